Background: an optimization exercise with open tools, aiming at small area. Do not read the settings as production practice. At most, simulation tests tie the RTL to the original design; equivalence was not proved. Runs are listed by start time; runs that overlapped did not see each other's results, and the first one shown may already differ from the original design. Some runs may be left out. An edit can pass the tests and still lose a function that they never use. The RTL of run 4 was laid out without a check of its function.

## design/flow/run.sh

```bash
#!/bin/bash
# synth_recipe.tcl (not shown) runs the flow's synth.tcl, then flattens the netlist and writes it again
# the make line also repeats each setting of config.mk as NAME=value (left out here)
make -C /OpenROAD-flow-scripts/flow DESIGN_CONFIG=/design/flow/config.mk WORK_HOME=/design/flow/orfs CLKGATE_MAP_FILE= SYNTH_SCRIPT=/design/flow/synth_recipe.tcl finish
```

## design/flow/config.mk

```make
export PLATFORM = sky130hd
export DESIGN_NAME = copter_soc
export DESIGN_NICKNAME = copter_soc
export VERILOG_FILES = /design/flow/design.v
export SDC_FILE = /design/flow/constraint.sdc
export NUM_CORES = 4
export LEC_CHECK = 0
export CAP_MARGIN = 20
export CORE_MARGIN = 2
export CORE_UTILIZATION = 40
export SLEW_MARGIN = 20
```

## design/flow/constraint.sdc

```tcl
create_clock -name core_clock -period 8.0 [get_ports {clk}]
set_input_delay 1.6000 -clock core_clock [delete_from_list [all_inputs] [get_ports {clk}]]
set_output_delay 1.6000 -clock core_clock [all_outputs]
set_load 0.01 [all_outputs]
```

## design/flow/design.v

```verilog
module spi_slave(
    input clk,
    input rst,
    input ss,
    input mosi,
    output miso,
    input sck,
    output done,
    input [7:0] din,
    output [7:0] dout
    );
reg mosi_d, mosi_q;
reg ss_d, ss_q;
reg sck_d, sck_q;
reg sck_old_d, sck_old_q;
reg [7:0] data_d, data_q;
reg done_d, done_q;
reg [2:0] bit_ct_d, bit_ct_q;
reg [7:0] dout_d, dout_q;
reg miso_d, miso_q;
assign miso = miso_q;
assign done = done_q;
assign dout = dout_q;
always @(*) begin
    ss_d = ss;
    mosi_d = mosi;
    miso_d = miso_q;
    sck_d = sck;
    sck_old_d = sck_q;
    data_d = data_q;
    done_d = 1'b0;
    bit_ct_d = bit_ct_q;
    dout_d = dout_q;
    if (ss_q) begin
        bit_ct_d = 3'b0;
        data_d = din;
        miso_d = data_q[7];
    end else begin
        if (!sck_old_q && sck_q) begin  
            data_d = {data_q[6:0], mosi_q};
            bit_ct_d = bit_ct_q + 1'b1;
            if (bit_ct_q == 3'b111) begin
                dout_d = {data_q[6:0], mosi_q};
                done_d = 1'b1;
                data_d = din;
            end
        end else if (sck_old_q && !sck_q) begin  
            miso_d = data_q[7];
        end
    end
end
always @(posedge clk) begin
    if (rst) begin
        done_q <= 1'b0;
        bit_ct_q <= 3'b0;
        dout_q <= 8'b0;
        miso_q <= 1'b1;
    end else begin
        done_q <= done_d;
        bit_ct_q <= bit_ct_d;
        dout_q <= dout_d;
        miso_q <= miso_d;
    end
    sck_q <= sck_d;
    mosi_q <= mosi_d;
    ss_q <= ss_d;
    data_q <= data_d;
    sck_old_q <= sck_old_d;
end
endmodule
module FIFO_v #(parameter ADDR_W = 4, DATA_W = 24, BUFF_L = 16, ALMST_F = 3, ALMST_E = 3) 	 
			(
			output reg 		[DATA_W- 1	:	0]				data_out,
			output reg 		[ADDR_W		:	0]				data_count,
			output	reg															empty,
			output	reg															full,
			output	reg															almst_empty,
			output	reg															almst_full,
			output	reg															err,
			input		wire	[DATA_W -1	:	0]				data_in,
			input		wire														wr_en,
			input		wire														rd_en,
			input		wire 														n_reset,
			input		wire														clk
			);
			reg 				[DATA_W-1 : 0] 	mem_array [0 : (2**ADDR_W)-1];
			reg					[ADDR_W-1 : 0]	rd_ptr, wr_ptr;
			reg					[ADDR_W-1 : 0]	rd_ptr_nxt, wr_ptr_nxt;
			reg														full_ff, empty_ff;
			reg														full_ff_nxt, empty_ff_nxt;
			reg														almst_f_ff, almst_e_ff;
			reg														almst_f_ff_nxt, almst_e_ff_nxt;
			reg					[ADDR_W : 0]		q_reg, q_nxt;
			reg														q_add, q_sub;
	always @ (posedge clk)
		begin	:	reg_update
			if(n_reset == 1'b 0)
				begin
					rd_ptr <= {(ADDR_W-1){1'b 0}};
					wr_ptr <= {(ADDR_W-1){1'b 0}};
					full_ff <= 1'b 0;
					empty_ff <= 1'b 1;
					almst_f_ff <= 1'b 0;
					almst_e_ff <= 1'b 1;
					q_reg <= {(ADDR_W){1'b 0}};
				end
			else
				begin
					rd_ptr <= rd_ptr_nxt;
					wr_ptr <= wr_ptr_nxt;
					full_ff <= full_ff_nxt;
					empty_ff <= empty_ff_nxt;
					almst_f_ff <= almst_f_ff_nxt;
					almst_e_ff <= almst_e_ff_nxt;
					q_reg <= q_nxt;
				 end
		end	 
	always @ ( almst_e_ff, almst_f_ff, q_reg)
		begin	:	Wtr_Mrk_Cont
			almst_e_ff_nxt = almst_e_ff;
			almst_f_ff_nxt = almst_f_ff;				
			if(q_reg < ALMST_E)
				almst_e_ff_nxt = 1'b 1;
			else
				almst_e_ff_nxt = 1'b 0;
			if(q_reg > BUFF_L-ALMST_F)
				almst_f_ff_nxt = 1'b 1;
			else
				almst_f_ff_nxt = 1'b 0;
		end	 
	always @ (wr_en, rd_en, wr_ptr, rd_ptr, empty_ff, full_ff, q_reg)
		begin
			wr_ptr_nxt = wr_ptr ;											 
			rd_ptr_nxt = rd_ptr;
			full_ff_nxt = full_ff;
			empty_ff_nxt = empty_ff;
			q_add = 1'b 0;
			q_sub = 1'b 0;
			if(wr_en == 1'b 1 & rd_en == 1'b 0)
				begin
					if(full_ff == 1'b 0)
						begin
							if(wr_ptr < BUFF_L-1)									
								begin
									q_add = 1'b 1;
									wr_ptr_nxt = wr_ptr + 1;
									empty_ff_nxt = 1'b 0;
								end
							else
								begin
									wr_ptr_nxt = {(ADDR_W-1){1'b 0}};
									empty_ff_nxt = 1'b 0;
								end
							if( (wr_ptr+1 == rd_ptr) || ((wr_ptr == BUFF_L-1) && (rd_ptr == 1'b 0)))   
								full_ff_nxt = 1'b 1;
						end
				end
			if( (wr_en == 1'b 0) && (rd_en == 1'b 1))
				begin					
					if(empty_ff == 1'b 0) 
						begin
							if(rd_ptr < BUFF_L-1 )													
								begin
									if(q_reg > 0)
										q_sub = 1'b 1;
									else
										q_sub = 1'b 0;
									rd_ptr_nxt = rd_ptr + 1;
									full_ff_nxt = 1'b 0;
								end
							else	
								begin
									rd_ptr_nxt = {(ADDR_W-1){1'b 0}}; 
									full_ff_nxt = 1'b 0;		
								end
							if( (rd_ptr  + 1 == wr_ptr) || ((rd_ptr == BUFF_L -1) && (wr_ptr == 1'b 0 )))  
								empty_ff_nxt = 1'b 1;
						end
				end
			if( (wr_en == 1'b 1) && (rd_en == 1'b 1) && (full_ff == 1'b 1))
				begin
					if(rd_ptr < BUFF_L -1)
						rd_ptr_nxt = rd_ptr + 1;
					else
						rd_ptr_nxt = {(ADDR_W-1){1'b 0}};
					full_ff_nxt = 1'b 0;
					q_sub = 1'b 1;
				end
			else if( (wr_en == 1'b 1) && (rd_en == 1'b 1)) 
				begin
					if(wr_ptr < BUFF_L -1) 
						wr_ptr_nxt = wr_ptr  + 1;	
					else											
						wr_ptr_nxt =  {(ADDR_W-1){1'b 0}}; 
					if(rd_ptr < BUFF_L -1) 
						rd_ptr_nxt = rd_ptr + 1;		
					else
						rd_ptr_nxt = {(ADDR_W-1){1'b 0}}; 
				end
		end   
	always @ (posedge clk)
		begin		:		mem_cont
			if( n_reset == 1'b 0)
				begin
					mem_array[rd_ptr] <=  {(DATA_W-1){1'b 0}}; 
					data_out <= {(DATA_W-1){1'b 0}}; 
					err <= 1'b 0;
				end
			else
				begin
					if( (wr_en == 1'b 1) && (full_ff == 1'b 0) )
						begin
							mem_array[wr_ptr] <=  data_in;
							err <= 1'b 0;						
						end
					else if( (wr_en == 1'b 1) && (full_ff == 1'b 1))       
						err <= 1'b 1;
					if( (rd_en == 1'b 1) && (empty_ff == 1'b 0))
						begin
							data_out <= mem_array[rd_ptr];
							err <= 1'b 0;
						end
					else if( (rd_en == 1'b 1) && (empty_ff == 1'b 1))
						err <= 1'b 1;
				end	 
		end	 
	always @ ( q_sub, q_add, q_reg)
		begin	:	Counter
			case( {q_sub , q_add} )
				2'b 01 :
						q_nxt = q_reg + 1;
				2'b 10 :
						q_nxt = q_reg - 1;
				default :
						q_nxt = q_reg;
			endcase 	
		end	 
	always @ (full_ff, empty_ff, almst_e_ff, almst_f_ff, q_reg)
		begin
			full = full_ff;
			empty = empty_ff;
			almst_empty = almst_e_ff; 
			almst_full = almst_f_ff;
			data_count = q_reg;
		end
endmodule
module axis_wb_master #
(
    parameter IMPLICIT_FRAMING = 0,                   
    parameter COUNT_SIZE = 16,                        
    parameter AXIS_DATA_WIDTH = 8,                    
    parameter AXIS_KEEP_WIDTH = (AXIS_DATA_WIDTH/8),  
    parameter WB_DATA_WIDTH = 32,                     
    parameter WB_ADDR_WIDTH = 32,                     
    parameter WB_SELECT_WIDTH = (WB_DATA_WIDTH/8),    
    parameter READ_REQ = 8'hA1,                       
    parameter WRITE_REQ = 8'hA2,                      
    parameter READ_RESP = 8'hA3,                      
    parameter WRITE_RESP = 8'hA4                      
)
(
    input  wire                       clk,
    input  wire                       rst,
    input  wire [AXIS_DATA_WIDTH-1:0] input_axis_tdata,
    input  wire [AXIS_KEEP_WIDTH-1:0] input_axis_tkeep,
    input  wire                       input_axis_tvalid,
    output wire                       input_axis_tready,
    input  wire                       input_axis_tlast,
    input  wire                       input_axis_tuser,
    output wire [AXIS_DATA_WIDTH-1:0] output_axis_tdata,
    output wire [AXIS_KEEP_WIDTH-1:0] output_axis_tkeep,
    output wire                       output_axis_tvalid,
    input  wire                       output_axis_tready,
    output wire                       output_axis_tlast,
    output wire                       output_axis_tuser,
    output wire [WB_ADDR_WIDTH-1:0]   wb_adr_o,    
    input  wire [WB_DATA_WIDTH-1:0]   wb_dat_i,    
    output wire [WB_DATA_WIDTH-1:0]   wb_dat_o,    
    output wire                       wb_we_o,     
    output wire [WB_SELECT_WIDTH-1:0] wb_sel_o,    
    output wire                       wb_stb_o,    
    input  wire                       wb_ack_i,    
    input  wire                       wb_err_i,    
    output wire                       wb_cyc_o,    
    output wire                       busy
);
localparam AXIS_DATA_WORD_SIZE = AXIS_DATA_WIDTH / AXIS_KEEP_WIDTH;
parameter WB_VALID_ADDR_WIDTH = WB_ADDR_WIDTH - $clog2(WB_SELECT_WIDTH);
parameter WB_WORD_WIDTH = WB_SELECT_WIDTH;
parameter WB_WORD_SIZE = WB_DATA_WIDTH/WB_WORD_WIDTH;
parameter WORD_PART_ADDR_WIDTH = $clog2(WB_WORD_SIZE/AXIS_DATA_WORD_SIZE);
parameter ADDR_WIDTH_ADJ = WB_ADDR_WIDTH+WORD_PART_ADDR_WIDTH;
parameter COUNT_WORD_WIDTH = (COUNT_SIZE+AXIS_DATA_WORD_SIZE-1)/AXIS_DATA_WORD_SIZE;
parameter ADDR_WORD_WIDTH = (ADDR_WIDTH_ADJ+AXIS_DATA_WORD_SIZE-1)/AXIS_DATA_WORD_SIZE;
localparam [2:0]
    STATE_IDLE = 3'd0,
    STATE_HEADER = 3'd1,
    STATE_READ_1 = 3'd2,
    STATE_READ_2 = 3'd3,
    STATE_WRITE_1 = 3'd4,
    STATE_WRITE_2 = 3'd5,
    STATE_WAIT_LAST = 3'd6;
reg [2:0] state_reg, state_next;
reg [COUNT_SIZE-1:0] ptr_reg, ptr_next;
reg [7:0] count_reg, count_next;
reg last_cycle_reg;
reg [ADDR_WIDTH_ADJ-1:0] addr_reg, addr_next;
reg [WB_DATA_WIDTH-1:0] data_reg, data_next;
reg input_axis_tready_reg, input_axis_tready_next;
reg wb_we_o_reg, wb_we_o_next;
reg [WB_SELECT_WIDTH-1:0] wb_sel_o_reg, wb_sel_o_next;
reg wb_stb_o_reg, wb_stb_o_next;
reg wb_cyc_o_reg, wb_cyc_o_next;
reg busy_reg;
reg [AXIS_DATA_WIDTH-1:0] output_axis_tdata_int;
reg [AXIS_KEEP_WIDTH-1:0] output_axis_tkeep_int;
reg                       output_axis_tvalid_int;
reg                       output_axis_tready_int_reg;
reg                       output_axis_tlast_int;
reg                       output_axis_tuser_int;
wire                      output_axis_tready_int_early;
assign input_axis_tready = input_axis_tready_reg;
assign wb_adr_o = {addr_reg[ADDR_WIDTH_ADJ-1:ADDR_WIDTH_ADJ-WB_VALID_ADDR_WIDTH], {WB_ADDR_WIDTH-WB_VALID_ADDR_WIDTH{1'b0}}};
assign wb_dat_o = data_reg;
assign wb_we_o = wb_we_o_reg;
assign wb_sel_o = wb_sel_o_reg;
assign wb_stb_o = wb_stb_o_reg;
assign wb_cyc_o = wb_cyc_o_reg;
assign busy = busy_reg;
always @* begin
    state_next = STATE_IDLE;
    ptr_next = ptr_reg;
    count_next = count_reg;
    input_axis_tready_next = 1'b0;
    output_axis_tdata_int = {AXIS_DATA_WIDTH{1'b0}};
    output_axis_tkeep_int = {{AXIS_KEEP_WIDTH-1{1'b0}}, 1'b1};
    output_axis_tvalid_int = 1'b0;
    output_axis_tlast_int = 1'b0;
    output_axis_tuser_int = 1'b0;
    addr_next = addr_reg;
    data_next = data_reg;
    wb_we_o_next = wb_we_o_reg;
    wb_sel_o_next = wb_sel_o_reg;
    wb_stb_o_next = 1'b0;
    wb_cyc_o_next = 1'b0;
    case (state_reg)
        STATE_IDLE: begin
            input_axis_tready_next = output_axis_tready_int_early;
            wb_we_o_next = 1'b0;
            if (input_axis_tready & input_axis_tvalid) begin
                if (!IMPLICIT_FRAMING & input_axis_tlast) begin
                    state_next = STATE_IDLE;
                end else if (input_axis_tdata == READ_REQ) begin
                    output_axis_tdata_int = READ_RESP;
                    output_axis_tvalid_int = 1'b1;
                    output_axis_tlast_int = 1'b0;
                    output_axis_tuser_int = 1'b0;
                    wb_we_o_next = 1'b0;
                    count_next = COUNT_WORD_WIDTH+ADDR_WORD_WIDTH-1;
                    state_next = STATE_HEADER;
                end else if (input_axis_tdata == WRITE_REQ) begin
                    output_axis_tdata_int = WRITE_RESP;
                    output_axis_tvalid_int = 1'b1;
                    output_axis_tlast_int = 1'b0;
                    output_axis_tuser_int = 1'b0;
                    wb_we_o_next = 1'b1;
                    count_next = COUNT_WORD_WIDTH+ADDR_WORD_WIDTH-1;
                    state_next = STATE_HEADER;
                end else begin
                    if (IMPLICIT_FRAMING) begin
                        state_next = STATE_IDLE;
                    end else begin
                        state_next = STATE_WAIT_LAST;
                    end
                end
            end else begin
                state_next = STATE_IDLE;
            end
        end
        STATE_HEADER: begin
            input_axis_tready_next = output_axis_tready_int_early;
            if (input_axis_tready & input_axis_tvalid) begin
                output_axis_tdata_int = input_axis_tdata;
                output_axis_tvalid_int = 1'b1;
                output_axis_tlast_int = 1'b0;
                output_axis_tuser_int = 1'b0;
                if (count_reg < COUNT_WORD_WIDTH) begin
                    ptr_next[AXIS_DATA_WORD_SIZE*count_reg +: AXIS_DATA_WORD_SIZE] = input_axis_tdata;
                end else begin
                    addr_next[AXIS_DATA_WORD_SIZE*(count_reg-COUNT_WORD_WIDTH) +: AXIS_DATA_WORD_SIZE] = input_axis_tdata;
                end
                count_next = count_reg - 1;
                if (count_reg == 0) begin
                    if (WB_ADDR_WIDTH == WB_VALID_ADDR_WIDTH && WORD_PART_ADDR_WIDTH == 0) begin
                        count_next = 0;
                    end else begin
                        count_next = addr_reg[ADDR_WIDTH_ADJ-WB_VALID_ADDR_WIDTH-1:0];
                    end
                    wb_sel_o_next = {WB_SELECT_WIDTH{1'b0}};
                    data_next = {WB_DATA_WIDTH{1'b0}};
                    if (wb_we_o_reg) begin
                        if (input_axis_tlast) begin
                            output_axis_tlast_int = 1'b1;
                            output_axis_tuser_int = 1'b1;
                            state_next = STATE_IDLE;
                        end else begin
                            output_axis_tlast_int = 1'b1;
                            state_next = STATE_WRITE_1;
                        end
                    end else begin
                        if (IMPLICIT_FRAMING) begin
                            input_axis_tready_next = 1'b0;
                        end else begin
                            input_axis_tready_next = !(last_cycle_reg || (input_axis_tvalid & input_axis_tlast));
                        end
                        wb_cyc_o_next = 1'b1;
                        wb_stb_o_next = 1'b1;
                        wb_sel_o_next = {WB_SELECT_WIDTH{1'b1}};
                        state_next = STATE_READ_1;
                    end
                end else begin
                    if (IMPLICIT_FRAMING) begin
                        state_next = STATE_HEADER;
                    end else begin
                        if (input_axis_tlast) begin
                            output_axis_tlast_int = 1'b1;
                            output_axis_tuser_int = 1'b1;
                            state_next = STATE_IDLE;
                        end else begin
                            state_next = STATE_HEADER;
                        end
                    end
                end
            end else begin
                state_next = STATE_HEADER;
            end
        end
        STATE_READ_1: begin
            wb_cyc_o_next = 1'b1;
            wb_stb_o_next = 1'b1;
            if (!IMPLICIT_FRAMING) begin
                input_axis_tready_next = !(last_cycle_reg || (input_axis_tvalid & input_axis_tlast));
            end
            if (wb_ack_i || wb_err_i) begin
                data_next = wb_dat_i;
                addr_next = addr_reg + (1 << (WB_ADDR_WIDTH-WB_VALID_ADDR_WIDTH+WORD_PART_ADDR_WIDTH));
                wb_cyc_o_next = 1'b0;
                wb_stb_o_next = 1'b0;
                wb_sel_o_next = {WB_SELECT_WIDTH{1'b0}};
                state_next = STATE_READ_2;
            end else begin
                state_next = STATE_READ_1;
            end
        end
        STATE_READ_2: begin
            if (!IMPLICIT_FRAMING) begin
                input_axis_tready_next = !(last_cycle_reg || (input_axis_tvalid & input_axis_tlast));
            end
            if (output_axis_tready_int_reg) begin
                output_axis_tdata_int = data_reg[AXIS_DATA_WORD_SIZE*count_reg +: AXIS_DATA_WORD_SIZE];
                output_axis_tvalid_int = 1'b1;
                output_axis_tlast_int = 1'b0;
                output_axis_tuser_int = 1'b0;
                count_next = count_reg + 1;
                ptr_next = ptr_reg - 1;
                if (ptr_reg == 1) begin
                    output_axis_tlast_int = 1'b1;
                    if (!IMPLICIT_FRAMING && !(last_cycle_reg || (input_axis_tvalid & input_axis_tlast))) begin
                        state_next = STATE_WAIT_LAST;
                    end else begin
                        input_axis_tready_next = output_axis_tready_int_early;
                        state_next = STATE_IDLE;
                    end
                end else if (count_reg == (WB_SELECT_WIDTH*WB_WORD_SIZE/AXIS_DATA_WORD_SIZE)-1) begin
                    count_next = 0;
                    wb_cyc_o_next = 1'b1;
                    wb_stb_o_next = 1'b1;
                    wb_sel_o_next = {WB_SELECT_WIDTH{1'b1}};
                    state_next = STATE_READ_1;
                end else begin
                    state_next = STATE_READ_2;
                end
            end else begin
                state_next = STATE_READ_2;
            end
        end
        STATE_WRITE_1: begin
            input_axis_tready_next = 1'b1;
            if (input_axis_tready & input_axis_tvalid) begin
                data_next[AXIS_DATA_WORD_SIZE*count_reg +: AXIS_DATA_WORD_SIZE] = input_axis_tdata;
                count_next = count_reg + 1;
                ptr_next = ptr_reg - 1;
                wb_sel_o_next[count_reg >> ((WB_WORD_SIZE/AXIS_DATA_WORD_SIZE)-1)] = 1'b1;
                if (count_reg == (WB_SELECT_WIDTH*WB_WORD_SIZE/AXIS_DATA_WORD_SIZE)-1 || ptr_reg == 1) begin
                    count_next = 0;
                    input_axis_tready_next = 1'b0;
                    wb_cyc_o_next = 1'b1;
                    wb_stb_o_next = 1'b1;
                    state_next = STATE_WRITE_2;
                end else begin
                    state_next = STATE_WRITE_1;
                end
            end else begin
                state_next = STATE_WRITE_1;
            end
        end
        STATE_WRITE_2: begin
            wb_cyc_o_next = 1'b1;
            wb_stb_o_next = 1'b1;
            if (wb_ack_i || wb_err_i) begin
                data_next = {WB_DATA_WIDTH{1'b0}};
                addr_next = addr_reg + (1 << (WB_ADDR_WIDTH-WB_VALID_ADDR_WIDTH+WORD_PART_ADDR_WIDTH));
                wb_cyc_o_next = 1'b0;
                wb_stb_o_next = 1'b0;
                wb_sel_o_next = {WB_SELECT_WIDTH{1'b0}};
                if (ptr_reg == 0) begin
                    if (!IMPLICIT_FRAMING && !last_cycle_reg) begin
                        input_axis_tready_next = 1'b1;
                        state_next = STATE_WAIT_LAST;
                    end else begin
                        input_axis_tready_next = output_axis_tready_int_early;
                        state_next = STATE_IDLE;
                    end
                end else begin
                    state_next = STATE_WRITE_1;
                end
            end else begin
                state_next = STATE_WRITE_2;
            end
        end
        STATE_WAIT_LAST: begin
            input_axis_tready_next = 1'b1;
            if (input_axis_tready & input_axis_tvalid) begin
                if (input_axis_tlast) begin
                    input_axis_tready_next = output_axis_tready_int_early;
                    state_next = STATE_IDLE;
                end else begin
                    state_next = STATE_WAIT_LAST;
                end
            end else begin
                state_next = STATE_WAIT_LAST;
            end
        end
    endcase
end
always @(posedge clk) begin
    if (rst) begin
        state_reg <= STATE_IDLE;
        input_axis_tready_reg <= 1'b0;
        wb_stb_o_reg <= 1'b0;
        wb_cyc_o_reg <= 1'b0;
        busy_reg <= 1'b0;
    end else begin
        state_reg <= state_next;
        input_axis_tready_reg <= input_axis_tready_next;
        wb_stb_o_reg <= wb_stb_o_next;
        wb_cyc_o_reg <= wb_cyc_o_next;
        busy_reg <= state_next != STATE_IDLE;
    end
    ptr_reg <= ptr_next;
    count_reg <= count_next;
    if (input_axis_tready & input_axis_tvalid) begin
        last_cycle_reg <= input_axis_tlast;
    end
    addr_reg <= addr_next;
    data_reg <= data_next;
    wb_we_o_reg <= wb_we_o_next;
    wb_sel_o_reg <= wb_sel_o_next;
end
reg [AXIS_DATA_WIDTH-1:0] output_axis_tdata_reg;
reg [AXIS_KEEP_WIDTH-1:0] output_axis_tkeep_reg;
reg                       output_axis_tvalid_reg, output_axis_tvalid_next;
reg                       output_axis_tlast_reg;
reg                       output_axis_tuser_reg;
reg [AXIS_DATA_WIDTH-1:0] temp_axis_tdata_reg;
reg [AXIS_KEEP_WIDTH-1:0] temp_axis_tkeep_reg;
reg                       temp_axis_tvalid_reg, temp_axis_tvalid_next;
reg                       temp_axis_tlast_reg;
reg                       temp_axis_tuser_reg;
reg store_axis_int_to_output;
reg store_axis_int_to_temp;
reg store_axis_temp_to_output;
assign output_axis_tdata = output_axis_tdata_reg;
assign output_axis_tkeep = output_axis_tkeep_reg;
assign output_axis_tvalid = output_axis_tvalid_reg;
assign output_axis_tlast = output_axis_tlast_reg;
assign output_axis_tuser = output_axis_tuser_reg;
assign output_axis_tready_int_early = output_axis_tready | (~temp_axis_tvalid_reg & (~output_axis_tvalid_reg | ~output_axis_tvalid_int));
always @* begin
    output_axis_tvalid_next = output_axis_tvalid_reg;
    temp_axis_tvalid_next = temp_axis_tvalid_reg;
    store_axis_int_to_output = 1'b0;
    store_axis_int_to_temp = 1'b0;
    store_axis_temp_to_output = 1'b0;
    if (output_axis_tready_int_reg) begin
        if (output_axis_tready | ~output_axis_tvalid_reg) begin
            output_axis_tvalid_next = output_axis_tvalid_int;
            store_axis_int_to_output = 1'b1;
        end else begin
            temp_axis_tvalid_next = output_axis_tvalid_int;
            store_axis_int_to_temp = 1'b1;
        end
    end else if (output_axis_tready) begin
        output_axis_tvalid_next = temp_axis_tvalid_reg;
        temp_axis_tvalid_next = 1'b0;
        store_axis_temp_to_output = 1'b1;
    end
end
always @(posedge clk) begin
    if (rst) begin
        output_axis_tvalid_reg <= 1'b0;
        output_axis_tready_int_reg <= 1'b0;
        temp_axis_tvalid_reg <= 1'b0;
    end else begin
        output_axis_tvalid_reg <= output_axis_tvalid_next;
        output_axis_tready_int_reg <= output_axis_tready_int_early;
        temp_axis_tvalid_reg <= temp_axis_tvalid_next;
    end
    if (store_axis_int_to_output) begin
        output_axis_tdata_reg <= output_axis_tdata_int;
        output_axis_tkeep_reg <= output_axis_tkeep_int;
        output_axis_tlast_reg <= output_axis_tlast_int;
        output_axis_tuser_reg <= output_axis_tuser_int;
    end else if (store_axis_temp_to_output) begin
        output_axis_tdata_reg <= temp_axis_tdata_reg;
        output_axis_tkeep_reg <= temp_axis_tkeep_reg;
        output_axis_tlast_reg <= temp_axis_tlast_reg;
        output_axis_tuser_reg <= temp_axis_tuser_reg;
    end
    if (store_axis_int_to_temp) begin
        temp_axis_tdata_reg <= output_axis_tdata_int;
        temp_axis_tkeep_reg <= output_axis_tkeep_int;
        temp_axis_tlast_reg <= output_axis_tlast_int;
        temp_axis_tuser_reg <= output_axis_tuser_int;
    end
end
endmodule
module spiwishbone
(
input wire          i_clk,
input wire          i_resetn,   
input wire          i_spi_clk,
output wire         o_spi_miso,
input wire          i_spi_mosi,
input wire          i_spi_cs,
output wire [31:0]  m_wb_adr_o,    
input wire [31:0]   m_wb_dat_i,    
output wire [31:0]  m_wb_dat_o,    
output wire         m_wb_we_o,     
output wire [3:0]   m_wb_sel_o,    
output wire         m_wb_stb_o,    
input wire          m_wb_ack_i,    
input wire          m_wb_err_i,    
output wire         m_wb_cyc_o,    
output wire         o_busy);
wire rx_ready_spi;
wire axis_tready;
reg readFifo;
reg readyToReadFifo;
wire [7:0] fifo_rd_byte;
wire fifo_empty;
wire s_axis_tkeep = 1'b1;
wire [7:0]  c_axis_tdata;
wire        c_axis_tvalid;
wire c_axis_tready;
wire [7:0]  s_axis_tdata;
wire        s_axis_tvalid;
wire        s_axis_tready;
assign s_axis_tvalid = rx_ready_spi & s_axis_tready;
always @(posedge i_clk or negedge i_resetn) begin
    if (!i_resetn) begin
         readFifo <= 1'b0;
         readyToReadFifo <= 1'b0;
    end
    else begin
        if ( ~readyToReadFifo  & rx_ready_spi )
            readyToReadFifo <= 1'b1;
        if (~fifo_empty & ~readFifo & readyToReadFifo) begin
            readFifo <= 1'b1;
            readyToReadFifo <= 1'b0;
        end
        else if (readFifo ) begin
                readFifo <= 1'b0;
        end
    end  
end
spi_slave spi(  .clk(i_clk),
                .rst(~i_resetn),
                .ss(i_spi_cs),
                .mosi(i_spi_mosi),
                .miso(o_spi_miso),
                .sck(i_spi_clk),
                .done(rx_ready_spi),
                .din(fifo_rd_byte),
                .dout(s_axis_tdata));
FIFO_v  #(.DATA_W(8))
          axis_fifo  ( .data_out(fifo_rd_byte),
                        .data_count(),
                        .empty(fifo_empty),
                        .full(c_axis_tready),
                        .almst_empty(),
                        .almst_full(),
                        .err(),
                        .data_in(c_axis_tdata),
                        .wr_en(c_axis_tvalid),
                        .rd_en(readFifo),
                        .n_reset(i_resetn),
                        .clk(i_clk));
axis_wb_master #( .IMPLICIT_FRAMING(1) )
                 wb_master (.clk(i_clk),
                            .rst(~i_resetn),
                            .input_axis_tdata(s_axis_tdata),
                            .input_axis_tkeep(s_axis_tkeep),
                            .input_axis_tvalid(s_axis_tvalid),
                            .input_axis_tready(s_axis_tready),
                            .input_axis_tlast(1'b0),
                            .input_axis_tuser(1'b0),
                            .output_axis_tdata(c_axis_tdata),
                            .output_axis_tkeep(),
                            .output_axis_tvalid(c_axis_tvalid),
                            .output_axis_tready(~c_axis_tready),
                            .output_axis_tlast(),
                            .output_axis_tuser(),
                            .wb_adr_o(m_wb_adr_o),
                            .wb_dat_i(m_wb_dat_i),
                            .wb_dat_o(m_wb_dat_o),
                            .wb_we_o(m_wb_we_o), 
                            .wb_sel_o(m_wb_sel_o),
                            .wb_stb_o(m_wb_stb_o),
                            .wb_ack_i(m_wb_ack_i),
                            .wb_err_i(m_wb_err_i),
                            .wb_cyc_o(m_wb_cyc_o),
                          .busy(o_busy));
endmodule
module threeport_mux #
(
    parameter DATA_WIDTH = 32,                     
    parameter ADDR_WIDTH = 32,                     
    parameter SELECT_WIDTH = (DATA_WIDTH/8)        
)
(
    input  wire                    clk,
    input  wire                    rst,
    input  wire [ADDR_WIDTH-1:0]   wbm_adr_i,      
    input  wire [DATA_WIDTH-1:0]   wbm_dat_i,      
    output wire [DATA_WIDTH-1:0]   wbm_dat_o,      
    input  wire                    wbm_we_i,       
    input  wire [SELECT_WIDTH-1:0] wbm_sel_i,      
    input  wire                    wbm_stb_i,      
    output wire                    wbm_ack_o,      
    output wire                    wbm_err_o,      
    output wire                    wbm_rty_o,      
    input  wire                    wbm_cyc_i,      
    output wire [ADDR_WIDTH-1:0]   wbs0_adr_o,     
    input  wire [DATA_WIDTH-1:0]   wbs0_dat_i,     
    output wire [DATA_WIDTH-1:0]   wbs0_dat_o,     
    output wire                    wbs0_we_o,      
    output wire [SELECT_WIDTH-1:0] wbs0_sel_o,     
    output wire                    wbs0_stb_o,     
    input  wire                    wbs0_ack_i,     
    input  wire                    wbs0_err_i,     
    input  wire                    wbs0_rty_i,     
    output wire                    wbs0_cyc_o,     
    input  wire [ADDR_WIDTH-1:0]   wbs0_addr,      
    input  wire [ADDR_WIDTH-1:0]   wbs0_addr_msk,  
    output wire [ADDR_WIDTH-1:0]   wbs1_adr_o,     
    input  wire [DATA_WIDTH-1:0]   wbs1_dat_i,     
    output wire [DATA_WIDTH-1:0]   wbs1_dat_o,     
    output wire                    wbs1_we_o,      
    output wire [SELECT_WIDTH-1:0] wbs1_sel_o,     
    output wire                    wbs1_stb_o,     
    input  wire                    wbs1_ack_i,     
    input  wire                    wbs1_err_i,     
    input  wire                    wbs1_rty_i,     
    output wire                    wbs1_cyc_o,     
    input  wire [ADDR_WIDTH-1:0]   wbs1_addr,      
    input  wire [ADDR_WIDTH-1:0]   wbs1_addr_msk,  
    output wire [ADDR_WIDTH-1:0]   wbs2_adr_o,     
    input  wire [DATA_WIDTH-1:0]   wbs2_dat_i,     
    output wire [DATA_WIDTH-1:0]   wbs2_dat_o,     
    output wire                    wbs2_we_o,      
    output wire [SELECT_WIDTH-1:0] wbs2_sel_o,     
    output wire                    wbs2_stb_o,     
    input  wire                    wbs2_ack_i,     
    input  wire                    wbs2_err_i,     
    input  wire                    wbs2_rty_i,     
    output wire                    wbs2_cyc_o,     
    input  wire [ADDR_WIDTH-1:0]   wbs2_addr,      
    input  wire [ADDR_WIDTH-1:0]   wbs2_addr_msk   
);
wire wbs0_match = ~|((wbm_adr_i ^ wbs0_addr) & wbs0_addr_msk);
wire wbs1_match = ~|((wbm_adr_i ^ wbs1_addr) & wbs1_addr_msk);
wire wbs2_match = ~|((wbm_adr_i ^ wbs2_addr) & wbs2_addr_msk);
wire wbs0_sel = wbs0_match;
wire wbs1_sel = wbs1_match & ~(wbs0_match);
wire wbs2_sel = wbs2_match & ~(wbs0_match | wbs1_match);
wire master_cycle = wbm_cyc_i & wbm_stb_i;
wire select_error = ~(wbs0_sel | wbs1_sel | wbs2_sel) & master_cycle;
assign wbm_dat_o = wbs0_sel ? wbs0_dat_i :
                   wbs1_sel ? wbs1_dat_i :
                   wbs2_sel ? wbs2_dat_i :
                   {DATA_WIDTH{1'b0}};
assign wbm_ack_o = wbs0_ack_i |
                   wbs1_ack_i |
                   wbs2_ack_i;
assign wbm_err_o = wbs0_err_i |
                   wbs1_err_i |
                   wbs2_err_i |
                   select_error;
assign wbm_rty_o = wbs0_rty_i |
                   wbs1_rty_i |
                   wbs2_rty_i;
assign wbs0_adr_o = wbm_adr_i;
assign wbs0_dat_o = wbm_dat_i;
assign wbs0_we_o = wbm_we_i & wbs0_sel;
assign wbs0_sel_o = wbm_sel_i;
assign wbs0_stb_o = wbm_stb_i & wbs0_sel;
assign wbs0_cyc_o = wbm_cyc_i & wbs0_sel;
assign wbs1_adr_o = wbm_adr_i;
assign wbs1_dat_o = wbm_dat_i;
assign wbs1_we_o = wbm_we_i & wbs1_sel;
assign wbs1_sel_o = wbm_sel_i;
assign wbs1_stb_o = wbm_stb_i & wbs1_sel;
assign wbs1_cyc_o = wbm_cyc_i & wbs1_sel;
assign wbs2_adr_o = wbm_adr_i;
assign wbs2_dat_o = wbm_dat_i;
assign wbs2_we_o = wbm_we_i & wbs2_sel;
assign wbs2_sel_o = wbm_sel_i;
assign wbs2_stb_o = wbm_stb_i & wbs2_sel;
assign wbs2_cyc_o = wbm_cyc_i & wbs2_sel;
endmodule
module mux_oneshotpwmled #
(
    parameter DATA_WIDTH = 32,                     
    parameter ADDR_WIDTH = 32,                     
    parameter SELECT_WIDTH = (DATA_WIDTH/8)        
)
(
    input  wire                    clk,
    input  wire                    rstn,
    input  wire [ADDR_WIDTH-1:0]   wbm_adr_i,      
    input  wire [DATA_WIDTH-1:0]   wbm_dat_i,      
    output wire [DATA_WIDTH-1:0]   wbm_dat_o,      
    input  wire                    wbm_we_i,       
    input  wire [SELECT_WIDTH-1:0] wbm_sel_i,      
    input  wire                    wbm_stb_i,      
    output wire                    wbm_ack_o,      
    output wire                    wbm_err_o,      
    output wire                    wbm_rty_o,      
    input  wire                    wbm_cyc_i,      
    output wire [ADDR_WIDTH-1:0]   led_adr_o,     
    input  wire [DATA_WIDTH-1:0]   led_dat_i,     
    output wire [DATA_WIDTH-1:0]   led_dat_o,     
    output wire                    led_we_o,      
    output wire [SELECT_WIDTH-1:0] led_sel_o,     
    output wire                    led_stb_o,     
    input  wire                    led_ack_i,     
    input  wire                    led_err_i,     
    input  wire                    led_rty_i,     
    output wire                    led_cyc_o,     
    output wire [ADDR_WIDTH-1:0]   pwmdecoder_adr_o,     
    input  wire [DATA_WIDTH-1:0]   pwmdecoder_dat_i,     
    output wire [DATA_WIDTH-1:0]   pwmdecoder_dat_o,     
    output wire                    pwmdecoder_we_o,      
    output wire [SELECT_WIDTH-1:0] pwmdecoder_sel_o,     
    output wire                    pwmdecoder_stb_o,     
    input  wire                    pwmdecoder_ack_i,     
    input  wire                    pwmdecoder_err_i,     
    input  wire                    pwmdecoder_rty_i,     
    output wire                    pwmdecoder_cyc_o,     
    output wire [ADDR_WIDTH-1:0]   oneshot_adr_o,     
    input  wire [DATA_WIDTH-1:0]   oneshot_dat_i,     
    output wire [DATA_WIDTH-1:0]   oneshot_dat_o,     
    output wire                    oneshot_we_o,      
    output wire [SELECT_WIDTH-1:0] oneshot_sel_o,     
    output wire                    oneshot_stb_o,     
    input  wire                    oneshot_ack_i,     
    input  wire                    oneshot_err_i,     
    input  wire                    oneshot_rty_i,     
    output wire                    oneshot_cyc_o  
);
threeport_mux mux( .clk(clk),
            .rst(rstn),
            .wbm_adr_i(wbm_adr_i),
            .wbm_dat_i(wbm_dat_i),
            .wbm_dat_o(wbm_dat_o),
            .wbm_we_i(wbm_we_i),
            .wbm_sel_i(wbm_sel_i),
            .wbm_stb_i(wbm_stb_i),
            .wbm_ack_o(wbm_ack_o),
            .wbm_err_o(wbm_err_o),
            .wbm_rty_o(wbm_rty_o),
            .wbm_cyc_i(wbm_cyc_i),
            .wbs0_adr_o(led_adr_o),
            .wbs0_dat_i(led_dat_i),
            .wbs0_dat_o(led_dat_o),
            .wbs0_we_o(led_we_o),
            .wbs0_sel_o(led_sel_o),
            .wbs0_stb_o(led_stb_o),
            .wbs0_ack_i(led_ack_i),
            .wbs0_err_i(led_err_i),
            .wbs0_rty_i(led_rty_i),
            .wbs0_cyc_o(led_cyc_o),
            .wbs0_addr(32'h0000_00FF),
            .wbs0_addr_msk(32'hFFFF_FF00),
            .wbs1_adr_o(pwmdecoder_adr_o),
            .wbs1_dat_i(pwmdecoder_dat_i),
            .wbs1_dat_o(pwmdecoder_dat_o),
            .wbs1_we_o(pwmdecoder_we_o),
            .wbs1_sel_o(pwmdecoder_sel_o),
            .wbs1_stb_o(pwmdecoder_stb_o),
            .wbs1_ack_i(pwmdecoder_ack_i),
            .wbs1_err_i(pwmdecoder_err_i),
            .wbs1_rty_i(pwmdecoder_rty_i),
            .wbs1_cyc_o(pwmdecoder_cyc_o),
            .wbs1_addr(32'h0000_01FF),
            .wbs1_addr_msk(32'hFFFF_FE00),
            .wbs2_adr_o(oneshot_adr_o),
            .wbs2_dat_i(oneshot_dat_i),
            .wbs2_dat_o(oneshot_dat_o),
            .wbs2_we_o(oneshot_we_o),
            .wbs2_sel_o(oneshot_sel_o),
            .wbs2_stb_o(oneshot_stb_o),
            .wbs2_ack_i(oneshot_ack_i),
            .wbs2_err_i(oneshot_err_i),
            .wbs2_rty_i(oneshot_rty_i),
            .wbs2_cyc_o(oneshot_cyc_o),
            .wbs2_addr(32'h0000_03FF),
        .wbs2_addr_msk(32'hFFFF_FC00));
endmodule
module led_wb #
(
    parameter DATA_WIDTH = 32,                   
    parameter ADDR_WIDTH = 32,                   
    parameter SELECT_WIDTH = (DATA_WIDTH/8)      
)
(
    input  wire                    clk,
    input  wire                    rst,
    input  wire [ADDR_WIDTH-1:0]   wb_adr_i,    
    input  wire [DATA_WIDTH-1:0]   wb_dat_i,    
    output wire [DATA_WIDTH-1:0]   wb_dat_o,    
    input  wire                    wb_we_i,     
    input  wire [SELECT_WIDTH-1:0] wb_sel_i,    
    input  wire                    wb_stb_i,    
    output wire                    wb_ack_o,    
    output wire                    wb_err_o,    
    output wire                    wb_rty_o,    
    input  wire                    wb_cyc_i,    
    output wire o_led_0,
    output wire o_led_1,
    output wire o_led_2,
    output wire o_led_3,
    output wire o_led_green,
    output wire o_led_blue,
    output wire o_led_red );
reg [31:0] led;
reg ack;
assign wb_rty_o = 0;
assign wb_err_o = 0;
assign wb_dat_o = led; 
assign o_led_0 = led[0];
assign o_led_1 = led[1];
assign o_led_2 = led[2];
assign o_led_3 = led[3];
assign o_led_green = led[4];
assign o_led_blue = led[5]; 
assign o_led_red = led[6];
always @(posedge clk) begin
    if (~rst) begin
        led <= 0;
        ack <= 1'b0;
    end else begin
        if ((~ack & wb_cyc_i & wb_stb_i)) begin
            if (wb_we_i) begin
                case(wb_adr_i[3:0])
                8'h4 :  led <= led ^ wb_dat_i;
                8'h8 :  led <= led & ~wb_dat_i;
                default:
                    led <= wb_dat_i;
                endcase
            end
            ack <= 1'b1;
        end
        if (ack) begin
            ack <= 1'b0;
        end
    end     
end
assign  wb_ack_o = ack;
endmodule
module oneshot_wb #
(
    parameter DATA_WIDTH = 32,                     
    parameter ADDR_WIDTH = 32,                     
    parameter SELECT_WIDTH = (DATA_WIDTH/8)        
)
(
    input wire i_clk,
    input wire i_rst,
    input  wire [ADDR_WIDTH-1:0]   wbm_adr_i,      
    input  wire [DATA_WIDTH-1:0]   wbm_dat_i,      
    output wire [DATA_WIDTH-1:0]   wbm_dat_o,      
    input  wire                    wbm_we_i,       
    input  wire [SELECT_WIDTH-1:0] wbm_sel_i,      
    input  wire                    wbm_stb_i,      
    output wire                    wbm_ack_o,      
    output wire                    wbm_err_o,      
    output wire                    wbm_rty_o,      
    input  wire                    wbm_cyc_i      
);
reg [DATA_WIDTH-1:0]   lcl_wbm_dat_o;      
reg                    lcl_wbm_ack_o;      
reg                    lcl_wbm_err_o;      
reg                    lcl_wbm_rty_o;      
reg                    lcl_ack;
wire [31:0]  pwm_0 = 32'h0;
wire [31:0]  pwm_1 = 32'h1;
wire [31:0]  pwm_2 = 32'h2;
wire [31:0]  pwm_3 = 32'h13;
wire [31:0]  pwm_4 = 32'h5;
wire [31:0]  pwm_5 = 32'h6;
    always @(posedge i_clk) begin
        if (~i_rst) begin
            lcl_ack <= 1'b0;
            lcl_wbm_dat_o <= {DATA_WIDTH{1'b0}};
        end
        else if ( wbm_stb_i & wbm_cyc_i & ~wbm_we_i & ~lcl_ack)
        begin
            lcl_ack <= 1'b1;
            case (wbm_adr_i & 32'h0FF)
            32'h0: begin
                lcl_wbm_dat_o <= pwm_0;
            end
            32'h4: begin
                lcl_wbm_dat_o <= pwm_1;
            end
            32'h8: begin
                lcl_wbm_dat_o <= pwm_2;
            end
            32'h0C: begin
                lcl_wbm_dat_o <= pwm_3;
            end
            32'h10: begin
                lcl_wbm_dat_o <= pwm_4;
            end   
            32'h14: begin
                lcl_wbm_dat_o <= pwm_5;
            end 
            endcase
        end
        else if (lcl_ack) begin
            lcl_ack <= 1'b0;
        end
end    
assign wbm_dat_o = lcl_wbm_dat_o;
assign wbm_ack_o = lcl_ack;
assign wbm_err_o = 1'b0;
assign wbm_rty_o = 1'b0;
endmodule
`default_nettype none
module pwmdecoder #(
        parameter clockFreq = 50000000)
        (input wire i_clk,
        input wire i_pwm,
        input wire i_resetn,
        output wire  o_pwm_ready,
        output reg [15:0] o_pwm_value);
reg [15:0] pwm_on_count;
reg [15:0] pwm_off_count;
reg pwm_ready;
reg [1:0] state;
reg [15:0] clk_counter;
reg [1:0] pwm_sig;
localparam CLK_DIVIDER = (clockFreq / 1_000_000) -1;
localparam GUARD_ERROR_LOW 	= 16'hC000;
localparam GUARD_ERROR_HIGH = 16'h8000;
localparam MEASURING_ON = 2'b1;
localparam MEASURING_OFF = 2'b0;
localparam MEASURE_COMPLETE = 2'b10;
localparam NO_ERROR = 16'h0;
localparam GUARD_TIME_ON_MAX = 16'd2600; 
localparam GUARD_TIME_ON_MIN = 16'd800;
localparam GUARD_TIME_OFF_MAX = 16'd20000;
assign o_pwm_ready = pwm_ready;
always @(posedge i_clk or negedge i_resetn) begin
    if (!i_resetn) begin
        pwm_ready <= 0;
        state <= MEASURING_OFF;
        clk_counter <= 0; 
        pwm_on_count <= 0;
        pwm_off_count <= 0;
        pwm_sig <= 0;
	    o_pwm_value <= GUARD_ERROR_LOW;
    end
    else begin
        if (clk_counter < CLK_DIVIDER )
            clk_counter <= clk_counter + 1'b1;
        else 
             clk_counter <= 0;
        pwm_sig = {pwm_sig[0], i_pwm};
        case (state)
            MEASURING_OFF: begin 
                if (pwm_sig[1] == 0) 
                begin
                    if (clk_counter == CLK_DIVIDER ) 
                    begin
                        if (pwm_off_count < GUARD_TIME_OFF_MAX)
                            pwm_off_count <= pwm_off_count + 1'b1;
                        else 
                        begin
                            o_pwm_value <= pwm_off_count | GUARD_ERROR_LOW; 
		                    pwm_ready <= 1;
                    	   state <= MEASURE_COMPLETE;
                        end
                    end
                end
                else begin
                    pwm_on_count <= 0;
                    pwm_ready <= 0;
                    state <= MEASURING_ON;
                    clk_counter <= 0;
                end
            end
            MEASURING_ON: begin  
                if (pwm_sig[1]) begin
                    if (clk_counter == CLK_DIVIDER )
                    begin
                        if (pwm_on_count < GUARD_TIME_ON_MAX)                           
                            pwm_on_count <= pwm_on_count + 1'b1;
                        else begin
						    state <= MEASURE_COMPLETE;
							o_pwm_value <= pwm_on_count  | GUARD_ERROR_HIGH;
							pwm_ready <= 1;
						end
                    end
                end
                else 
                begin
                    pwm_ready <= 1;
                    state <= MEASURE_COMPLETE;
		            o_pwm_value <= pwm_on_count;
                end
            end
            MEASURE_COMPLETE: begin  
                clk_counter <= 0;
                pwm_ready <= 0;
                state <= MEASURING_OFF;
                pwm_on_count <=0;
                pwm_off_count <= 0;
            end
        endcase 
    end
end
endmodule
`default_nettype none
module pwmdecoder_wb #
    (
    parameter clockFreq = 100_000_000,
    parameter DATA_WIDTH = 32,                     
    parameter ADDR_WIDTH = 32,                     
    parameter SELECT_WIDTH = (DATA_WIDTH/8)        
)
(
    input wire i_clk,
    input wire i_rstn,
    input  wire [ADDR_WIDTH-1:0]              wb_adr_i,      
    input  wire [DATA_WIDTH-1:0]   wb_dat_i,      
    output wire [DATA_WIDTH-1:0]   wb_dat_o,      
    input  wire                    wb_we_i,       
    input  wire [SELECT_WIDTH-1:0] wb_sel_i,      
    input  wire                    wb_stb_i,      
    output wire                    wb_ack_o,      
    output wire                    wb_err_o,      
    output wire                    wb_rty_o,      
    input  wire                    wb_cyc_i,      
    input wire i_pwm_0,
    input wire i_pwm_1,
    input wire i_pwm_2,
    input wire i_pwm_3,
    input wire i_pwm_4,
    input wire i_pwm_5
);
reg [DATA_WIDTH-1:0]   lcl_wb_dat_o;      
reg                    lcl_wb_ack_o;
wire pwm_ready_0;
wire [15:0] pwm_value_0;
wire [15:0] pwm_value_1;
wire [15:0] pwm_value_2;
wire [15:0] pwm_value_3;
wire [15:0] pwm_value_4;
wire [15:0] pwm_value_5;
always @(posedge i_clk) begin
    if ( wb_stb_i & wb_cyc_i)
        begin
            casez (wb_adr_i)
            5'h0: begin
               lcl_wb_dat_o <= { 16'h0, pwm_value_0};
            end
            5'h4: begin
                lcl_wb_dat_o <= { 16'h0, pwm_value_1};
            end
            5'h8: begin
                lcl_wb_dat_o <= { 16'h0,  pwm_value_2};
            end
            5'h0C: begin
                lcl_wb_dat_o <= { 16'h0, pwm_value_3};
            end
            5'h10: begin
                lcl_wb_dat_o <= { 16'h0, pwm_value_4};
            end   
            5'h14: begin
                lcl_wb_dat_o <= { 16'h0, pwm_value_5};
            end 
            default:
                lcl_wb_dat_o <= 32'hFFFFFFFF;
            endcase
        end
end
pwmdecoder #(.clockFreq(clockFreq)) pwmDecoder_0  (.i_clk(i_clk),
                        .i_pwm(i_pwm_0),
                        .i_resetn(i_rstn),
                        .o_pwm_ready(),
                        .o_pwm_value(pwm_value_0));   
pwmdecoder #(.clockFreq(clockFreq)) pwmDecoder_1 (.i_clk(i_clk),
                        .i_pwm(i_pwm_1),
                        .i_resetn(i_rstn),
                        .o_pwm_ready(),
                        .o_pwm_value(pwm_value_1));   
pwmdecoder #(.clockFreq(clockFreq)) pwmDecoder_2 
                        (.i_clk(i_clk),
                        .i_pwm(i_pwm_2),
                        .i_resetn(i_rstn),
                        .o_pwm_ready(),
                        .o_pwm_value(pwm_value_2));   
pwmdecoder #(.clockFreq(clockFreq)) pwmDecoder_3 
                        (.i_clk(i_clk),
                        .i_pwm(i_pwm_3),
                        .i_resetn(i_rstn),
                        .o_pwm_ready(),
                        .o_pwm_value(pwm_value_3));   
pwmdecoder #(.clockFreq(clockFreq)) pwmDecoder_4 
                        (.i_clk(i_clk),
                        .i_pwm(i_pwm_4),
                        .i_resetn(i_rstn),
                        .o_pwm_ready(),
                        .o_pwm_value(pwm_value_4));   
pwmdecoder #(.clockFreq(clockFreq)) pwmDecoder_5
                        (.i_clk(i_clk),
                        .i_pwm(i_pwm_5),
                        .i_resetn(i_rstn),
                        .o_pwm_ready(),
                        .o_pwm_value(pwm_value_5));   
always @(posedge i_clk) begin
if ( wb_stb_i & wb_cyc_i & ~lcl_wb_ack_o)
    begin
        lcl_wb_ack_o <= 1'b1;
    end
    else begin
        lcl_wb_ack_o <= 1'b0;
    end
end
assign wb_dat_o = lcl_wb_dat_o;
assign wb_ack_o = lcl_wb_ack_o;
assign wb_err_o = 1'b0;
assign wb_rty_o = 1'b0;
endmodule
module copter_soc (
    input  wire       clk,
    input  wire       rstn,          
    input  wire       spi_sck,
    input  wire       spi_mosi,
    input  wire       spi_cs,        
    output wire       spi_miso,
    input  wire [5:0] pwm_in,
    output wire [6:0] led,
    output wire       busy
);
wire [31:0] m_adr;
wire [31:0] m_dat_r;
wire [31:0] m_dat_w;
wire        m_we;
wire [3:0]  m_sel;
wire        m_stb;
wire        m_ack;
wire        m_err;
wire        m_rty;
wire        m_cyc;
wire [31:0] led_adr, led_dat_r, led_dat_w;
wire        led_we, led_stb, led_ack, led_err, led_rty, led_cyc;
wire [3:0]  led_sel;
wire [31:0] pwm_adr, pwm_dat_r, pwm_dat_w;
wire        pwm_we, pwm_stb, pwm_ack, pwm_err, pwm_rty, pwm_cyc;
wire [3:0]  pwm_sel;
wire [31:0] os_adr, os_dat_r, os_dat_w;
wire        os_we, os_stb, os_ack, os_err, os_rty, os_cyc;
wire [3:0]  os_sel;
spiwishbone bridge (
    .i_clk(clk),
    .i_resetn(rstn),
    .i_spi_clk(spi_sck),
    .o_spi_miso(spi_miso),
    .i_spi_mosi(spi_mosi),
    .i_spi_cs(spi_cs),
    .m_wb_adr_o(m_adr),
    .m_wb_dat_i(m_dat_r),
    .m_wb_dat_o(m_dat_w),
    .m_wb_we_o(m_we),
    .m_wb_sel_o(m_sel),
    .m_wb_stb_o(m_stb),
    .m_wb_ack_i(m_ack),
    .m_wb_err_i(m_err),
    .m_wb_cyc_o(m_cyc),
    .o_busy(busy));
mux_oneshotpwmled mux (
    .clk(clk),
    .rstn(rstn),
    .wbm_adr_i(m_adr),
    .wbm_dat_i(m_dat_w),
    .wbm_dat_o(m_dat_r),
    .wbm_we_i(m_we),
    .wbm_sel_i(m_sel),
    .wbm_stb_i(m_stb),
    .wbm_ack_o(m_ack),
    .wbm_err_o(m_err),
    .wbm_rty_o(m_rty),
    .wbm_cyc_i(m_cyc),
    .led_adr_o(led_adr),
    .led_dat_i(led_dat_r),
    .led_dat_o(led_dat_w),
    .led_we_o(led_we),
    .led_sel_o(led_sel),
    .led_stb_o(led_stb),
    .led_ack_i(led_ack),
    .led_err_i(led_err),
    .led_rty_i(led_rty),
    .led_cyc_o(led_cyc),
    .pwmdecoder_adr_o(pwm_adr),
    .pwmdecoder_dat_i(pwm_dat_r),
    .pwmdecoder_dat_o(pwm_dat_w),
    .pwmdecoder_we_o(pwm_we),
    .pwmdecoder_sel_o(pwm_sel),
    .pwmdecoder_stb_o(pwm_stb),
    .pwmdecoder_ack_i(pwm_ack),
    .pwmdecoder_err_i(pwm_err),
    .pwmdecoder_rty_i(pwm_rty),
    .pwmdecoder_cyc_o(pwm_cyc),
    .oneshot_adr_o(os_adr),
    .oneshot_dat_i(os_dat_r),
    .oneshot_dat_o(os_dat_w),
    .oneshot_we_o(os_we),
    .oneshot_sel_o(os_sel),
    .oneshot_stb_o(os_stb),
    .oneshot_ack_i(os_ack),
    .oneshot_err_i(os_err),
    .oneshot_rty_i(os_rty),
    .oneshot_cyc_o(os_cyc));
led_wb leds (
    .clk(clk),
    .rst(rstn),
    .wb_adr_i(led_adr),
    .wb_dat_i(led_dat_w),
    .wb_dat_o(led_dat_r),
    .wb_we_i(led_we),
    .wb_sel_i(led_sel),
    .wb_stb_i(led_stb),
    .wb_ack_o(led_ack),
    .wb_err_o(led_err),
    .wb_rty_o(led_rty),
    .wb_cyc_i(led_cyc),
    .o_led_0(led[0]),
    .o_led_1(led[1]),
    .o_led_2(led[2]),
    .o_led_3(led[3]),
    .o_led_green(led[4]),
    .o_led_blue(led[5]),
    .o_led_red(led[6]));
pwmdecoder_wb #(.clockFreq(16_000_000)) pwm (
    .i_clk(clk),
    .i_rstn(rstn),
    .wb_adr_i({24'h0, pwm_adr[7:0]}),
    .wb_dat_i(pwm_dat_w),
    .wb_dat_o(pwm_dat_r),
    .wb_we_i(pwm_we),
    .wb_sel_i(pwm_sel),
    .wb_stb_i(pwm_stb),
    .wb_ack_o(pwm_ack),
    .wb_err_o(pwm_err),
    .wb_rty_o(pwm_rty),
    .wb_cyc_i(pwm_cyc),
    .i_pwm_0(pwm_in[0]),
    .i_pwm_1(pwm_in[1]),
    .i_pwm_2(pwm_in[2]),
    .i_pwm_3(pwm_in[3]),
    .i_pwm_4(pwm_in[4]),
    .i_pwm_5(pwm_in[5]));
oneshot_wb oneshot (
    .i_clk(clk),
    .i_rst(rstn),
    .wbm_adr_i(os_adr),
    .wbm_dat_i(os_dat_w),
    .wbm_dat_o(os_dat_r),
    .wbm_we_i(os_we),
    .wbm_sel_i(os_sel),
    .wbm_stb_i(os_stb),
    .wbm_ack_o(os_ack),
    .wbm_err_o(os_err),
    .wbm_rty_o(os_rty),
    .wbm_cyc_i(os_cyc));
endmodule
```

==> impl_metrics.py, run 1 <==
metrics = {
    "timing": {
        "setup-tns-final_ps": 0,
        "maxSlewViolCount": 0,
        "finalCritPeriodShare_pct": 70.9,
        "max_slew_margin_pct": 26.5,
        "clock.fmax_ghz": 0.176,
        "worstMarginPinSlew_ps": 1100,
        "min_period_ps": 5670,
        "clock_skew_ps": 24.2,
        "hold_viol": 0,
        "setup_viol": 0,
        "rsz0062_at_grt": "no",
    },
    "synth": {
        "synthAdderAreaFrac_pct": 3.41,
        "syn_inst": 3496,
        "synthTopCellsByArea": "dfrtp_1 26%, edfxtp_1 21%, dfxtp_1 4.5%",
        "synth_mux_area_share_pct": 8.93,
        "yosysWarnings": 8,
        "synth_top_family_by_area": "simple AND/OR/NAND/NOR gates",
        "synthSimpleGateAreaFrac_pct": 17.2,
        "synthArstFlopShare_pct": 54.2,
        "synth-xor-area-share_pct": 2.62,
        "synth_compound_area_share_pct": 11.7,
        "synth_top_area_share_pct": 26.5,
        "synth_edf_count": 258,
        "ys_ff_latch": 745,
        "yosysTopAreaCell": "dfrtp_1",
        "dominantRegCellSynth": "dfrtp_1",
        "syn_avg_cell_area_sq_um": 10.6,
        "syn_area_sq_mm": 0.0370,
        "seq_area_frac_synth_pct": 52.7,
        "synth_cell_types": 91,
    },
    "critical_path": {
        "cp.required_ps": 8360,
        "cp.depth": 14,
        "crit_buf_inv": 1,
        "endpoint_kind": "flip-flop",
        "worstSetupEndpoint": "bridge.wb_master.addr_reg[24]",
        "critical_path.slowest_cell": "edfxtp_1",
        "rrSetupSlack_ps": 2330,
        "worstPathArrival_ps": 6030,
        "reg2reg_depth": 14,
        "r2r-end": "bridge.wb_master.addr_reg[24]",
        "r2r_start": "bridge.wb_master.count_reg[1]",
        "crit_chain": "clkinv_1 > ha_1 > nor3b_2 > nand3_1 > nand4_2 > or3_1 > ha_1 > nor4bb_1 > nand4_1 > nand2b_1 > nor4_1 > nand4_1 > o21ai_0 > a21oi_1",
        "worstSetupPathType": "flip-flop to flip-flop",
        "critPathMaxFanout": 16,
        "slowest_delay_ps": 710,
        "critPathTopFamily": "simple AND/OR/NAND/NOR gates",
        "startpoint": "bridge.wb_master.count_reg[1]",
        "start_kind": "flip-flop",
    },
    "floorplanning": {
        "die_w_um": 308,
        "die_y_um": 308,
        "num_rows": 111,
        "initial_utilization_pct": 40.4,
        "core_sq_mm": 0.0917,
        "die_area_sq_mm": 0.0950,
        "io_pins": 20,
    },
    "finish": {
        "layout-drive-gt1-share_pct": 11.8,
        "design_area_sq_mm": 0.0417,
        "largest_reg_flops": 128,
        "antenna_cells": 0,
        "regMostFlops": "bridge.axis_fifo.mem_array",
        "final_net_count": 3635,
        "area_growth_syn_to_layout_pct": 12.5,
    },
    "clock_tree": {
        "clkLatencyLatePin_ps": 650,
        "cts_tree": "done",
        "path_clk_slew_ps": 60,
        "hold_buffers": 0,
        "cts_root_buf": "clkbuf_16",
        "htreeDepth": 3,
        "cts_made_buffers": 85,
        "post-cts-setup-buffer-count": 0,
        "clockBufferDepth": 3,
        "clock_sinks": 745,
        "ctsResizeCount": 0,
    },
    "flow_run": {
        "drv_cap": 0,
    },
    "status": {
        "status": "no timing/DRC/antenna violations",
    },
    "grt": {
        "grt_pass1_wl_um": 144000,
        "overflow": 0,
        "grt_max_degree": 134,
        "antenna_found_initial": 1,
        "grt_util_all_layers_pct": 19.0,
        "grt_pass1_vias": 25600,
    },
    "min_path": {
        "hold_path_class": "flip-flop to flip-flop",
        "hold_start": "bridge.spi.sck_q",
    },
    "drt": {
        "drt_iter0_drc": 2322,
        "drc": 0,
        "routed_wl_um": 89800,
        "drtAntennaViolNets": 0,
        "firstDrtPassIters": 7,
        "wl_per_cell_um": 18.8,
        "vias": 26500,
        "avgViaCountPerCell": 5.55,
    },
    "placed_design": {
        "dp_hpwl_um": 59900,
        "placed_area_sq_mm": 0.0386,
        "io_buffers": 19,
        "place_congestion": 0.916,
    },
}
## Yosys cell counts (all sizes together) (11+ instances only)
master	n
nor3	95
o22ai	41
a222oi	32
or2	12
o31ai	11
or3	46
mux4	48
a31oi	41
nor4b	11
xor2	20
a21o	15
nor2	326
nor2b	48
dfrtp	392
o211ai	42
nand2	288
dfstp	12
nand4	42
nor4	64
and3	57
ha	101
a21oi	220
a21boi	13
nor3b	17
nand2b	68
inv	120
mux2i	74
edfxtp	258
o21ai	148
nand3	171
and2	13
mux2	132
dfxtp	83
buf	32
xnor2	91
clkbuf	157
## kinds of logic after synthesis
logic type,Yosys count
buffers and inverters,311
xor gates and xnor gates,111
and+or+nand+nor,1295
other,1
muxes,254
DFF,745
AOI/OAI and AO/OA,678
adders and majority gates,101
## metal layers
metal,share of wire (%),track usage [%],up-vias
li1,-,-,12800
met2,46,30.0,642
met3,4.8,2.56,143
met4,2.7,5.49,2
met5,0.014,0,-
met1,47,27.2,12900
## layout by cell type, fill, tap and decap left out, types with 42 or more instances in the layout
cell | synthesis | final
dfrtp_1 | 392 | 392
nor2_1 | 326 | 324
nand2_1 | 288 | 288
edfxtp_1 | 258 | 258
a21oi_1 | 220 | 218
nand3_1 | 171 | 171
o21ai_0 | 147 | 145
mux2_2 | 132 | 132
inv_1 | 120 | 119
ha_1 | 101 | 99
nor3_1 | 95 | 94
xnor2_1 | 91 | 91
clkbuf_16 | 0 | 88
dfxtp_1 | 83 | 82
mux2i_1 | 74 | 74
conb_1 | 1 | 72
nand2b_1 | 68 | 68
nor4_1 | 63 | 59
and3_1 | 57 | 57
mux4_2 | 48 | 48
nor2b_1 | 48 | 48
or3_1 | 46 | 46
o211ai_1 | 42 | 42
## worst reg2reg max path, cell delays in order, from the launching register on
cell      delay [ps]
edfxtp_1         710
clkinv_1         460
ha_1             450
nor3b_2          260
nand3_1          200
nand4_2          200
or3_1            530
ha_1             340
nor4bb_1         280
nand4_1          150
nand2b_1         180
nor4_1           500
nand4_1          650
o21ai_0          420
a21oi_1           60
## worst min-delay path by stage
stage | end | slack, ps | cells after the start
after floorplan | bridge.spi.sck_old_q | 330 | 0
after global placement | bridge.spi.sck_old_q | 350 | 0
after detailed placement | bridge.spi.sck_old_q | 340 | 0
after CTS | bridge.spi.sck_old_q | 360 | 0
after global routing | bridge.spi.sck_old_q | 370 | 0
final | bridge.spi.sck_old_q | 360 | 0
## area by class of cell
class                   count  area [sq um]
well taps                1186          1480
flip-flops and latches    745         19500
multi-input cells        2511         16600
clock buffers             110          2370
inverters                 122           458
clock inverters            48           684
repair buffers             58           500
fillers                  8492         50000
## metrics by stage
stage / hold slack (ps) / util (%) / setup slack, ps / std cells
6_report: 356 / 45.5 / 2330 / 4780
2_1_floorplan: 331 / - / 3570 / 3567
5_1_grt: 367 / 45.5 / 1610 / 4780
4_1_cts: 359 / 45.4 / 2310 / 4780
3_3_place_gp: 346 / 42.1 / 2420 / 4622
3_5_place_dp: 344 / 42.1 / 2310 / 4622
Power of run 1 is not shown: the default activity estimate is doubtful for this run.
==> run 2: changes to the inputs <==
==> design/flow/design.v (replaced) <==
`default_nettype none
module pwmdecoder (
    input  wire        clk,
    input  wire        rstn,
    input  wire        pwm,
    output wire [15:0] value
);
reg        sig;        
reg        on;         
reg        fin;        
reg [18:0] ctr;        
reg [11:0] val;
reg        f15, f14;
wire [14:0] cnt  = ctr[18:4];
wire        tick = &ctr[3:0];
wire        at_on_max  = cnt[11] & cnt[9] & cnt[5] & cnt[3];              
wire        at_off_max = cnt[14] & cnt[11] & cnt[10] & cnt[9] & cnt[5];   
wire        stop = on ? (~sig | (tick & at_on_max)) : (~sig & tick & at_off_max);
assign value = {f15, f14, 2'b00, val};
always @(posedge clk) begin
    if (!rstn) begin
        sig <= 1'b0;
        on  <= 1'b0;
        fin <= 1'b0;
        ctr <= 19'd0;
        val <= 12'd0;
        f15 <= 1'b1;
        f14 <= 1'b1;
    end else begin
        sig <= pwm;
        if (fin | (~on & sig))
            ctr <= 19'd0;
        else
            ctr <= ctr + 1'b1;
        if (fin) begin
            fin <= 1'b0;
        end else if (stop) begin
            fin <= 1'b1;
            on  <= 1'b0;
            val <= cnt[11:0];
            f15 <= ~on | sig;
            f14 <= ~on;
        end else if (sig) begin
            on  <= 1'b1;
        end
    end
end
endmodule
`default_nettype wire
`default_nettype none
module copter_soc (
    input  wire       clk,
    input  wire       rstn,          
    input  wire       spi_sck,
    input  wire       spi_mosi,
    input  wire       spi_cs,        
    output wire       spi_miso,
    input  wire [5:0] pwm_in,
    output wire [6:0] led,
    output wire       busy
);
reg        sck_q, sck_old_q, mosi_q, ss_q;
reg  [7:0] sh;           
reg        rx_valid;     
reg  [2:0] bit_ct;
reg  [7:0] rx_byte;
reg        miso_q;
wire [7:0] fifo_q;
wire sck_rise = ~ss_q & ~sck_old_q & sck_q;
wire sck_fall = ~ss_q & sck_old_q & ~sck_q;
wire rx_done  = sck_rise & (&bit_ct);
always @(posedge clk) begin
    sck_q     <= spi_sck;
    sck_old_q <= sck_q;
    mosi_q    <= spi_mosi;
    ss_q      <= spi_cs;
    if (ss_q | rx_done)
        sh <= fifo_q;
    else if (sck_rise)
        sh <= {sh[6:0], mosi_q};
    if (rx_done)
        rx_byte <= {sh[6:0], mosi_q};
    if (!rstn) begin
        rx_valid <= 1'b0;
        bit_ct   <= 3'd0;
        miso_q   <= 1'b1;
    end else begin
        rx_valid <= rx_done;
        if (ss_q)
            bit_ct <= 3'd0;
        else if (sck_rise)
            bit_ct <= bit_ct + 1'b1;
        if (ss_q | sck_fall)
            miso_q <= sh[7];
    end
end
assign spi_miso = miso_q;
reg rd_fifo, rd_pend;
reg fifo_empty;
always @(posedge clk) begin
    if (!rstn) begin
        rd_fifo <= 1'b0;
        rd_pend <= 1'b0;
    end else begin
        if (~rd_pend & rx_valid)
            rd_pend <= 1'b1;
        if (~fifo_empty & ~rd_fifo & rd_pend) begin
            rd_fifo <= 1'b1;
            rd_pend <= 1'b0;
        end else begin
            rd_fifo <= 1'b0;
        end
    end
end
reg  [7:0] mem [0:15];
reg  [3:0] rp, wp;
reg        fifo_full;
reg  [7:0] fifo_dout;
reg        ov;           
reg  [7:0] od;
wire       fifo_wr = ov & ~fifo_full;
assign fifo_q = fifo_dout;
always @(posedge clk) begin
    if (fifo_wr)
        mem[wp] <= od;
    if (!rstn) begin
        rp         <= 4'd0;
        wp         <= 4'd0;
        fifo_full  <= 1'b0;
        fifo_empty <= 1'b1;
        fifo_dout  <= 8'd0;
    end else begin
        if (fifo_wr)
            wp <= wp + 1'b1;
        if (rd_fifo) begin
            rp        <= rp + 1'b1;
            fifo_dout <= mem[rp];
        end
        if (rd_fifo)
            fifo_full <= 1'b0;
        else if (fifo_wr)
            fifo_full <= (wp + 1'b1) == rp;
        if (rd_fifo & ~ov)
            fifo_empty <= (rp + 1'b1) == wp;
        else if (fifo_wr)
            fifo_empty <= 1'b0;
    end
end
localparam [2:0] S_IDLE = 3'd0,
                 S_HR   = 3'd1,    
                 S_HW   = 3'd2,    
                 S_R1   = 3'd3,    
                 S_R2   = 3'd4,    
                 S_W1   = 3'd5,    
                 S_W2   = 3'd6;    
localparam [1:0] H_ZERO = 2'd0,    
                 H_ONES = 2'd1,    
                 H_FFFE = 2'd2,    
                 H_FAR  = 2'd3;    
reg  [2:0]  st;
reg  [15:0] ptr;         
reg  [2:0]  cnt;         
reg  [1:0]  hc;          
reg  [5:0]  u6;          
reg  [7:0]  alo;         
reg  [31:0] data;
reg         tready;      
reg         ack;         
reg         oready;         
reg         tv;          
reg  [7:0]  td;
reg  [31:0] led_r;
reg  [2:0]  os_r;        
wire [15:0] pv0, pv1, pv2, pv3, pv4, pv5;
wire       in_v    = rx_valid & tready;
wire [7:0] in_d    = rx_byte;
wire       out_rdy = ~fifo_full;
wire       is_hdr = (st == S_HR) | (st == S_HW);
wire       stb    = (st == S_R1) | (st == S_W2);
wire       we     = (st == S_W2);
wire       hi_zero = (hc == H_ZERO) & (u6 == 6'd0);
wire       sel_led = hi_zero & (alo[7:6] == 2'b00);
wire       sel_pwm = hi_zero & (alo[7:6] == 2'b01);
wire       sel_os  = hi_zero & alo[7];
wire       bus_err  = stb & ~hi_zero;
wire       bus_done = ack | bus_err;
wire       first    = stb & ~ack;
reg  [2:0] os_new;
always @* begin
    case (alo[5:0])
        6'd0: os_new = 3'd0;
        6'd1: os_new = 3'd1;
        6'd2: os_new = 3'd2;
        6'd3: os_new = 3'd3;
        6'd4: os_new = 3'd5;
        6'd5: os_new = 3'd6;
        default: os_new = os_r;
    endcase
end
reg [31:0] pwm_word;
always @* begin
    case (alo[5:0])
        6'd0: pwm_word = {16'h0, pv0};
        6'd1: pwm_word = {16'h0, pv1};
        6'd2: pwm_word = {16'h0, pv2};
        6'd3: pwm_word = {16'h0, pv3};
        6'd4: pwm_word = {16'h0, pv4};
        6'd5: pwm_word = {16'h0, pv5};
        default: pwm_word = 32'hFFFF_FFFF;
    endcase
end
wire [31:0] rd_val = sel_led ? led_r :
                     sel_pwm ? pwm_word :
                     sel_os  ? {27'd0, os_new == 3'd3, 1'b0, os_new} :
                               32'd0;
reg        tv_int;
reg  [7:0] td_int;
always @* begin
    tv_int = 1'b0;
    td_int = 8'h00;
    case (st)
        S_IDLE: if (in_v & (in_d == 8'hA1)) begin
                    tv_int = 1'b1;
                    td_int = 8'hA3;
                end else if (in_v & (in_d == 8'hA2)) begin
                    tv_int = 1'b1;
                    td_int = 8'hA4;
                end
        S_HR, S_HW: if (in_v) begin
                    tv_int = 1'b1;
                    td_int = in_d;
                end
        S_R2: if (oready) begin
                    tv_int = 1'b1;
                    td_int = data[8*cnt[1:0] +: 8];
                end
        default: ;
    endcase
end
wire early = out_rdy | (~tv & (~ov | ~tv_int));
wire [13:0] a_inc = {u6, alo} + 1'b1;
wire        a_cy  = &{u6, alo};
reg  [1:0]  hc_inc;
always @* begin
    case (hc)
        H_ZERO:  hc_inc = H_FAR;
        H_ONES:  hc_inc = H_ZERO;
        H_FFFE:  hc_inc = H_ONES;
        default: hc_inc = H_FAR;
    endcase
end
always @(posedge clk) begin
    if (!rstn) begin
        st     <= S_IDLE;
        tready <= 1'b0;
        ack    <= 1'b0;
    end else begin
        ack    <= first & hi_zero & ~(sel_os & we);
        tready <= 1'b0;
        case (st)
            S_IDLE: begin
                tready <= early;
                if (in_v & (in_d == 8'hA1))
                    st <= S_HR;
                else if (in_v & (in_d == 8'hA2))
                    st <= S_HW;
            end
            S_HR, S_HW: begin
                tready <= early;
                if (in_v & (cnt == 3'd0)) begin
                    if (st == S_HW) begin
                        st <= S_W1;
                    end else begin
                        tready <= 1'b0;
                        st <= S_R1;
                    end
                end
            end
            S_R1: if (bus_done) st <= S_R2;
            S_R2: if (oready) begin
                if (ptr == 16'd1) begin
                    tready <= early;
                    st <= S_IDLE;
                end else if (cnt[1:0] == 2'd3) begin
                    st <= S_R1;
                end
            end
            S_W1: begin
                tready <= 1'b1;
                if (in_v & ((cnt[1:0] == 2'd3) | (ptr == 16'd1))) begin
                    tready <= 1'b0;
                    st <= S_W2;
                end
            end
            S_W2: if (bus_done) begin
                if (ptr == 16'd0) begin
                    tready <= early;
                    st <= S_IDLE;
                end else begin
                    st <= S_W1;
                end
            end
            default: st <= S_IDLE;
        endcase
    end
end
always @(posedge clk) begin
    case (st)
        S_IDLE: if (in_v & ((in_d == 8'hA1) | (in_d == 8'hA2)))
            cnt <= 3'd5;
        S_HR, S_HW: if (in_v) begin
            cnt <= cnt - 1'b1;
            case (cnt)
                3'd5: hc <= (in_d == 8'h00) ? H_ZERO : (in_d == 8'hFF) ? H_ONES : H_FAR;
                3'd4: hc <= (hc == H_ZERO && in_d == 8'h00) ? H_ZERO :
                            (hc == H_ONES && in_d == 8'hFF) ? H_ONES :
                            (hc == H_ONES && in_d == 8'hFE) ? H_FFFE : H_FAR;
                3'd3: {u6, alo[7:6]} <= in_d;
                3'd2: {alo[5:0], ptr[1:0]} <= in_d;
                3'd1: ptr[15:8] <= in_d;
                default: begin
                    ptr[7:0] <= in_d;
                    cnt  <= {1'b0, ptr[1:0]};
                    data <= 32'd0;
                end
            endcase
        end
        S_R1: begin
            if (~ack)
                data <= rd_val;
            if (bus_done) begin
                {u6, alo} <= a_inc;
                if (a_cy) hc <= hc_inc;
            end
        end
        S_R2: if (oready) begin
            cnt <= cnt + 1'b1;
            ptr <= ptr - 1'b1;
            if (cnt[1:0] == 2'd3)
                cnt <= 3'd0;
        end
        S_W1: if (in_v) begin
            data[8*cnt[1:0] +: 8] <= in_d;
            cnt <= cnt + 1'b1;
            ptr <= ptr - 1'b1;
            if ((cnt[1:0] == 2'd3) | (ptr == 16'd1))
                cnt <= 3'd0;
        end
        S_W2: if (bus_done) begin
            data <= 32'd0;
            {u6, alo} <= a_inc;
            if (a_cy) hc <= hc_inc;
        end
        default: ;
    endcase
end
always @(posedge clk) begin
    if (!rstn) begin
        ov  <= 1'b0;
        oready <= 1'b0;
        tv  <= 1'b0;
    end else begin
        oready <= early;
        if (oready) begin
            if (out_rdy | ~ov)
                ov <= tv_int;
            else
                tv <= tv_int;
        end else if (out_rdy) begin
            ov <= tv;
            tv <= 1'b0;
        end
    end
    if (oready) begin
        if (out_rdy | ~ov)
            od <= td_int;
        else
            td <= td_int;
    end else if (out_rdy) begin
        od <= td;
    end
end
always @(posedge clk) begin
    if (!rstn) begin
        led_r <= 32'd0;
        os_r  <= 3'd0;
    end else begin
        if (first & sel_led & we) begin
            case (alo[1:0])
                2'b01:   led_r <= led_r ^ data;
                2'b10:   led_r <= led_r & ~data;
                default: led_r <= data;
            endcase
        end
        if (first & sel_os & ~we)
            os_r <= os_new;
    end
end
assign led  = led_r[6:0];
assign busy = (st != S_IDLE);
pwmdecoder ch0 (.clk(clk), .rstn(rstn), .pwm(pwm_in[0]), .value(pv0));
pwmdecoder ch1 (.clk(clk), .rstn(rstn), .pwm(pwm_in[1]), .value(pv1));
pwmdecoder ch2 (.clk(clk), .rstn(rstn), .pwm(pwm_in[2]), .value(pv2));
pwmdecoder ch3 (.clk(clk), .rstn(rstn), .pwm(pwm_in[3]), .value(pv3));
pwmdecoder ch4 (.clk(clk), .rstn(rstn), .pwm(pwm_in[4]), .value(pv4));
pwmdecoder ch5 (.clk(clk), .rstn(rstn), .pwm(pwm_in[5]), .value(pv5));
endmodule
`default_nettype wire
==> run 2 against run 1 <==
- worst setup slack improved by 1800 ps
- fmax rose by 46%
- sequential share of layout area fell by 0.26 points
- first-iteration DRC count fell by 37%
- sequential cell count fell by 230
- largest cell class unchanged
- still clean
- synthesized cell count fell by 35%
- area after synthesis fell by 34%
- clock skew rose by 0.86 ps
==> impl_metrics.py, run 2 <==
metrics = {
    "status": {
        "status": "no timing/DRC/antenna violations",
    },
    "finish": {
        "layout-drive-gt1-share_pct": 9.44,
        "regArea_sq_mm": 0.0126,
        "final_cell_mix": "287 x dfxtp_1, 258 x nor2_1, 227 x edfxtp_1, 132 x nand2_1, 115 x nor2b_1",
        "largest_reg_flops": 128,
        "final_net_count": 2313,
        "multi_input_area_sq_mm": 0.0107,
        "area_growth_syn_to_layout_pct": 11.2,
        "antenna_cells": 0,
        "layout.cells.most_common": "dfxtp_1",
        "post-route-util_pct": 44.9,
        "regMostFlops": "mem",
        "fillers": 5500,
        "top_regs": "mem x128, data x32, led_r x32",
    },
    "timing": {
        "maxSlewViolCount": 0,
        "clock_skew_ps": 25.1,
        "min_period_ps": 3870,
        "hold_viol": 0,
        "clock.fmax_ghz": 0.258,
        "setup-tns-final_ps": 0,
        "finalCritPeriodShare_pct": 48.4,
        "max_slew_margin_pct": 25.3,
        "worstMarginPinSlew_ps": 1120,
        "rsz0062_at_grt": "no",
        "setup_viol": 0,
    },
    "synth": {
        "yosysTopAreaCell": "edfxtp_1",
        "syn_avg_cell_area_sq_um": 10.7,
        "syn_area_sq_mm": 0.0243,
        "syn_inst": 2279,
        "synthTopCellsByCount": "288 x dfxtp_1, 258 x nor2_1, 227 x edfxtp_1, 132 x nand2_1, 115 x nor2b_1",
        "ys_ff_latch": 515,
        "seq_area_frac_synth_pct": 51.8,
        "synthArstFlopShare_pct": 0,
        "synth_cell_types": 82,
        "yosys.cell_count.top_type": "dfxtp_1",
        "synth_edf_count": 227,
        "synthTopCellsByArea": "edfxtp_1 28%, dfxtp_1 24%, mux4_2 4.5%",
        "yosysWarnings": 2,
        "synth_top_area_share_pct": 28.1,
        "dominantRegCellSynth": "dfxtp_1",
    },
    "min_path": {
        "hold_path_class": "flip-flop to flip-flop",
    },
    "critical_path": {
        "rrSetupSlack_ps": 4300,
        "reg2reg_depth": 8,
        "worstSetupEndpoint": "busy",
        "worstSetupPathType": "flip-flop to output pin",
        "critPathMaxFanout": 19,
        "cp.required_ps": 6400,
        "r2r_start": "cnt[0]",
        "slowest_delay_ps": 730,
        "r2r-end": "data[30]",
        "startpoint": "st[1]",
        "critical_path.slowest_cell": "dfxtp_1",
        "worstPathArrival_ps": 2270,
        "endpoint_kind": "output pin",
        "crit_chain": "or3_1 > clkdlybuf4s50_1",
        "start_kind": "flip-flop",
    },
    "floorplanning": {
        "die_y_um": 250,
        "die_w_um": 250,
        "die_area_sq_mm": 0.0627,
        "num_rows": 90,
        "core_sq_mm": 0.0601,
        "initial_utilization_pct": 40.4,
        "io_pins": 20,
    },
    "drt": {
        "drc": 0,
        "wl_per_cell_um": 18.3,
        "avgViaCountPerCell": 5.47,
        "drt_iter0_drc": 1460,
        "routed_wl_um": 56200,
        "drtAntennaViolNets": 0,
        "firstDrtPassIters": 6,
        "vias": 16800,
    },
    "grt": {
        "met2_usage_pct": 28.3,
        "overflow": 0,
        "antenna_found_initial": 2,
        "grt_max_degree": 77,
        "grt_pass1_wl_um": 89300,
        "use_met3_pct": 2.60,
        "grt_pass1_vias": 16100,
        "use_met1_pct": 24.8,
        "grt_util_all_layers_pct": 17.7,
        "grt_busiest_layer": "met2",
    },
    "clock_tree": {
        "cts_made_buffers": 57,
        "clock_sinks": 515,
        "path_clk_slew_ps": 60,
        "clockBufferDepth": 3,
        "post-cts-setup-buffer-count": 0,
        "cts_tree": "done",
        "ctsResizeCount": 0,
        "clkLatencyLatePin_ps": 620,
        "cts_root_buf": "clkbuf_16",
        "htreeDepth": 2,
        "hold_buffers": 0,
    },
    "flow_run": {
        "drv_cap": 0,
    },
    "placed_design": {
        "dp_hpwl_um": 38200,
        "place_congestion": 0.830,
        "io_buffers": 19,
    },
}
-- run 2: cell types whose count changed in the layout (fill, tap and decap cells not counted), moves of 90 or more --
cell and change:
dfxtp_1 +205, dfrtp_1 -392, a21oi_1 -124, nand2_1 -156
o21ai_0 -90, mux2_2 -114
-- run 2: critical path: cells and delay by family, from the launching register on --
family,cells,cell delay (ps)
buf+inv,1,620
simple gates,1,310
flops,1,730
-- run 2: final cells by class --
type / instances / area share (%)
clock inverter: 33 / 1.33
multi-input combinational: 1521 / 39.8
tap: 782 / 3.62
sequential: 515 / 46.6
timing repair buffer: 39 / 1.25
inverter: 106 / 1.47
clock buffer: 74 / 5.94
-- run 2: cell families after synthesis --
| group | Yosys count | synth area share, % |
|---|---|---|
| compound gates | 376 | 10.7 |
| flops | 515 | 51.8 |
| simple gates | 801 | 16.6 |
| buf+inv | 243 | 4.13 |
| fa+ha+maj | 62 | 3.19 |
| mux | 153 | 8.87 |
| xor+xnor | 129 | 4.65 |
-- run 2: worst min path at each step --
stage / start / end / cells past startpoint
2_1_floorplan: sck_q / sck_old_q / 0
3_3_place_gp: sck_q / sck_old_q / 0
3_5_place_dp: sck_q / sck_old_q / 0
4_1_cts: sck_q / sck_old_q / 0
5_1_grt: sck_q / sck_old_q / 0
6_report: sck_q / sck_old_q / 0
-- run 2: metal layers --
| layer | wire length (um) | vias to the layer above | part of all wire [%] |
|---|---|---|---|
| met2 | 25800 | 412 | 46 |
| li1 | - | 8103 | - |
| met4 | 1320 | 0 | 2.4 |
| met1 | 26400 | 8188 | 47 |
| met5 | 0 | - | 0 |
| met3 | 2650 | 89 | 4.7 |
-- run 2: metrics by stage --
step | worst slack, ps | area [sq um] | hold WS, ps | cells
finish | 4130 | 27000 | 375 | 3070
global route | 3910 | 27000 | 380 | 3070
CTS | 4110 | 27000 | 372 | 3070
detailed placement | 4310 | 25000 | 363 | 2963
global placement | 4400 | 25000 | 356 | 2963
floorplan | 3910 | 24300 | 331 | 2279
Power of run 2 is not shown: the default activity estimate is doubtful for this run.
==> run 3: changes to the inputs <==
--- a/design/flow/config.mk
+++ b/design/flow/config.mk
@@ -5,7 +5,8 @@
 export SDC_FILE = /design/flow/constraint.sdc
 export NUM_CORES = 4
 export LEC_CHECK = 0
+export ABC_AREA = 1
 export CAP_MARGIN = 20
 export CORE_MARGIN = 2
-export CORE_UTILIZATION = 40
+export CORE_UTILIZATION = 70
 export SLEW_MARGIN = 20
==> run 3 against run 2 <==
- largest cell class unchanged
- utilization rose by 31 points
- critical endpoint unchanged
- critical path type unchanged
- non-clock buffer count down 12
- area after synthesis shrank 0.27%
- via count up 22%
==> impl_metrics.py, run 3 <==
metrics = {
    "clock_tree": {
        "cts_made_buffers": 50,
        "post-cts-setup-buffer-count": 0,
        "cts_tree": "done",
        "clockBufferDepth": 3,
        "htreeDepth": 2,
        "clkLatencyLatePin_ps": 610,
        "ctsResizeCount": 0,
        "path_clk_slew_ps": 60,
        "clock_sinks": 515,
        "hold_buffers": 0,
        "cts_root_buf": "clkbuf_16",
    },
    "drt": {
        "wl_per_cell_um": 18.0,
        "drt_iter0_drc": 2028,
        "drtAntennaViolNets": 0,
        "avgViaCountPerCell": 6.06,
        "drc": 0,
        "vias": 20500,
        "routed_wl_um": 60700,
        "firstDrtPassIters": 8,
    },
    "finish": {
        "antenna_cells": 0,
        "area_growth_syn_to_layout_pct": 8.07,
        "largest_reg_flops": 128,
        "top_regs": "mem x128, data x32, led_r x32",
        "layout.cells.most_common": "nand2_1",
        "regMostFlops": "mem",
        "final_cell_mix": "483 x nand2_1, 388 x o21ai_0, 338 x inv_1, 327 x nor2_1, 287 x dfxtp_1",
        "final_net_count": 2958,
        "layout-drive-gt1-share_pct": 4.72,
    },
    "synth": {
        "syn_area_sq_mm": 0.0242,
        "synth_edf_count": 227,
        "syn_inst": 2930,
        "synthArstFlopShare_pct": 0,
        "synthTopCellsByArea": "edfxtp_1 28%, dfxtp_1 24%, o21ai_0 8.0%",
        "yosys.cell_count.top_type": "nand2_1",
        "synth_top_area_share_pct": 28.1,
        "synth_cell_types": 50,
        "dominantRegCellSynth": "dfxtp_1",
        "synthTopCellsByCount": "485 x nand2_1, 388 x o21ai_0, 338 x inv_1, 327 x nor2_1, 288 x dfxtp_1",
        "seq_area_frac_synth_pct": 52.0,
        "ys_ff_latch": 515,
        "yosysWarnings": 2,
        "syn_avg_cell_area_sq_um": 8.27,
        "yosysTopAreaCell": "edfxtp_1",
    },
    "critical_path": {
        "cp.required_ps": 6400,
        "critPathMaxFanout": 6,
        "start_kind": "flip-flop",
        "worstPathArrival_ps": 2080,
        "crit_chain": "nor2_1 > inv_1 > nor2_1 > inv_1 > clkdlybuf4s50_1",
        "rrSetupSlack_ps": 4490,
        "slowest_delay_ps": 500,
        "worstSetupPathType": "flip-flop to output pin",
        "critical_path.slowest_cell": "clkdlybuf4s50_1",
        "endpoint_kind": "output pin",
    },
    "floorplanning": {
        "die_area_sq_mm": 0.0361,
        "initial_utilization_pct": 70.6,
        "io_pins": 20,
        "die_y_um": 190,
        "num_rows": 68,
        "core_sq_mm": 0.0343,
        "die_w_um": 190,
    },
    "grt": {
        "grt_max_degree": 108,
        "grt_pass1_vias": 19300,
        "grt_pass1_wl_um": 96900,
        "antenna_found_initial": 0,
        "use_met1_pct": 44.2,
        "grt_busiest_layer": "met2",
        "overflow": 0,
        "grt_util_all_layers_pct": 33.4,
        "met2_usage_pct": 54.8,
        "use_met3_pct": 5.42,
    },
    "timing": {
        "clock_skew_ps": 20.4,
        "min_period_ps": 3680,
        "rsz0062_at_grt": "no",
        "finalCritPeriodShare_pct": 46.0,
        "max_slew_margin_pct": 26.1,
        "setup_viol": 0,
        "clock.fmax_ghz": 0.272,
        "setup_slack_ps": 4320,
        "maxSlewViolCount": 0,
        "setup-tns-final_ps": 0,
        "worstMarginPinSlew_ps": 1110,
        "hold_viol": 0,
    },
    "min_path": {
        "hold_path_class": "flip-flop to flip-flop",
    },
    "placed_design": {
        "place_congestion": 0.952,
        "dp_hpwl_um": 41300,
        "io_buffers": 19,
        "place_ws_ps": 4570,
    },
    "flow_run": {
        "drv_cap": 0,
    },
    "status": {
        "status": "no timing/DRC/antenna violations",
    },
}
## run 3: cell count changes in the layout (fill, tap and decap cells not counted), moves of 52 or more
| cell | delta |
|---|---|
| nor2b_1 | -115 |
| mux2i_1 | -87 |
| a21oi_1 | +151 |
| o21ai_0 | +333 |
| nor2_1 | +69 |
| nand2_1 | +351 |
| inv_1 | +232 |
| o21ai_1 | +53 |
| xor2_1 | -52 |
## run 3: cell type report
type,instances,area (sq um)
clock inverter,21,256
multi-input combinational,1936,9770
fill,2468,8110
inverter,355,1330
timing repair buffer,27,248
tap,455,569
sequential,515,12600
clock buffer,69,1410
## run 3: cell families after synthesis
kind of cell	count (synthesis)	share of synthesized area (%)
adder cells (fa/ha/maj)	62	3.20
flip-flops	515	52.0
buffers and inverters	479	7.76
XOR/XNOR	27	0.976
AO/OA/AOI/OAI	837	18.7
AND/OR/NAND/NOR	1010	17.5
## run 3: stage by stage
stage               instance area, sq um  cells  hold WS, ps  util [%]
global route                       26200   3378          369      76.3
floorplan                          24200   2930          331         -
global placement                   24500   3288          334      71.5
CTS                                26200   3378          356      76.3
detailed placement                 24500   3288          343      71.5
finish                             26200   3378          354      76.3
## run 3: final timing paths
check / startpoint / depth (start not counted) / endpoint
worst max-delay path: st[1] / 5 / busy
worst min-delay path: sck_q / 0 / sck_old_q
worst max register to register: cnt[0] / 10 / data[9]
worst min register to register: sck_q / 0 / sck_old_q
## run 3: critical path: cells and delay by family (launching register included)
family	cells	cell delay, ps
buf+inv	3	720
flops	1	370
simple gates	2	390
## run 3: metal layers
layer  routed length, um  share of wire, %
met2               28600                47
met4                2500               4.1
met1               25100                41
met3                4550               7.5
met5                   0                 0
Power of run 3 is not shown: the default activity estimate is doubtful for this run.
==> run 4: changes to the inputs <==
--- a/design/flow/design.v
+++ b/design/flow/design.v
@@ -16,6 +16,16 @@
 wire        at_on_max  = cnt[11] & cnt[9] & cnt[5] & cnt[3];              
 wire        at_off_max = cnt[14] & cnt[11] & cnt[10] & cnt[9] & cnt[5];   
 wire        stop = on ? (~sig | (tick & at_on_max)) : (~sig & tick & at_off_max);
+reg [18:0] ctr_inc;
+reg        c;
+integer    i;
+always @* begin
+    c = 1'b1;
+    for (i = 0; i < 19; i = i + 1) begin
+        ctr_inc[i] = ctr[i] ^ c;
+        c = c & ctr[i];
+    end
+end
 assign value = {f15, f14, 2'b00, val};
 always @(posedge clk) begin
     if (!rstn) begin
@@ -31,7 +41,7 @@
         if (fin | (~on & sig))
             ctr <= 19'd0;
         else
-            ctr <= ctr + 1'b1;
+            ctr <= ctr_inc;
         if (fin) begin
             fin <= 1'b0;
         end else if (stop) begin
@@ -59,6 +69,28 @@
     output wire [6:0] led,
     output wire       busy
 );
+function [15:0] inc16(input [15:0] x);
+    integer i;
+    reg c;
+    begin
+        c = 1'b1;
+        for (i = 0; i < 16; i = i + 1) begin
+            inc16[i] = x[i] ^ c;
+            c = c & x[i];
+        end
+    end
+endfunction
+function [15:0] dec16(input [15:0] x);
+    integer i;
+    reg b;
+    begin
+        b = 1'b1;
+        for (i = 0; i < 16; i = i + 1) begin
+            dec16[i] = x[i] ^ b;
+            b = b & ~x[i];
+        end
+    end
+endfunction
 reg        sck_q, sck_old_q, mosi_q, ss_q;
 reg  [7:0] sh;           
 reg        rx_valid;     
@@ -89,7 +121,7 @@
         if (ss_q)
             bit_ct <= 3'd0;
         else if (sck_rise)
-            bit_ct <= bit_ct + 1'b1;
+            bit_ct <= inc16({13'd0, bit_ct});
         if (ss_q | sck_fall)
             miso_q <= sh[7];
     end
@@ -119,6 +151,10 @@
 reg        ov;           
 reg  [7:0] od;
 wire       fifo_wr = ov & ~fifo_full;
+wire [15:0] wp_inc16 = inc16({12'd0, wp});
+wire [15:0] rp_inc16 = inc16({12'd0, rp});
+wire [3:0] wp_inc = wp_inc16[3:0];
+wire [3:0] rp_inc = rp_inc16[3:0];
 assign fifo_q = fifo_dout;
 always @(posedge clk) begin
     if (fifo_wr)
@@ -131,17 +167,17 @@
         fifo_dout  <= 8'd0;
     end else begin
         if (fifo_wr)
-            wp <= wp + 1'b1;
+            wp <= wp_inc;
         if (rd_fifo) begin
-            rp        <= rp + 1'b1;
+            rp        <= rp_inc;
             fifo_dout <= mem[rp];
         end
         if (rd_fifo)
             fifo_full <= 1'b0;
         else if (fifo_wr)
-            fifo_full <= (wp + 1'b1) == rp;
+            fifo_full <= wp_inc == rp;
         if (rd_fifo & ~ov)
-            fifo_empty <= (rp + 1'b1) == wp;
+            fifo_empty <= rp_inc == wp;
         else if (fifo_wr)
             fifo_empty <= 1'b0;
     end
@@ -155,8 +191,7 @@
                  S_W2   = 3'd6;    
 localparam [1:0] H_ZERO = 2'd0,    
                  H_ONES = 2'd1,    
-                 H_FFFE = 2'd2,    
-                 H_FAR  = 2'd3;    
+                 H_FAR  = 2'd2;    
 reg  [2:0]  st;
 reg  [15:0] ptr;         
 reg  [2:0]  cnt;         
@@ -237,15 +272,19 @@
         default: ;
     endcase
 end
+wire [15:0] cnt_inc16 = inc16({13'd0, cnt});
+wire [15:0] cnt_dec16 = dec16({13'd0, cnt});
+wire [2:0] cnt_inc = cnt_inc16[2:0];
+wire [2:0] cnt_dec = cnt_dec16[2:0];
 wire early = out_rdy | (~tv & (~ov | ~tv_int));
-wire [13:0] a_inc = {u6, alo} + 1'b1;
+wire [15:0] a_inc16 = inc16({2'd0, u6, alo});
+wire [13:0] a_inc = a_inc16[13:0];
 wire        a_cy  = &{u6, alo};
 reg  [1:0]  hc_inc;
 always @* begin
     case (hc)
         H_ZERO:  hc_inc = H_FAR;
         H_ONES:  hc_inc = H_ZERO;
-        H_FFFE:  hc_inc = H_ONES;
         default: hc_inc = H_FAR;
     endcase
 end
@@ -309,12 +348,11 @@
         S_IDLE: if (in_v & ((in_d == 8'hA1) | (in_d == 8'hA2)))
             cnt <= 3'd5;
         S_HR, S_HW: if (in_v) begin
-            cnt <= cnt - 1'b1;
+            cnt <= cnt_dec;
             case (cnt)
                 3'd5: hc <= (in_d == 8'h00) ? H_ZERO : (in_d == 8'hFF) ? H_ONES : H_FAR;
                 3'd4: hc <= (hc == H_ZERO && in_d == 8'h00) ? H_ZERO :
-                            (hc == H_ONES && in_d == 8'hFF) ? H_ONES :
-                            (hc == H_ONES && in_d == 8'hFE) ? H_FFFE : H_FAR;
+                            (hc == H_ONES && in_d == 8'hFF) ? H_ONES : H_FAR;
                 3'd3: {u6, alo[7:6]} <= in_d;
                 3'd2: {alo[5:0], ptr[1:0]} <= in_d;
                 3'd1: ptr[15:8] <= in_d;
@@ -334,15 +372,15 @@
             end
         end
         S_R2: if (oready) begin
-            cnt <= cnt + 1'b1;
-            ptr <= ptr - 1'b1;
+            cnt <= cnt_inc;
+            ptr <= dec16(ptr);
             if (cnt[1:0] == 2'd3)
                 cnt <= 3'd0;
         end
         S_W1: if (in_v) begin
             data[8*cnt[1:0] +: 8] <= in_d;
-            cnt <= cnt + 1'b1;
-            ptr <= ptr - 1'b1;
+            cnt <= cnt_inc;
+            ptr <= dec16(ptr);
             if ((cnt[1:0] == 2'd3) | (ptr == 16'd1))
                 cnt <= 3'd0;
         end
--- a/design/flow/config.mk
+++ b/design/flow/config.mk
@@ -5,8 +5,7 @@
 export SDC_FILE = /design/flow/constraint.sdc
 export NUM_CORES = 4
 export LEC_CHECK = 0
-export ABC_AREA = 1
 export CAP_MARGIN = 20
 export CORE_MARGIN = 2
-export CORE_UTILIZATION = 70
+export CORE_UTILIZATION = 75
 export SLEW_MARGIN = 20
==> run 4 against run 3 <==
- global-route usage rose by 1.5 points
- critical path depth rose by 14
- highest routed layer unchanged
- via count fell by 17%
- area after synthesis fell by 2.5%
- hold slack improved by 26 ps
- routed wire length fell by 5.8%
- die area fell by 8.8%
- clock-buffer cell count rose by 13
- utilization rose by 6.5 points
- final area fell by 2.4%
==> impl_metrics.py, run 4 <==
metrics = {
    "status": {
        "status": "no timing/DRC/antenna violations",
    },
    "timing": {
        "finalCritPeriodShare_pct": 53.3,
        "clock.fmax_ghz": 0.234,
        "maxSlewViolCount": 0,
        "setup_slack_ps": 3730,
        "setup_viol": 0,
        "rsz0062_at_grt": "no",
        "min_period_ps": 4270,
        "setup-tns-final_ps": 0,
        "max_slew_margin_pct": 28.4,
        "fin_hold_ws_ps": 381,
        "worstMarginPinSlew_ps": 1070,
        "hold_viol": 0,
        "clock_skew_ps": 16.3,
    },
    "finish": {
        "regArea_sq_mm": 0.0126,
        "top_regs": "mem x128, data x32, led_r x32",
        "final_cell_mix": "287 x dfxtp_1, 227 x edfxtp_1, 225 x nand2_1, 180 x ha_1, 117 x and2_1",
        "area_growth_syn_to_layout_pct": 8.15,
        "multi_input_area_sq_mm": 0.0102,
        "largest_reg_flops": 128,
        "layoutNonFillerInstCount": 2535,
        "final_net_count": 2290,
        "layout-drive-gt1-share_pct": 8.79,
        "layout.cells.most_common": "dfxtp_1",
        "fillers": 1748,
        "antenna_cells": 0,
        "regMostFlops": "mem",
    },
    "critical_path": {
        "reg2reg_depth": 19,
        "endpoint_kind": "flip-flop",
        "start_kind": "flip-flop",
        "r2r-end": "ch1.ctr[18]",
        "r2r_start": "ch1.ctr[0]",
        "slowest_delay_ps": 320,
        "crit_chain": "ha_1 > ha_1 > ha_1 > ha_1 > ha_1 > ha_1 > ha_1 > ha_1 > ha_1 > ha_1 > ha_1 > ha_1 > ha_1 > ha_1 > ha_1 > ha_1 > ha_1 > xnor2_1 > nor4_1",
        "cp_common_cell": "ha_1",
        "critPathMaxFanout": 2,
        "rrSetupSlack_ps": 3730,
        "worstPathArrival_ps": 4730,
        "critical_path.slowest_cell": "dfxtp_1",
        "cp.required_ps": 8460,
        "worstSetupPathType": "flip-flop to flip-flop",
    },
    "floorplanning": {
        "num_rows": 64,
        "core_sq_mm": 0.0308,
        "die_y_um": 181,
        "die_w_um": 181,
        "die_area_sq_mm": 0.0329,
        "io_pins": 20,
        "initial_utilization_pct": 76.6,
    },
    "placed_design": {
        "place_ws_ps": 3880,
        "dp_hpwl_um": 36900,
        "placedCellCount": 2440,
        "io_buffers": 19,
        "place_congestion": 0.897,
    },
    "clock_tree": {
        "path_clk_slew_ps": 70,
        "cts_tree": "done",
        "clockBufferDepth": 3,
        "clkLatencyLatePin_ps": 580,
        "hold_buffers": 0,
        "clock_sinks": 515,
        "post-cts-setup-buffer-count": 0,
        "htreeDepth": 2,
        "cts_made_buffers": 50,
        "cts_root_buf": "clkbuf_16",
        "ctsResizeCount": 0,
    },
    "drt": {
        "drc": 0,
        "avgViaCountPerCell": 6.71,
        "routed_wl_um": 57200,
        "drt_iter0_drc": 2093,
        "firstDrtPassIters": 8,
        "wl_per_cell_um": 22.6,
        "drtAntennaViolNets": 0,
        "vias": 17000,
    },
    "grt": {
        "grt_pass1_vias": 16700,
        "antenna_found_initial": 0,
        "overflow": 0,
        "grt_util_all_layers_pct": 34.9,
        "grt_pass1_wl_um": 90600,
        "grt_max_degree": 100,
    },
    "flow_run": {
        "drv_cap": 0,
    },
    "synth": {
        "synthAdderAreaFrac_pct": 9.64,
        "ys_ff_latch": 515,
        "yosysWarnings": 2,
        "synth_top_family_by_area": "simple AND/OR/NAND/NOR gates",
        "dominantRegCellSynth": "dfxtp_1",
        "synth_mux_area_share_pct": 6.15,
        "syn_avg_cell_area_sq_um": 11.0,
        "synthArstFlopShare_pct": 0,
        "synth_edf_count": 227,
        "seq_area_frac_synth_pct": 53.3,
        "yosys.cell_count.top_type": "dfxtp_1",
        "synthTopCellsByCount": "288 x dfxtp_1, 227 x edfxtp_1, 225 x nand2_1, 182 x ha_1",
        "synth_top_area_share_pct": 28.9,
        "synth_compound_area_share_pct": 11.7,
        "synth-xor-area-share_pct": 0.816,
        "synthSimpleGateAreaFrac_pct": 14.7,
        "syn_inst": 2143,
        "syn_area_sq_mm": 0.0236,
        "yosysTopAreaCell": "edfxtp_1",
        "synth_cell_types": 71,
        "synthTopCellsByArea": "edfxtp_1 29%, dfxtp_1 24%, ha_1 9.6%",
    },
    "min_path": {
        "hold-path-endpoint": "sck_old_q",
        "hold_path_class": "flip-flop to flip-flop",
        "hold_depth": 0,
        "hold_start": "sck_q",
    },
}
-- run 4: cell types whose count changed after synthesis, moves of 26 or more --
cell	delta
o22ai_1	-37
o21ai_0	-282
nand2_1	-260
a21oi_1	-158
mux4_2	+40
ha_1	+120
o21ai_1	-56
and2_1	+117
nor2_1	-210
o211ai_1	+44
mux2_2	+26
inv_1	-268
mux2i_1	+26
-- run 4: layer usage --
layer / up-vias / global-route usage [%] / share of wire, %
met5: - / 0 / 0
met4: 0 / 12.1 / 3.5
met3: 170 / 7.24 / 9.6
met2: 944 / 57.1 / 47
met1: 8156 / 46.8 / 39
li1: 7743 / - / -
-- run 4: area by class of cell --
class	instances	area share (%)
sequential	515	49.3
multi-input combinational	1413	40.0
clock buffer	82	5.84
tap	396	1.94
timing repair buffer	46	1.53
inverter	71	1.04
clock inverter	12	0.421
-- run 4: cell families (layout without fill, tap and decap cells) --
family	count (synthesis)	in the layout
XOR/XNOR	22	22
multiplexers	92	92
buffers and inverters	215	211
AO/OA/AOI/OAI	417	417
flip-flops	515	515
AND/OR/NAND/NOR	700	700
adder cells (fa/ha/maj)	182	182
-- run 4: critical path: cells and delay by family, from the launching register on --
family        cells  cell delay [ps]
fa+ha+maj        17             3440
simple gates      1              260
flops             1              320
xor+xnor          1              120
-- run 4: worst max-delay path by stage --
stage,cells past startpoint,end,startpoint,slack [ps]
3_5_place_dp,19,ch1.ctr[18],ch1.ctr[0],3880
6_report,19,ch1.ctr[18],ch1.ctr[0],3730
4_1_cts,19,ch1.ctr[18],ch1.ctr[0],3750
3_3_place_gp,5,ch4.ctr[17],rstn,3670
2_1_floorplan,9,data[0],cnt[0],4020
5_1_grt,19,ch1.ctr[18],ch1.ctr[0],3620
-- run 4: metrics by stage --
stage                     area [sq um]  util [%]
final                            25500      82.9
after detailed placement         23900      77.6
after global routing             25500      82.9
after CTS                        25500      82.8
after global placement           23900      77.5
after floorplan                  23600         -
Power of run 4 is not shown: the default activity estimate is doubtful for this run.
==> run 5: changes to the inputs <==
--- a/design/flow/design.v
+++ b/design/flow/design.v
@@ -198,7 +198,7 @@
 reg  [1:0]  hc;          
 reg  [5:0]  u6;          
 reg  [7:0]  alo;         
-reg  [31:0] data;
+reg  [13:0] sd;
 reg         tready;      
 reg         ack;         
 reg         oready;         
@@ -232,22 +232,36 @@
         default: os_new = os_r;
     endcase
 end
-reg [31:0] pwm_word;
+reg [15:0] pwm_sel;
 always @* begin
-    case (alo[5:0])
-        6'd0: pwm_word = {16'h0, pv0};
-        6'd1: pwm_word = {16'h0, pv1};
-        6'd2: pwm_word = {16'h0, pv2};
-        6'd3: pwm_word = {16'h0, pv3};
-        6'd4: pwm_word = {16'h0, pv4};
-        6'd5: pwm_word = {16'h0, pv5};
-        default: pwm_word = 32'hFFFF_FFFF;
+    case (alo[2:0])
+        3'd0:    pwm_sel = pv0;
+        3'd1:    pwm_sel = pv1;
+        3'd2:    pwm_sel = pv2;
+        3'd3:    pwm_sel = pv3;
+        3'd4:    pwm_sel = pv4;
+        default: pwm_sel = pv5;
     endcase
 end
-wire [31:0] rd_val = sel_led ? led_r :
-                     sel_pwm ? pwm_word :
-                     sel_os  ? {27'd0, os_new == 3'd3, 1'b0, os_new} :
-                               32'd0;
+wire pwm_none = (alo[5:0] > 6'd5);    
+wire [1:0] lane = cnt[1:0];
+reg  [7:0] rd_byte;
+always @* begin
+    rd_byte = 8'h00;
+    if (sel_led)
+        rd_byte = led_r[8*lane +: 8];
+    else if (sel_pwm) begin
+        if (pwm_none)
+            rd_byte = 8'hFF;
+        else if (lane == 2'd0)
+            rd_byte = sd[7:0];
+        else if (lane == 2'd1)
+            rd_byte = {sd[13:12], 2'b00, sd[11:8]};
+    end else if (sel_os) begin
+        if (lane == 2'd0)
+            rd_byte = {3'd0, os_r == 3'd3, 1'b0, os_r};
+    end
+end
 reg        tv_int;
 reg  [7:0] td_int;
 always @* begin
@@ -267,7 +281,7 @@
                 end
         S_R2: if (oready) begin
                     tv_int = 1'b1;
-                    td_int = data[8*cnt[1:0] +: 8];
+                    td_int = rd_byte;
                 end
         default: ;
     endcase
@@ -358,34 +372,36 @@
                 3'd1: ptr[15:8] <= in_d;
                 default: begin
                     ptr[7:0] <= in_d;
-                    cnt  <= {1'b0, ptr[1:0]};
-                    data <= 32'd0;
+                    cnt <= {1'b0, ptr[1:0]};
+                    sd  <= 14'd0;
                 end
             endcase
         end
-        S_R1: begin
-            if (~ack)
-                data <= rd_val;
-            if (bus_done) begin
-                {u6, alo} <= a_inc;
-                if (a_cy) hc <= hc_inc;
-            end
-        end
+        S_R1: if (~ack)
+            sd <= {pwm_sel[15:14], pwm_sel[11:0]};
         S_R2: if (oready) begin
             cnt <= cnt_inc;
             ptr <= dec16(ptr);
-            if (cnt[1:0] == 2'd3)
+            if (cnt[1:0] == 2'd3) begin
                 cnt <= 3'd0;
+                {u6, alo} <= a_inc;
+                if (a_cy) hc <= hc_inc;
+            end
         end
         S_W1: if (in_v) begin
-            data[8*cnt[1:0] +: 8] <= in_d;
+            case (lane)
+                2'd0: sd[7:0] <= in_d;
+                2'd1: sd[8]   <= 1'b1;
+                2'd2: sd[9]   <= 1'b1;
+                default: sd[10] <= 1'b1;
+            endcase
             cnt <= cnt_inc;
             ptr <= dec16(ptr);
             if ((cnt[1:0] == 2'd3) | (ptr == 16'd1))
                 cnt <= 3'd0;
         end
         S_W2: if (bus_done) begin
-            data <= 32'd0;
+            sd <= 14'd0;
             {u6, alo} <= a_inc;
             if (a_cy) hc <= hc_inc;
         end
@@ -423,11 +439,23 @@
         led_r <= 32'd0;
         os_r  <= 3'd0;
     end else begin
+        if ((st == S_W1) & in_v & sel_led & (lane != 2'd0)) begin
+            case (alo[1:0])
+                2'b01:   led_r[8*lane +: 8] <= led_r[8*lane +: 8] ^ in_d;
+                2'b10:   led_r[8*lane +: 8] <= led_r[8*lane +: 8] & ~in_d;
+                default: led_r[8*lane +: 8] <= in_d;
+            endcase
+        end
         if (first & sel_led & we) begin
             case (alo[1:0])
-                2'b01:   led_r <= led_r ^ data;
-                2'b10:   led_r <= led_r & ~data;
-                default: led_r <= data;
+                2'b01:   led_r[7:0] <= led_r[7:0] ^ sd[7:0];
+                2'b10:   led_r[7:0] <= led_r[7:0] & ~sd[7:0];
+                default: begin
+                    led_r[7:0] <= sd[7:0];
+                    if (~sd[8])  led_r[15:8]  <= 8'd0;
+                    if (~sd[9])  led_r[23:16] <= 8'd0;
+                    if (~sd[10]) led_r[31:24] <= 8'd0;
+                end
             endcase
         end
         if (first & sel_os & ~we)
--- a/design/flow/config.mk
+++ b/design/flow/config.mk
@@ -8,4 +8,7 @@
 export CAP_MARGIN = 20
 export CORE_MARGIN = 2
 export CORE_UTILIZATION = 75
+export CTS_BUF_LIST = sky130_fd_sc_hd__clkbuf_8
+export CTS_CLUSTER_DIAMETER = 50
+export CTS_CLUSTER_SIZE = 18
 export SLEW_MARGIN = 20
==> run 5 against run 4 <==
- hold slack got worse by 12 ps
- synthesized cell count is 13% lower
- first-iteration DRC count is 28% lower
- sequential cell count down 18
- critical path type unchanged
- sequential share of layout area grew 2.2 points
- area after synthesis is 6.2% lower
- routed wire length decreased by 14%
- register-to-register slack better by 60 ps
- via count fell by 14%
- critical endpoint is now ch2.ctr[18]
==> impl_metrics.py, run 5 <==
metrics = {
    "synth": {
        "synthTopCellsByArea": "edfxtp_1 28%, dfxtp_1 26%, ha_1 9.5%",
        "yosysTopAreaCell": "edfxtp_1",
        "synth_compound_area_share_pct": 8.42,
        "dominantRegCellSynth": "dfxtp_1",
        "synth_edf_count": 209,
        "synth_top_area_share_pct": 28.3,
        "yosys.cell_count.top_type": "dfxtp_1",
        "syn_inst": 1871,
        "synth_cell_types": 70,
        "synthTopCellsByCount": "288 x dfxtp_1, 209 x edfxtp_1, 177 x nor2_1, 168 x ha_1, 131 x and2_1",
        "synthSimpleGateAreaFrac_pct": 13.8,
        "yosysWarnings": 2,
        "syn_area_sq_mm": 0.0221,
        "synthAdderAreaFrac_pct": 9.49,
        "seq_area_frac_synth_pct": 54.4,
        "synth_mux_area_share_pct": 10.1,
        "synth-xor-area-share_pct": 0.870,
        "ys_ff_latch": 497,
        "syn_avg_cell_area_sq_um": 11.8,
        "synthArstFlopShare_pct": 0,
        "synth_top_family_by_area": "simple AND/OR/NAND/NOR gates",
    },
    "timing": {
        "min_period_ps": 4210,
        "worstMarginPinSlew_ps": 1120,
        "maxSlewViolCount": 0,
        "setup_slack_ps": 3790,
        "finalCritPeriodShare_pct": 52.6,
        "clock.fmax_ghz": 0.237,
        "setup_viol": 0,
        "hold_viol": 0,
        "clock_skew_ps": 23.4,
        "max_slew_margin_pct": 24.9,
        "setup-tns-final_ps": 0,
        "rsz0062_at_grt": "no",
    },
    "clock_tree": {
        "cts_root_buf": "clkbuf_8",
        "clockBufferDepth": 3,
        "cts_tree": "done",
        "clock_sinks": 497,
        "cts_made_buffers": 39,
        "ctsResizeCount": 0,
        "path_clk_slew_ps": 110,
        "hold_buffers": 0,
        "post-cts-setup-buffer-count": 0,
        "htreeDepth": 2,
        "clkLatencyLatePin_ps": 610,
    },
    "drt": {
        "wl_per_cell_um": 22.0,
        "firstDrtPassIters": 6,
        "drt_iter0_drc": 1509,
        "drc": 0,
        "routed_wl_um": 49400,
        "avgViaCountPerCell": 6.52,
        "drtAntennaViolNets": 0,
        "vias": 14700,
    },
    "placed_design": {
        "io_buffers": 19,
        "place_ws_ps": 3570,
        "place_congestion": 0.936,
        "placed_area_sq_mm": 0.0225,
        "dp_hpwl_um": 35000,
    },
    "finish": {
        "area_growth_syn_to_layout_pct": 5.64,
        "final_net_count": 2019,
        "layout.cells.most_common": "dfxtp_1",
        "layout-drive-gt1-share_pct": 9.15,
        "design_area_sq_mm": 0.0234,
        "antenna_cells": 0,
        "post-route-util_pct": 81.1,
        "largest_reg_flops": 128,
        "final_cell_mix": "287 x dfxtp_1, 209 x edfxtp_1, 176 x nor2_1, 168 x ha_1, 131 x and2_1",
        "top_regs": "mem x128, led_r x32",
        "fillers": 1715,
        "regMostFlops": "mem",
    },
    "grt": {
        "antenna_found_initial": 0,
        "grt_pass1_wl_um": 79000,
        "overflow": 0,
        "grt_max_degree": 87,
        "grt_util_all_layers_pct": 32.8,
        "grt_pass1_vias": 14400,
    },
    "floorplanning": {
        "core_sq_mm": 0.0289,
        "die_y_um": 176,
        "num_rows": 62,
        "die_w_um": 176,
        "die_area_sq_mm": 0.0309,
        "io_pins": 20,
        "initial_utilization_pct": 76.7,
    },
    "critical_path": {
        "cp.required_ps": 8510,
        "worstPathArrival_ps": 4720,
        "critPathMaxFanout": 2,
        "start_kind": "flip-flop",
        "rrSetupSlack_ps": 3790,
        "endpoint_kind": "flip-flop",
        "worstSetupPathType": "flip-flop to flip-flop",
    },
    "min_path": {
        "hold_path_class": "flip-flop to flip-flop",
    },
    "flow_run": {
        "drv_cap": 0,
    },
    "status": {
        "status": "no timing/DRC/antenna violations",
    },
}
==> run 5: path summary, 6_finish.rpt <==
check                 to  startpoint  cells past startpoint
max          ch2.ctr[18]  ch2.ctr[0]                     19
min            sck_old_q       sck_q                      0
max reg2reg  ch2.ctr[18]  ch2.ctr[0]                     19
min reg2reg    sck_old_q       sck_q                      0
==> run 5: layer usage <==
metal | track usage, % | part of all wire [%] | vias to the layer above
li1 | - | - | 6768
met1 | 45.6 | 42 | 7172
met2 | 53.9 | 48 | 627
met3 | 4.91 | 7.4 | 121
met4 | 10.5 | 3.1 | 0
met5 | 0 | 0 | -
==> run 5: cells by family (layout without fill, tap and decap cells) <==
kind of cell             count (synthesis)  in the layout
AO/OA/AOI/OAI                          270            270
multiplexers                           160            160
adder cells (fa/ha/maj)                168            168
AND/OR/NAND/NOR                        593            593
XOR/XNOR                                22             22
buffers and inverters                  161            158
flip-flops                             497            497
==> run 5: final cells by class <==
cell class / instances / area [sq um] / area share [%]
tap: 384 / 480 / 2.05
clock inverter: 29 / 310 / 1.33
clock buffer: 40 / 551 / 2.35
timing repair buffer: 37 / 320 / 1.37
inverter: 52 / 198 / 0.845
multi-input combinational: 1213 / 9490 / 40.6
sequential: 497 / 12000 / 51.5
==> run 5: per-stage QoR <==
stage,hold WS [ps],cells
after floorplan,331,1871
after CTS,370,2252
final,369,2252
after detailed placement,356,2183
after global placement,337,2182
after global routing,391,2252
==> run 5: critical path, stage by stage, from the launching register on <==
cell	delay, ps
dfxtp_1	340
ha_1	230
ha_1	200
ha_1	190
ha_1	200
ha_1	210
ha_1	200
ha_1	200
ha_1	200
ha_1	210
ha_1	220
ha_1	210
ha_1	210
ha_1	220
ha_1	200
ha_1	200
ha_1	200
ha_1	200
xnor2_1	120
nor4_1	150
Power of run 5 is not shown: the default activity estimate is doubtful for this run.
==> run 6: changes to the inputs <==
--- a/design/flow/config.mk
+++ b/design/flow/config.mk
@@ -8,7 +8,7 @@
 export CAP_MARGIN = 20
 export CORE_MARGIN = 2
 export CORE_UTILIZATION = 75
-export CTS_BUF_LIST = sky130_fd_sc_hd__clkbuf_8
-export CTS_CLUSTER_DIAMETER = 50
-export CTS_CLUSTER_SIZE = 18
+export CTS_BUF_LIST = sky130_fd_sc_hd__clkbuf_4 sky130_fd_sc_hd__clkbuf_8
+export CTS_CLUSTER_DIAMETER = 40
+export CTS_CLUSTER_SIZE = 16
 export SLEW_MARGIN = 20
==> run 6 against run 5 <==
- die area is the same
- synthesized cell count did not move
- fmax up 0.37%
- sequential cell count unchanged
- highest routed layer unchanged
- clock-buffer cell count increased by 20
- hold slack lost 7.0 ps
- sequential share of layout area down 0.54 points
- routed wire length rose by 1.6%
- via count rose by 1.1%
==> impl_metrics.py, run 6 <==
metrics = {
    "floorplanning": {
        "die_y_um": 176,
        "num_rows": 62,
        "die_w_um": 176,
        "core_sq_mm": 0.0289,
        "io_pins": 20,
        "die_area_sq_mm": 0.0309,
        "initial_utilization_pct": 76.7,
    },
    "timing": {
        "setup_viol": 0,
        "hold_viol": 0,
        "min_period_ps": 4200,
        "max_slew_margin_pct": 24.0,
        "clock.fmax_ghz": 0.238,
        "finalCritPeriodShare_pct": 52.5,
        "fin_hold_ws_ps": 362,
        "worstMarginPinSlew_ps": 1130,
        "rsz0062_at_grt": "no",
        "maxSlewViolCount": 0,
        "setup-tns-final_ps": 0,
        "clock_skew_ps": 42.1,
    },
    "grt": {
        "grt_util_all_layers_pct": 33.3,
        "grt_pass1_vias": 14600,
        "grt_pass1_wl_um": 80200,
        "antenna_found_initial": 0,
        "overflow": 0,
        "grt_max_degree": 87,
    },
    "placed_design": {
        "io_buffers": 19,
        "dp_hpwl_um": 35000,
        "place_congestion": 0.936,
    },
    "critical_path": {
        "endpoint_kind": "flip-flop",
        "start_kind": "flip-flop",
        "cp.required_ps": 8520,
        "rrSetupSlack_ps": 3800,
        "critPathMaxFanout": 2,
        "reg2reg_depth": 19,
        "startpoint": "ch0.ctr[0]",
        "cp_common_cell": "ha_1",
        "crit_chain": "ha_1 > ha_1 > ha_1 > ha_1 > ha_1 > ha_1 > ha_1 > ha_1 > ha_1 > ha_1 > ha_1 > ha_1 > ha_1 > ha_1 > ha_1 > ha_1 > ha_1 > xor2_1 > and2_1",
        "critical_path.slowest_cell": "dfxtp_1",
        "r2r-end": "ch0.ctr[18]",
        "worstSetupPathType": "flip-flop to flip-flop",
        "r2r_start": "ch0.ctr[0]",
        "slowest_delay_ps": 350,
        "worstPathArrival_ps": 4720,
    },
    "synth": {
        "synth_top_area_share_pct": 28.3,
        "yosys.cell_count.top_type": "dfxtp_1",
        "seq_area_frac_synth_pct": 54.4,
        "synthSimpleGateAreaFrac_pct": 13.8,
        "synthAdderAreaFrac_pct": 9.49,
        "yosysWarnings": 2,
        "syn_area_sq_mm": 0.0221,
        "synth_compound_area_share_pct": 8.42,
        "syn_inst": 1871,
        "synth_mux_area_share_pct": 10.1,
        "synthTopCellsByCount": "288 x dfxtp_1, 209 x edfxtp_1, 177 x nor2_1, 168 x ha_1, 131 x and2_1",
        "syn_avg_cell_area_sq_um": 11.8,
        "yosysTopAreaCell": "edfxtp_1",
        "synth-xor-area-share_pct": 0.870,
        "synth_edf_count": 209,
        "ys_ff_latch": 497,
        "synth_top_family_by_area": "simple AND/OR/NAND/NOR gates",
        "synth_cell_types": 70,
        "synthArstFlopShare_pct": 0,
        "dominantRegCellSynth": "dfxtp_1",
        "synthTopCellsByArea": "edfxtp_1 28%, dfxtp_1 26%, ha_1 9.5%",
    },
    "clock_tree": {
        "htreeDepth": 2,
        "cts_made_buffers": 49,
        "cts_root_buf": "clkbuf_8",
        "clockBufferDepth": 3,
        "ctsResizeCount": 0,
        "clock_sinks": 497,
        "clkLatencyLatePin_ps": 620,
        "hold_buffers": 0,
        "cts_tree": "done",
        "post-cts-setup-buffer-count": 0,
        "path_clk_slew_ps": 100,
    },
    "finish": {
        "fillers": 1668,
        "antenna_cells": 0,
        "top_regs": "mem x128, led_r x32",
        "layout.cells.most_common": "dfxtp_1",
        "multi_input_area_sq_mm": 0.00949,
        "post-route-util_pct": 81.9,
        "layout-drive-gt1-share_pct": 10.6,
        "final_net_count": 2029,
        "area_growth_syn_to_layout_pct": 6.75,
        "regMostFlops": "mem",
        "final_cell_mix": "287 x dfxtp_1, 209 x edfxtp_1, 176 x nor2_1, 168 x ha_1, 131 x and2_1",
        "regArea_sq_mm": 0.0120,
        "largest_reg_flops": 128,
    },
    "drt": {
        "drc": 0,
        "wl_met1_um": 20600,
        "vias": 14800,
        "highest_layer": "met4",
        "avgViaCountPerCell": 6.53,
        "wl_met3_um": 4120,
        "wl_per_cell_um": 22.1,
        "drt_iter0_drc": 1637,
        "drtAntennaViolNets": 0,
        "firstDrtPassIters": 6,
        "routed_wl_um": 50200,
        "met2_length_um": 23900,
    },
    "flow_run": {
        "drv_cap": 0,
    },
    "min_path": {
        "hold_start": "sck_q",
        "hold_depth": 0,
        "hold-path-endpoint": "sck_old_q",
        "hold_path_class": "flip-flop to flip-flop",
    },
    "status": {
        "status": "no timing/DRC/antenna violations",
    },
}
==> run 6: cell counts after synthesis <==
No cell type changed its count.
==> run 6: metrics by stage <==
stage / cell area, sq um / cells / setup slack, ps
2_1_floorplan: 22100 / 1871 / 4100
3_3_place_gp: 22500 / 2182 / 3740
3_5_place_dp: 22500 / 2183 / 3570
4_1_cts: 23600 / 2274 / 3790
5_1_grt: 23600 / 2274 / 3600
6_report: 23600 / 2274 / 3800
==> run 6: how the worst max path moves through the flow <==
| stage | slack [ps] | end | cells past startpoint |
|---|---|---|---|
| 2_1_floorplan | 4100 | ch0.ctr[18] | 19 |
| 4_1_cts | 3790 | ch0.ctr[18] | 19 |
| 3_5_place_dp | 3570 | ch2.ctr[5] | 6 |
| 5_1_grt | 3600 | ch2.ctr[18] | 19 |
| 6_report | 3800 | ch0.ctr[18] | 19 |
| 3_3_place_gp | 3740 | ch2.ctr[17] | 6 |
==> run 6: layer usage <==
| layer | up-vias | GRT usage, % |
|---|---|---|
| met4 | 0 | 11.1 |
| met5 | - | 0 |
| met3 | 140 | 5.04 |
| li1 | 6790 | - |
| met2 | 678 | 54.6 |
| met1 | 7238 | 46.0 |
==> run 6: kinds of logic after synthesis <==
family / after synthesis
xor gates and xnor gates: 22
muxes: 160
buffers and inverters: 161
and+or+nand+nor: 593
DFF: 497
AOI/OAI and AO/OA: 270
adders and majority gates: 168
==> run 6: cell type report <==
type / count / share of cell area, %
sequential: 497 / 50.9
multi-input combinational: 1213 / 40.1
clock buffer: 60 / 3.28
tap: 384 / 2.03
clock inverter: 31 / 1.42
timing repair buffer: 37 / 1.35
inverter: 52 / 0.836
==> run 6: critical path, delay by kind of cell (launching register included) <==
kind,cells,cell delay (ps)
xor gates and xnor gates,1,130
adders and majority gates,17,3450
DFF,1,350
and+or+nand+nor,1,140
Power of run 6 is not shown: the default activity estimate is doubtful for this run.
==> run 7: changes to the inputs <==
--- a/design/flow/design.v
+++ b/design/flow/design.v
@@ -3,19 +3,18 @@
     input  wire        clk,
     input  wire        rstn,
     input  wire        pwm,
-    output wire [15:0] value
+    output wire [11:0] code
 );
 reg        sig;        
 reg        on;         
-reg        fin;        
 reg [18:0] ctr;        
 reg [11:0] val;
-reg        f15, f14;
 wire [14:0] cnt  = ctr[18:4];
 wire        tick = &ctr[3:0];
+wire        fin  = cnt[14] & cnt[13];
 wire        at_on_max  = cnt[11] & cnt[9] & cnt[5] & cnt[3];              
 wire        at_off_max = cnt[14] & cnt[11] & cnt[10] & cnt[9] & cnt[5];   
-wire        stop = on ? (~sig | (tick & at_on_max)) : (~sig & tick & at_off_max);
+wire        stop = ~fin & (on ? (~sig | (tick & at_on_max)) : (~sig & tick & at_off_max));
 reg [18:0] ctr_inc;
 reg        c;
 integer    i;
@@ -26,33 +25,24 @@
         c = c & ctr[i];
     end
 end
-assign value = {f15, f14, 2'b00, val};
+assign code = val;
 always @(posedge clk) begin
     if (!rstn) begin
         sig <= 1'b0;
         on  <= 1'b0;
-        fin <= 1'b0;
         ctr <= 19'd0;
-        val <= 12'd0;
-        f15 <= 1'b1;
-        f14 <= 1'b1;
+        val <= 12'hFFF;
     end else begin
         sig <= pwm;
         if (fin | (~on & sig))
             ctr <= 19'd0;
+        else if (stop)
+            ctr <= {2'b11, ctr_inc[16:0]};
         else
             ctr <= ctr_inc;
-        if (fin) begin
-            fin <= 1'b0;
-        end else if (stop) begin
-            fin <= 1'b1;
-            on  <= 1'b0;
-            val <= cnt[11:0];
-            f15 <= ~on | sig;
-            f14 <= ~on;
-        end else if (sig) begin
-            on  <= 1'b1;
-        end
+        on <= ~fin & ~stop & (on | sig);
+        if (stop)
+            val <= {cnt[11], cnt[10] | (on & sig), cnt[9:0]};
     end
 end
 endmodule
@@ -198,7 +188,7 @@
 reg  [1:0]  hc;          
 reg  [5:0]  u6;          
 reg  [7:0]  alo;         
-reg  [13:0] sd;
+reg  [11:0] sd;
 reg         tready;      
 reg         ack;         
 reg         oready;         
@@ -206,7 +196,7 @@
 reg  [7:0]  td;
 reg  [31:0] led_r;
 reg  [2:0]  os_r;        
-wire [15:0] pv0, pv1, pv2, pv3, pv4, pv5;
+wire [11:0] pv0, pv1, pv2, pv3, pv4, pv5;
 wire       in_v    = rx_valid & tready;
 wire [7:0] in_d    = rx_byte;
 wire       out_rdy = ~fifo_full;
@@ -232,7 +222,7 @@
         default: os_new = os_r;
     endcase
 end
-reg [15:0] pwm_sel;
+reg [11:0] pwm_sel;
 always @* begin
     case (alo[2:0])
         3'd0:    pwm_sel = pv0;
@@ -244,6 +234,10 @@
     endcase
 end
 wire pwm_none = (alo[5:0] > 6'd5);    
+wire        sp     = sd[11] & sd[10];
+wire [15:0] pwm_val = ~sp    ? {4'h0, sd} :
+                      sd[8]  ? 16'hC000 :
+                      sd[3]  ? 16'h8A28 : 16'hCE20;
 wire [1:0] lane = cnt[1:0];
 reg  [7:0] rd_byte;
 always @* begin
@@ -254,9 +248,9 @@
         if (pwm_none)
             rd_byte = 8'hFF;
         else if (lane == 2'd0)
-            rd_byte = sd[7:0];
+            rd_byte = pwm_val[7:0];
         else if (lane == 2'd1)
-            rd_byte = {sd[13:12], 2'b00, sd[11:8]};
+            rd_byte = pwm_val[15:8];
     end else if (sel_os) begin
         if (lane == 2'd0)
             rd_byte = {3'd0, os_r == 3'd3, 1'b0, os_r};
@@ -373,12 +367,12 @@
                 default: begin
                     ptr[7:0] <= in_d;
                     cnt <= {1'b0, ptr[1:0]};
-                    sd  <= 14'd0;
+                    sd  <= 12'd0;
                 end
             endcase
         end
         S_R1: if (~ack)
-            sd <= {pwm_sel[15:14], pwm_sel[11:0]};
+            sd <= pwm_sel;
         S_R2: if (oready) begin
             cnt <= cnt_inc;
             ptr <= dec16(ptr);
@@ -401,7 +395,7 @@
                 cnt <= 3'd0;
         end
         S_W2: if (bus_done) begin
-            sd <= 14'd0;
+            sd <= 12'd0;
             {u6, alo} <= a_inc;
             if (a_cy) hc <= hc_inc;
         end
@@ -464,11 +458,11 @@
 end
 assign led  = led_r[6:0];
 assign busy = (st != S_IDLE);
-pwmdecoder ch0 (.clk(clk), .rstn(rstn), .pwm(pwm_in[0]), .value(pv0));
-pwmdecoder ch1 (.clk(clk), .rstn(rstn), .pwm(pwm_in[1]), .value(pv1));
-pwmdecoder ch2 (.clk(clk), .rstn(rstn), .pwm(pwm_in[2]), .value(pv2));
-pwmdecoder ch3 (.clk(clk), .rstn(rstn), .pwm(pwm_in[3]), .value(pv3));
-pwmdecoder ch4 (.clk(clk), .rstn(rstn), .pwm(pwm_in[4]), .value(pv4));
-pwmdecoder ch5 (.clk(clk), .rstn(rstn), .pwm(pwm_in[5]), .value(pv5));
+pwmdecoder ch0 (.clk(clk), .rstn(rstn), .pwm(pwm_in[0]), .code(pv0));
+pwmdecoder ch1 (.clk(clk), .rstn(rstn), .pwm(pwm_in[1]), .code(pv1));
+pwmdecoder ch2 (.clk(clk), .rstn(rstn), .pwm(pwm_in[2]), .code(pv2));
+pwmdecoder ch3 (.clk(clk), .rstn(rstn), .pwm(pwm_in[3]), .code(pv3));
+pwmdecoder ch4 (.clk(clk), .rstn(rstn), .pwm(pwm_in[4]), .code(pv4));
+pwmdecoder ch5 (.clk(clk), .rstn(rstn), .pwm(pwm_in[5]), .code(pv5));
 endmodule
 `default_nettype wire
--- a/design/flow/config.mk
+++ b/design/flow/config.mk
@@ -8,7 +8,7 @@
 export CAP_MARGIN = 20
 export CORE_MARGIN = 2
 export CORE_UTILIZATION = 75
-export CTS_BUF_LIST = sky130_fd_sc_hd__clkbuf_4 sky130_fd_sc_hd__clkbuf_8
-export CTS_CLUSTER_DIAMETER = 40
-export CTS_CLUSTER_SIZE = 16
+export CTS_BUF_LIST = sky130_fd_sc_hd__clkbuf_8
+export CTS_CLUSTER_DIAMETER = 50
+export CTS_CLUSTER_SIZE = 18
 export SLEW_MARGIN = 20
==> run 7 against run 6 <==
- global-route usage decreased by 1.4 points
- critical path depth is the same
- first-iteration DRC count increased by 4.9%
- clock skew decreased by 22 ps
- routed wire length down 4.7%
- critical endpoint is now ch1.ctr[18]
- non-clock buffer count shrank 8
- sequential share of layout area shrank 0.30 points
==> impl_metrics.py, run 7 <==
metrics = {
    "status": {
        "status": "no timing/DRC/antenna violations",
    },
    "synth": {
        "synth_cell_types": 74,
        "dominantRegCellSynth": "dfxtp_1",
        "syn_inst": 1927,
        "synthTopCellsByCount": "270 x dfxtp_1, 207 x edfxtp_1, 167 x ha_1, 148 x nand2_1, 128 x and2_1",
        "synth-xor-area-share_pct": 0.961,
        "yosysTopAreaCell": "edfxtp_1",
        "synth_edf_count": 207,
        "ys_ff_latch": 477,
        "synth_mux_area_share_pct": 7.19,
        "synthSimpleGateAreaFrac_pct": 13.7,
        "yosys.cell_count.top_type": "dfxtp_1",
        "synth_top_family_by_area": "simple AND/OR/NAND/NOR gates",
        "synthTopCellsByArea": "edfxtp_1 28%, dfxtp_1 25%, ha_1 9.6%",
        "syn_area_sq_mm": 0.0219,
        "synth_compound_area_share_pct": 10.9,
        "yosysWarnings": 2,
        "synthAdderAreaFrac_pct": 9.55,
        "synthArstFlopShare_pct": 0,
        "synth_top_area_share_pct": 28.4,
        "syn_avg_cell_area_sq_um": 11.4,
        "seq_area_frac_synth_pct": 53.1,
    },
    "placed_design": {
        "placed_area_sq_mm": 0.0221,
        "dp_hpwl_um": 33400,
        "place_congestion": 0.921,
        "io_buffers": 19,
    },
    "timing": {
        "clock_skew_ps": 20.1,
        "setup-tns-final_ps": 0,
        "finalCritPeriodShare_pct": 53.0,
        "worstMarginPinSlew_ps": 1090,
        "maxSlewViolCount": 0,
        "setup_viol": 0,
        "clock.fmax_ghz": 0.236,
        "min_period_ps": 4240,
        "hold_viol": 0,
        "rsz0062_at_grt": "no",
        "max_slew_margin_pct": 27.1,
    },
    "drt": {
        "avgViaCountPerCell": 6.51,
        "drtAntennaViolNets": 0,
        "routed_wl_um": 47800,
        "wl_per_cell_um": 20.8,
        "drc": 0,
        "drt_iter0_drc": 1717,
        "firstDrtPassIters": 9,
        "vias": 14900,
    },
    "grt": {
        "grt_max_degree": 52,
        "met2_usage_pct": 51.4,
        "antenna_found_initial": 0,
        "use_met3_pct": 5.11,
        "grt_busiest_layer": "met2",
        "grt_pass1_vias": 14600,
        "grt_pass1_wl_um": 77000,
        "use_met1_pct": 43.7,
        "grt_util_all_layers_pct": 31.9,
        "overflow": 0,
    },
    "clock_tree": {
        "cts_made_buffers": 39,
        "cts_tree": "done",
        "clock_sinks": 477,
        "path_clk_slew_ps": 110,
        "ctsResizeCount": 0,
        "clockBufferDepth": 3,
        "clkLatencyLatePin_ps": 580,
        "cts_root_buf": "clkbuf_8",
        "post-cts-setup-buffer-count": 0,
        "hold_buffers": 0,
        "htreeDepth": 2,
    },
    "critical_path": {
        "critPathTopFamily": "adder cells",
        "slowest_delay_ps": 340,
        "cp.required_ps": 8490,
        "worstPathArrival_ps": 4720,
        "worstSetupPathType": "flip-flop to flip-flop",
        "crit_chain": "ha_1 > ha_1 > ha_1 > ha_1 > ha_1 > ha_1 > ha_1 > ha_1 > ha_1 > ha_1 > ha_1 > ha_1 > ha_1 > ha_1 > ha_1 > ha_1 > ha_1 > xor2_1 > o21a_1",
        "critPathMaxFanout": 2,
        "critical_path.slowest_cell": "dfxtp_1",
        "cp_common_cell": "ha_1",
        "start_kind": "flip-flop",
        "endpoint_kind": "flip-flop",
        "crit_buf_inv": 0,
    },
    "finish": {
        "final_cell_mix": "269 x dfxtp_1, 207 x edfxtp_1, 167 x ha_1, 148 x nand2_1, 132 x inv_1",
        "post-route-util_pct": 80.0,
        "area_growth_syn_to_layout_pct": 4.91,
        "top_regs": "mem x128, led_r x32",
        "regMostFlops": "mem",
        "final_net_count": 2060,
        "layout-drive-gt1-share_pct": 8.42,
        "fillers": 1754,
        "design_area_sq_mm": 0.0230,
        "antenna_cells": 0,
        "layout.cells.most_common": "dfxtp_1",
        "largest_reg_flops": 128,
    },
    "min_path": {
        "hold_path_class": "flip-flop to flip-flop",
    },
    "floorplanning": {
        "num_rows": 62,
        "io_pins": 20,
        "initial_utilization_pct": 76.2,
        "core_sq_mm": 0.0287,
        "die_y_um": 175,
        "die_w_um": 175,
        "die_area_sq_mm": 0.0306,
    },
    "flow_run": {
        "drv_cap": 0,
    },
}
-- run 7: per-layer routing --
layer,routed length [um],vias up
met3,3720,148
li1,-,6909
met1,20000,7217
met2,22200,665
met5,0,-
met4,1890,0
-- run 7: area by class of cell --
cell class,instances,area [sq um],area share (%)
Multi-Input combinational cell,1212,9290,40.5
Sequential cell,477,11600,50.6
Timing Repair Buffer,29,263,1.14
Inverter,123,462,2.01
Tap cell,384,480,2.09
Clock buffer,42,578,2.52
Clock inverter,28,260,1.13
-- run 7: logic make-up after synthesis --
logic type | Yosys count
AND/OR/NAND/NOR | 579
AO/OA/AOI/OAI | 347
buffers and inverters | 238
XOR/XNOR | 24
flip-flops | 477
multiplexers | 95
adder cells (fa/ha/maj) | 167
-- run 7: worst paths after layout --
kind	start	cells after the start	endpoint	slack, ps
worst max register to register	ch1.ctr[0]	19	ch1.ctr[18]	3760
worst min register to register	sck_q	0	sck_old_q	360
worst max-delay path	ch1.ctr[0]	19	ch1.ctr[18]	3760
worst min-delay path	sck_q	0	sck_old_q	360
-- run 7: worst register-to-register path, stage by stage, from the launching register on --
cell and delay (ps):
dfxtp_1 340, ha_1 230, ha_1 210, ha_1 190, ha_1 200, ha_1 210, ha_1 210, ha_1 200
ha_1 200, ha_1 200, ha_1 200, ha_1 200, ha_1 200, ha_1 210, ha_1 200, ha_1 200
ha_1 220, ha_1 210, xor2_1 150, o21a_1 170
-- run 7: metrics by stage --
stage          hold WS (ps)  worst slack (ps)  cells
6_report                360              3760   2295
5_1_grt                 363              3600   2295
4_1_cts                 361              3780   2295
3_5_place_dp            345              3800   2225
3_3_place_gp            343              3990   2225
2_1_floorplan           331              4080   1927
Power of run 7 is not shown: the default activity estimate is doubtful for this run.
==> run 8: changes to the inputs <==
--- a/design/flow/config.mk
+++ b/design/flow/config.mk
@@ -7,8 +7,8 @@
 export LEC_CHECK = 0
 export CAP_MARGIN = 20
 export CORE_MARGIN = 2
-export CORE_UTILIZATION = 75
+export CORE_UTILIZATION = 85
 export CTS_BUF_LIST = sky130_fd_sc_hd__clkbuf_8
-export CTS_CLUSTER_DIAMETER = 50
-export CTS_CLUSTER_SIZE = 18
+export CTS_CLUSTER_DIAMETER = 45
+export CTS_CLUSTER_SIZE = 20
 export SLEW_MARGIN = 20
==> run 8 against run 7 <==
- critical path depth did not move
- first-iteration DRC count rose by 53%
- sequential cell count did not move
- final area fell by 0.38%
- fmax fell by 4.3%
- still clean
- via count rose by 6.7%
==> impl_metrics.py, run 8 <==
metrics = {
    "status": {
        "status": "no timing/DRC/antenna violations",
    },
    "timing": {
        "setup_viol": 0,
        "setup_slack_ps": 3570,
        "min_period_ps": 4430,
        "worstMarginPinSlew_ps": 1060,
        "finalCritPeriodShare_pct": 55.3,
        "setup-tns-final_ps": 0,
        "max_slew_margin_pct": 29.6,
        "clock_skew_ps": 43.2,
        "hold_viol": 0,
        "maxSlewViolCount": 0,
        "rsz0062_at_grt": "no",
        "clock.fmax_ghz": 0.226,
    },
    "finish": {
        "area_growth_syn_to_layout_pct": 4.51,
        "largest_reg_flops": 128,
        "post-route-util_pct": 90.5,
        "regMostFlops": "mem",
        "layout.cells.most_common": "dfxtp_1",
        "top_regs": "mem x128, led_r x32",
        "antenna_cells": 0,
        "layout-drive-gt1-share_pct": 8.62,
        "multi_input_area_sq_mm": 0.00929,
        "final_cell_mix": "269 x dfxtp_1, 207 x edfxtp_1, 167 x ha_1, 148 x nand2_1, 129 x inv_1",
        "regArea_sq_mm": 0.0116,
        "fillers": 989,
        "final_net_count": 2061,
    },
    "synth": {
        "syn_inst": 1927,
        "synth_top_family_by_area": "simple AND/OR/NAND/NOR gates",
        "syn_area_sq_mm": 0.0219,
        "syn_avg_cell_area_sq_um": 11.4,
        "synth_compound_area_share_pct": 10.9,
        "synthAdderAreaFrac_pct": 9.55,
        "yosysWarnings": 2,
        "seq_area_frac_synth_pct": 53.1,
        "synth_top_area_share_pct": 28.4,
        "yosys.cell_count.top_type": "dfxtp_1",
        "synth-xor-area-share_pct": 0.961,
        "dominantRegCellSynth": "dfxtp_1",
        "synth_cell_types": 74,
        "synthSimpleGateAreaFrac_pct": 13.7,
        "synthTopCellsByCount": "270 x dfxtp_1, 207 x edfxtp_1, 167 x ha_1, 148 x nand2_1, 128 x and2_1",
        "synthArstFlopShare_pct": 0,
        "synthTopCellsByArea": "edfxtp_1 28%, dfxtp_1 25%, ha_1 9.6%",
        "ys_ff_latch": 477,
        "synth_edf_count": 207,
        "synth_mux_area_share_pct": 7.19,
        "yosysTopAreaCell": "edfxtp_1",
    },
    "placed_design": {
        "place_ws_ps": 3690,
        "io_buffers": 19,
        "dp_hpwl_um": 35600,
        "place_congestion": 0.955,
    },
    "drt": {
        "firstDrtPassIters": 11,
        "routed_wl_um": 55100,
        "avgViaCountPerCell": 7.11,
        "drtAntennaViolNets": 0,
        "drc": 0,
        "drt_iter0_drc": 2620,
        "vias": 15900,
        "wl_per_cell_um": 24.5,
    },
    "floorplanning": {
        "io_pins": 20,
        "num_rows": 58,
        "die_area_sq_mm": 0.0270,
        "die_y_um": 164,
        "die_w_um": 164,
        "core_sq_mm": 0.0253,
        "initial_utilization_pct": 86.6,
    },
    "min_path": {
        "hold_start": "sck_q",
        "hold-path-endpoint": "sck_old_q",
        "hold_depth": 0,
        "hold_path_class": "flip-flop to flip-flop",
    },
    "grt": {
        "grt_util_all_layers_pct": 41.6,
        "overflow": 0,
        "grt_pass1_vias": 15600,
        "grt_max_degree": 79,
        "antenna_found_initial": 1,
        "grt_pass1_wl_um": 85400,
    },
    "critical_path": {
        "start_kind": "flip-flop",
        "rrSetupSlack_ps": 3570,
        "critPathMaxFanout": 2,
        "worstSetupPathType": "flip-flop to flip-flop",
        "cp.required_ps": 8520,
        "r2r-end": "ch1.ctr[18]",
        "worstPathArrival_ps": 4950,
        "reg2reg_depth": 19,
        "endpoint_kind": "flip-flop",
        "r2r_start": "ch1.ctr[0]",
    },
    "clock_tree": {
        "htreeDepth": 2,
        "cts_tree": "done",
        "clkLatencyLatePin_ps": 620,
        "ctsResizeCount": 0,
        "path_clk_slew_ps": 120,
        "clock_sinks": 477,
        "cts_made_buffers": 39,
        "clockBufferDepth": 3,
        "cts_root_buf": "clkbuf_8",
        "post-cts-setup-buffer-count": 0,
        "hold_buffers": 0,
    },
    "flow_run": {
        "drv_cap": 0,
    },
}
run 8: cell count changes in the layout (fill, tap and decap cells not counted), sizes merged:
cell	change
inv	+4
clkinvlp	-1
clkinv	+1
bufinv	-3
clkbuf	+1
buf	+1
run 8: cells by family (layout without fill, tap and decap cells):
family,after synthesis,count (layout)
AO/OA/AOI/OAI,347,347
XOR/XNOR,24,24
adder cells (fa/ha/maj),167,167
buffers and inverters,238,225
flip-flops,477,477
multiplexers,95,95
AND/OR/NAND/NOR,579,579
run 8: final cells by class:
type / count / share of cell area (%)
Clock buffer: 43 / 2.59
Clock inverter: 29 / 0.941
Inverter: 123 / 2.02
Multi-Input combinational cell: 1212 / 40.6
Sequential cell: 477 / 50.8
Tap cell: 330 / 1.81
Timing Repair Buffer: 30 / 1.18
run 8: worst max-delay path by stage:
stage,start,end,slack [ps],cells after the start
finish,ch1.ctr[0],ch1.ctr[18],3570,19
global route,ch1.ctr[0],ch1.ctr[18],3440,19
CTS,ch1.ctr[0],ch1.ctr[18],3600,19
detailed placement,ch1.ctr[0],ch1.ctr[18],3690,19
global placement,ch2.ctr[0],ch2.ctr[18],3990,19
floorplan,ch3.ctr[0],ch3.ctr[18],4080,19
run 8: layer usage:
| layer | up-vias | share of wire [%] | routed length, um | GRT usage [%] |
|---|---|---|---|---|
| li1 | 6897 | - | - | - |
| met1 | 7606 | 36 | 19700 | 52.6 |
| met2 | 1150 | 47 | 26100 | 68.4 |
| met3 | 292 | 11 | 5890 | 8.46 |
| met4 | 0 | 6.2 | 3410 | 22.1 |
| met5 | - | 0 | 0 | 0 |
run 8: worst max-delay path: stages, from the launching register on:
cell and delay (ps):
dfxtp_1 360, ha_1 250, ha_1 220, ha_1 210, ha_1 200, ha_1 210
ha_1 210, ha_1 200, ha_1 200, ha_1 200, ha_1 200, ha_1 240
ha_1 260, ha_1 210, ha_1 210, ha_1 200, ha_1 190, ha_1 220
xor2_1 160, o21a_1 180
run 8: per-stage QoR:
stage	hold WS, ps	std cells	instance area (sq um)
CTS	375	2244	22800
floorplan	331	1927	21900
global route	392	2244	22900
detailed placement	352	2172	22000
global placement	337	2172	22000
finish	387	2244	22900
Power of run 8 is not shown: the default activity estimate is doubtful for this run.
==> run 9: changes to the inputs <==
==> design/flow/flow/run.sh (new file) <==
#!/bin/bash
# Layout flow: the standard ORFS flow (standard.sh) with two changes:
#  - clock tree synthesis without dummy loads, clustered onto clkbuf_8 leaves;
#  - input and output ports buffered with the smallest buffer.
# Each tool's output goes to a log of its own in this folder.
set -euo pipefail
export CTS_ARGS="-sink_clustering_enable -repair_clock_nets -sink_clustering_size 18 -sink_clustering_max_diameter 50 -buf_list sky130_fd_sc_hd__clkbuf_8 -dont_use_dummy_load"
export BUFFER_PORTS_ARGS="-buffer_cell sky130_fd_sc_hd__buf_1"
bash standard.sh > orfs_make.log 2>&1
==> design/flow/standard.sh (new file) <==
#!/bin/bash
# synth_recipe.tcl (not shown) runs the flow's synth.tcl, then flattens the netlist and writes it again
# the make line also repeats each setting of config.mk as NAME=value (left out here)
make -C /OpenROAD-flow-scripts/flow DESIGN_CONFIG=/design/flow/config.mk WORK_HOME=/design/flow/orfs CLKGATE_MAP_FILE= SYNTH_SCRIPT=/design/flow/synth_recipe.tcl "${@:-finish}"
--- a/design/flow/config.mk
+++ b/design/flow/config.mk
@@ -7,8 +7,8 @@
 export LEC_CHECK = 0
 export CAP_MARGIN = 20
 export CORE_MARGIN = 2
-export CORE_UTILIZATION = 85
+export CORE_UTILIZATION = 75
 export CTS_BUF_LIST = sky130_fd_sc_hd__clkbuf_8
-export CTS_CLUSTER_DIAMETER = 45
-export CTS_CLUSTER_SIZE = 20
+export CTS_CLUSTER_DIAMETER = 50
+export CTS_CLUSTER_SIZE = 18
 export SLEW_MARGIN = 20
removed: design/flow/run.sh
==> run 9 against run 8 <==
- still clean on timing, DRC and antenna
- cell count is 0.89% higher
- clock skew rose by 26 ps
- sequential share of layout area rose by 0.75 points
- critical path depth did not move
- non-clock buffer count decreased by 1
- worst setup slack improved by 280 ps
- global-route usage shrank 11 points
- fmax is 6.9% higher
- register-to-register slack improved by 280 ps
- first-iteration DRC count decreased by 38%
- critical path type unchanged
==> impl_metrics.py, run 9 <==
metrics = {
    "status": {
        "status": "no timing/DRC/antenna violations",
    },
    "min_path": {
        "hold_path_class": "flip-flop to flip-flop",
    },
    "clock_tree": {
        "clock_sinks": 477,
        "cts_root_buf": "clkbuf_8",
        "cts_made_buffers": 39,
        "cts_tree": "done",
        "hold_buffers": 0,
        "clockBufferDepth": 3,
        "ctsResizeCount": 0,
        "clkLatencyLatePin_ps": 590,
        "post-cts-setup-buffer-count": 0,
        "path_clk_slew_ps": 110,
        "htreeDepth": 2,
    },
    "timing": {
        "hold_viol": 0,
        "min_period_ps": 4140,
        "rsz0062_at_grt": "no",
        "worstMarginPinSlew_ps": 1040,
        "setup-tns-final_ps": 0,
        "clock_skew_ps": 69.7,
        "max_slew_margin_pct": 29.6,
        "fin_hold_ws_ps": 361,
        "setup_slack_ps": 3860,
        "clock.fmax_ghz": 0.241,
        "finalCritPeriodShare_pct": 51.8,
        "maxSlewViolCount": 0,
        "setup_viol": 0,
    },
    "floorplanning": {
        "io_pins": 20,
        "die_area_sq_mm": 0.0306,
        "num_rows": 62,
        "die_y_um": 175,
        "initial_utilization_pct": 76.2,
        "core_sq_mm": 0.0287,
        "die_w_um": 175,
    },
    "synth": {
        "ys_ff_latch": 477,
        "synth_cell_types": 74,
        "yosysTopAreaCell": "edfxtp_1",
        "synthTopCellsByArea": "edfxtp_1 28%, dfxtp_1 25%, ha_1 9.6%",
        "synthTopCellsByCount": "270 x dfxtp_1, 207 x edfxtp_1, 167 x ha_1, 148 x nand2_1, 128 x and2_1",
        "synthArstFlopShare_pct": 0,
        "synth_edf_count": 207,
        "syn_area_sq_mm": 0.0219,
        "yosysWarnings": 2,
        "seq_area_frac_synth_pct": 53.1,
        "syn_inst": 1927,
        "synth_top_area_share_pct": 28.4,
        "dominantRegCellSynth": "dfxtp_1",
        "yosys.cell_count.top_type": "dfxtp_1",
        "syn_avg_cell_area_sq_um": 11.4,
    },
    "finish": {
        "regMostFlops": "mem",
        "fillers": 1823,
        "final_cell_mix": "269 x dfxtp_1, 207 x edfxtp_1, 167 x ha_1, 148 x nand2_1, 128 x and2_1",
        "top_regs": "mem x128, led_r x32",
        "layout-drive-gt1-share_pct": 7.34,
        "area_growth_syn_to_layout_pct": 3.00,
        "final_net_count": 2060,
        "largest_reg_flops": 128,
        "layout.cells.most_common": "dfxtp_1",
        "antenna_cells": 0,
    },
    "grt": {
        "grt_max_degree": 52,
        "grt_util_all_layers_pct": 31.1,
        "grt_pass1_vias": 14100,
        "antenna_found_initial": 0,
        "overflow": 0,
        "grt_pass1_wl_um": 75500,
    },
    "placed_design": {
        "dp_hpwl_um": 32500,
        "place_congestion": 0.916,
        "place_ws_ps": 3840,
        "io_buffers": 19,
    },
    "critical_path": {
        "cp.required_ps": 8460,
        "critPathMaxFanout": 2,
        "endpoint_kind": "flip-flop",
        "cp_common_cell": "ha_1",
        "critical_path.slowest_cell": "dfxtp_1",
        "worstPathArrival_ps": 4600,
        "crit_chain": "ha_1 > ha_1 > ha_1 > ha_1 > ha_1 > ha_1 > ha_1 > ha_1 > ha_1 > ha_1 > ha_1 > ha_1 > ha_1 > ha_1 > ha_1 > ha_1 > ha_1 > xor2_1 > o21a_1",
        "worstSetupPathType": "flip-flop to flip-flop",
        "start_kind": "flip-flop",
        "slowest_delay_ps": 330,
    },
    "flow_run": {
        "drv_cap": 0,
    },
    "drt": {
        "drt_iter0_drc": 1612,
        "firstDrtPassIters": 6,
        "avgViaCountPerCell": 6.49,
        "drc": 0,
        "wl_per_cell_um": 20.5,
        "routed_wl_um": 46400,
        "drtAntennaViolNets": 0,
        "vias": 14700,
    },
}
==> run 9: path summary, 6_finish.rpt <==
path                                  from           to  slack [ps]  depth (start not counted)
worst min-delay path                 sck_q    sck_old_q         360                          0
worst max-delay path            ch5.ctr[0]  ch5.ctr[18]        3860                         19
worst min register to register       sck_q    sck_old_q         360                          0
worst max register to register  ch5.ctr[0]  ch5.ctr[18]        3860                         19
==> run 9: per-stage QoR <==
stage / std cells / area (sq um) / utilization (%)
CTS: 2263 / 22500 / 78.4
floorplan: 1927 / 21900 / -
detailed placement: 2224 / 22000 / 76.5
global placement: 2224 / 22000 / 76.5
global route: 2264 / 22500 / 78.5
finish: 2264 / 22500 / 78.5
==> run 9: per-layer routing <==
| layer | part of all wire (%) | GRT usage (%) | up-vias |
|---|---|---|---|
| met3 | 7.2 | 3.96 | 113 |
| met5 | 0 | 0 | - |
| met4 | 3.5 | 10.4 | 0 |
| met2 | 46 | 49.5 | 601 |
| met1 | 43 | 44.7 | 7118 |
| li1 | - | - | 6867 |
==> run 9: worst max-delay path, delay by kind of cell (launching register included) <==
family,cells,cell delay (ps)
XOR/XNOR,1,140
adder cells (fa/ha/maj),17,3400
AO/OA/AOI/OAI,1,160
flip-flops,1,330
==> run 9: area by class of cell <==
class                   count  area, sq um  area share [%]
well taps                 384          480            2.13
flip-flops and latches    477        11600            51.6
repair buffers             29          150           0.666
inverters                 123          462            2.05
multi-input cells        1212         9280            41.2
clock buffers              39          537            2.38
==> run 9: cell families (layout without fill, tap and decap cells) <==
group	Yosys count	count (layout)	share of synthesized area [%]
AND/OR/NAND/NOR	579	579	13.7
flip-flops	477	477	53.1
AO/OA/AOI/OAI	347	347	10.9
buffers and inverters	238	191	4.59
adder cells (fa/ha/maj)	167	167	9.55
multiplexers	95	95	7.19
XOR/XNOR	24	24	0.961
Power of run 9 is not shown: the default activity estimate is doubtful for this run.
==> run 10: changes to the inputs <==
--- a/design/flow/design.v
+++ b/design/flow/design.v
@@ -383,12 +383,8 @@
             end
         end
         S_W1: if (in_v) begin
-            case (lane)
-                2'd0: sd[7:0] <= in_d;
-                2'd1: sd[8]   <= 1'b1;
-                2'd2: sd[9]   <= 1'b1;
-                default: sd[10] <= 1'b1;
-            endcase
+            if (lane == 2'd0)
+                sd[7:0] <= in_d;
             cnt <= cnt_inc;
             ptr <= dec16(ptr);
             if ((cnt[1:0] == 2'd3) | (ptr == 16'd1))
@@ -428,30 +424,39 @@
         od <= td;
     end
 end
+wire led_set  = (alo[1] == alo[0]);
+wire led_tog  = ~alo[1] & alo[0];
+wire led_clrm = alo[1] & ~alo[0];
+wire led_w0   = first & sel_led & we;
+wire led_w1   = (st == S_W1) & in_v & sel_led;
+wire led_zero = ~rstn | (sel_led & led_set &
+                ((st == S_HW) & in_v & (cnt == 3'd0) | (st == S_W1) & ~tready));
+genvar gk, gj;
+generate
+    for (gj = 0; gj < 8; gj = gj + 1) begin : g_lane0
+        wire q  = led_r[gj];
+        wire en = ~rstn | (led_w0 & (led_set | sd[gj]));
+        wire dv = rstn & (led_set ? sd[gj] : (led_tog & ~q));
+        always @(posedge clk)
+            if (en)
+                led_r[gj] <= dv;
+    end
+    for (gk = 1; gk < 4; gk = gk + 1) begin : g_lane
+        wire put = led_w1 & (lane == gk);
+        for (gj = 0; gj < 8; gj = gj + 1) begin : g_bit
+            wire q  = led_r[8*gk + gj];
+            wire en = led_zero | (put & in_d[gj]);
+            wire dv = ~led_zero & ~led_clrm & ~q;
+            always @(posedge clk)
+                if (en)
+                    led_r[8*gk + gj] <= dv;
+        end
+    end
+endgenerate
 always @(posedge clk) begin
     if (!rstn) begin
-        led_r <= 32'd0;
-        os_r  <= 3'd0;
+        os_r <= 3'd0;
     end else begin
-        if ((st == S_W1) & in_v & sel_led & (lane != 2'd0)) begin
-            case (alo[1:0])
-                2'b01:   led_r[8*lane +: 8] <= led_r[8*lane +: 8] ^ in_d;
-                2'b10:   led_r[8*lane +: 8] <= led_r[8*lane +: 8] & ~in_d;
-                default: led_r[8*lane +: 8] <= in_d;
-            endcase
-        end
-        if (first & sel_led & we) begin
-            case (alo[1:0])
-                2'b01:   led_r[7:0] <= led_r[7:0] ^ sd[7:0];
-                2'b10:   led_r[7:0] <= led_r[7:0] & ~sd[7:0];
-                default: begin
-                    led_r[7:0] <= sd[7:0];
-                    if (~sd[8])  led_r[15:8]  <= 8'd0;
-                    if (~sd[9])  led_r[23:16] <= 8'd0;
-                    if (~sd[10]) led_r[31:24] <= 8'd0;
-                end
-            endcase
-        end
         if (first & sel_os & ~we)
             os_r <= os_new;
     end
==> run 10 against run 9 <==
- sequential share of layout area is 2.3 points higher
- register-to-register slack worse by 70 ps
- first-iteration DRC count is 13% lower
- area after synthesis is 1.7% lower
- global-route usage is 0.14 points lower
- die area is 1.7% lower
- via count is 4.4% lower
- utilization is 0.62 points higher
- clock-buffer cell count stayed put
- final area is 1.6% lower
- highest routed layer unchanged
==> impl_metrics.py, run 10 <==
metrics = {
    "critical_path": {
        "worstPathArrival_ps": 4680,
        "endpoint_kind": "flip-flop",
        "slowest_delay_ps": 330,
        "worstSetupPathType": "flip-flop to flip-flop",
        "reg2reg_depth": 19,
        "cp_common_cell": "ha_1",
        "crit_buf_inv": 0,
        "start_kind": "flip-flop",
        "cp.required_ps": 8470,
        "critPathMaxFanout": 2,
        "crit_chain": "ha_1 > ha_1 > ha_1 > ha_1 > ha_1 > ha_1 > ha_1 > ha_1 > ha_1 > ha_1 > ha_1 > ha_1 > ha_1 > ha_1 > ha_1 > ha_1 > ha_1 > xor2_1 > o21a_1",
        "cp.depth": 19,
        "critPathTopFamily": "adder cells",
        "critical_path.slowest_cell": "dfxtp_1",
    },
    "grt": {
        "grt_max_degree": 60,
        "overflow": 0,
        "grt_pass1_wl_um": 73700,
        "grt_pass1_vias": 13900,
        "antenna_found_initial": 1,
        "grt_util_all_layers_pct": 30.9,
    },
    "synth": {
        "synthTopCellsByArea": "edfxtp_1 33%, dfxtp_1 22%, ha_1 8.8%",
        "yosysTopAreaCell": "edfxtp_1",
        "ys_ff_latch": 477,
        "synth_edf_count": 239,
        "synth_top_area_share_pct": 33.4,
        "synth_cell_types": 70,
        "synthArstFlopShare_pct": 0,
        "syn_avg_cell_area_sq_um": 11.6,
        "syn_area_sq_mm": 0.0215,
        "yosys.cell_count.top_type": "edfxtp_1",
        "yosysWarnings": 2,
        "synthTopCellsByCount": "239 x edfxtp_1, 238 x dfxtp_1, 151 x ha_1, 116 x nor2_1, 115 x and2_1",
        "syn_inst": 1847,
        "dominantRegCellSynth": "edfxtp_1",
        "seq_area_frac_synth_pct": 55.5,
    },
    "drt": {
        "drc": 0,
        "firstDrtPassIters": 5,
        "avgViaCountPerCell": 6.44,
        "routed_wl_um": 45500,
        "wl_per_cell_um": 20.8,
        "vias": 14100,
        "drtAntennaViolNets": 0,
        "drt_iter0_drc": 1406,
    },
    "timing": {
        "min_period_ps": 4210,
        "rsz0062_at_grt": "no",
        "finalCritPeriodShare_pct": 52.6,
        "fin_hold_ws_ps": 356,
        "hold_viol": 0,
        "maxSlewViolCount": 0,
        "worstMarginPinSlew_ps": 1040,
        "clock.fmax_ghz": 0.238,
        "setup-tns-final_ps": 0,
        "clock_skew_ps": 84.0,
        "max_slew_margin_pct": 30.1,
        "setup_viol": 0,
    },
    "floorplanning": {
        "die_y_um": 173,
        "io_pins": 20,
        "core_sq_mm": 0.0280,
        "initial_utilization_pct": 76.8,
        "num_rows": 61,
        "die_area_sq_mm": 0.0300,
        "die_w_um": 173,
    },
    "finish": {
        "area_growth_syn_to_layout_pct": 3.05,
        "largest_reg_flops": 128,
        "regMostFlops": "mem",
        "layout-drive-gt1-share_pct": 7.54,
        "layout.cells.most_common": "edfxtp_1",
        "final_cell_mix": "239 x edfxtp_1, 237 x dfxtp_1, 151 x ha_1, 116 x nor2_1, 115 x and2_1",
        "design_area_sq_mm": 0.0222,
        "final_net_count": 1968,
        "top_regs": "mem x128, led_r x32",
        "antenna_cells": 0,
    },
    "placed_design": {
        "place_congestion": 0.927,
        "placed_area_sq_mm": 0.0216,
        "io_buffers": 19,
        "dp_hpwl_um": 31800,
    },
    "flow_run": {
        "drv_cap": 0,
    },
    "clock_tree": {
        "post-cts-setup-buffer-count": 0,
        "cts_made_buffers": 39,
        "path_clk_slew_ps": 100,
        "hold_buffers": 0,
        "clkLatencyLatePin_ps": 580,
        "cts_root_buf": "clkbuf_8",
        "cts_tree": "done",
        "clockBufferDepth": 3,
        "ctsResizeCount": 0,
        "clock_sinks": 477,
        "htreeDepth": 2,
    },
    "status": {
        "status": "no timing/DRC/antenna violations",
    },
    "min_path": {
        "hold_path_class": "flip-flop to flip-flop",
        "hold_depth": 0,
    },
}
[run 10: routing by layer]
metal	routed length [um]	track usage (%)
met5	0	0
met2	21500	50.0
met4	1470	10.6
met1	19100	43.2
met3	3470	5.00
[run 10: final timing paths]
check | start | to | slack (ps)
max | ch1.ctr[0] | ch1.ctr[18] | 3790
min | sck_q | sck_old_q | 360
max reg2reg | ch1.ctr[0] | ch1.ctr[18] | 3790
min reg2reg | sck_q | sck_old_q | 360
[run 10: per-stage QoR]
stage | setup slack [ps] | cells | util [%]
2_1_floorplan | 4080 | 1847 | -
3_3_place_gp | 3980 | 2143 | 77.1
3_5_place_dp | 3850 | 2143 | 77.1
4_1_cts | 3770 | 2182 | 79.1
5_1_grt | 3640 | 2182 | 79.1
6_report | 3790 | 2182 | 79.1
[run 10: cell type report]
class | count | area (sq um)
flip-flops and latches | 477 | 11900
fillers | 1718 | 5850
well taps | 378 | 473
inverters | 113 | 424
multi-input cells | 1142 | 8610
repair buffers | 33 | 180
clock buffers | 39 | 537
[run 10: cells by family (layout without fill, tap and decap cells)]
logic type               after synthesis  in the layout  share of synthesized area, %
AO/OA/AOI/OAI                        332            332                          10.3
AND/OR/NAND/NOR                      560            560                          13.4
buffers and inverters                228            185                          4.61
adder cells (fa/ha/maj)              151            151                          8.78
XOR/XNOR                              23             23                         0.937
flip-flops                           477            477                          55.5
multiplexers                          76             76                          6.39
Power of run 10 is not shown: the default activity estimate is doubtful for this run.
==> run 11: changes to the inputs <==
==> design/flow/flow/run.sh (replaced) <==
#!/bin/bash
# Layout flow: the standard ORFS flow (standard.sh) with two changes:
#  - clock tree synthesis without dummy loads, clustered onto clkbuf_16 leaves;
#  - input and output ports buffered with the smallest buffer.
# Each tool's output goes to a log of its own in this folder.
set -euo pipefail
export CTS_ARGS="-sink_clustering_enable -repair_clock_nets -sink_clustering_size 36 -sink_clustering_max_diameter 70 -buf_list sky130_fd_sc_hd__clkbuf_16 -dont_use_dummy_load"
export BUFFER_PORTS_ARGS="-buffer_cell sky130_fd_sc_hd__buf_1"
bash standard.sh > orfs_make.log 2>&1
==> run 11 against run 10 <==
- first-iteration DRC count increased by 16%
- critical path type unchanged
- routed wire length increased by 5.4%
- die area unchanged
- register-to-register slack got worse by 210 ps
- sequential share of layout area decreased by 0.28 points
- clock-buffer cell count decreased by 13
- synthesized cell count unchanged
- still clean on timing, DRC and antenna
- global-route usage increased by 1.6 points
- via count increased by 1.4%
- cell count decreased by 0.60%
- worst setup slack got worse by 210 ps
==> impl_metrics.py, run 11 <==
metrics = {
    "finish": {
        "fillers": 1677,
        "layout.cells.most_common": "edfxtp_1",
        "antenna_cells": 0,
        "area_growth_syn_to_layout_pct": 3.58,
        "layout-drive-gt1-share_pct": 6.87,
        "top_regs": "mem x128, led_r x32",
        "final_cell_mix": "239 x edfxtp_1, 237 x dfxtp_1, 151 x ha_1, 116 x nor2_1, 115 x and2_1",
        "post-route-util_pct": 79.5,
        "final_net_count": 1955,
        "largest_reg_flops": 128,
        "regMostFlops": "mem",
    },
    "drt": {
        "drt_iter0_drc": 1635,
        "firstDrtPassIters": 6,
        "drc": 0,
        "avgViaCountPerCell": 6.57,
        "routed_wl_um": 47900,
        "drtAntennaViolNets": 0,
        "wl_per_cell_um": 22.1,
        "vias": 14300,
    },
    "grt": {
        "grt_pass1_wl_um": 77300,
        "grt_util_all_layers_pct": 32.6,
        "antenna_found_initial": 1,
        "overflow": 0,
        "grt_pass1_vias": 14200,
        "grt_max_degree": 60,
    },
    "placed_design": {
        "place_ws_ps": 3850,
        "io_buffers": 19,
        "place_congestion": 0.927,
        "dp_hpwl_um": 31800,
    },
    "flow_run": {
        "drv_cap": 0,
    },
    "clock_tree": {
        "post-cts-setup-buffer-count": 0,
        "clock_sinks": 477,
        "cts_tree": "done",
        "clkLatencyLatePin_ps": 590,
        "clockBufferDepth": 3,
        "ctsResizeCount": 0,
        "htreeDepth": 1,
        "path_clk_slew_ps": 90,
        "hold_buffers": 0,
        "cts_root_buf": "clkbuf_16",
        "cts_made_buffers": 26,
    },
    "critical_path": {
        "rrSetupSlack_ps": 3580,
        "worstSetupPathType": "flip-flop to flip-flop",
        "crit_chain": "ha_1 > ha_1 > ha_1 > ha_1 > ha_1 > ha_1 > ha_1 > ha_1 > ha_1 > ha_1 > ha_1 > ha_1 > ha_1 > ha_1 > ha_1 > ha_1 > ha_1 > o21a_1",
        "cp.required_ps": 8460,
        "start_kind": "flip-flop",
        "cp_common_cell": "ha_1",
        "crit_buf_inv": 0,
        "critPathMaxFanout": 2,
        "critical_path.slowest_cell": "dfxtp_1",
        "endpoint_kind": "flip-flop",
        "slowest_delay_ps": 340,
        "worstPathArrival_ps": 4880,
        "critPathTopFamily": "adder cells",
    },
    "synth": {
        "yosys.cell_count.top_type": "edfxtp_1",
        "synth_top_area_share_pct": 33.4,
        "dominantRegCellSynth": "edfxtp_1",
        "syn_area_sq_mm": 0.0215,
        "synthTopCellsByArea": "edfxtp_1 33%, dfxtp_1 22%, ha_1 8.8%",
        "seq_area_frac_synth_pct": 55.5,
        "yosysTopAreaCell": "edfxtp_1",
        "synth_cell_types": 70,
        "synthArstFlopShare_pct": 0,
        "syn_avg_cell_area_sq_um": 11.6,
        "syn_inst": 1847,
        "synthTopCellsByCount": "239 x edfxtp_1, 238 x dfxtp_1, 151 x ha_1, 116 x nor2_1, 115 x and2_1",
        "synth_edf_count": 239,
        "yosysWarnings": 2,
        "ys_ff_latch": 477,
    },
    "timing": {
        "clock_skew_ps": 79.9,
        "rsz0062_at_grt": "no",
        "setup_viol": 0,
        "min_period_ps": 4420,
        "hold_viol": 0,
        "max_slew_margin_pct": 31.0,
        "clock.fmax_ghz": 0.226,
        "worstMarginPinSlew_ps": 1030,
        "setup_slack_ps": 3580,
        "setup-tns-final_ps": 0,
        "finalCritPeriodShare_pct": 55.2,
        "maxSlewViolCount": 0,
    },
    "floorplanning": {
        "die_area_sq_mm": 0.0300,
        "io_pins": 20,
        "initial_utilization_pct": 76.8,
        "die_y_um": 173,
        "core_sq_mm": 0.0280,
        "num_rows": 61,
        "die_w_um": 173,
    },
    "min_path": {
        "hold_path_class": "flip-flop to flip-flop",
    },
    "status": {
        "status": "no timing/DRC/antenna violations",
    },
}
-- run 11: area by class of cell --
type	instances	area [sq um]	share of cell area (%)
multi-input combinational	1142	8610	38.6
tap	378	473	2.12
timing repair buffer	33	180	0.809
inverter	113	424	1.90
sequential	477	11900	53.6
clock buffer	26	651	2.92
-- run 11: path summary, 6_finish.rpt --
path,start,endpoint,cells after the start
hold / removal,sck_q,sck_old_q,0
setup / recovery,ch1.ctr[0],ch1.ctr[17],18
setup reg to reg,ch1.ctr[0],ch1.ctr[17],18
hold reg to reg,sck_q,sck_old_q,0
-- run 11: metrics by stage --
| stage | std cells | area, sq um | hold slack [ps] |
|---|---|---|---|
| 6_report | 2169 | 22300 | 352 |
| 4_1_cts | 2169 | 22300 | 352 |
| 3_3_place_gp | 2143 | 21600 | 336 |
| 2_1_floorplan | 1847 | 21500 | 331 |
| 3_5_place_dp | 2143 | 21600 | 337 |
| 5_1_grt | 2169 | 22300 | 351 |
-- run 11: metal layers --
layer / GRT usage (%) / vias to the layer above / wire length [um]
met5: 0 / - / 0
met1: 44.6 / 6916 / 19200
li1: - / 6564 / -
met4: 10.8 / 0 / 1700
met3: 4.89 / 116 / 4000
met2: 54.0 / 658 / 23000
-- run 11: cell families after synthesis --
kind of cell / after synthesis / synth area share, %
and+or+nand+nor: 560 / 13.4
DFF: 477 / 55.5
AOI/OAI and AO/OA: 332 / 10.3
buffers and inverters: 228 / 4.61
adders and majority gates: 151 / 8.78
muxes: 76 / 6.39
xor gates and xnor gates: 23 / 0.937
Power of run 11 is not shown: the default activity estimate is doubtful for this run.
==> run 12: changes to the inputs <==
==> design/flow/flow/run.sh (replaced) <==
#!/bin/bash
# Layout flow: the standard ORFS flow (standard.sh) with two changes:
#  - clock tree synthesis without dummy loads, clustered onto clkbuf_16 leaves;
#  - input and output ports buffered with the smallest buffer.
# Each tool's output goes to a log of its own in this folder.
set -euo pipefail
export CTS_ARGS="-sink_clustering_enable -repair_clock_nets -sink_clustering_size 24 -sink_clustering_max_diameter 50 -buf_list sky130_fd_sc_hd__clkbuf_16 -dont_use_dummy_load"
export BUFFER_PORTS_ARGS="-buffer_cell sky130_fd_sc_hd__buf_1"
bash standard.sh > orfs_make.log 2>&1
==> run 12 against run 11 <==
- critical endpoint is now ch1.ctr[18]
- largest cell class unchanged
- critical path depth is 1 higher
- sequential cell count stayed put
- routed wire length is 0.47% lower
==> impl_metrics.py, run 12 <==
metrics = {
    "synth": {
        "synthArstFlopShare_pct": 0,
        "ys_ff_latch": 477,
        "yosysTopAreaCell": "edfxtp_1",
        "synthTopCellsByCount": "239 x edfxtp_1, 238 x dfxtp_1, 151 x ha_1, 116 x nor2_1, 115 x and2_1",
        "yosysWarnings": 2,
        "syn_inst": 1847,
        "synth_edf_count": 239,
        "syn_area_sq_mm": 0.0215,
        "dominantRegCellSynth": "edfxtp_1",
        "yosys.cell_count.top_type": "edfxtp_1",
        "synth_top_area_share_pct": 33.4,
        "syn_avg_cell_area_sq_um": 11.6,
        "seq_area_frac_synth_pct": 55.5,
        "synthTopCellsByArea": "edfxtp_1 33%, dfxtp_1 22%, ha_1 8.8%",
        "synth_cell_types": 70,
    },
    "critical_path": {
        "startpoint": "ch1.ctr[0]",
        "worstPathArrival_ps": 4730,
        "rrSetupSlack_ps": 3720,
        "worstSetupPathType": "flip-flop to flip-flop",
        "start_kind": "flip-flop",
        "worstSetupEndpoint": "ch1.ctr[18]",
        "endpoint_kind": "flip-flop",
        "critPathMaxFanout": 2,
        "r2r_start": "ch1.ctr[0]",
        "r2r-end": "ch1.ctr[18]",
        "cp.required_ps": 8440,
        "reg2reg_depth": 19,
    },
    "grt": {
        "antenna_found_initial": 0,
        "grt_pass1_wl_um": 76700,
        "grt_pass1_vias": 14200,
        "grt_max_degree": 60,
        "overflow": 0,
        "grt_util_all_layers_pct": 32.4,
    },
    "drt": {
        "drc": 0,
        "wl_per_cell_um": 21.9,
        "drt_iter0_drc": 1749,
        "vias": 14300,
        "routed_wl_um": 47700,
        "drtAntennaViolNets": 0,
        "firstDrtPassIters": 5,
        "avgViaCountPerCell": 6.56,
    },
    "timing": {
        "min_period_ps": 4280,
        "rsz0062_at_grt": "no",
        "maxSlewViolCount": 0,
        "fin_hold_ws_ps": 353,
        "hold_viol": 0,
        "setup-tns-final_ps": 0,
        "clock_skew_ps": 44.3,
        "worstMarginPinSlew_ps": 993,
        "max_slew_margin_pct": 33.2,
        "setup_viol": 0,
        "clock.fmax_ghz": 0.233,
        "finalCritPeriodShare_pct": 53.5,
    },
    "placed_design": {
        "placed_area_sq_mm": 0.0216,
        "place_congestion": 0.927,
        "io_buffers": 19,
        "placedCellCount": 2143,
        "dp_hpwl_um": 31800,
    },
    "clock_tree": {
        "post-cts-setup-buffer-count": 0,
        "clockBufferDepth": 3,
        "hold_buffers": 0,
        "clock_sinks": 477,
        "cts_made_buffers": 37,
        "path_clk_slew_ps": 90,
        "ctsResizeCount": 0,
        "htreeDepth": 2,
        "cts_tree": "done",
        "cts_root_buf": "clkbuf_16",
        "clkLatencyLatePin_ps": 540,
    },
    "finish": {
        "design_area_sq_mm": 0.0226,
        "regMostFlops": "mem",
        "final_cell_mix": "239 x edfxtp_1, 237 x dfxtp_1, 151 x ha_1, 116 x nor2_1, 115 x and2_1",
        "area_growth_syn_to_layout_pct": 4.86,
        "largest_reg_flops": 128,
        "final_net_count": 1966,
        "layout.cells.most_common": "edfxtp_1",
        "top_regs": "mem x128, led_r x32",
        "antenna_cells": 0,
        "layout-drive-gt1-share_pct": 7.44,
        "layoutNonFillerInstCount": 2180,
    },
    "floorplanning": {
        "die_w_um": 173,
        "core_sq_mm": 0.0280,
        "io_pins": 20,
        "die_area_sq_mm": 0.0300,
        "num_rows": 61,
        "initial_utilization_pct": 76.8,
        "die_y_um": 173,
    },
    "status": {
        "status": "no timing/DRC/antenna violations",
    },
    "min_path": {
        "hold_path_class": "flip-flop to flip-flop",
    },
    "flow_run": {
        "drv_cap": 0,
    },
}
-- run 12: area by class of cell --
cell class / instances / area [sq um]
fillers: 1631 / 5460
repair buffers: 33 / 180
multi-input cells: 1142 / 8610
well taps: 378 / 473
inverters: 113 / 424
flip-flops and latches: 477 / 11900
clock buffers: 37 / 926
-- run 12: per-stage QoR --
stage / utilization, % / setup slack (ps)
3_5_place_dp: 77.1 / 3850
4_1_cts: 80.4 / 3730
6_report: 80.5 / 3720
5_1_grt: 80.5 / 3520
3_3_place_gp: 77.1 / 3980
2_1_floorplan: - / 4080
-- run 12: routing by layer --
| layer | vias to the layer above | GRT usage, % | share of wire (%) | wire (um) |
|---|---|---|---|---|
| met3 | 125 | 4.32 | 7.4 | 3540 |
| met1 | 6974 | 45.0 | 41 | 19600 |
| met4 | 0 | 11.6 | 3.3 | 1560 |
| met2 | 624 | 53.2 | 48 | 23000 |
| li1 | 6587 | - | - | - |
| met5 | - | 0 | 0 | 0 |
-- run 12: cells by family after synthesis --
kind of cell	synth area share, %
buf+inv	4.61
fa+ha+maj	8.78
mux	6.39
simple gates	13.4
xor+xnor	0.937
compound gates	10.3
flops	55.5
-- run 12: worst min-delay path by stage --
stage | start | endpoint | cells after the start
final | sck_q | sck_old_q | 0
after global routing | sck_q | sck_old_q | 0
after CTS | sck_q | sck_old_q | 0
after detailed placement | sck_q | sck_old_q | 0
after global placement | sck_q | sck_old_q | 0
after floorplan | sck_q | sck_old_q | 0
-- run 12: critical path: stages, from the launching register on --
cell and delay, ps:
dfxtp_1 330, ha_1 220, ha_1 210, ha_1 200, ha_1 220, ha_1 220
ha_1 210, ha_1 210, ha_1 210, ha_1 210, ha_1 210, ha_1 220
ha_1 200, ha_1 200, ha_1 200, ha_1 200, ha_1 200, ha_1 210
xor2_1 150, o21a_1 170
Power of run 12 is not shown: the default activity estimate is doubtful for this run.
==> run 13: changes to the inputs <==
--- a/design/flow/design.v
+++ b/design/flow/design.v
@@ -179,13 +179,10 @@
                  S_R2   = 3'd4,    
                  S_W1   = 3'd5,    
                  S_W2   = 3'd6;    
-localparam [1:0] H_ZERO = 2'd0,    
-                 H_ONES = 2'd1,    
-                 H_FAR  = 2'd2;    
 reg  [2:0]  st;
 reg  [15:0] ptr;         
 reg  [2:0]  cnt;         
-reg  [1:0]  hc;          
+reg         hz, ho;      
 reg  [5:0]  u6;          
 reg  [7:0]  alo;         
 reg  [11:0] sd;
@@ -203,7 +200,7 @@
 wire       is_hdr = (st == S_HR) | (st == S_HW);
 wire       stb    = (st == S_R1) | (st == S_W2);
 wire       we     = (st == S_W2);
-wire       hi_zero = (hc == H_ZERO) & (u6 == 6'd0);
+wire       hi_zero = hz & (u6 == 6'd0);
 wire       sel_led = hi_zero & (alo[7:6] == 2'b00);
 wire       sel_pwm = hi_zero & (alo[7:6] == 2'b01);
 wire       sel_os  = hi_zero & alo[7];
@@ -288,14 +285,6 @@
 wire [15:0] a_inc16 = inc16({2'd0, u6, alo});
 wire [13:0] a_inc = a_inc16[13:0];
 wire        a_cy  = &{u6, alo};
-reg  [1:0]  hc_inc;
-always @* begin
-    case (hc)
-        H_ZERO:  hc_inc = H_FAR;
-        H_ONES:  hc_inc = H_ZERO;
-        default: hc_inc = H_FAR;
-    endcase
-end
 always @(posedge clk) begin
     if (!rstn) begin
         st     <= S_IDLE;
@@ -358,9 +347,10 @@
         S_HR, S_HW: if (in_v) begin
             cnt <= cnt_dec;
             case (cnt)
-                3'd5: hc <= (in_d == 8'h00) ? H_ZERO : (in_d == 8'hFF) ? H_ONES : H_FAR;
-                3'd4: hc <= (hc == H_ZERO && in_d == 8'h00) ? H_ZERO :
-                            (hc == H_ONES && in_d == 8'hFF) ? H_ONES : H_FAR;
+                3'd5, 3'd4: begin
+                    hz <= (in_d == 8'h00) & (cnt[0] | hz);
+                    ho <= (in_d == 8'hFF) & (cnt[0] | ho);
+                end
                 3'd3: {u6, alo[7:6]} <= in_d;
                 3'd2: {alo[5:0], ptr[1:0]} <= in_d;
                 3'd1: ptr[15:8] <= in_d;
@@ -379,7 +369,10 @@
             if (cnt[1:0] == 2'd3) begin
                 cnt <= 3'd0;
                 {u6, alo} <= a_inc;
-                if (a_cy) hc <= hc_inc;
+                if (a_cy) begin
+                    hz <= ho;
+                    ho <= 1'b0;
+                end
             end
         end
         S_W1: if (in_v) begin
@@ -393,7 +386,10 @@
         S_W2: if (bus_done) begin
             sd <= 12'd0;
             {u6, alo} <= a_inc;
-            if (a_cy) hc <= hc_inc;
+            if (a_cy) begin
+                hz <= ho;
+                ho <= 1'b0;
+            end
         end
         default: ;
     endcase
==> design/flow/flow/run.sh (replaced) <==
#!/bin/bash
# Layout flow: the standard ORFS flow (standard.sh) with two changes:
#  - clock tree synthesis without dummy loads, clustered onto clkbuf_8 leaves;
#  - input and output ports buffered with the smallest buffer.
# Each tool's output goes to a log of its own in this folder.
set -euo pipefail
export CTS_ARGS="-sink_clustering_enable -repair_clock_nets -sink_clustering_size 18 -sink_clustering_max_diameter 50 -buf_list sky130_fd_sc_hd__clkbuf_8 -dont_use_dummy_load"
export BUFFER_PORTS_ARGS="-buffer_cell sky130_fd_sc_hd__buf_1"
bash standard.sh > orfs_make.log 2>&1
==> run 13 against run 12 <==
- still clean
- die area fell by 1.0%
- first-iteration DRC count decreased by 4.1%
- non-clock buffer count is 5 higher
- clock-buffer cell count is 3 higher
- critical path depth unchanged
- largest cell class unchanged
- highest routed layer unchanged
==> impl_metrics.py, run 13 <==
metrics = {
    "status": {
        "status": "no timing/DRC/antenna violations",
    },
    "synth": {
        "yosysTopAreaCell": "edfxtp_1",
        "dominantRegCellSynth": "edfxtp_1",
        "synthTopCellsByArea": "edfxtp_1 34%, dfxtp_1 22%, ha_1 8.9%",
        "syn_avg_cell_area_sq_um": 12.0,
        "yosysWarnings": 2,
        "synthArstFlopShare_pct": 0,
        "synth_cell_types": 78,
        "synthTopCellsByCount": "239 x edfxtp_1, 238 x dfxtp_1, 162 x nand2_1, 151 x ha_1, 120 x and2_1",
        "syn_area_sq_mm": 0.0213,
        "seq_area_frac_synth_pct": 56.1,
        "synth_edf_count": 239,
        "synth_top_area_share_pct": 33.7,
        "ys_ff_latch": 477,
        "yosys.cell_count.top_type": "edfxtp_1",
        "syn_inst": 1776,
    },
    "timing": {
        "maxSlewViolCount": 0,
        "max_slew_margin_pct": 28.4,
        "rsz0062_at_grt": "no",
        "finalCritPeriodShare_pct": 51.0,
        "min_period_ps": 4080,
        "clock_skew_ps": 48.9,
        "clock.fmax_ghz": 0.245,
        "hold_viol": 0,
        "setup-tns-final_ps": 0,
        "worstMarginPinSlew_ps": 1070,
        "setup_viol": 0,
    },
    "clock_tree": {
        "post-cts-setup-buffer-count": 0,
        "ctsResizeCount": 0,
        "clockBufferDepth": 3,
        "hold_buffers": 0,
        "cts_tree": "done",
        "path_clk_slew_ps": 110,
        "htreeDepth": 2,
        "clkLatencyLatePin_ps": 570,
        "cts_made_buffers": 40,
        "clock_sinks": 477,
        "cts_root_buf": "clkbuf_8",
    },
    "drt": {
        "routed_wl_um": 46200,
        "drtAntennaViolNets": 0,
        "wl_per_cell_um": 21.7,
        "vias": 13900,
        "firstDrtPassIters": 6,
        "drt_iter0_drc": 1677,
        "drc": 0,
        "avgViaCountPerCell": 6.52,
    },
    "placed_design": {
        "io_buffers": 19,
        "dp_hpwl_um": 32600,
        "place_congestion": 0.929,
    },
    "critical_path": {
        "r2r_start": "ch5.ctr[0]",
        "start_kind": "flip-flop",
        "crit_chain": "ha_1 > ha_1 > ha_1 > ha_1 > ha_1 > ha_1 > ha_1 > ha_1 > ha_1 > ha_1 > ha_1 > ha_1 > ha_1 > ha_1 > ha_1 > ha_1 > ha_1 > xnor2_1 > a21oi_1",
        "rrSetupSlack_ps": 3920,
        "worstSetupPathType": "flip-flop to flip-flop",
        "r2r-end": "ch5.ctr[18]",
        "reg2reg_depth": 19,
        "endpoint_kind": "flip-flop",
        "critPathMaxFanout": 2,
        "worstPathArrival_ps": 4540,
        "critical_path.slowest_cell": "dfxtp_1",
        "cp_common_cell": "ha_1",
        "critPathTopFamily": "adder cells",
        "crit_buf_inv": 0,
        "cp.required_ps": 8450,
        "slowest_delay_ps": 330,
    },
    "finish": {
        "regMostFlops": "mem",
        "top_regs": "mem x128, led_r x32",
        "fillers": 1663,
        "area_growth_syn_to_layout_pct": 3.87,
        "antenna_cells": 0,
        "multi_input_area_sq_mm": 0.00879,
        "final_cell_mix": "239 x edfxtp_1, 237 x dfxtp_1, 162 x nand2_1, 151 x ha_1, 120 x and2_1",
        "layout-drive-gt1-share_pct": 7.30,
        "largest_reg_flops": 128,
        "final_net_count": 1917,
        "regArea_sq_mm": 0.0119,
        "layout.cells.most_common": "edfxtp_1",
    },
    "grt": {
        "grt_max_degree": 70,
        "overflow": 0,
        "grt_pass1_vias": 13100,
        "grt_util_all_layers_pct": 31.7,
        "antenna_found_initial": 0,
        "grt_pass1_wl_um": 72000,
    },
    "floorplanning": {
        "die_area_sq_mm": 0.0297,
        "core_sq_mm": 0.0279,
        "io_pins": 20,
        "die_y_um": 172,
        "num_rows": 61,
        "initial_utilization_pct": 76.4,
        "die_w_um": 172,
    },
    "flow_run": {
        "drv_cap": 0,
    },
    "min_path": {
        "hold_path_class": "flip-flop to flip-flop",
        "hold_depth": 0,
        "hold_start": "sck_q",
        "hold-path-endpoint": "sck_old_q",
    },
}
-- run 13: cell types whose count changed in the layout (fill, tap and decap cells not counted), moves of 19 or more --
| cell | previous run | this run |
|---|---|---|
| nand3_1 | 83 | 31 |
| inv_1 | 112 | 36 |
| mux2i_1 | 17 | 78 |
| nor3_1 | 31 | 12 |
| clkbuf_16 | 37 | 0 |
| nand2_1 | 101 | 162 |
| o211ai_1 | 69 | 3 |
| clkbuf_8 | 0 | 40 |
-- run 13: layout make-up --
cell class,count,share of cell area (%)
Sequential cell,477,54.0
Tap cell,378,2.14
Clock buffer,40,2.49
Timing Repair Buffer,38,0.984
Inverter,38,0.645
Multi-Input combinational cell,1160,39.7
-- run 13: cells by family (layout without fill, tap and decap cells) --
kind of cell | count (synthesis) | count (layout) | synth area share, %
buffers and inverters | 139 | 116 | 2.67
DFF | 477 | 477 | 56.1
adders and majority gates | 151 | 151 | 8.87
AOI/OAI and AO/OA | 295 | 295 | 9.19
muxes | 128 | 128 | 8.43
and+or+nand+nor | 563 | 563 | 13.8
xor gates and xnor gates | 23 | 23 | 0.946
-- run 13: worst max path at each step --
stage / from / end / slack, ps / depth (start not counted)
after detailed placement: ch0.ctr[0] / ch0.ctr[18] / 3930 / 19
after global routing: cnt[0] / sd[0] / 3670 / 7
after CTS: ch5.ctr[0] / ch5.ctr[18] / 3910 / 19
after floorplan: ch5.ctr[0] / ch5.ctr[18] / 4170 / 19
final: ch5.ctr[0] / ch5.ctr[18] / 3920 / 19
after global placement: ch4.ctr[0] / ch4.ctr[18] / 4060 / 19
-- run 13: through the flow --
| step | worst slack, ps | area, sq um | hold slack, ps | util [%] | cells |
|---|---|---|---|---|---|
| 2_1_floorplan | 4170 | 21300 | 331 | - | 1776 |
| 3_3_place_gp | 4060 | 21600 | 343 | 77.4 | 2091 |
| 3_5_place_dp | 3930 | 21600 | 354 | 77.4 | 2091 |
| 4_1_cts | 3910 | 22100 | 365 | 79.4 | 2131 |
| 5_1_grt | 3670 | 22100 | 381 | 79.4 | 2131 |
| 6_report | 3920 | 22100 | 368 | 79.4 | 2131 |
-- run 13: routing by layer --
layer  global-route usage (%)  routed length (um)  vias to the layer above
li1                         -                   -                     6444
met1                     43.0               18700                     6721
met2                     52.9               22500                      629
met3                     5.10                3620                      104
met4                     10.1                1360                        0
met5                        0                   0                        -
Power of run 13 is not shown: the default activity estimate is doubtful for this run.
==> run 14: changes to the inputs <==
==> design/flow/flow/run.sh (replaced) <==
#!/bin/bash
# Layout flow: the standard ORFS flow (standard.sh) with two changes:
#  - clock tree synthesis without dummy loads, clustered onto clkbuf_8 leaves;
#  - input and output ports buffered with the smallest buffer.
# Each tool's output goes to a log of its own in this folder.
set -euo pipefail
export CTS_ARGS="-sink_clustering_enable -repair_clock_nets -sink_clustering_size 20 -sink_clustering_max_diameter 50 -buf_list sky130_fd_sc_hd__clkbuf_8 -dont_use_dummy_load"
export BUFFER_PORTS_ARGS="-buffer_cell sky130_fd_sc_hd__buf_1"
export RECOVER_POWER=100
bash standard.sh > orfs_make.log 2>&1
==> run 14 against run 13 <==
- now fails the layout checks on max-capacitance violations, max-slew violations
- critical path depth down 13
- synthesized cell count unchanged
- clock skew up 18 ps
- clock-buffer cell count down 2
- via count down 0.37%
- register-to-register slack worse by 870 ps
- final area down 0.58%
- sequential cell count unchanged
- utilization down 0.46 points
- die area unchanged
- fmax down 20%
==> impl_metrics.py, run 14 <==
metrics = {
    "clock_tree": {
        "hold_buffers": 0,
        "clock_sinks": 477,
        "path_clk_slew_ps": 110,
        "clkLatencyLatePin_ps": 590,
        "cts_tree": "done",
        "cts_made_buffers": 38,
        "clockBufferDepth": 3,
        "cts_root_buf": "clkbuf_8",
        "post-cts-setup-buffer-count": 0,
        "htreeDepth": 2,
        "ctsResizeCount": 0,
    },
    "grt": {
        "grt_max_degree": 70,
        "overflow": 0,
        "use_met3_pct": 5.77,
        "grt_busiest_layer": "met2",
        "grt_pass1_wl_um": 71900,
        "use_met1_pct": 42.8,
        "met2_usage_pct": 53.0,
        "grt_pass1_vias": 13200,
        "grt_util_all_layers_pct": 31.8,
        "antenna_found_initial": 0,
    },
    "critical_path": {
        "cp_common_cell": "clkbuf_1",
        "reg2reg_depth": 9,
        "crit_chain": "clkbuf_1 > clkbuf_1 > o31ai_1 > clkbuf_1 > or2_0 > nor2_1",
        "endpoint_kind": "flip-flop",
        "slowest_delay_ps": 1210,
        "r2r-end": "led_r[25]",
        "rrSetupSlack_ps": 3050,
        "worstPathArrival_ps": 5480,
        "critPathMaxFanout": 34,
        "start_kind": "input pin",
        "cp.required_ps": 8360,
        "r2r_start": "cnt[0]",
        "worstSetupPathType": "input pin to flip-flop",
        "critPathTopFamily": "buffers and inverters",
        "startpoint": "rstn",
        "critical_path.slowest_cell": "clkbuf_1",
        "crit_buf_inv": 3,
    },
    "synth": {
        "seq_area_frac_synth_pct": 56.1,
        "dominantRegCellSynth": "edfxtp_1",
        "syn_inst": 1776,
        "synthArstFlopShare_pct": 0,
        "synth_edf_count": 239,
        "synth_cell_types": 78,
        "yosys.cell_count.top_type": "edfxtp_1",
        "syn_area_sq_mm": 0.0213,
        "yosysTopAreaCell": "edfxtp_1",
        "synthTopCellsByCount": "239 x edfxtp_1, 238 x dfxtp_1, 162 x nand2_1, 151 x ha_1, 120 x and2_1",
        "ys_ff_latch": 477,
        "syn_avg_cell_area_sq_um": 12.0,
        "synthTopCellsByArea": "edfxtp_1 34%, dfxtp_1 22%, ha_1 8.9%",
        "yosysWarnings": 2,
        "synth_top_area_share_pct": 33.7,
    },
    "floorplanning": {
        "die_y_um": 172,
        "num_rows": 61,
        "die_area_sq_mm": 0.0297,
        "core_sq_mm": 0.0279,
        "die_w_um": 172,
        "initial_utilization_pct": 76.4,
        "io_pins": 20,
    },
    "finish": {
        "layout.cells.most_common": "edfxtp_1",
        "layoutNonFillerInstCount": 2129,
        "final_net_count": 1915,
        "regMostFlops": "mem",
        "area_growth_syn_to_layout_pct": 3.27,
        "top_regs": "mem x128, led_r x32",
        "antenna_cells": 0,
        "layout-drive-gt1-share_pct": 6.05,
        "largest_reg_flops": 128,
        "final_cell_mix": "239 x edfxtp_1, 237 x dfxtp_1, 162 x nand2_1, 151 x ha_1, 100 x nor2_1",
    },
    "status": {
        "status": "complete, but fails checks",
        "so.violations": "max-capacitance violations, max-slew violations",
    },
    "timing": {
        "fin_hold_ws_ps": 369,
        "clock_skew_ps": 66.9,
        "finalCritPeriodShare_pct": 63.9,
        "setup-tns-final_ps": 0,
        "max_slew_margin_pct": -88.7,
        "hold_viol": 0,
        "clock.fmax_ghz": 0.196,
        "min_period_ps": 5110,
        "worstMarginPinSlew_ps": 2830,
        "rsz0062_at_grt": "no",
        "maxSlewViolCount": 136,
        "setup_viol": 0,
    },
    "placed_design": {
        "placedCellCount": 2091,
        "dp_hpwl_um": 32600,
        "io_buffers": 19,
        "place_congestion": 0.929,
    },
    "drt": {
        "drtAntennaViolNets": 0,
        "firstDrtPassIters": 8,
        "drt_iter0_drc": 1700,
        "drc": 0,
        "routed_wl_um": 46300,
        "vias": 13800,
        "avgViaCountPerCell": 6.50,
        "wl_per_cell_um": 21.8,
    },
    "flow_run": {
        "drv_cap": 3,
    },
    "min_path": {
        "hold-path-endpoint": "sck_old_q",
        "hold_start": "sck_q",
        "hold_path_class": "flip-flop to flip-flop",
        "hold_depth": 0,
    },
}
run 14: cell counts after synthesis:
Identical to the previous run, type by type.
run 14: metrics by stage:
| step | worst slack, ps | utilization, % | area [sq um] |
|---|---|---|---|
| floorplan | 4170 | - | 21300 |
| CTS | 3900 | 79.3 | 22100 |
| finish | 2890 | 78.9 | 22000 |
| global placement | 4060 | 77.4 | 21600 |
| global route | 2650 | 78.9 | 22000 |
| detailed placement | 3930 | 77.4 | 21600 |
run 14: how the worst max path moves through the flow:
stage,slack (ps),end,cells past startpoint
final,2890,led_r[25],6
after global routing,2650,led_r[25],6
after CTS,3900,ch5.ctr[17],19
after detailed placement,3930,ch0.ctr[18],19
after global placement,4060,ch4.ctr[18],19
after floorplan,4170,ch5.ctr[18],19
run 14: cell families (layout without fill, tap and decap cells):
kind of cell / after synthesis / in the layout / synth area share, %
multiplexers: 128 / 128 / 8.43
flip-flops: 477 / 477 / 56.1
buffers and inverters: 139 / 114 / 2.67
XOR/XNOR: 23 / 23 / 0.946
AND/OR/NAND/NOR: 563 / 563 / 13.8
adder cells (fa/ha/maj): 151 / 151 / 8.87
AO/OA/AOI/OAI: 295 / 295 / 9.19
run 14: worst register-to-register path: stages, from the launching register on:
cell and delay [ps]:
edfxtp_1 730, inv_1 240, ha_1 580, ha_1 320, nand3_1 110, o32a_1 330
o31ai_1 220, clkbuf_1 900, or2_0 1080, nor2_1 120
run 14: final cells by class:
class / instances / area [sq um]
clock buffer: 38 / 523
fill: 1685 / 5870
inverter: 38 / 143
multi-input combinational: 1160 / 8730
sequential: 477 / 11900
tap: 378 / 473
timing repair buffer: 38 / 173
run 14: routing by layer:
layer  wire [um]  vias up
li1            -     6433
met1       18600     6709
met2       22700      610
met3        3780       94
met4        1300        0
met5           0        -
Power of run 14 is not shown: the default activity estimate is doubtful for this run.
==> run 15: changes to the inputs <==
--- a/design/flow/design.v
+++ b/design/flow/design.v
@@ -26,12 +26,15 @@
     end
 end
 assign code = val;
+always @(posedge clk)
+    if (~rstn | stop)
+        val <= {cnt[11] | ~rstn, cnt[10] | (on & sig) | ~rstn, cnt[9:0]};
+always @(posedge clk)
+    on <= ~fin & ~stop & (on | sig);
 always @(posedge clk) begin
     if (!rstn) begin
         sig <= 1'b0;
-        on  <= 1'b0;
         ctr <= 19'd0;
-        val <= 12'hFFF;
     end else begin
         sig <= pwm;
         if (fin | (~on & sig))
@@ -40,9 +43,6 @@
             ctr <= {2'b11, ctr_inc[16:0]};
         else
             ctr <= ctr_inc;
-        on <= ~fin & ~stop & (on | sig);
-        if (stop)
-            val <= {cnt[11], cnt[10] | (on & sig), cnt[9:0]};
     end
 end
 endmodule
@@ -102,16 +102,14 @@
         sh <= {sh[6:0], mosi_q};
     if (rx_done)
         rx_byte <= {sh[6:0], mosi_q};
+    rx_valid <= rx_done;
+    if (ss_q)
+        bit_ct <= 3'd0;
+    else if (sck_rise)
+        bit_ct <= inc16({13'd0, bit_ct});
     if (!rstn) begin
-        rx_valid <= 1'b0;
-        bit_ct   <= 3'd0;
         miso_q   <= 1'b1;
     end else begin
-        rx_valid <= rx_done;
-        if (ss_q)
-            bit_ct <= 3'd0;
-        else if (sck_rise)
-            bit_ct <= inc16({13'd0, bit_ct});
         if (ss_q | sck_fall)
             miso_q <= sh[7];
     end
@@ -233,7 +231,7 @@
 wire pwm_none = (alo[5:0] > 6'd5);    
 wire        sp     = sd[11] & sd[10];
 wire [15:0] pwm_val = ~sp    ? {4'h0, sd} :
-                      sd[8]  ? 16'hC000 :
+                      ~sd[9] ? 16'hC000 :
                       sd[3]  ? 16'h8A28 : 16'hCE20;
 wire [1:0] lane = cnt[1:0];
 reg  [7:0] rd_byte;
==> design/flow/flow/run.sh (replaced) <==
#!/bin/bash
# Layout flow: the standard ORFS flow (standard.sh) with two changes:
#  - clock tree synthesis without dummy loads, clustered onto clkbuf_8 leaves;
#  - input and output ports buffered with the smallest buffer.
# Each tool's output goes to a log of its own in this folder.
set -euo pipefail
export CTS_ARGS="-sink_clustering_enable -repair_clock_nets -sink_clustering_size 18 -sink_clustering_max_diameter 50 -buf_list sky130_fd_sc_hd__clkbuf_8 -dont_use_dummy_load"
export BUFFER_PORTS_ARGS="-buffer_cell sky130_fd_sc_hd__buf_1"
bash standard.sh > orfs_make.log 2>&1
==> run 15 against run 14 <==
- the run now finishes clean
- sequential cell count stayed put
- utilization is 0.14 points lower
- die area is 1.3% lower
- critical path depth is 13 higher
- cell count is 7.4% lower
- hold slack worse by 7.2 ps
- non-clock buffer count is 1 lower
- via count is 6.8% lower
- routed wire length is 3.0% lower
- clock skew is 7.9 ps higher
- critical endpoint is now ch0.ctr[18]
==> impl_metrics.py, run 15 <==
metrics = {
    "status": {
        "status": "no timing/DRC/antenna violations",
    },
    "finish": {
        "design_area_sq_mm": 0.0218,
        "largest_reg_flops": 128,
        "top_regs": "mem x128, led_r x32",
        "layout.cells.most_common": "edfxtp_1",
        "multi_input_area_sq_mm": 0.00779,
        "antenna_cells": 0,
        "regMostFlops": "mem",
        "final_cell_mix": "311 x edfxtp_1, 165 x dfxtp_1, 151 x ha_1, 109 x nor2_1, 106 x and2_1",
        "final_net_count": 1758,
        "layout-drive-gt1-share_pct": 8.47,
        "fillers": 1635,
        "area_growth_syn_to_layout_pct": 3.90,
        "regArea_sq_mm": 0.0127,
    },
    "critical_path": {
        "cp_common_cell": "ha_1",
        "endpoint_kind": "flip-flop",
        "worstPathArrival_ps": 4700,
        "cp.required_ps": 8440,
        "critical_path.slowest_cell": "dfxtp_1",
        "critPathTopFamily": "adder cells",
        "crit_chain": "ha_1 > ha_1 > ha_1 > ha_1 > ha_1 > ha_1 > ha_1 > ha_1 > ha_1 > ha_1 > ha_1 > ha_1 > ha_1 > ha_1 > ha_1 > ha_1 > ha_1 > o31ai_1 > a31oi_1",
        "crit_buf_inv": 0,
        "critPathMaxFanout": 2,
        "slowest_delay_ps": 320,
        "worstSetupPathType": "flip-flop to flip-flop",
        "start_kind": "flip-flop",
    },
    "clock_tree": {
        "path_clk_slew_ps": 90,
        "post-cts-setup-buffer-count": 0,
        "htreeDepth": 2,
        "ctsResizeCount": 0,
        "hold_buffers": 0,
        "cts_root_buf": "clkbuf_8",
        "clock_sinks": 477,
        "clkLatencyLatePin_ps": 590,
        "cts_made_buffers": 38,
        "cts_tree": "done",
        "clockBufferDepth": 3,
    },
    "grt": {
        "grt_pass1_wl_um": 70000,
        "grt_util_all_layers_pct": 31.8,
        "overflow": 0,
        "antenna_found_initial": 0,
        "grt_max_degree": 43,
        "grt_pass1_vias": 12700,
    },
    "drt": {
        "wl_per_cell_um": 22.8,
        "routed_wl_um": 45000,
        "firstDrtPassIters": 6,
        "avgViaCountPerCell": 6.55,
        "drt_iter0_drc": 1645,
        "vias": 12900,
        "drtAntennaViolNets": 0,
        "drc": 0,
    },
    "timing": {
        "finalCritPeriodShare_pct": 53.2,
        "clock.fmax_ghz": 0.235,
        "min_period_ps": 4260,
        "hold_viol": 0,
        "rsz0062_at_grt": "no",
        "max_slew_margin_pct": 27.0,
        "setup_viol": 0,
        "clock_skew_ps": 74.8,
        "setup-tns-final_ps": 0,
        "maxSlewViolCount": 0,
        "worstMarginPinSlew_ps": 1080,
    },
    "synth": {
        "synth_cell_types": 74,
        "seq_area_frac_synth_pct": 60.3,
        "synthTopCellsByArea": "edfxtp_1 44%, dfxtp_1 16%, ha_1 9.0%",
        "synthTopCellsByCount": "311 x edfxtp_1, 166 x dfxtp_1, 151 x ha_1, 109 x nor2_1, 106 x and2_1",
        "syn_area_sq_mm": 0.0210,
        "yosysTopAreaCell": "edfxtp_1",
        "dominantRegCellSynth": "edfxtp_1",
        "yosys.cell_count.top_type": "edfxtp_1",
        "synth_edf_count": 311,
        "synthArstFlopShare_pct": 0,
        "syn_avg_cell_area_sq_um": 13.0,
        "ys_ff_latch": 477,
        "synth_top_area_share_pct": 44.5,
        "yosysWarnings": 2,
        "syn_inst": 1611,
    },
    "floorplanning": {
        "initial_utilization_pct": 75.8,
        "die_area_sq_mm": 0.0294,
        "core_sq_mm": 0.0277,
        "die_y_um": 171,
        "die_w_um": 171,
        "num_rows": 61,
        "io_pins": 20,
    },
    "placed_design": {
        "placed_area_sq_mm": 0.0213,
        "io_buffers": 19,
        "dp_hpwl_um": 31600,
        "place_congestion": 0.905,
    },
    "flow_run": {
        "drv_cap": 0,
    },
    "min_path": {
        "hold_path_class": "flip-flop to flip-flop",
    },
}
## run 15: changes by cell type in the layout (fill, tap and decap cells not counted), moves of 21 or more
cell,delta
and2_0,-37
a21oi_1,-21
edfxtp_1,+72
mux2i_1,-61
and2_1,+21
nand2_1,-59
dfxtp_1,-72
## run 15: metal layers
layer  GRT usage [%]  vias up  wire, um  part of all wire [%]
li1                -     5903         -                     -
met4            11.6        0      1720                   3.8
met3            6.35      129      3990                   8.9
met2            50.8      600     21000                    47
met5               0        -         0                     0
met1            43.9     6277     18200                    41
## run 15: worst paths after layout
kind / startpoint / endpoint / slack (ps) / depth (start not counted)
setup / recovery: ch0.ctr[0] / ch0.ctr[18] / 3740 / 19
hold / removal: sck_q / sck_old_q / 360 / 0
setup reg to reg: ch0.ctr[0] / ch0.ctr[18] / 3740 / 19
hold reg to reg: sck_q / sck_old_q / 360 / 0
## run 15: cell families after synthesis
family                   count (synthesis)  synth area share, %
adder cells (fa/ha/maj)                151                 8.99
multiplexers                            76                 6.55
XOR/XNOR                                20                0.834
AO/OA/AOI/OAI                          273                 8.96
buffers and inverters                  137                 2.70
flip-flops                             477                 60.3
AND/OR/NAND/NOR                        477                 11.7
## run 15: per-stage QoR
| stage | utilization [%] | hold slack (ps) | instances | worst slack [ps] |
|---|---|---|---|---|
| after floorplan | - | 331 | 1611 | 4090 |
| after global placement | 76.9 | 333 | 1934 | 3980 |
| after detailed placement | 76.9 | 354 | 1934 | 3750 |
| after CTS | 78.8 | 364 | 1972 | 3730 |
| after global routing | 78.8 | 372 | 1972 | 3510 |
| final | 78.8 | 362 | 1972 | 3740 |
## run 15: cell type report
class,instances,area share [%]
Multi-Input combinational cell,997,35.7
Clock buffer,38,2.40
Timing Repair Buffer,37,0.952
Tap cell,378,2.17
Sequential cell,477,58.0
Inverter,45,0.774
Power of run 15 is not shown: the default activity estimate is doubtful for this run.
==> run 16: changes to the inputs <==
==> design/flow/run.sh (new file) <==
#!/bin/bash
# synth_recipe.tcl (not shown) runs the flow's synth.tcl, then flattens the netlist and writes it again
# the make line also repeats each setting of config.mk as NAME=value (left out here)
make -C /OpenROAD-flow-scripts/flow DESIGN_CONFIG=/design/flow/config.mk WORK_HOME=/design/flow/orfs CLKGATE_MAP_FILE= SYNTH_SCRIPT=/design/flow/synth_recipe.tcl finish
--- a/design/flow/config.mk
+++ b/design/flow/config.mk
@@ -8,7 +8,4 @@
 export CAP_MARGIN = 20
 export CORE_MARGIN = 2
 export CORE_UTILIZATION = 75
-export CTS_BUF_LIST = sky130_fd_sc_hd__clkbuf_8
-export CTS_CLUSTER_DIAMETER = 50
-export CTS_CLUSTER_SIZE = 18
 export SLEW_MARGIN = 20
removed: design/flow/flow/run.sh
removed: design/flow/standard.sh
==> run 16 against run 15 <==
- area after synthesis unchanged
- synthesized cell count stayed put
- global-route usage is 2.5 points higher
- hold slack lost 4.8 ps
- register-to-register slack got worse by 30 ps
- routed wire length up 8.0%
- highest routed layer unchanged
==> impl_metrics.py, run 16 <==
metrics = {
    "status": {
        "status": "no timing/DRC/antenna violations",
    },
    "critical_path": {
        "startpoint": "ch2.ctr[0]",
        "start_kind": "flip-flop",
        "crit_chain": "ha_1 > ha_1 > ha_1 > ha_1 > ha_1 > ha_1 > ha_1 > ha_1 > ha_1 > ha_1 > ha_1 > ha_1 > ha_1 > ha_1 > ha_1 > ha_1 > ha_1 > xnor2_1 > a21oi_1",
        "r2r_start": "ch2.ctr[0]",
        "worstPathArrival_ps": 4730,
        "endpoint_kind": "flip-flop",
        "critPathMaxFanout": 2,
        "cp.required_ps": 8440,
        "cp_common_cell": "ha_1",
        "rrSetupSlack_ps": 3710,
        "critical_path.slowest_cell": "dfxtp_1",
        "reg2reg_depth": 19,
        "r2r-end": "ch2.ctr[18]",
        "worstSetupPathType": "flip-flop to flip-flop",
        "slowest_delay_ps": 320,
    },
    "timing": {
        "maxSlewViolCount": 0,
        "clock.fmax_ghz": 0.233,
        "fin_hold_ws_ps": 358,
        "setup_viol": 0,
        "rsz0062_at_grt": "no",
        "worstMarginPinSlew_ps": 1000,
        "max_slew_margin_pct": 32.6,
        "clock_skew_ps": 28.7,
        "setup-tns-final_ps": 0,
        "hold_viol": 0,
        "finalCritPeriodShare_pct": 53.6,
        "min_period_ps": 4290,
    },
    "synth": {
        "synth_cell_types": 74,
        "synthTopCellsByArea": "edfxtp_1 44%, dfxtp_1 16%, ha_1 9.0%",
        "synth_top_area_share_pct": 44.5,
        "syn_inst": 1611,
        "synth_edf_count": 311,
        "yosysWarnings": 2,
        "yosysTopAreaCell": "edfxtp_1",
        "synthArstFlopShare_pct": 0,
        "synthTopCellsByCount": "311 x edfxtp_1, 166 x dfxtp_1, 151 x ha_1, 109 x nor2_1, 106 x and2_1",
        "dominantRegCellSynth": "edfxtp_1",
        "seq_area_frac_synth_pct": 60.3,
        "syn_avg_cell_area_sq_um": 13.0,
        "syn_area_sq_mm": 0.0210,
        "yosys.cell_count.top_type": "edfxtp_1",
        "ys_ff_latch": 477,
    },
    "grt": {
        "grt_util_all_layers_pct": 34.2,
        "antenna_found_initial": 0,
        "overflow": 0,
        "grt_pass1_vias": 13100,
        "grt_max_degree": 43,
        "grt_pass1_wl_um": 75300,
    },
    "floorplanning": {
        "num_rows": 61,
        "die_area_sq_mm": 0.0294,
        "io_pins": 20,
        "die_w_um": 171,
        "die_y_um": 171,
        "core_sq_mm": 0.0277,
        "initial_utilization_pct": 75.8,
    },
    "clock_tree": {
        "cts_tree": "done",
        "clock_sinks": 477,
        "hold_buffers": 0,
        "htreeDepth": 2,
        "clkLatencyLatePin_ps": 560,
        "cts_root_buf": "clkbuf_16",
        "post-cts-setup-buffer-count": 0,
        "ctsResizeCount": 0,
        "cts_made_buffers": 46,
        "path_clk_slew_ps": 60,
        "clockBufferDepth": 3,
    },
    "finish": {
        "antenna_cells": 0,
        "layout-drive-gt1-share_pct": 9.75,
        "top_regs": "mem x128, led_r x32",
        "regMostFlops": "mem",
        "final_cell_mix": "311 x edfxtp_1, 165 x dfxtp_1, 151 x ha_1, 109 x nor2_1, 106 x and2_1",
        "final_net_count": 1767,
        "layout.cells.most_common": "edfxtp_1",
        "area_growth_syn_to_layout_pct": 8.74,
        "fillers": 1469,
        "multi_input_area_sq_mm": 0.00779,
        "regArea_sq_mm": 0.0127,
        "layoutNonFillerInstCount": 2019,
        "largest_reg_flops": 128,
    },
    "placed_design": {
        "placedCellCount": 1935,
        "io_buffers": 19,
        "place_congestion": 0.985,
        "dp_hpwl_um": 30800,
    },
    "min_path": {
        "hold_path_class": "flip-flop to flip-flop",
        "hold_start": "sck_q",
        "hold_depth": 0,
        "hold-path-endpoint": "sck_old_q",
    },
    "drt": {
        "vias": 13500,
        "wl_per_cell_um": 24.0,
        "firstDrtPassIters": 10,
        "routed_wl_um": 48500,
        "avgViaCountPerCell": 6.68,
        "drtAntennaViolNets": 0,
        "drc": 0,
        "drt_iter0_drc": 1733,
    },
    "flow_run": {
        "drv_cap": 0,
    },
}
-- run 16: cell types whose count changed in the layout (fill, tap and decap cells not counted), moves of 17 or more --
cell,before,now
clkbuf_8,38,5
clkdlybuf4s50_1,0,18
buf_1,18,0
clkbuf_1,0,17
clkbuf_16,0,46
-- run 16: how the worst max path moves through the flow --
| stage | to | cells past startpoint |
|---|---|---|
| global placement | ch3.ctr[18] | 19 |
| global route | ch2.ctr[18] | 19 |
| CTS | ch2.ctr[18] | 19 |
| detailed placement | ch5.ctr[18] | 19 |
| floorplan | ch0.ctr[18] | 19 |
| finish | ch2.ctr[18] | 19 |
-- run 16: layout make-up --
class / instances / area share (%)
sequential: 477 / 55.4
multi-input combinational: 997 / 34.1
clock buffer: 68 / 5.62
tap: 378 / 2.07
timing repair buffer: 38 / 1.43
inverter: 45 / 0.739
clock inverter: 16 / 0.592
-- run 16: kinds of logic (layout without fill, tap and decap cells) --
group | count (synthesis) | count (layout) | synth area share, %
flops | 477 | 477 | 60.3
mux | 76 | 76 | 6.55
xor+xnor | 20 | 20 | 0.834
compound gates | 273 | 273 | 8.96
simple gates | 477 | 477 | 11.7
buf+inv | 137 | 167 | 2.70
fa+ha+maj | 151 | 151 | 8.99
-- run 16: metrics by stage --
step	setup slack, ps	cell area (sq um)	util, %
after floorplan	4090	21000	-
after global placement	3960	21400	77.3
after detailed placement	3840	21400	77.3
final	3710	22800	82.5
after CTS	3720	22800	82.5
after global routing	3490	22800	82.5
-- run 16: routing by layer --
metal	GRT usage (%)	vias up	wire (um)
met5	0	-	0
met4	14.7	0	2000
met3	5.13	133	4660
met2	54.0	770	22700
met1	48.2	6613	19100
li1	-	5978	-
-- run 16: worst max-delay path: cells and delay by family, from the launching register on --
family / cells / cell delay (ps)
adder cells (fa/ha/maj): 17 / 3570
flip-flops: 1 / 320
AO/OA/AOI/OAI: 1 / 90
XOR/XNOR: 1 / 190
Power of run 16 is not shown: the default activity estimate is doubtful for this run.
==> run 17: changes to the inputs <==
--- a/design/flow/design.v
+++ b/design/flow/design.v
@@ -184,7 +184,6 @@
 reg  [5:0]  u6;          
 reg  [7:0]  alo;         
 reg  [11:0] sd;
-reg         tready;      
 reg         ack;         
 reg         oready;         
 reg         tv;          
@@ -192,7 +191,7 @@
 reg  [31:0] led_r;
 reg  [2:0]  os_r;        
 wire [11:0] pv0, pv1, pv2, pv3, pv4, pv5;
-wire       in_v    = rx_valid & tready;
+wire       in_v    = rx_valid & (oready | (st == S_W1));
 wire [7:0] in_d    = rx_byte;
 wire       out_rdy = ~fifo_full;
 wire       is_hdr = (st == S_HR) | (st == S_HW);
@@ -286,53 +285,37 @@
 always @(posedge clk) begin
     if (!rstn) begin
         st     <= S_IDLE;
-        tready <= 1'b0;
         ack    <= 1'b0;
     end else begin
         ack    <= first & hi_zero & ~(sel_os & we);
-        tready <= 1'b0;
         case (st)
             S_IDLE: begin
-                tready <= early;
                 if (in_v & (in_d == 8'hA1))
                     st <= S_HR;
                 else if (in_v & (in_d == 8'hA2))
                     st <= S_HW;
             end
             S_HR, S_HW: begin
-                tready <= early;
-                if (in_v & (cnt == 3'd0)) begin
-                    if (st == S_HW) begin
-                        st <= S_W1;
-                    end else begin
-                        tready <= 1'b0;
-                        st <= S_R1;
-                    end
-                end
+                if (in_v & (cnt == 3'd0))
+                    st <= (st == S_HW) ? S_W1 : S_R1;
             end
             S_R1: if (bus_done) st <= S_R2;
             S_R2: if (oready) begin
-                if (ptr == 16'd1) begin
-                    tready <= early;
+                if (ptr == 16'd1)
                     st <= S_IDLE;
-                end else if (cnt[1:0] == 2'd3) begin
+                else if (cnt[1:0] == 2'd3) begin
                     st <= S_R1;
                 end
             end
             S_W1: begin
-                tready <= 1'b1;
-                if (in_v & ((cnt[1:0] == 2'd3) | (ptr == 16'd1))) begin
-                    tready <= 1'b0;
+                if (in_v & ((cnt[1:0] == 2'd3) | (ptr == 16'd1)))
                     st <= S_W2;
-                end
             end
             S_W2: if (bus_done) begin
-                if (ptr == 16'd0) begin
-                    tready <= early;
+                if (ptr == 16'd0)
                     st <= S_IDLE;
-                end else begin
+                else
                     st <= S_W1;
-                end
             end
             default: st <= S_IDLE;
         endcase
@@ -423,8 +406,10 @@
 wire led_clrm = alo[1] & ~alo[0];
 wire led_w0   = first & sel_led & we;
 wire led_w1   = (st == S_W1) & in_v & sel_led;
-wire led_zero = ~rstn | (sel_led & led_set &
-                ((st == S_HW) & in_v & (cnt == 3'd0) | (st == S_W1) & ~tready));
+wire led_zero = ~rstn |
+                (st == S_HW) & in_v & (cnt == 3'd0) & sel_led & led_set |
+                (st == S_W2) & bus_done & (ptr != 16'd0) &
+                ((sel_led & ~(&alo[5:0]) & alo[1]) | (ho & (&u6) & (&alo)));
 genvar gk, gj;
 generate
     for (gj = 0; gj < 8; gj = gj + 1) begin : g_lane0
==> design/flow/flow/run.sh (new file) <==
#!/bin/bash
# Layout flow: the standard ORFS flow (standard.sh) with two changes:
#  - clock tree synthesis without dummy loads, clustered onto clkbuf_8 leaves;
#  - input and output ports buffered with the smallest buffer.
# Each tool's output goes to a log of its own in this folder.
set -euo pipefail
export CTS_ARGS="-sink_clustering_enable -repair_clock_nets -sink_clustering_size 18 -sink_clustering_max_diameter 50 -buf_list sky130_fd_sc_hd__clkbuf_8 -dont_use_dummy_load"
export BUFFER_PORTS_ARGS="-buffer_cell sky130_fd_sc_hd__buf_1"
bash standard.sh > orfs_make.log 2>&1
==> design/flow/standard.sh (new file) <==
#!/bin/bash
# synth_recipe.tcl (not shown) runs the flow's synth.tcl, then flattens the netlist and writes it again
# the make line also repeats each setting of config.mk as NAME=value (left out here)
make -C /OpenROAD-flow-scripts/flow DESIGN_CONFIG=/design/flow/config.mk WORK_HOME=/design/flow/orfs CLKGATE_MAP_FILE= SYNTH_SCRIPT=/design/flow/synth_recipe.tcl "${@:-finish}"
--- a/design/flow/config.mk
+++ b/design/flow/config.mk
@@ -8,4 +8,7 @@
 export CAP_MARGIN = 20
 export CORE_MARGIN = 2
 export CORE_UTILIZATION = 75
+export CTS_BUF_LIST = sky130_fd_sc_hd__clkbuf_8
+export CTS_CLUSTER_DIAMETER = 50
+export CTS_CLUSTER_SIZE = 18
 export SLEW_MARGIN = 20
removed: design/flow/run.sh
==> run 17 against run 16 <==
- sequential cell count down 1
- area after synthesis about the same
- via count down 5.0%
- cell count down 2.9%
- global-route usage down 3.4 points
- synthesized cell count down 0.74%
- final area down 4.3%
- critical path type unchanged
==> impl_metrics.py, run 17 <==
metrics = {
    "placed_design": {
        "io_buffers": 19,
        "place_congestion": 0.955,
        "placed_area_sq_mm": 0.0213,
        "dp_hpwl_um": 31100,
    },
    "synth": {
        "syn_area_sq_mm": 0.0210,
        "synth_cell_types": 76,
        "yosys.cell_count.top_type": "edfxtp_1",
        "yosysTopAreaCell": "edfxtp_1",
        "synth_top_area_share_pct": 44.4,
        "seq_area_frac_synth_pct": 60.1,
        "synthTopCellsByArea": "edfxtp_1 44%, dfxtp_1 16%, ha_1 9.0%",
        "ys_ff_latch": 476,
        "synthArstFlopShare_pct": 0,
        "syn_inst": 1599,
        "syn_avg_cell_area_sq_um": 13.2,
        "synthTopCellsByCount": "311 x edfxtp_1, 165 x dfxtp_1, 151 x ha_1, 111 x and2_1, 105 x nand2_1",
        "dominantRegCellSynth": "edfxtp_1",
        "yosysWarnings": 2,
        "synth_edf_count": 311,
    },
    "critical_path": {
        "r2r-end": "ch4.ctr[18]",
        "worstPathArrival_ps": 4650,
        "critPathMaxFanout": 2,
        "cp.required_ps": 8460,
        "endpoint_kind": "flip-flop",
        "startpoint": "ch4.ctr[0]",
        "reg2reg_depth": 19,
        "worstSetupPathType": "flip-flop to flip-flop",
        "start_kind": "flip-flop",
        "r2r_start": "ch4.ctr[0]",
        "rrSetupSlack_ps": 3820,
        "worstSetupEndpoint": "ch4.ctr[18]",
    },
    "finish": {
        "area_growth_syn_to_layout_pct": 3.92,
        "layout-drive-gt1-share_pct": 9.92,
        "layout.cells.most_common": "edfxtp_1",
        "design_area_sq_mm": 0.0219,
        "antenna_cells": 0,
        "regMostFlops": "mem",
        "final_net_count": 1747,
        "final_cell_mix": "311 x edfxtp_1, 164 x dfxtp_1, 151 x ha_1, 111 x and2_1, 105 x nand2_1",
        "post-route-util_pct": 78.9,
        "largest_reg_flops": 128,
        "fillers": 1693,
        "top_regs": "mem x128, led_r x32",
    },
    "drt": {
        "highest_layer": "met4",
        "drc": 0,
        "drtAntennaViolNets": 0,
        "met2_length_um": 21300,
        "wl_met3_um": 3730,
        "routed_wl_um": 44300,
        "vias": 12800,
        "firstDrtPassIters": 8,
        "wl_per_cell_um": 22.6,
        "wl_met1_um": 17700,
        "avgViaCountPerCell": 6.53,
        "drt_iter0_drc": 1445,
    },
    "floorplanning": {
        "core_sq_mm": 0.0277,
        "die_area_sq_mm": 0.0294,
        "num_rows": 61,
        "initial_utilization_pct": 75.9,
        "die_w_um": 171,
        "io_pins": 20,
        "die_y_um": 171,
    },
    "grt": {
        "grt_util_all_layers_pct": 30.8,
        "overflow": 0,
        "grt_max_degree": 37,
        "grt_pass1_vias": 12400,
        "grt_pass1_wl_um": 68200,
        "antenna_found_initial": 0,
    },
    "timing": {
        "min_period_ps": 4180,
        "setup_viol": 0,
        "worstMarginPinSlew_ps": 1090,
        "hold_viol": 0,
        "clock_skew_ps": 60.0,
        "rsz0062_at_grt": "no",
        "finalCritPeriodShare_pct": 52.3,
        "max_slew_margin_pct": 26.8,
        "clock.fmax_ghz": 0.239,
        "maxSlewViolCount": 0,
        "setup-tns-final_ps": 0,
    },
    "clock_tree": {
        "clockBufferDepth": 3,
        "hold_buffers": 0,
        "htreeDepth": 2,
        "clkLatencyLatePin_ps": 590,
        "ctsResizeCount": 0,
        "post-cts-setup-buffer-count": 0,
        "cts_made_buffers": 38,
        "path_clk_slew_ps": 110,
        "clock_sinks": 476,
        "cts_tree": "done",
        "cts_root_buf": "clkbuf_8",
    },
    "status": {
        "status": "no timing/DRC/antenna violations",
    },
    "min_path": {
        "hold_path_class": "flip-flop to flip-flop",
        "hold_depth": 0,
    },
    "flow_run": {
        "drv_cap": 0,
    },
}
[run 17: cell count changes after synthesis, moves of 4 or more]
| cell | previous run | this run |
|---|---|---|
| buf_2 | 9 | 5 |
| nand3_1 | 19 | 11 |
| clkbuf_1 | 70 | 66 |
| nor2_1 | 109 | 88 |
| a31oi_1 | 11 | 18 |
| and2_1 | 106 | 111 |
| nor2_2 | 0 | 19 |
| nor4_1 | 10 | 6 |
| nand3b_1 | 14 | 9 |
[run 17: per-layer routing]
metal,GRT usage [%],vias to the layer above
li1,-,5867
met1,41.7,6244
met2,50.9,576
met3,5.22,128
met4,11.3,0
met5,0,-
[run 17: worst min-delay path by stage]
stage / from / to / slack, ps
6_report: sck_q / sck_old_q / 370
5_1_grt: sck_q / sck_old_q / 380
4_1_cts: sck_q / sck_old_q / 370
3_5_place_dp: sck_q / sck_old_q / 360
3_3_place_gp: sck_q / sck_old_q / 340
2_1_floorplan: sck_q / sck_old_q / 330
[run 17: per-stage QoR]
step | setup slack [ps] | cells | hold slack (ps)
floorplan | 4090 | 1599 | 331
global placement | 3980 | 1922 | 343
detailed placement | 3850 | 1923 | 357
CTS | 3810 | 1961 | 373
global route | 3580 | 1961 | 381
finish | 3820 | 1961 | 373
[run 17: final cells by class]
cell class	count	area [sq um]	share of cell area (%)
Sequential cell	476	12600	57.9
Timing Repair Buffer	35	193	0.882
Tap cell	378	473	2.16
Multi-Input combinational cell	986	7840	35.9
Clock buffer	38	523	2.39
Inverter	48	180	0.825
[run 17: kinds of logic (layout without fill, tap and decap cells)]
family	after synthesis	after routing	share of synthesized area (%)
flops	476	476	60.1
simple gates	459	459	11.6
compound gates	276	276	8.98
fa+ha+maj	151	151	8.98
buf+inv	137	121	2.74
mux	78	78	6.64
xor+xnor	22	22	0.916
[run 17: worst max-delay path, stage by stage (launching register included)]
cell and delay (ps):
dfxtp_1 330, ha_1 220, ha_1 210, ha_1 200, ha_1 200, ha_1 200, ha_1 200, ha_1 200
ha_1 210, ha_1 210, ha_1 200, ha_1 200, ha_1 200, ha_1 200, ha_1 200, ha_1 200
ha_1 210, ha_1 220, xnor2_1 190, a21oi_1 90
Power of run 17 is not shown: the default activity estimate is doubtful for this run.
==> run 18: changes to the inputs <==
==> design/flow/config.mk (replaced) <==
export PLATFORM = sky130hd
export DESIGN_NAME = copter_soc
export DESIGN_NICKNAME = copter_soc
export VERILOG_FILES = /design/flow/design.v
export SDC_FILE = /design/flow/constraint.sdc
export NUM_CORES = 4
export LEC_CHECK = 0
export CAP_MARGIN = 5
export CORE_MARGIN = 2
export CORE_UTILIZATION = 75
export GPL_TIMING_DRIVEN = 0
export SLEW_MARGIN = 5
==> run 18 against run 17 <==
- critical path type unchanged
- critical endpoint is now ch2.ctr[18]
- register-to-register slack got worse by 70 ps
- global-route usage up 1.7 points
- non-clock buffer count up 76
- routed wire length grew 5.7%
==> impl_metrics.py, run 18 <==
metrics = {
    "status": {
        "status": "no timing/DRC/antenna violations",
    },
    "grt": {
        "overflow": 0,
        "grt_pass1_vias": 13100,
        "grt_util_all_layers_pct": 32.6,
        "grt_max_degree": 19,
        "antenna_found_initial": 0,
        "grt_pass1_wl_um": 71800,
    },
    "drt": {
        "firstDrtPassIters": 8,
        "drc": 0,
        "wl_per_cell_um": 23.0,
        "drt_iter0_drc": 1599,
        "routed_wl_um": 46800,
        "drtAntennaViolNets": 0,
        "avgViaCountPerCell": 6.54,
        "vias": 13300,
    },
    "synth": {
        "syn_avg_cell_area_sq_um": 13.2,
        "synth_edf_count": 311,
        "syn_area_sq_mm": 0.0210,
        "synth_top_area_share_pct": 44.4,
        "yosysTopAreaCell": "edfxtp_1",
        "dominantRegCellSynth": "edfxtp_1",
        "ys_ff_latch": 476,
        "synthTopCellsByCount": "311 x edfxtp_1, 165 x dfxtp_1, 151 x ha_1, 111 x and2_1, 105 x nand2_1",
        "synthArstFlopShare_pct": 0,
        "synth_cell_types": 76,
        "synthTopCellsByArea": "edfxtp_1 44%, dfxtp_1 16%, ha_1 9.0%",
        "seq_area_frac_synth_pct": 60.1,
        "yosys.cell_count.top_type": "edfxtp_1",
        "syn_inst": 1599,
        "yosysWarnings": 2,
    },
    "critical_path": {
        "crit_chain": "ha_1 > ha_1 > ha_1 > ha_1 > ha_1 > ha_1 > ha_1 > ha_1 > ha_1 > ha_1 > ha_1 > ha_1 > ha_1 > ha_1 > ha_1 > ha_1 > ha_1 > o31ai_1 > a31oi_1",
        "worstPathArrival_ps": 4730,
        "critical_path.slowest_cell": "dfxtp_1",
        "start_kind": "flip-flop",
        "cp.required_ps": 8480,
        "cp_common_cell": "ha_1",
        "slowest_delay_ps": 330,
        "critPathTopFamily": "adder cells",
        "endpoint_kind": "flip-flop",
        "worstSetupPathType": "flip-flop to flip-flop",
        "critPathMaxFanout": 2,
        "crit_buf_inv": 0,
    },
    "clock_tree": {
        "clock_sinks": 476,
        "post-cts-setup-buffer-count": 0,
        "ctsResizeCount": 0,
        "path_clk_slew_ps": 100,
        "clkLatencyLatePin_ps": 580,
        "cts_root_buf": "clkbuf_8",
        "cts_made_buffers": 40,
        "clockBufferDepth": 3,
        "hold_buffers": 0,
        "htreeDepth": 2,
        "cts_tree": "done",
    },
    "finish": {
        "final_cell_mix": "311 x edfxtp_1, 165 x dfxtp_1, 151 x ha_1, 111 x and2_1, 105 x nand2_1",
        "largest_reg_flops": 128,
        "final_net_count": 1825,
        "antenna_cells": 0,
        "top_regs": "mem x128, led_r x32",
        "post-route-util_pct": 80.0,
        "fillers": 1625,
        "area_growth_syn_to_layout_pct": 5.38,
        "regMostFlops": "mem",
        "layout.cells.most_common": "edfxtp_1",
        "layout-drive-gt1-share_pct": 9.57,
    },
    "floorplanning": {
        "core_sq_mm": 0.0277,
        "die_y_um": 171,
        "initial_utilization_pct": 75.9,
        "die_w_um": 171,
        "num_rows": 61,
        "die_area_sq_mm": 0.0294,
        "io_pins": 20,
    },
    "timing": {
        "clock_skew_ps": 88.5,
        "finalCritPeriodShare_pct": 53.2,
        "rsz0062_at_grt": "no",
        "setup_viol": 0,
        "maxSlewViolCount": 0,
        "setup-tns-final_ps": 0,
        "min_period_ps": 4260,
        "worstMarginPinSlew_ps": 1250,
        "hold_viol": 0,
        "clock.fmax_ghz": 0.235,
        "max_slew_margin_pct": 16.0,
    },
    "flow_run": {
        "drv_cap": 0,
    },
    "placed_design": {
        "dp_hpwl_um": 33400,
        "place_congestion": 0.987,
        "io_buffers": 18,
    },
    "min_path": {
        "hold_path_class": "flip-flop to flip-flop",
    },
}
-- run 18: cell counts after synthesis --
Identical to the previous run, type by type.
-- run 18: final timing paths --
| path | slack, ps | cells past startpoint | end | startpoint |
|---|---|---|---|---|
| setup / recovery | 3740 | 19 | ch2.ctr[18] | ch2.ctr[0] |
| hold / removal | 360 | 0 | sck_old_q | sck_q |
| setup reg to reg | 3740 | 19 | ch2.ctr[18] | ch2.ctr[0] |
| hold reg to reg | 360 | 0 | sck_old_q | sck_q |
-- run 18: kinds of logic after synthesis --
logic type | share of synthesized area [%]
AO/OA/AOI/OAI | 8.98
XOR/XNOR | 0.916
adder cells (fa/ha/maj) | 8.98
buffers and inverters | 2.74
flip-flops | 60.1
multiplexers | 6.64
AND/OR/NAND/NOR | 11.6
-- run 18: area by class of cell --
| cell class | instances | area (sq um) | area share, % |
|---|---|---|---|
| clock buffer | 40 | 551 | 2.48 |
| multi-input combinational | 986 | 7820 | 35.3 |
| timing repair buffer | 22 | 97.6 | 0.440 |
| inverter | 48 | 180 | 0.813 |
| buffer | 89 | 397 | 1.79 |
| tap | 378 | 473 | 2.13 |
| sequential | 476 | 12600 | 57.0 |
-- run 18: per-stage QoR --
step / setup slack (ps) / instance area (sq um) / hold WS (ps) / instances
after global routing: 3510 / 22200 / 367 / 2039
after floorplan: 4090 / 21000 / 331 / 1599
final: 3740 / 22200 / 361 / 2039
after detailed placement: 3740 / 21600 / 346 / 1998
after CTS: 3710 / 22100 / 360 / 2038
after global placement: 3740 / 21600 / 344 / 1995
-- run 18: per-layer routing --
layer	track usage [%]	up-vias	part of all wire, %
li1	-	6029	-
met1	45.5	6492	40
met2	52.5	675	47
met3	4.74	145	8.7
met4	12.5	0	4.2
met5	0	-	0
-- run 18: worst register-to-register path, cell delays in order, from the launching register on --
cell	delay, ps
dfxtp_1	330
ha_1	230
ha_1	210
ha_1	200
ha_1	190
ha_1	200
ha_1	190
ha_1	190
ha_1	210
ha_1	210
ha_1	200
ha_1	200
ha_1	220
ha_1	210
ha_1	200
ha_1	220
ha_1	230
ha_1	230
o31ai_1	240
a31oi_1	60
Power of run 18 is not shown: the default activity estimate is doubtful for this run.
==> run 19: changes to the inputs <==
--- a/design/flow/design.v
+++ b/design/flow/design.v
@@ -144,6 +144,13 @@
 wire [3:0] wp_inc = wp_inc16[3:0];
 wire [3:0] rp_inc = rp_inc16[3:0];
 assign fifo_q = fifo_dout;
+reg [7:0] rd_word;
+integer ri;
+always @* begin
+    rd_word = 8'd0;
+    for (ri = 0; ri < 16; ri = ri + 1)
+        rd_word = rd_word | ({8{rp == ri[3:0]}} & mem[ri]);
+end
 always @(posedge clk) begin
     if (fifo_wr)
         mem[wp] <= od;
@@ -158,7 +165,7 @@
             wp <= wp_inc;
         if (rd_fifo) begin
             rp        <= rp_inc;
-            fifo_dout <= mem[rp];
+            fifo_dout <= rd_word;
         end
         if (rd_fifo)
             fifo_full <= 1'b0;
==> design/flow/config.mk (replaced) <==
export PLATFORM = sky130hd
export DESIGN_NAME = copter_soc
export DESIGN_NICKNAME = copter_soc
export VERILOG_FILES = /design/flow/design.v
export SDC_FILE = /design/flow/constraint.sdc
export NUM_CORES = 4
export LEC_CHECK = 0
export CAP_MARGIN = 20
export CORE_MARGIN = 2
export CORE_UTILIZATION = 75
export CTS_BUF_LIST = sky130_fd_sc_hd__clkbuf_8
export CTS_CLUSTER_DIAMETER = 50
export CTS_CLUSTER_SIZE = 18
export SLEW_MARGIN = 20
==> run 19 against run 18 <==
- still clean on timing, DRC and antenna
- critical path type unchanged
- clock skew down 40 ps
- worst setup slack improved by 3.8 ps
- die area hardly changed
- utilization fell by 1.1 points
- critical endpoint is now ch1.ctr[18]
==> impl_metrics.py, run 19 <==
metrics = {
    "placed_design": {
        "io_buffers": 19,
        "placedCellCount": 2014,
        "placed_area_sq_mm": 0.0213,
        "place_congestion": 0.955,
        "dp_hpwl_um": 31200,
    },
    "finish": {
        "design_area_sq_mm": 0.0219,
        "post-route-util_pct": 78.9,
        "antenna_cells": 0,
        "final_net_count": 1842,
        "layout-drive-gt1-share_pct": 7.28,
        "largest_reg_flops": 128,
        "final_cell_mix": "311 x edfxtp_1, 165 x dfxtp_1, 154 x ha_1, 124 x and2_1, 116 x nand2_1",
        "area_growth_syn_to_layout_pct": 3.85,
        "top_regs": "mem x128, led_r x32",
        "regMostFlops": "mem",
        "layoutNonFillerInstCount": 2053,
        "layout.cells.most_common": "edfxtp_1",
    },
    "drt": {
        "vias": 13600,
        "routed_wl_um": 45200,
        "wl_per_cell_um": 22.0,
        "drtAntennaViolNets": 0,
        "drc": 0,
        "drt_iter0_drc": 1881,
        "firstDrtPassIters": 8,
        "avgViaCountPerCell": 6.60,
    },
    "critical_path": {
        "r2r_start": "ch1.ctr[0]",
        "r2r-end": "ch1.ctr[18]",
        "slowest_delay_ps": 330,
        "cp_common_cell": "ha_1",
        "worstSetupPathType": "flip-flop to flip-flop",
        "cp.required_ps": 8440,
        "critical_path.slowest_cell": "dfxtp_1",
        "reg2reg_depth": 19,
        "start_kind": "flip-flop",
        "critPathTopFamily": "adder cells",
        "worstPathArrival_ps": 4700,
        "rrSetupSlack_ps": 3750,
        "endpoint_kind": "flip-flop",
        "critPathMaxFanout": 2,
        "crit_buf_inv": 0,
        "crit_chain": "ha_1 > ha_1 > ha_1 > ha_1 > ha_1 > ha_1 > ha_1 > ha_1 > ha_1 > ha_1 > ha_1 > ha_1 > ha_1 > ha_1 > ha_1 > ha_1 > ha_1 > o31ai_1 > a31oi_1",
    },
    "floorplanning": {
        "die_y_um": 171,
        "num_rows": 61,
        "core_sq_mm": 0.0277,
        "die_w_um": 171,
        "die_area_sq_mm": 0.0294,
        "io_pins": 20,
        "initial_utilization_pct": 75.9,
    },
    "clock_tree": {
        "clockBufferDepth": 3,
        "cts_tree": "done",
        "hold_buffers": 0,
        "ctsResizeCount": 0,
        "clkLatencyLatePin_ps": 570,
        "path_clk_slew_ps": 90,
        "htreeDepth": 2,
        "post-cts-setup-buffer-count": 0,
        "clock_sinks": 476,
        "cts_root_buf": "clkbuf_8",
        "cts_made_buffers": 39,
    },
    "synth": {
        "seq_area_frac_synth_pct": 60.1,
        "yosysWarnings": 2,
        "synthArstFlopShare_pct": 0,
        "yosysTopAreaCell": "edfxtp_1",
        "synth_edf_count": 311,
        "syn_inst": 1691,
        "syn_area_sq_mm": 0.0210,
        "yosys.cell_count.top_type": "edfxtp_1",
        "ys_ff_latch": 476,
        "synthTopCellsByCount": "311 x edfxtp_1, 165 x dfxtp_1, 154 x ha_1, 124 x and2_1, 116 x nand2_1",
        "syn_avg_cell_area_sq_um": 12.4,
        "synth_top_area_share_pct": 44.4,
        "dominantRegCellSynth": "edfxtp_1",
        "synthTopCellsByArea": "edfxtp_1 44%, dfxtp_1 16%, ha_1 9.2%",
        "synth_cell_types": 79,
    },
    "grt": {
        "overflow": 0,
        "antenna_found_initial": 1,
        "grt_max_degree": 51,
        "grt_util_all_layers_pct": 31.5,
        "grt_pass1_wl_um": 70700,
        "grt_pass1_vias": 13200,
    },
    "timing": {
        "worstMarginPinSlew_ps": 993,
        "clock_skew_ps": 48.2,
        "clock.fmax_ghz": 0.235,
        "setup_viol": 0,
        "hold_viol": 0,
        "rsz0062_at_grt": "no",
        "max_slew_margin_pct": 33.7,
        "min_period_ps": 4250,
        "setup-tns-final_ps": 0,
        "finalCritPeriodShare_pct": 53.2,
        "maxSlewViolCount": 0,
    },
    "status": {
        "status": "no timing/DRC/antenna violations",
    },
    "min_path": {
        "hold-path-endpoint": "sck_old_q",
        "hold_start": "sck_q",
        "hold_depth": 0,
        "hold_path_class": "flip-flop to flip-flop",
    },
    "flow_run": {
        "drv_cap": 0,
    },
}
-- run 19: area by class of cell --
type | instances | area (sq um)
clock buffer | 39 | 537
fill | 1730 | 5850
inverter | 51 | 191
multi-input combinational | 1071 | 7790
sequential | 476 | 12600
tap | 378 | 473
timing repair buffer | 38 | 215
-- run 19: how the worst max path moves through the flow --
| stage | from | endpoint | cells past startpoint | slack (ps) |
|---|---|---|---|---|
| finish | ch1.ctr[0] | ch1.ctr[18] | 19 | 3750 |
| global route | ch1.ctr[0] | ch1.ctr[18] | 19 | 3570 |
| CTS | ch1.ctr[0] | ch1.ctr[18] | 19 | 3720 |
| detailed placement | ch1.ctr[0] | ch1.ctr[18] | 19 | 3740 |
| global placement | ch1.ctr[0] | ch1.ctr[18] | 19 | 4010 |
| floorplan | ch1.ctr[0] | ch1.ctr[18] | 19 | 4090 |
-- run 19: through the flow --
step	worst slack, ps	hold WS, ps
final	3750	354
after global routing	3570	365
after CTS	3720	355
after detailed placement	3740	340
after global placement	4010	341
after floorplan	4090	331
-- run 19: metal layers --
metal	vias to the layer above	share of wire, %	global-route usage, %
met5	-	0.027	0
met4	2	3.4	11.8
met3	116	8.9	5.15
met2	652	47	50.8
met1	6555	40	43.7
li1	6226	-	-
-- run 19: cell families (layout without fill, tap and decap cells) --
family	Yosys count	in the layout	synth area share (%)
AND/OR/NAND/NOR	502	502	12.8
AO/OA/AOI/OAI	357	357	11.8
multiplexers	36	36	2.40
adder cells (fa/ha/maj)	154	154	9.16
flip-flops	476	476	60.1
XOR/XNOR	22	22	0.916
buffers and inverters	144	128	2.91
-- run 19: worst register-to-register path: stages (launching register included) --
cell and delay, ps:
dfxtp_1 330, ha_1 220, ha_1 210, ha_1 200, ha_1 190, ha_1 190
ha_1 210, ha_1 200, ha_1 210, ha_1 200, ha_1 200, ha_1 210
ha_1 200, ha_1 200, ha_1 200, ha_1 200, ha_1 200, ha_1 210
o31ai_1 270, a31oi_1 70
Power of run 19 is not shown: the default activity estimate is doubtful for this run.
==> run 20: changes to the inputs <==
==> design/flow/flow/run.sh (replaced) <==
#!/bin/bash
# Layout flow: the standard ORFS flow (standard.sh) with two changes:
#  - clock tree synthesis without dummy loads, clustered onto clkbuf_8 leaves;
#  - input and output ports buffered with the smallest buffer.
# Each tool's output goes to a log of its own in this folder.
set -euo pipefail
export CTS_ARGS="-sink_clustering_enable -repair_clock_nets -sink_clustering_size 22 -sink_clustering_max_diameter 40 -buf_list sky130_fd_sc_hd__clkbuf_8 -dont_use_dummy_load"
export BUFFER_PORTS_ARGS="-buffer_cell sky130_fd_sc_hd__buf_1"
bash standard.sh > orfs_make.log 2>&1
==> run 20 against run 19 <==
- first-iteration DRC count is 2.2% higher
- sequential cell count stayed put
- highest routed layer unchanged
- sequential share of layout area is 0.29 points lower
- critical path type unchanged
- routed wire length is 0.96% higher
- clock-buffer cell count is 8 higher
- utilization is 0.40 points higher
- cell count is 0.39% higher
==> impl_metrics.py, run 20 <==
metrics = {
    "finish": {
        "fillers": 1703,
        "regMostFlops": "mem",
        "multi_input_area_sq_mm": 0.00779,
        "largest_reg_flops": 128,
        "final_cell_mix": "311 x edfxtp_1, 165 x dfxtp_1, 154 x ha_1, 124 x and2_1, 116 x nand2_1",
        "layout.cells.most_common": "edfxtp_1",
        "top_regs": "mem x128, led_r x32",
        "antenna_cells": 0,
        "post-route-util_pct": 79.3,
        "regArea_sq_mm": 0.0126,
        "final_net_count": 1850,
        "area_growth_syn_to_layout_pct": 4.37,
        "layout-drive-gt1-share_pct": 7.72,
    },
    "synth": {
        "dominantRegCellSynth": "edfxtp_1",
        "yosysWarnings": 2,
        "ys_ff_latch": 476,
        "yosysTopAreaCell": "edfxtp_1",
        "synthTopCellsByArea": "edfxtp_1 44%, dfxtp_1 16%, ha_1 9.2%",
        "synth_mux_area_share_pct": 2.40,
        "synth_edf_count": 311,
        "synthSimpleGateAreaFrac_pct": 12.8,
        "syn_avg_cell_area_sq_um": 12.4,
        "synth_top_family_by_area": "simple AND/OR/NAND/NOR gates",
        "synth_compound_area_share_pct": 11.8,
        "syn_area_sq_mm": 0.0210,
        "synth_top_area_share_pct": 44.4,
        "syn_inst": 1691,
        "synthTopCellsByCount": "311 x edfxtp_1, 165 x dfxtp_1, 154 x ha_1, 124 x and2_1, 116 x nand2_1",
        "synthAdderAreaFrac_pct": 9.16,
        "synth-xor-area-share_pct": 0.916,
        "synthArstFlopShare_pct": 0,
        "yosys.cell_count.top_type": "edfxtp_1",
        "synth_cell_types": 79,
        "seq_area_frac_synth_pct": 60.1,
    },
    "grt": {
        "overflow": 0,
        "grt_pass1_vias": 13300,
        "grt_util_all_layers_pct": 31.7,
        "grt_max_degree": 51,
        "antenna_found_initial": 1,
        "grt_pass1_wl_um": 71200,
    },
    "floorplanning": {
        "initial_utilization_pct": 75.9,
        "core_sq_mm": 0.0277,
        "die_w_um": 171,
        "num_rows": 61,
        "die_area_sq_mm": 0.0294,
        "io_pins": 20,
        "die_y_um": 171,
    },
    "critical_path": {
        "worstSetupEndpoint": "ch1.ctr[18]",
        "rrSetupSlack_ps": 3720,
        "worstPathArrival_ps": 4730,
        "r2r-end": "ch1.ctr[18]",
        "endpoint_kind": "flip-flop",
        "r2r_start": "ch1.ctr[0]",
        "start_kind": "flip-flop",
        "critPathMaxFanout": 2,
        "startpoint": "ch1.ctr[0]",
        "worstSetupPathType": "flip-flop to flip-flop",
        "reg2reg_depth": 19,
        "cp.required_ps": 8450,
    },
    "drt": {
        "avgViaCountPerCell": 6.59,
        "firstDrtPassIters": 10,
        "wl_per_cell_um": 22.1,
        "wl_met1_um": 18400,
        "drtAntennaViolNets": 0,
        "routed_wl_um": 45600,
        "vias": 13600,
        "drc": 0,
        "wl_met3_um": 4080,
        "met2_length_um": 21700,
        "drt_iter0_drc": 1922,
        "highest_layer": "met5",
    },
    "status": {
        "status": "no timing/DRC/antenna violations",
    },
    "timing": {
        "setup-tns-final_ps": 0,
        "hold_viol": 0,
        "worstMarginPinSlew_ps": 1020,
        "setup_viol": 0,
        "rsz0062_at_grt": "no",
        "min_period_ps": 4280,
        "maxSlewViolCount": 0,
        "clock.fmax_ghz": 0.234,
        "clock_skew_ps": 82.4,
        "max_slew_margin_pct": 32.2,
        "finalCritPeriodShare_pct": 53.5,
    },
    "placed_design": {
        "place_congestion": 0.955,
        "io_buffers": 19,
        "dp_hpwl_um": 31200,
    },
    "clock_tree": {
        "hold_buffers": 0,
        "ctsResizeCount": 0,
        "post-cts-setup-buffer-count": 0,
        "path_clk_slew_ps": 110,
        "cts_made_buffers": 47,
        "clkLatencyLatePin_ps": 610,
        "clock_sinks": 476,
        "htreeDepth": 2,
        "cts_root_buf": "clkbuf_8",
        "clockBufferDepth": 3,
        "cts_tree": "done",
    },
    "flow_run": {
        "drv_cap": 0,
    },
    "min_path": {
        "hold_path_class": "flip-flop to flip-flop",
        "hold_depth": 0,
    },
}
## run 20: worst min path at each step
stage	startpoint	endpoint	slack, ps
after floorplan	sck_q	sck_old_q	330
final	sck_q	sck_old_q	320
after global routing	sck_q	sck_old_q	330
after CTS	sck_q	sck_old_q	320
after detailed placement	sck_q	sck_old_q	340
after global placement	sck_q	sck_old_q	340
## run 20: worst max-delay path: stages, from the launching register on
cell and delay (ps):
dfxtp_1 330, ha_1 220, ha_1 210, ha_1 200
ha_1 190, ha_1 190, ha_1 210, ha_1 200
ha_1 210, ha_1 200, ha_1 200, ha_1 210
ha_1 200, ha_1 200, ha_1 200, ha_1 200
ha_1 200, ha_1 210, o31ai_1 260, a31oi_1 70
## run 20: cell type report
class / count / area share, %
flip-flops and latches: 476 / 57.6
repair buffers: 38 / 0.980
inverters: 51 / 0.872
well taps: 378 / 2.15
clock buffers: 47 / 2.95
multi-input cells: 1071 / 35.5
## run 20: per-stage QoR
| stage | std cells | area (sq um) | hold slack (ps) | setup WS [ps] |
|---|---|---|---|---|
| after global routing | 2061 | 22000 | 333 | 3550 |
| after detailed placement | 2014 | 21300 | 340 | 3740 |
| after global placement | 2014 | 21300 | 341 | 4010 |
| final | 2061 | 22000 | 324 | 3720 |
| after CTS | 2061 | 22000 | 324 | 3700 |
| after floorplan | 1691 | 21000 | 331 | 4090 |
## run 20: cells by family after synthesis
logic type,after synthesis
XOR/XNOR,22
multiplexers,36
buffers and inverters,144
adder cells (fa/ha/maj),154
AND/OR/NAND/NOR,502
AO/OA/AOI/OAI,357
flip-flops,476
## run 20: routing by layer
layer	up-vias	global-route usage, %
met4	2	10.7
met5	-	0
li1	6244	-
met1	6543	43.5
met3	112	5.22
met2	674	52.1
Power of run 20 is not shown: the default activity estimate is doubtful for this run.
==> run 21: changes to the inputs <==
--- a/design/flow/design.v
+++ b/design/flow/design.v
@@ -29,13 +29,13 @@
 always @(posedge clk)
     if (~rstn | stop)
         val <= {cnt[11] | ~rstn, cnt[10] | (on & sig) | ~rstn, cnt[9:0]};
-always @(posedge clk)
-    on <= ~fin & ~stop & (on | sig);
 always @(posedge clk) begin
     if (!rstn) begin
         sig <= 1'b0;
+        on  <= 1'b0;
         ctr <= 19'd0;
     end else begin
+        on  <= ~fin & ~stop & (on | sig);
         sig <= pwm;
         if (fin | (~on & sig))
             ctr <= 19'd0;
@@ -102,14 +102,16 @@
         sh <= {sh[6:0], mosi_q};
     if (rx_done)
         rx_byte <= {sh[6:0], mosi_q};
-    rx_valid <= rx_done;
-    if (ss_q)
-        bit_ct <= 3'd0;
-    else if (sck_rise)
-        bit_ct <= inc16({13'd0, bit_ct});
     if (!rstn) begin
+        rx_valid <= 1'b0;
+        bit_ct   <= 3'd0;
         miso_q   <= 1'b1;
     end else begin
+        rx_valid <= rx_done;
+        if (ss_q)
+            bit_ct <= 3'd0;
+        else if (sck_rise)
+            bit_ct <= inc16({13'd0, bit_ct});
         if (ss_q | sck_fall)
             miso_q <= sh[7];
     end
==> design/flow/flow/run.sh (replaced) <==
#!/bin/bash
# Layout flow: the standard ORFS flow (standard.sh) with two changes:
#  - clock tree synthesis without dummy loads, clustered onto clkbuf_8 leaves;
#  - input and output ports buffered with the smallest buffer.
# Each tool's output goes to a log of its own in this folder.
set -euo pipefail
export CTS_ARGS="-sink_clustering_enable -repair_clock_nets -sink_clustering_size 18 -sink_clustering_max_diameter 50 -buf_list sky130_fd_sc_hd__clkbuf_8 -dont_use_dummy_load"
export BUFFER_PORTS_ARGS="-buffer_cell sky130_fd_sc_hd__buf_1"
bash standard.sh > orfs_make.log 2>&1
==> run 21 against run 20 <==
- utilization decreased by 0.59 points
- still clean on timing, DRC and antenna
- register-to-register slack improved by 110 ps
- highest routed layer is now met4
- critical path type unchanged
- clock skew decreased by 24 ps
==> impl_metrics.py, run 21 <==
metrics = {
    "placed_design": {
        "placedCellCount": 1997,
        "place_congestion": 0.919,
        "dp_hpwl_um": 29500,
        "io_buffers": 19,
    },
    "critical_path": {
        "endpoint_kind": "flip-flop",
        "cp_common_cell": "ha_1",
        "critical_path.slowest_cell": "dfxtp_1",
        "cp.required_ps": 8450,
        "worstPathArrival_ps": 4610,
        "rrSetupSlack_ps": 3830,
        "start_kind": "flip-flop",
        "critPathMaxFanout": 2,
        "slowest_delay_ps": 310,
        "worstSetupPathType": "flip-flop to flip-flop",
        "crit_chain": "ha_1 > ha_1 > ha_1 > ha_1 > ha_1 > ha_1 > ha_1 > ha_1 > ha_1 > ha_1 > ha_1 > ha_1 > ha_1 > ha_1 > ha_1 > ha_1 > ha_1 > xnor2_1 > a21boi_0",
    },
    "clock_tree": {
        "cts_root_buf": "clkbuf_8",
        "hold_buffers": 0,
        "clockBufferDepth": 3,
        "clock_sinks": 476,
        "htreeDepth": 2,
        "cts_made_buffers": 39,
        "post-cts-setup-buffer-count": 0,
        "ctsResizeCount": 0,
        "clkLatencyLatePin_ps": 580,
        "path_clk_slew_ps": 100,
        "cts_tree": "done",
    },
    "synth": {
        "synthTopCellsByCount": "311 x edfxtp_1, 165 x dfxtp_1, 154 x ha_1, 122 x nand2_1, 110 x and2_1",
        "yosys.cell_count.top_type": "edfxtp_1",
        "yosysWarnings": 2,
        "ys_ff_latch": 476,
        "syn_area_sq_mm": 0.0211,
        "syn_inst": 1687,
        "synth_edf_count": 311,
        "synthArstFlopShare_pct": 0,
        "syn_avg_cell_area_sq_um": 12.5,
        "yosysTopAreaCell": "edfxtp_1",
        "seq_area_frac_synth_pct": 60.0,
        "synthTopCellsByArea": "edfxtp_1 44%, dfxtp_1 16%, ha_1 9.1%",
        "dominantRegCellSynth": "edfxtp_1",
        "synth_cell_types": 85,
        "synth_top_area_share_pct": 44.3,
    },
    "floorplanning": {
        "num_rows": 61,
        "die_w_um": 172,
        "die_y_um": 172,
        "die_area_sq_mm": 0.0295,
        "io_pins": 20,
        "initial_utilization_pct": 76.1,
        "core_sq_mm": 0.0277,
    },
    "timing": {
        "rsz0062_at_grt": "no",
        "maxSlewViolCount": 0,
        "setup-tns-final_ps": 0,
        "min_period_ps": 4170,
        "setup_viol": 0,
        "clock.fmax_ghz": 0.240,
        "fin_hold_ws_ps": 379,
        "max_slew_margin_pct": 25.5,
        "clock_skew_ps": 58.7,
        "finalCritPeriodShare_pct": 52.1,
        "worstMarginPinSlew_ps": 1110,
        "hold_viol": 0,
    },
    "drt": {
        "vias": 13300,
        "routed_wl_um": 43700,
        "drtAntennaViolNets": 0,
        "drt_iter0_drc": 1659,
        "avgViaCountPerCell": 6.52,
        "firstDrtPassIters": 13,
        "wl_per_cell_um": 21.5,
        "drc": 0,
    },
    "finish": {
        "layoutNonFillerInstCount": 2037,
        "layout-drive-gt1-share_pct": 7.17,
        "area_growth_syn_to_layout_pct": 3.41,
        "regMostFlops": "mem",
        "final_cell_mix": "311 x edfxtp_1, 165 x dfxtp_1, 153 x ha_1, 122 x nand2_1, 110 x and2_1",
        "antenna_cells": 0,
        "final_net_count": 1826,
        "largest_reg_flops": 128,
        "fillers": 1707,
        "top_regs": "mem x128, led_r x32",
        "layout.cells.most_common": "edfxtp_1",
    },
    "status": {
        "status": "no timing/DRC/antenna violations",
    },
    "grt": {
        "antenna_found_initial": 0,
        "overflow": 0,
        "grt_util_all_layers_pct": 30.4,
        "grt_max_degree": 53,
        "grt_pass1_vias": 12700,
        "grt_pass1_wl_um": 68500,
    },
    "flow_run": {
        "drv_cap": 0,
    },
    "min_path": {
        "hold_path_class": "flip-flop to flip-flop",
    },
}
[run 21: cell count changes after synthesis, sizes merged, moves of 11 or more]
cell and delta:
a21boi +11, a22oi -15, and2 -13, nand3 -14, nor2 -18, nor3 +37
[run 21: path summary, 6_finish.rpt]
check | to | cells after the start | startpoint
worst max-delay path | ch5.ctr[18] | 19 | ch5.ctr[0]
worst min-delay path | sck_old_q | 0 | sck_q
worst max register to register | ch5.ctr[18] | 19 | ch5.ctr[0]
worst min register to register | sck_old_q | 0 | sck_q
[run 21: critical path: cells and delay by family, from the launching register on]
| family | cells | cell delay, ps |
|---|---|---|
| fa+ha+maj | 17 | 3470 |
| compound gates | 1 | 110 |
| flops | 1 | 310 |
| xor+xnor | 1 | 160 |
[run 21: metal layers]
metal | track usage [%] | routed length [um]
met3 | 4.79 | 3540
met1 | 42.2 | 17600
met4 | 12.3 | 1750
met2 | 48.7 | 20900
met5 | 0 | 0
[run 21: cell type report]
| type | count | area [sq um] | share of cell area [%] |
|---|---|---|---|
| flip-flops and latches | 476 | 12600 | 58.0 |
| multi-input cells | 1060 | 7780 | 35.7 |
| clock buffers | 39 | 537 | 2.46 |
| well taps | 378 | 473 | 2.17 |
| inverters | 52 | 195 | 0.895 |
| repair buffers | 32 | 170 | 0.781 |
[run 21: cell families (layout without fill, tap and decap cells)]
kind of cell / count (synthesis) / count (layout) / share of synthesized area (%)
compound gates: 340 / 340 / 11.0
xor+xnor: 23 / 23 / 0.956
fa+ha+maj: 154 / 154 / 9.14
buf+inv: 151 / 123 / 3.44
flops: 476 / 476 / 60.0
mux: 38 / 38 / 2.61
simple gates: 505 / 505 / 12.9
[run 21: metrics by stage]
step	utilization [%]	instance area, sq um	setup slack, ps
final	78.7	21800	3830
after global routing	78.7	21800	3680
after CTS	78.5	21800	3840
after detailed placement	76.6	21200	3840
after global placement	76.6	21200	4050
after floorplan	-	21100	4160
Power of run 21 is not shown: the default activity estimate is doubtful for this run.
==> run 22: changes to the inputs <==
==> design/flow/run.sh (new file) <==
#!/bin/bash
# synth_recipe.tcl (not shown) runs the flow's synth.tcl, then flattens the netlist and writes it again
# the make line also repeats each setting of config.mk as NAME=value (left out here)
make -C /OpenROAD-flow-scripts/flow DESIGN_CONFIG=/design/flow/config.mk WORK_HOME=/design/flow/orfs CLKGATE_MAP_FILE= SYNTH_SCRIPT=/design/flow/synth_recipe.tcl finish
--- a/design/flow/config.mk
+++ b/design/flow/config.mk
@@ -8,7 +8,4 @@
 export CAP_MARGIN = 20
 export CORE_MARGIN = 2
 export CORE_UTILIZATION = 75
-export CTS_BUF_LIST = sky130_fd_sc_hd__clkbuf_8
-export CTS_CLUSTER_DIAMETER = 50
-export CTS_CLUSTER_SIZE = 18
 export SLEW_MARGIN = 20
removed: design/flow/flow/run.sh
removed: design/flow/standard.sh
==> run 22 against run 21 <==
- worst setup slack worse by 47 ps
- cell count up 2.3%
- fmax down 1.1%
- die area unchanged
- sequential cell count unchanged
==> impl_metrics.py, run 22 <==
metrics = {
    "timing": {
        "worstMarginPinSlew_ps": 1180,
        "max_slew_margin_pct": 20.7,
        "min_period_ps": 4210,
        "clock_skew_ps": 16.1,
        "clock.fmax_ghz": 0.237,
        "setup_viol": 0,
        "setup-tns-final_ps": 0,
        "rsz0062_at_grt": "no",
        "maxSlewViolCount": 0,
        "hold_viol": 0,
        "finalCritPeriodShare_pct": 52.7,
    },
    "drt": {
        "vias": 13600,
        "routed_wl_um": 46200,
        "avgViaCountPerCell": 6.52,
        "firstDrtPassIters": 8,
        "drc": 0,
        "drtAntennaViolNets": 0,
        "wl_per_cell_um": 22.2,
        "drt_iter0_drc": 1686,
    },
    "grt": {
        "grt_util_all_layers_pct": 32.1,
        "grt_pass1_wl_um": 71700,
        "met2_usage_pct": 52.9,
        "grt_busiest_layer": "met2",
        "grt_pass1_vias": 13300,
        "antenna_found_initial": 0,
        "overflow": 0,
        "use_met3_pct": 5.75,
        "grt_max_degree": 53,
        "use_met1_pct": 42.6,
    },
    "synth": {
        "synthTopCellsByArea": "edfxtp_1 44%, dfxtp_1 16%, ha_1 9.1%",
        "synthTopCellsByCount": "311 x edfxtp_1, 165 x dfxtp_1, 154 x ha_1, 122 x nand2_1, 110 x and2_1",
        "yosys.cell_count.top_type": "edfxtp_1",
        "syn_avg_cell_area_sq_um": 12.5,
        "yosysTopAreaCell": "edfxtp_1",
        "synthArstFlopShare_pct": 0,
        "synth_edf_count": 311,
        "dominantRegCellSynth": "edfxtp_1",
        "syn_inst": 1687,
        "ys_ff_latch": 476,
        "synth_top_area_share_pct": 44.3,
        "synth_cell_types": 85,
        "yosysWarnings": 2,
        "syn_area_sq_mm": 0.0211,
        "seq_area_frac_synth_pct": 60.0,
    },
    "finish": {
        "layout-drive-gt1-share_pct": 9.21,
        "final_cell_mix": "311 x edfxtp_1, 165 x dfxtp_1, 153 x ha_1, 122 x nand2_1, 110 x and2_1",
        "final_net_count": 1832,
        "area_growth_syn_to_layout_pct": 9.35,
        "post-route-util_pct": 83.2,
        "antenna_cells": 0,
        "regMostFlops": "mem",
        "top_regs": "mem x128, led_r x32",
        "largest_reg_flops": 128,
        "layout.cells.most_common": "edfxtp_1",
    },
    "clock_tree": {
        "clockBufferDepth": 3,
        "cts_tree": "done",
        "cts_made_buffers": 46,
        "post-cts-setup-buffer-count": 0,
        "cts_root_buf": "clkbuf_16",
        "clkLatencyLatePin_ps": 560,
        "path_clk_slew_ps": 60,
        "clock_sinks": 476,
        "hold_buffers": 0,
        "htreeDepth": 2,
        "ctsResizeCount": 0,
    },
    "floorplanning": {
        "die_w_um": 172,
        "die_y_um": 172,
        "io_pins": 20,
        "core_sq_mm": 0.0277,
        "num_rows": 61,
        "initial_utilization_pct": 76.1,
        "die_area_sq_mm": 0.0295,
    },
    "placed_design": {
        "dp_hpwl_um": 29500,
        "place_congestion": 0.928,
        "io_buffers": 19,
    },
    "status": {
        "status": "no timing/DRC/antenna violations",
    },
    "critical_path": {
        "critPathMaxFanout": 2,
        "start_kind": "flip-flop",
        "critical_path.slowest_cell": "dfxtp_1",
        "worstSetupPathType": "flip-flop to flip-flop",
        "endpoint_kind": "flip-flop",
        "reg2reg_depth": 19,
        "cp_common_cell": "ha_1",
        "worstPathArrival_ps": 4690,
        "slowest_delay_ps": 330,
        "rrSetupSlack_ps": 3790,
        "cp.required_ps": 8480,
        "crit_chain": "ha_1 > ha_1 > ha_1 > ha_1 > ha_1 > ha_1 > ha_1 > ha_1 > ha_1 > ha_1 > ha_1 > ha_1 > ha_1 > ha_1 > ha_1 > ha_1 > ha_1 > xnor2_1 > a21boi_0",
    },
    "min_path": {
        "hold_depth": 0,
        "hold_path_class": "flip-flop to flip-flop",
    },
    "flow_run": {
        "drv_cap": 0,
    },
}
## run 22: changes by cell type in the layout (fill, tap and decap cells not counted), moves of 2 or more
| cell | delta |
|---|---|
| clkbuf_8 | -36 |
| buf_1 | -18 |
| clkinvlp_4 | +3 |
| clkinv_2 | +9 |
| nor3_2 | +2 |
| clkbuf_1 | +10 |
| clkdlybuf4s50_1 | +18 |
| clkbuf_16 | +48 |
| nor3_1 | -2 |
| bufinv_16 | +10 |
## run 22: through the flow
stage	cells	instance area (sq um)	worst slack [ps]	hold slack, ps
after floorplan	1687	21100	4160	331
after global placement	1997	21300	4040	342
after detailed placement	1997	21300	3900	346
after CTS	2083	23000	3780	355
after global routing	2083	23100	3580	367
final	2083	23100	3790	358
## run 22: cell families after synthesis
| family | count (synthesis) | share of synthesized area, % |
|---|---|---|
| xor gates and xnor gates | 23 | 0.956 |
| muxes | 38 | 2.61 |
| AOI/OAI and AO/OA | 340 | 11.0 |
| DFF | 476 | 60.0 |
| and+or+nand+nor | 505 | 12.9 |
| buffers and inverters | 151 | 3.44 |
| adders and majority gates | 154 | 9.14 |
## run 22: final timing paths
check,startpoint,to
setup / recovery,ch5.ctr[0],ch5.ctr[18]
hold / removal,sck_q,sck_old_q
setup reg to reg,ch5.ctr[0],ch5.ctr[18]
hold reg to reg,sck_q,sck_old_q
## run 22: per-layer routing
metal  vias up  part of all wire (%)
li1       6210                     -
met1      6500                    39
met2       721                    48
met3       143                   8.8
met4         0                   3.8
met5         -                     0
## run 22: worst max-delay path: cells and delay by family, from the launching register on
family                     cells  cell delay, ps
adders and majority gates     17            3510
DFF                            1             330
AOI/OAI and AO/OA              1             180
xor gates and xnor gates       1             120
## run 22: cell type report
| class | instances | area, sq um |
|---|---|---|
| clock buffers | 61 | 1280 |
| clock inverters | 25 | 400 |
| fillers | 1501 | 4650 |
| inverters | 52 | 195 |
| multi-input cells | 1060 | 7780 |
| flip-flops and latches | 476 | 12600 |
| well taps | 378 | 473 |
| repair buffers | 31 | 275 |
Power of run 22 is not shown: the default activity estimate is doubtful for this run.
==> run 23: changes to the inputs <==
==> design/flow/flow/run.sh (new file) <==
#!/bin/bash
# Layout flow: the standard ORFS flow (standard.sh) with two changes:
#  - clock tree synthesis without dummy loads, clustered onto clkbuf_4 leaves;
#  - input and output ports buffered with the smallest buffer.
# Each tool's output goes to a log of its own in this folder.
set -euo pipefail
export CTS_ARGS="-sink_clustering_enable -repair_clock_nets -sink_clustering_size 10 -sink_clustering_max_diameter 30 -buf_list sky130_fd_sc_hd__clkbuf_4 -dont_use_dummy_load"
export BUFFER_PORTS_ARGS="-buffer_cell sky130_fd_sc_hd__buf_1"
bash standard.sh > orfs_make.log 2>&1
==> design/flow/standard.sh (new file) <==
#!/bin/bash
# synth_recipe.tcl (not shown) runs the flow's synth.tcl, then flattens the netlist and writes it again
# the make line also repeats each setting of config.mk as NAME=value (left out here)
make -C /OpenROAD-flow-scripts/flow DESIGN_CONFIG=/design/flow/config.mk WORK_HOME=/design/flow/orfs CLKGATE_MAP_FILE= SYNTH_SCRIPT=/design/flow/synth_recipe.tcl "${@:-finish}"
--- a/design/flow/config.mk
+++ b/design/flow/config.mk
@@ -8,4 +8,7 @@
 export CAP_MARGIN = 20
 export CORE_MARGIN = 2
 export CORE_UTILIZATION = 75
+export CTS_BUF_LIST = sky130_fd_sc_hd__clkbuf_8
+export CTS_CLUSTER_DIAMETER = 50
+export CTS_CLUSTER_SIZE = 18
 export SLEW_MARGIN = 20
removed: design/flow/run.sh
==> run 23 against run 22 <==
- still clean on timing, DRC and antenna
- area after synthesis is the same
- hold slack gained 1.2 ps
- non-clock buffer count is the same
- critical endpoint unchanged
- largest cell class unchanged
==> impl_metrics.py, run 23 <==
metrics = {
    "placed_design": {
        "dp_hpwl_um": 29500,
        "place_congestion": 0.919,
        "io_buffers": 19,
    },
    "synth": {
        "yosys.cell_count.top_type": "edfxtp_1",
        "synthAdderAreaFrac_pct": 9.14,
        "synthSimpleGateAreaFrac_pct": 12.9,
        "yosysWarnings": 2,
        "yosysTopAreaCell": "edfxtp_1",
        "syn_area_sq_mm": 0.0211,
        "synthArstFlopShare_pct": 0,
        "synth-xor-area-share_pct": 0.956,
        "syn_avg_cell_area_sq_um": 12.5,
        "synth_edf_count": 311,
        "synth_mux_area_share_pct": 2.61,
        "synth_top_area_share_pct": 44.3,
        "synthTopCellsByCount": "311 x edfxtp_1, 165 x dfxtp_1, 154 x ha_1, 122 x nand2_1, 110 x and2_1",
        "seq_area_frac_synth_pct": 60.0,
        "synth_top_family_by_area": "simple AND/OR/NAND/NOR gates",
        "synthTopCellsByArea": "edfxtp_1 44%, dfxtp_1 16%, ha_1 9.1%",
        "dominantRegCellSynth": "edfxtp_1",
        "ys_ff_latch": 476,
        "syn_inst": 1687,
        "synth_compound_area_share_pct": 11.0,
        "synth_cell_types": 85,
    },
    "timing": {
        "clock_skew_ps": 90.9,
        "maxSlewViolCount": 0,
        "max_slew_margin_pct": 29.0,
        "finalCritPeriodShare_pct": 51.8,
        "clock.fmax_ghz": 0.241,
        "worstMarginPinSlew_ps": 1050,
        "rsz0062_at_grt": "no",
        "min_period_ps": 4150,
        "setup_viol": 0,
        "hold_viol": 0,
        "setup-tns-final_ps": 0,
    },
    "critical_path": {
        "cp.required_ps": 8590,
        "crit_buf_inv": 0,
        "endpoint_kind": "flip-flop",
        "reg2reg_depth": 19,
        "r2r-end": "ch5.ctr[18]",
        "cp_common_cell": "ha_1",
        "crit_chain": "ha_1 > ha_1 > ha_1 > ha_1 > ha_1 > ha_1 > ha_1 > ha_1 > ha_1 > ha_1 > ha_1 > ha_1 > ha_1 > ha_1 > ha_1 > ha_1 > ha_1 > xnor2_1 > a21boi_0",
        "r2r_start": "ch5.ctr[0]",
        "start_kind": "flip-flop",
        "rrSetupSlack_ps": 3850,
        "critPathMaxFanout": 2,
        "worstPathArrival_ps": 4740,
        "worstSetupPathType": "flip-flop to flip-flop",
        "startpoint": "ch5.ctr[0]",
        "critical_path.slowest_cell": "dfxtp_1",
        "critPathTopFamily": "adder cells",
        "slowest_delay_ps": 310,
    },
    "min_path": {
        "hold_path_class": "flip-flop to flip-flop",
        "hold_start": "sck_q",
        "hold_depth": 0,
        "hold-path-endpoint": "sck_old_q",
    },
    "floorplanning": {
        "initial_utilization_pct": 76.1,
        "die_y_um": 172,
        "core_sq_mm": 0.0277,
        "die_area_sq_mm": 0.0295,
        "num_rows": 61,
        "io_pins": 20,
        "die_w_um": 172,
    },
    "grt": {
        "overflow": 0,
        "antenna_found_initial": 1,
        "grt_max_degree": 53,
        "grt_pass1_wl_um": 69100,
        "grt_util_all_layers_pct": 30.9,
        "grt_pass1_vias": 13100,
    },
    "status": {
        "status": "no timing/DRC/antenna violations",
    },
    "clock_tree": {
        "ctsResizeCount": 0,
        "hold_buffers": 0,
        "clkLatencyLatePin_ps": 730,
        "path_clk_slew_ps": 100,
        "cts_made_buffers": 86,
        "htreeDepth": 3,
        "post-cts-setup-buffer-count": 0,
        "clockBufferDepth": 3,
        "cts_root_buf": "clkbuf_4",
        "clock_sinks": 476,
        "cts_tree": "done",
    },
    "drt": {
        "vias": 13600,
        "avgViaCountPerCell": 6.52,
        "drtAntennaViolNets": 0,
        "wl_per_cell_um": 21.2,
        "firstDrtPassIters": 9,
        "drc": 0,
        "highest_layer": "met4",
        "wl_met3_um": 3850,
        "wl_met1_um": 17300,
        "drt_iter0_drc": 1720,
        "routed_wl_um": 44100,
        "met2_length_um": 21000,
    },
    "finish": {
        "final_net_count": 1872,
        "layout-drive-gt1-share_pct": 9.74,
        "regMostFlops": "mem",
        "largest_reg_flops": 128,
        "layout.cells.most_common": "edfxtp_1",
        "top_regs": "mem x128, led_r x32",
        "area_growth_syn_to_layout_pct": 3.92,
        "final_cell_mix": "311 x edfxtp_1, 165 x dfxtp_1, 153 x ha_1, 122 x nand2_1, 110 x and2_1",
    },
    "flow_run": {
        "drv_cap": 0,
    },
}
run 23: cell counts after synthesis:
Identical to the previous run, type by type.
run 23: cell type report:
| cell class | count | area (sq um) |
|---|---|---|
| clock buffers | 86 | 646 |
| well taps | 378 | 473 |
| multi-input cells | 1060 | 7780 |
| diodes | 1 | 2.50 |
| inverters | 52 | 195 |
| fillers | 1720 | 5800 |
| repair buffers | 31 | 163 |
| flip-flops and latches | 476 | 12600 |
run 23: stage by stage:
stage	util [%]	area (sq um)	hold slack [ps]	setup WS (ps)	instances
after floorplan	-	21100	331	4160	1687
after global placement	76.6	21200	342	4050	1997
after detailed placement	76.6	21200	346	3840	1997
after CTS	78.9	21900	361	3820	2083
after global routing	79.1	21900	373	3650	2084
final	79.1	21900	359	3850	2084
run 23: worst register-to-register path, delay by kind of cell, from the launching register on:
family | cells | cell delay, ps
DFF | 1 | 310
AOI/OAI and AO/OA | 1 | 120
xor gates and xnor gates | 1 | 160
adders and majority gates | 17 | 3440
run 23: worst max path at each step:
stage / endpoint / slack, ps / cells past startpoint
CTS: ch2.ctr[18] / 3820 / 19
floorplan: ch0.ctr[18] / 4160 / 19
detailed placement: ch5.ctr[18] / 3840 / 19
global route: ch2.ctr[18] / 3650 / 19
global placement: ch4.ctr[18] / 4050 / 19
finish: ch5.ctr[18] / 3850 / 19
run 23: per-layer routing:
| layer | vias to the layer above | GRT usage, % |
|---|---|---|
| li1 | 6300 | - |
| met1 | 6514 | 41.3 |
| met2 | 624 | 48.9 |
| met3 | 141 | 6.17 |
| met4 | 0 | 15.1 |
| met5 | - | 0 |
run 23: cell families after synthesis:
family | count (synthesis)
AO/OA/AOI/OAI | 340
XOR/XNOR | 23
adder cells (fa/ha/maj) | 154
buffers and inverters | 151
flip-flops | 476
multiplexers | 38
AND/OR/NAND/NOR | 505
Power of run 23 is not shown: the default activity estimate is doubtful for this run.

-- re-timing with driven ports --
How much do the figures lean on ideal ports? The routed layouts below were timed once more, with nothing changed but the port constraints. Step 1 assumes that a clkbuf_16 drives the clock port and a buf_2 every other input. Step 2 adds t to the input delays and takes it off the output delays; t is the mean of the earliest and latest rising clock arrival at the registers after step 1. Input paths then give back, and output paths get back, about the clock's delay inside the block. Slacks: ideal ports / drivers / drivers and shift; pairs: ideal ports / drivers.
| run | t, ns | setup slack, ns | hold WS [ns] | worst slew at a driven data input, ns | cell pins on the clock port's net |
|---|---|---|---|---|---|
| run 1 | 0.712 | 2.329 / 2.329 / 2.329 | 0.356 / 0.356 / 0.356 | 0.07 | 1 |
| run 2 | 0.667 | 4.126 / 4.062 / 4.301 | 0.375 / 0.375 / 0.375 | 0.03 | 1 |
| run 3 | 0.649 | 4.319 / 4.266 / 4.489 | 0.354 / 0.354 / 0.354 | 0.03 | 1 |
| run 4 | 0.629 | 3.733 / 3.733 / 3.733 | 0.381 / 0.381 / 0.381 | 0.05 | 1 |
| run 5 | 0.647 | 3.788 / 3.788 / 3.788 | 0.369 / 0.369 / 0.369 | 0.03 | 1 |
| run 6 | 0.653 | 3.803 / 3.803 / 3.803 | 0.362 / 0.362 / 0.362 | 0.03 | 1 |
| run 7 | 0.617 | 3.763 / 3.763 / 3.763 | 0.360 / 0.360 / 0.360 | 0.04 | 1 |
| run 8 | 0.651 | 3.574 / 3.574 / 3.574 | 0.387 / 0.387 / 0.387 | 0.05 | 1 |
| run 9 | 0.602 | 3.859 / 3.859 / 3.859 | 0.361 / 0.361 / 0.361 | 0.03 | 1 |
| run 10 | 0.586 | 3.793 / 3.793 / 3.793 | 0.356 / 0.356 / 0.356 | 0.03 | 1 |
| run 11 | 0.609 | 3.581 / 3.581 / 3.581 | 0.352 / 0.352 / 0.352 | 0.03 | 1 |
| run 12 | 0.575 | 3.716 / 3.716 / 3.716 | 0.353 / 0.353 / 0.353 | 0.03 | 1 |
| run 13 | 0.605 | 3.917 / 3.917 / 3.917 | 0.368 / 0.368 / 0.368 | 0.04 | 1 |
| run 14 | 0.613 | 2.885 / 2.900 / 2.288 | 0.369 / 0.369 / 0.369 | 0.04 | 1 |
| run 15 | 0.599 | 3.743 / 3.743 / 3.743 | 0.362 / 0.362 / 0.362 | 0.08 | 1 |
| run 16 | 0.603 | 3.710 / 3.710 / 3.710 | 0.358 / 0.358 / 0.358 | 0.04 | 1 |
| run 17 | 0.606 | 3.817 / 3.817 / 3.817 | 0.373 / 0.373 / 0.373 | 0.03 | 1 |
| run 18 | 0.587 | 3.742 / 3.742 / 3.742 | 0.361 / 0.361 / 0.361 | 0.03 | 1 |
| run 19 | 0.593 | 3.746 / 3.746 / 3.746 | 0.354 / 0.354 / 0.354 | 0.04 | 1 |
| run 20 | 0.621 | 3.721 / 3.721 / 3.721 | 0.324 / 0.324 / 0.324 | 0.04 | 1 |
| run 21 | 0.599 | 3.834 / 3.834 / 3.834 | 0.379 / 0.379 / 0.379 | 0.03 | 1 |
| run 22 | 0.607 | 3.787 / 3.787 / 3.787 | 0.358 / 0.358 / 0.358 | 0.04 | 1 |
| run 23 | 0.736 | 3.854 / 3.854 / 3.854 | 0.359 / 0.359 / 0.359 | 0.03 | 1 |
For run 14, which loses most, drivers alone change the setup slack by +0.015 ns; drivers and shift together by -0.597 ns.
